What follows belongs to an exercise in optimizing a design on an open flow for small area; a production flow would make more cautious choices.
RTL that was checked went through simulation tests only; none was proved equivalent to the original.
Runs are listed by start time; runs that overlapped did not see each other's results, and the first one shown may already differ from the original design.
The series may have gaps, and a smaller design here may also do less where the tests do not look.
The RTL of runs 9, 11 and 14 was laid out without a check of its function.
The clock port is modelled as an ideal driver, which makes a skipped or thinned clock tree look cheaper than it is; a real chip needs a root buffer or a tree.
No activity file was given, so power comes from the tool's default toggle rates.

File: run.sh
#!/bin/bash
# synth_recipe.tcl (not shown) runs the flow's synth.tcl, then flattens the netlist and writes it again
# the make line also repeats each setting of config.mk as NAME=value (left out here)
make -C /OpenROAD-flow-scripts/flow DESIGN_CONFIG=/design/flow/config.mk WORK_HOME=/design/flow/orfs CLKGATE_MAP_FILE= SYNTH_SCRIPT=/design/flow/synth_recipe.tcl finish
File: design.v
module divisorDeReloj(
    input relojNexys2,  
    input rst,          
    output salidaReloj,  
    output pulsoReloj    
    );
	reg [23:0]divisorDeReloj;
	always@(posedge(relojNexys2), posedge(rst))
	begin
		if(rst)
			divisorDeReloj <= 24'b000000000000000000000000;
		else  
			divisorDeReloj <= divisorDeReloj + 1;
	end
	assign salidaReloj = divisorDeReloj[16];
	assign pulsoReloj = (divisorDeReloj[16:0] == 17'h0FFFF);
endmodule
module contadorSelector(
    input clk,              
    input rst,              
    input frecuenciaReloj,  
    output [1:0] contador
    );
	reg [1:0] conteoAscendente;  
	always@(posedge(clk), posedge(rst))
	begin
		if(rst)
			conteoAscendente <= 2'b00;
		else if(frecuenciaReloj)
			conteoAscendente <= conteoAscendente + 2'b01;
	end
	assign contador = conteoAscendente;
endmodule
module funcionMatematica(
    input [3:0] binario, 
    input [1:0] selectorOperacion, 
    output reg [7:0] Result 
    );
	always@(binario or selectorOperacion)
	begin
		case(selectorOperacion)
			2'b01 : Result = 2*binario+2;
			2'b10 : Result = binario*binario;
			default : Result = 8'b00000000; 
		endcase
	end
endmodule
module decodificadorBinBCD(
    input [7:0] numBinario, 
    output [3:0] centenasBCD,
    output [3:0] decenasBCD,
    output [3:0] unidadesBCD
    );
	reg [11:0] codigoBCDcompleto;
	reg [19:0] posiciones;
	integer ciclos;
	integer i;
	always@(numBinario)
	begin
		for(ciclos=0; ciclos<=19; ciclos=ciclos+1) begin
			posiciones[ciclos] = 1'b0; 
		end
		posiciones[7:0] = numBinario[7:0];
		for(i=0; i<=7; i=i+1) begin
			if(posiciones[11:8]>4'b0100) begin
				posiciones[11:8] = posiciones[11:8] + 4'b0011;  
			end
			if(posiciones[15:12]>4'b0100) begin
				posiciones[15:12] = posiciones[15:12] + 4'b0011;  
			end
			if(posiciones[19:16]>4'b0100) begin
				posiciones[19:16] = posiciones[19:16] + 4'b0011;  
			end
			posiciones[19:1] = posiciones[18:0];
		end
		codigoBCDcompleto = posiciones[19:8];
	end
	assign centenasBCD = codigoBCDcompleto[11:8]; 
	assign decenasBCD  = codigoBCDcompleto[7:4]; 
	assign unidadesBCD = codigoBCDcompleto[3:0]; 
endmodule
module display7Seg(
    input [3:0] unidades,  
    input [3:0] decenas,  
    input [3:0] centenas,  
    input [1:0] selectorMUX,  
    output reg [3:0] prenderDisplay,  
    output reg [7:0] ledsAhastaDP  
    );
	reg [3:0] digito;
	always@(selectorMUX or unidades or decenas or centenas or digito)
	begin : digitoDisplay  
		case(selectorMUX)
			2'b00 : begin  
				prenderDisplay = 4'b1101; 
				digito = unidades;
			end
			2'b01 : begin  
				prenderDisplay = 4'b1011; 
				digito = decenas;
			end
			2'b10 : begin  
				prenderDisplay = 4'b0111; 
				digito = centenas;
			end
			default : begin  
				prenderDisplay = 4'b1111; 
				digito = 4'b1111;
		   end
		endcase
	end
	always@(digito)
	begin : HEXtoDISP7SEG  
		case(digito)
			4'b0000 : ledsAhastaDP = 8'b00000011;
			4'b0001 : ledsAhastaDP = 8'b10011111;
			4'b0010 : ledsAhastaDP = 8'b00100101;
			4'b0011 : ledsAhastaDP = 8'b00001101;
			4'b0100 : ledsAhastaDP = 8'b10011001;
			4'b0101 : ledsAhastaDP = 8'b01001001;
			4'b0110 : ledsAhastaDP = 8'b01000001;
			4'b0111 : ledsAhastaDP = 8'b00011011;
			4'b1000 : ledsAhastaDP = 8'b00000001;
			4'b1001 : ledsAhastaDP = 8'b00001001;
			default : ledsAhastaDP = 8'b11111111;
		endcase
	end
endmodule
module relojContadorAritmeticaMuxDisp7SegTLD(
    input [3:0] numBinario,
    input [1:0] seleccionarOperacion,
    input clkNexys2,
    input Reset,
    output [3:0] leds,
    output [7:0] ledsDisplay,
    output [3:0] anodoComun
    );
	 assign leds = numBinario;
	wire reloj; 
	wire pulso; 
	wire [1:0] selector; 
	wire [7:0] resultado; 
	wire [3:0] CENTENAS; 
	wire [3:0] DECENAS; 
	wire [3:0] UNIDADES; 
	divisorDeReloj frecuenciaReloj(
			.relojNexys2(clkNexys2),  
			.rst(Reset),
			.salidaReloj(reloj),
			.pulsoReloj(pulso)
		);
	contadorSelector selectorDisplay(
			.clk(clkNexys2),
			.rst(Reset),
			.frecuenciaReloj(pulso),
			.contador(selector)
		);
	funcionMatematica seleccionarFuncion(
			.binario(numBinario),
			.selectorOperacion(seleccionarOperacion),
			.Result(resultado)
		);
	decodificadorBinBCD ShiftAdd_3(
			.numBinario(resultado),
			.centenasBCD(CENTENAS),
			.decenasBCD(DECENAS),
			.unidadesBCD(UNIDADES)
		);
	display7Seg mostrarDigito(
			.unidades(UNIDADES),
			.decenas(DECENAS),
			.centenas(CENTENAS),
			.selectorMUX(selector),  
			.prenderDisplay(anodoComun),  
			.ledsAhastaDP(ledsDisplay)
		);
endmodule
File: constraint.sdc
create_clock -name core_clock -period 20.0 [get_ports {clkNexys2}]
set_input_delay 4.0000 -clock core_clock [delete_from_list [all_inputs] [get_ports {clkNexys2}]]
set_output_delay 4.0000 -clock core_clock [all_outputs]
set_load 0.01 [all_outputs]
File: config.mk
export PLATFORM = sky130hd
export DESIGN_NAME = relojContadorAritmeticaMuxDisp7SegTLD
export DESIGN_NICKNAME = relojContadorAritmeticaMuxDisp7SegTLD
export VERILOG_FILES = /design/flow/design.v
export SDC_FILE = /design/flow/constraint.sdc
export NUM_CORES = 4
export LEC_CHECK = 0
export CAP_MARGIN = 20
export CORE_MARGIN = 2
export CORE_UTILIZATION = 40
export SLEW_MARGIN = 20
==> summary.md, run 1 <==
| Metric | Value |
|---|---|
| Startpoint Class | input port |
| Share of the synthesized area in the top cell type | 17.9% |
| Crit-path max FO | 11 |
| DRT Wirelength | 5.44 mm |
| GRT Residual Overflow | 0 |
| Placed Cells | 400 |
| Fin. max-slew vios | 0 |
| CTS Buffer Depth | 2 |
| Die extent in x | 85.4 um |
| Final worst clock skew | 0.00180 ns |
| Initial Util | 41.5% |
| # diodes | 0 |
| Synth cell count leaders | ha_1, inv_1, nor2_1, dfrtp_1, nand2_1 |
| Synth cell types | 65 |
| Input/output buffers | 21 |
| PwrDens | 53.2 nW/um^2 |
| FP Rows | 29 |
| Clock sink total | 19 |
| CP Data Arrival Time | 12.89 ns |
| R2r startpoint | frecuenciaReloj.divisorDeReloj[2] |
| Synthesized area | 2650 um^2 |
| Detailed-placement wirelength estimate | 4.36 mm |
| CTS Root Cell | clkbuf_8 |
| CP Capture Type | output port |
| Initial antenna violation count | 0 |
| RSZ-0062 raised after global routing | no |
| Die outline area | 7290 um^2 |
| CP most frequent cell | ha_1 |
| Register area share after synthesis | 17.9% |
| Buffers plus inverters on the worst setup path | 7 |
| Nets | 371 |
| Avg Inst Size Synth | 8.49 um^2 |
| I/O pin count | 24 |
| Synthesized flop and latch total | 19 |
| Hold EP | frecuenciaReloj.divisorDeReloj[5] |
| Hold path start | frecuenciaReloj.divisorDeReloj[5] |
| Leakage power | 0.00132 uW |
| Setup bufs post-CTS | 0 |
| Vias in the first global route | 2201 |
| P&R area growth vs syn | 10.3% |
| Num CTS Buffers | 3 |
| Post-CTS Resized | 0 |
| Detailed Route Iter0 Violations | 113 |
| Synth Instances | 312 |
| Async SR Flop Fraction | 100% |
| Worst vdd ir | 56.3 uV |
| Hold depth | 1 |
| # DRC | 0 |
| TritonRoute pass-1 iters | 4 |
| Final period utilization | 84.4% |
| Tot GR Track Use | 15.6% |
| Max_cap viols | 0 |
| Placeable Area | 6390 um^2 |
| Most frequent cell after synthesis | ha_1 |
| Worst path slowest cell | clkdlybuf4s50_1 |
| TNS Setup | 0 ns |
| Fillers | 623 |
| Vias | 2289 |
| Clock latency on the worst-skew pair | 0.25 ns |
| Ys flop type | dfrtp_1 |
| Most area-consuming cells after synthesis | dfrtp_1, ha_1, xnor2_1 |
| Warnings from Yosys | 5 |
| Slew of the pin with the lowest slew margin | 0.874 ns |
| Fraction of layout cells with a size suffix above 1 | 6.73% |
| WL per Instance | 13.5 um |
| Vias per std cell | 5.67 |
| CTS tree | done |
| Post-synth EDFFs | 0 |
| Crit path max-delay family | simple AND/OR/NAND/NOR gates |
| Hold-fix buffers at CTS | 0 |
| Max_slew headroom | 41.4% |
| Fmax | 59.2 MHz |
| Critical Path RT | 16.00 ns |
| Routed Antenna Nets | 0 |
| Pin count of the biggest net entering global routing | 20 |
| Max stage delay on crit path | 0.60 ns |
| Endpoints failing setup | 0 |
| Final-report hold violation count | 0 |
| Chip height | 85.4 um |
| Crit path from | numBinario[0] |
| Fin crit period | 16.89 ns |
| Cell taking the most area after synthesis | dfrtp_1 |
| Non-Filler Instances | 404 |
| CP Class | input port to output port |
| First-pass GRT wire length | 9.74 mm |
| R2R Setup Slk | 18.08 ns |
| Status | timing/DRC/antenna clean |
| Worst reg2reg path depth | 8 |
| Clock transition at the registers of the reported paths | 0.07 ns |
| Hold Path Class | flop to flop |
| Worst hold slack | 0.464 ns |
| H-tree depth | 1 |
| Crit. path cell count | 37 |
| RR Endpoint | selectorDisplay.conteoAscendente[1] |
| Gpl congestion | 0.907 |
[report_power, final]
part	switching, uW	total, uW	internal [uW]
sequential	0	38.4	38.4
combinational	46.5	91.0	44.5
clock	11.9	26.0	14.1
[worst max path at each step]
stage | end | slack, ns
floorplan | ledsDisplay[3] | 5.01
global placement | ledsDisplay[3] | 3.30
detailed placement | ledsDisplay[3] | 3.15
CTS | ledsDisplay[3] | 3.14
global route | ledsDisplay[3] | 2.35
finish | ledsDisplay[3] | 3.11
[cells in the final DEF, fill, tap and decap left out, types with 3 or more instances in the layout]
master,count
ha_1,35
a211oi_1,6
nand2b_1,7
mux2_2,4
nand3_1,11
clkbuf_8,3
a31oi_1,4
nand2_1,19
dfrtp_1,19
and4_1,4
clkdlybuf4s50_1,21
o211ai_1,3
o21ai_0,6
xor2_1,7
and3_1,7
nor2_1,20
or3_1,4
and2_1,5
nor3_1,14
nor2b_1,4
inv_1,30
a21oi_1,13
nand4_1,5
mux2i_1,11
xnor2_1,15
[area by class of cell]
| type | instances | area (um^2) | area share [%] |
|---|---|---|---|
| Clock buffer | 4 | 45.0 | 1.54 |
| Inverter | 31 | 116 | 3.98 |
| Multi-Input combinational cell | 252 | 1980 | 67.7 |
| Sequential cell | 19 | 475 | 16.3 |
| Tap cell | 77 | 96.3 | 3.29 |
| Timing Repair Buffer | 21 | 210 | 7.19 |
[logic make-up after synthesis]
logic type / after synthesis / share of synthesized area (%)
AO/OA/AOI/OAI: 64 / 20.5
AND/OR/NAND/NOR: 113 / 23.7
adder cells (fa/ha/maj): 35 / 16.5
flip-flops: 19 / 17.9
other: 1 / 0.142
buffers and inverters: 42 / 7.46
multiplexers: 16 / 6.42
XOR/XNOR: 22 / 7.27
[through the flow]
step                utilization (%)  power, uW  setup WS (ns)  cell area (um^2)
detailed placement             45.1        130           3.15              2880
global route                   45.8        167           2.35              2920
floorplan                         -        102           5.01              2650
finish                         45.8        155           3.11              2920
global placement               45.1        130           3.30              2880
CTS                            45.8        156           3.14              2920
[per-layer routing]
metal	vias to the layer above	global-route usage [%]	part of all wire (%)	routed length [um]
met1	1070	22.1	49	2640
met5	-	0	0	0
met2	49	25.0	46	2490
li1	1162	-	-	-
met3	8	2.33	4.3	235
met4	0	3.75	1.2	67
[registers in the layout (all words and copies together) (netlist names)]
signal / count
frecuenciaReloj.divisorDeReloj: 17
selectorDisplay.conteoAscendente: 2
==> inputs of run 2 (changes only) <==
==> design.v (replaced) <==
module divisorDeReloj(
    input relojNexys2,
    input rst,
    output pulsoReloj
    );
	reg [16:0] q;
	wire ceros = ~|q[15:0];
	always @(posedge relojNexys2, posedge rst)
	begin
		if (rst)
			q <= 17'h00204;
		else
			q <= {q[15:0], q[16] ^ q[13] ^ ceros};
	end
	assign pulsoReloj = ceros & ~q[16];
endmodule
module contadorSelector(
    input clk,
    input rst,
    input frecuenciaReloj,
    output [1:0] contador
    );
	reg [1:0] j;
	always @(posedge clk, posedge rst)
	begin
		if (rst)
			j <= 2'b00;
		else if (frecuenciaReloj)
			j <= {j[0], ~j[1]};
	end
	assign contador = j;
endmodule
module display7Seg(x, op, sel, an, seg);
  input [3:0] x;
  wire [3:0] x;
  input [1:0] op;
  wire [1:0] op;
  input [1:0] sel;
  wire [1:0] sel;
  output [3:0] an;
  wire [3:0] an;
  output [7:0] seg;
  wire [7:0] seg;
  wire _126_;
  wire _127_;
  wire _128_;
  wire _129_;
  wire _130_;
  wire _131_;
  wire _132_;
  wire _133_;
  wire _134_;
  wire _135_;
  wire _136_;
  wire _137_;
  wire _138_;
  wire _139_;
  wire _140_;
  wire _141_;
  wire _142_;
  wire _143_;
  wire _144_;
  wire _145_;
  wire _146_;
  wire _147_;
  wire _148_;
  wire _149_;
  wire _150_;
  wire _151_;
  wire _152_;
  wire _153_;
  wire _154_;
  wire _155_;
  wire _156_;
  wire _157_;
  wire _158_;
  wire _159_;
  wire _160_;
  wire _161_;
  wire _162_;
  wire _163_;
  wire _164_;
  wire _165_;
  wire _166_;
  wire _167_;
  wire _168_;
  wire _169_;
  wire _170_;
  wire _171_;
  wire _172_;
  wire _173_;
  wire _174_;
  wire _175_;
  wire _176_;
  wire _177_;
  wire _178_;
  wire _179_;
  wire _180_;
  wire _181_;
  wire _182_;
  wire _183_;
  wire _184_;
  wire _185_;
  wire _186_;
  wire _187_;
  wire _188_;
  wire _189_;
  wire _190_;
  wire _191_;
  wire _192_;
  wire _193_;
  wire _194_;
  wire _195_;
  wire _196_;
  wire _197_;
  wire _198_;
  wire _199_;
  wire _200_;
  wire _201_;
  wire _202_;
  wire _203_;
  wire _204_;
  wire _205_;
  wire _206_;
  wire _207_;
  wire _208_;
  wire _209_;
  wire _210_;
  wire _211_;
  wire _212_;
  wire _213_;
  wire _214_;
  wire _215_;
  wire _216_;
  wire _217_;
  wire _218_;
  wire _219_;
  wire _220_;
  wire _221_;
  wire _222_;
  wire _223_;
  wire _224_;
  wire _225_;
  wire _226_;
  wire _227_;
  wire _228_;
  wire _229_;
  wire _230_;
  wire _231_;
  wire _232_;
  wire _233_;
  wire _234_;
  wire _235_;
  wire _236_;
  wire _237_;
  wire _238_;
  wire _239_;
  wire _240_;
  wire _241_;
  wire _242_;
  wire _243_;
  wire _244_;
  wire _245_;
  wire _246_;
  wire _247_;
  wire _248_;
  wire _249_;
  wire _250_;
  wire _251_;
  wire _252_;
  wire _253_;
  wire _254_;
  wire _255_;
  wire _256_;
  wire _257_;
  wire _258_;
  wire _259_;
  wire _260_;
  wire _261_;
  wire _262_;
  wire _263_;
  wire _264_;
  wire _265_;
  wire _266_;
  wire _267_;
  wire _268_;
  wire _269_;
  wire _270_;
  wire _271_;
  wire _272_;
  wire _273_;
  wire _274_;
  wire _275_;
  wire _276_;
  wire _277_;
  wire _278_;
  wire _279_;
  wire _280_;
  wire _281_;
  wire _282_;
  wire _283_;
  wire _284_;
  wire _285_;
  wire _286_;
  wire _287_;
  wire _288_;
  wire _289_;
  wire _290_;
  wire _291_;
  wire _292_;
  wire _293_;
  wire _294_;
  wire _295_;
  wire _296_;
  wire _297_;
  wire _298_;
  wire _299_;
  wire _300_;
  wire _301_;
  wire _302_;
  wire _303_;
  wire _304_;
  wire _305_;
  wire _306_;
  wire _307_;
  wire _308_;
  wire _309_;
  wire _310_;
  wire _311_;
  wire _312_;
  wire _313_;
  wire _314_;
  wire _315_;
  wire _316_;
  wire _317_;
  wire _318_;
  wire _319_;
  wire _320_;
  wire _321_;
  wire _322_;
  wire _323_;
  wire _324_;
  wire _325_;
  wire _326_;
  wire _327_;
  wire _328_;
  wire _329_;
  wire _330_;
  wire _331_;
  wire _332_;
  wire _333_;
  wire _334_;
  wire _335_;
  wire _336_;
  wire _337_;
  wire _338_;
  wire _339_;
  wire _340_;
  wire _341_;
  wire _342_;
  wire _343_;
  wire _344_;
  wire _345_;
  wire _346_;
  wire _347_;
  wire _348_;
  wire _349_;
  wire _350_;
  wire _351_;
  wire _352_;
  wire _353_;
  wire _354_;
  wire _355_;
  wire _356_;
  wire _357_;
  wire _358_;
  wire _359_;
  wire _360_;
  wire _361_;
  wire _362_;
  wire _363_;
  wire _364_;
  wire _365_;
  wire _366_;
  wire _367_;
  wire _368_;
  wire _369_;
  wire _370_;
  wire _371_;
  wire _372_;
  wire _373_;
  wire _374_;
  wire _375_;
  wire _376_;
  wire _377_;
  wire _378_;
  wire _379_;
  wire _380_;
  wire _381_;
  wire _382_;
  wire _383_;
  wire _384_;
  wire _385_;
  wire _386_;
  wire _387_;
  wire _388_;
  wire _389_;
  wire _390_;
  wire _391_;
  wire _392_;
  wire _393_;
  wire _394_;
  wire _395_;
  wire _396_;
  wire _397_;
  wire _398_;
  wire _399_;
  wire _400_;
  wire _401_;
  wire _402_;
  wire _403_;
  wire _404_;
  wire _405_;
  wire _406_;
  wire _407_;
  wire _408_;
  wire _409_;
  wire _410_;
  wire _411_;
  wire _412_;
  wire _413_;
  wire _414_;
  wire _415_;
  wire _416_;
  wire _417_;
  wire _418_;
  wire _419_;
  wire _420_;
  wire _421_;
  wire _422_;
  wire _423_;
  wire _424_;
  wire _425_;
  wire _426_;
  wire _427_;
  wire _428_;
  wire _429_;
  wire _430_;
  wire _431_;
  wire _432_;
  wire _433_;
  wire _434_;
  wire _435_;
  wire _436_;
  wire _437_;
  wire _438_;
  wire _439_;
  wire _440_;
  wire _441_;
  wire _442_;
  wire _443_;
  wire _444_;
  wire _445_;
  wire _446_;
  wire _447_;
  wire _448_;
  wire _449_;
  wire _450_;
  wire _451_;
  wire _452_;
  wire _453_;
  wire _454_;
  wire _455_;
  wire _456_;
  wire _457_;
  wire _458_;
  wire _459_;
  wire _460_;
  wire _461_;
  wire _462_;
  wire _463_;
  wire _464_;
  wire _465_;
  wire _466_;
  wire _467_;
  wire _468_;
  wire _469_;
  wire _470_;
  wire _471_;
  wire _472_;
  wire _473_;
  wire _474_;
  wire _475_;
  wire _476_;
  wire _477_;
  wire _478_;
  wire _479_;
  wire _480_;
  wire _481_;
  wire _482_;
  wire _483_;
  wire _484_;
  wire _485_;
  wire _486_;
  wire _487_;
  wire _488_;
  wire _489_;
  wire _490_;
  wire _491_;
  wire _492_;
  wire _493_;
  wire _494_;
  wire _495_;
  wire _496_;
  wire _497_;
  wire _498_;
  wire _499_;
  wire _500_;
  wire _501_;
  wire _502_;
  wire _503_;
  wire _504_;
  wire _505_;
  wire _506_;
  wire _507_;
  wire _508_;
  wire _509_;
  wire _510_;
  wire _511_;
  wire _512_;
  wire _513_;
  wire _514_;
  wire _515_;
  wire _516_;
  wire _517_;
  wire _518_;
  wire _519_;
  wire _520_;
  wire _521_;
  wire _522_;
  wire _523_;
  wire _524_;
  wire _525_;
  wire _526_;
  wire _527_;
  wire _528_;
  wire _529_;
  wire _530_;
  wire _531_;
  wire _532_;
  wire _533_;
  wire _534_;
  wire _535_;
  assign _307_ = ~sel[0];
  assign _308_ = ~sel[1];
  assign _309_ = _350_ | _351_;
  assign _350_ = ~_307_;
  assign _351_ = ~_308_;
  assign _207_ = _352_ | _353_;
  assign _352_ = ~sel[0];
  assign _353_ = ~sel[1];
  assign _298_ = _354_ & _355_;
  assign _354_ = ~sel[1];
  assign _355_ = ~_307_;
  assign _172_ = ~_298_;
  assign _258_ = _356_ | _357_;
  assign _356_ = ~_307_;
  assign _357_ = ~sel[1];
  assign _270_ = ~x[2];
  assign _277_ = ~x[3];
  assign _283_ = ~op[0];
  assign _280_ = _358_ & _359_;
  assign _358_ = ~op[1];
  assign _359_ = ~_283_;
  assign _278_ = ~_280_;
  assign _364_ = _360_ & _361_;
  assign _365_ = _362_ & _363_;
  assign _243_ = _364_ | _365_;
  assign _360_ = ~_298_;
  assign _361_ = ~_278_;
  assign _362_ = ~_277_;
  assign _363_ = ~_278_;
  assign _271_ = _366_ & _367_;
  assign _366_ = ~x[1];
  assign _367_ = ~_277_;
  assign _247_ = _368_ & _369_;
  assign _368_ = ~_270_;
  assign _369_ = ~_271_;
  assign _265_ = ~op[1];
  assign _261_ = _370_ & _371_;
  assign _370_ = ~op[0];
  assign _371_ = ~_265_;
  assign _375_ = _372_ & _373_;
  assign _248_ = _375_ | _374_;
  assign _372_ = ~_308_;
  assign _373_ = ~x[3];
  assign _374_ = ~_261_;
  assign _253_ = ~_271_;
  assign _379_ = _376_ & _377_;
  assign _249_ = _379_ & _378_;
  assign _376_ = ~_307_;
  assign _377_ = ~x[2];
  assign _378_ = ~_253_;
  assign _389_ = _380_ & _381_;
  assign _390_ = _389_ & _382_;
  assign _391_ = _383_ & _384_;
  assign _392_ = _391_ & _385_;
  assign _393_ = _386_ & _387_;
  assign _394_ = _393_ & _388_;
  assign _395_ = _390_ | _392_;
  assign _240_ = _395_ | _394_;
  assign _380_ = ~sel[0];
  assign _381_ = ~_248_;
  assign _382_ = ~_249_;
  assign _383_ = ~x[0];
  assign _384_ = ~_248_;
  assign _385_ = ~_249_;
  assign _386_ = ~_247_;
  assign _387_ = ~_248_;
  assign _388_ = ~_249_;
  assign _402_ = _396_ & _397_;
  assign _403_ = _398_ & _399_;
  assign _404_ = _400_ & _401_;
  assign _405_ = _402_ | _403_;
  assign _179_ = _405_ | _404_;
  assign _396_ = ~_240_;
  assign _397_ = ~_243_;
  assign _398_ = ~x[0];
  assign _399_ = ~_243_;
  assign _400_ = ~x[3];
  assign _401_ = ~_243_;
  assign _231_ = ~x[0];
  assign _409_ = _406_ & _407_;
  assign _230_ = _409_ & _408_;
  assign _406_ = ~sel[0];
  assign _407_ = ~_270_;
  assign _408_ = ~_271_;
  assign _208_ = _410_ | _411_;
  assign _410_ = ~_230_;
  assign _411_ = ~_231_;
  assign _215_ = _412_ & _413_;
  assign _412_ = ~x[0];
  assign _413_ = ~_270_;
  assign _219_ = _414_ & _415_;
  assign _414_ = ~x[2];
  assign _415_ = ~_231_;
  assign _216_ = _416_ & _417_;
  assign _416_ = ~_271_;
  assign _417_ = ~_219_;
  assign _213_ = _418_ & _419_;
  assign _418_ = ~_215_;
  assign _419_ = ~_216_;
  assign _423_ = _420_ & _421_;
  assign _206_ = _423_ | _422_;
  assign _420_ = ~_307_;
  assign _421_ = ~_231_;
  assign _422_ = ~_213_;
  assign _427_ = _424_ | _425_;
  assign _178_ = _427_ | _426_;
  assign _424_ = ~_206_;
  assign _425_ = ~_207_;
  assign _426_ = ~_208_;
  assign _200_ = ~x[1];
  assign _196_ = _428_ & _429_;
  assign _428_ = ~x[3];
  assign _429_ = ~_200_;
  assign _191_ = _430_ & _431_;
  assign _430_ = ~_271_;
  assign _431_ = ~_196_;
  assign _435_ = _432_ & _433_;
  assign _187_ = _435_ | _434_;
  assign _432_ = ~_231_;
  assign _433_ = ~_191_;
  assign _434_ = ~x[2];
  assign _184_ = _436_ & _437_;
  assign _436_ = ~_248_;
  assign _437_ = ~_187_;
  assign _441_ = _438_ & _439_;
  assign _180_ = _441_ | _440_;
  assign _438_ = ~x[0];
  assign _439_ = ~_196_;
  assign _440_ = ~_184_;
  assign _445_ = _442_ & _443_;
  assign _176_ = _445_ | _444_;
  assign _442_ = ~_178_;
  assign _443_ = ~_179_;
  assign _444_ = ~_180_;
  assign _142_ = ~_176_;
  assign _448_ = _446_ & _447_;
  assign _170_ = _448_ | _240_;
  assign _446_ = ~_172_;
  assign _447_ = ~_278_;
  assign _452_ = _449_ & _450_;
  assign _166_ = _452_ | _451_;
  assign _449_ = ~_247_;
  assign _450_ = ~_178_;
  assign _451_ = ~_170_;
  assign _144_ = ~_166_;
  assign _158_ = _453_ & _454_;
  assign _453_ = ~_219_;
  assign _454_ = ~_253_;
  assign _458_ = _455_ & _456_;
  assign _149_ = _458_ | _457_;
  assign _455_ = ~_196_;
  assign _456_ = ~_158_;
  assign _457_ = ~_307_;
  assign _462_ = _459_ & _460_;
  assign _148_ = _462_ | _461_;
  assign _459_ = ~_215_;
  assign _460_ = ~_219_;
  assign _461_ = ~_298_;
  assign _463_ = _277_ & _149_;
  assign _464_ = _148_ & _149_;
  assign _145_ = _463_ | _464_;
  assign _141_ = _465_ | _466_;
  assign _465_ = ~_144_;
  assign _466_ = ~_145_;
  assign _139_ = _467_ | _468_;
  assign _467_ = ~_141_;
  assign _468_ = ~_142_;
  assign _473_ = _469_ & _470_;
  assign _474_ = _471_ & _472_;
  assign _263_ = _473_ | _474_;
  assign _469_ = ~sel[0];
  assign _470_ = ~_139_;
  assign _471_ = ~_270_;
  assign _472_ = ~_139_;
  assign _478_ = _475_ & _476_;
  assign _333_ = _478_ | _477_;
  assign _475_ = ~_230_;
  assign _476_ = ~_158_;
  assign _477_ = ~op[1];
  assign _482_ = _479_ | _480_;
  assign _328_ = _482_ | _481_;
  assign _479_ = ~_213_;
  assign _480_ = ~_191_;
  assign _481_ = ~_265_;
  assign _487_ = _483_ & _484_;
  assign _488_ = _487_ | _485_;
  assign _229_ = _488_ | _486_;
  assign _483_ = ~_213_;
  assign _484_ = ~_191_;
  assign _485_ = ~_328_;
  assign _486_ = ~_333_;
  assign _202_ = _489_ | _490_;
  assign _489_ = ~_261_;
  assign _490_ = ~_308_;
  assign _205_ = _491_ & _492_;
  assign _491_ = ~x[0];
  assign _492_ = ~_200_;
  assign _194_ = _493_ & _494_;
  assign _493_ = ~_280_;
  assign _494_ = ~_261_;
  assign _499_ = _495_ & _496_;
  assign _500_ = _497_ & _498_;
  assign _225_ = _499_ | _500_;
  assign _495_ = ~sel[0];
  assign _496_ = ~_194_;
  assign _497_ = ~_205_;
  assign _498_ = ~_202_;
  assign _267_ = _501_ | _502_;
  assign _501_ = ~_229_;
  assign _502_ = ~_225_;
  assign _506_ = _503_ & _504_;
  assign _255_ = _506_ | _505_;
  assign _503_ = ~_267_;
  assign _504_ = ~_263_;
  assign _505_ = ~_258_;
  assign _510_ = _507_ | _508_;
  assign _313_ = _510_ | _509_;
  assign _507_ = ~_176_;
  assign _508_ = ~_166_;
  assign _509_ = ~_267_;
  assign _306_ = _511_ | _512_;
  assign _511_ = ~_313_;
  assign _512_ = ~_258_;
  assign _322_ = _513_ | _514_;
  assign _513_ = ~_139_;
  assign _514_ = ~_267_;
  assign _341_ = _515_ | _516_;
  assign _515_ = ~_322_;
  assign _516_ = ~_258_;
  assign _521_ = _517_ & _518_;
  assign _522_ = _519_ & _520_;
  assign _337_ = _521_ | _522_;
  assign _517_ = ~_144_;
  assign _518_ = ~_267_;
  assign _519_ = ~x[0];
  assign _520_ = ~_267_;
  assign _526_ = _523_ & _524_;
  assign _336_ = _526_ | _525_;
  assign _523_ = ~_145_;
  assign _524_ = ~_194_;
  assign _525_ = ~_142_;
  assign _530_ = _527_ & _528_;
  assign _340_ = _530_ | _529_;
  assign _527_ = ~_337_;
  assign _528_ = ~_336_;
  assign _529_ = ~_258_;
  assign _531_ = _341_ & _340_;
  assign _532_ = _263_ & _337_;
  assign _345_ = _531_ | _532_;
  assign _535_ = _533_ & _534_;
  assign _344_ = _535_ | _345_;
  assign _533_ = ~_166_;
  assign _534_ = ~_337_;
  assign _126_ = _205_;
  assign _127_ = _213_;
  assign _128_ = _191_;
  assign _129_ = _265_;
  assign _130_ = _328_;
  assign _131_ = _200_;
  assign _132_ = _230_;
  assign _133_ = _158_;
  assign _134_ = op[1];
  assign _135_ = _333_;
  assign _136_ = x[0];
  assign _137_ = sel[0];
  assign _138_ = _270_;
  assign _140_ = _263_;
  assign _143_ = _139_;
  assign _146_ = _141_;
  assign _147_ = _277_;
  assign _150_ = _145_;
  assign _151_ = _194_;
  assign _152_ = _215_;
  assign _153_ = _219_;
  assign _154_ = _298_;
  assign _155_ = _148_;
  assign _156_ = _261_;
  assign _157_ = _196_;
  assign _159_ = _307_;
  assign _160_ = _149_;
  assign _161_ = _280_;
  assign _162_ = _219_;
  assign _163_ = _253_;
  assign _164_ = _158_;
  assign _165_ = _261_;
  assign _167_ = _144_;
  assign _168_ = _247_;
  assign _169_ = _178_;
  assign _171_ = _166_;
  assign _173_ = _278_;
  assign _174_ = _240_;
  assign _175_ = _170_;
  assign _177_ = _142_;
  assign _181_ = _176_;
  assign _182_ = x[0];
  assign _183_ = _196_;
  assign _185_ = _180_;
  assign _186_ = _248_;
  assign _188_ = _184_;
  assign _189_ = _225_;
  assign _190_ = _231_;
  assign _192_ = x[2];
  assign _193_ = _187_;
  assign _195_ = _271_;
  assign _197_ = _191_;
  assign _198_ = sel[0];
  assign _199_ = x[3];
  assign _201_ = _196_;
  assign _203_ = x[1];
  assign _204_ = _200_;
  assign _209_ = _178_;
  assign _210_ = _308_;
  assign _211_ = _307_;
  assign _212_ = _231_;
  assign _214_ = _206_;
  assign _217_ = _213_;
  assign _218_ = _271_;
  assign _220_ = _216_;
  assign _221_ = _267_;
  assign _222_ = x[2];
  assign _223_ = _231_;
  assign _224_ = _219_;
  assign _226_ = x[0];
  assign _227_ = _270_;
  assign _228_ = _215_;
  assign _232_ = _208_;
  assign _233_ = _202_;
  assign _234_ = sel[0];
  assign _235_ = _270_;
  assign _236_ = _271_;
  assign _237_ = _230_;
  assign _238_ = x[0];
  assign _239_ = _231_;
  assign _241_ = x[0];
  assign _242_ = x[3];
  assign _244_ = _179_;
  assign _245_ = sel[0];
  assign _246_ = x[0];
  assign _250_ = _240_;
  assign _251_ = _307_;
  assign _252_ = x[2];
  assign _254_ = _249_;
  assign _256_ = _271_;
  assign _257_ = _253_;
  assign _259_ = _308_;
  assign _260_ = x[3];
  assign _262_ = _248_;
  assign _264_ = op[0];
  assign _266_ = _261_;
  assign _268_ = op[1];
  assign _269_ = _265_;
  assign _272_ = _247_;
  assign _273_ = x[1];
  assign _274_ = _277_;
  assign _275_ = _271_;
  assign _276_ = _298_;
  assign _279_ = _243_;
  assign _281_ = _278_;
  assign _282_ = op[1];
  assign _284_ = _280_;
  assign _285_ = _313_;
  assign _286_ = op[0];
  assign _287_ = _283_;
  assign _288_ = _267_;
  assign _289_ = x[3];
  assign _290_ = _277_;
  assign _291_ = _166_;
  assign _292_ = x[2];
  assign _293_ = _270_;
  assign _294_ = _176_;
  assign _295_ = _307_;
  assign _296_ = sel[1];
  assign _297_ = _258_;
  assign _299_ = _172_;
  assign _300_ = sel[1];
  assign _301_ = _307_;
  assign _302_ = _298_;
  assign _303_ = sel[0];
  assign _304_ = sel[1];
  assign _305_ = _207_;
  assign _310_ = _258_;
  assign _311_ = sel[1];
  assign _312_ = _308_;
  assign _314_ = sel[0];
  assign _315_ = _307_;
  assign _316_ = _322_;
  assign _317_ = _267_;
  assign _318_ = _139_;
  assign _319_ = _213_;
  assign _320_ = _341_;
  assign _321_ = _258_;
  assign _323_ = _191_;
  assign _324_ = _337_;
  assign _325_ = _267_;
  assign _326_ = x[0];
  assign _327_ = _144_;
  assign _329_ = _336_;
  assign _330_ = _142_;
  assign _331_ = _194_;
  assign _332_ = _145_;
  assign _334_ = _340_;
  assign _335_ = _258_;
  assign _338_ = _229_;
  assign _339_ = _345_;
  assign _342_ = _337_;
  assign _343_ = _263_;
  assign _346_ = _337_;
  assign _347_ = _166_;
  assign _348_ = _345_;
  assign _349_ = _345_;
  assign seg = { _345_, _255_, _306_, _345_, _344_, _341_, _340_, 1'h1 };
  assign an = { _207_, _172_, _309_, 1'h1 };
endmodule
module relojContadorAritmeticaMuxDisp7SegTLD(
    input [3:0] numBinario,
    input [1:0] seleccionarOperacion,
    input clkNexys2,
    input Reset,
    output [3:0] leds,
    output [7:0] ledsDisplay,
    output [3:0] anodoComun
    );
	assign leds = numBinario;
	wire pulso;
	wire [1:0] selector;
	divisorDeReloj frecuenciaReloj(.relojNexys2(clkNexys2), .rst(Reset), .pulsoReloj(pulso));
	contadorSelector selectorDisplay(.clk(clkNexys2), .rst(Reset), .frecuenciaReloj(pulso), .contador(selector));
	display7Seg mostrarDigito(.x(numBinario), .op(seleccionarOperacion), .sel(selector), .an(anodoComun), .seg(ledsDisplay));
endmodule
==> summary.md, run 2 <==
| Metric | Value |
|---|---|
| Top Registers | frecuenciaReloj.q (17), selectorDisplay.j (2) |
| Hold depth | 0 |
| Area of the multi-input gates | 549 um^2 |
| Fin. max-slew vios | 0 |
| Input/output buffers | 21 |
| Share of the synthesized area in the top cell type | 34.9% |
| RSZ-0062 raised after global routing | no |
| Vias | 842 |
| GRT Residual Overflow | 0 |
| Initial Util | 40.9% |
| Crit-path max FO | 11 |
| Clock transition at the registers of the reported paths | 0.10 ns |
| Die extent in x | 59.2 um |
| Warnings from Yosys | 2 |
| Placeable Area | 2980 um^2 |
| Leakage power | 0.000598 uW |
| Hold Path Class | flop to flop |
| CP Class | input port to output port |
| Clk pwr share | 25.3% |
| I/O pin count | 24 |
| Switch Pwr | 19.6 uW |
| Sw Share | 26.5% |
| Synthesized flop and latch total | 19 |
| TNS Setup | 0 ns |
| Placed Cells | 155 |
| Async SR Flop Fraction | 100% |
| TritonRoute pass-1 iters | 4 |
| Commonest cells after routing, fill and taps aside | clkdlybuf4s50_1, dfrtp_1, inv_1 |
| Final worst clock skew | 0.00322 ns |
| Most area-consuming cells after synthesis | dfrtp_1, buf_4, ha_1 |
| Fin crit period | 10.83 ns |
| Worst reg2reg path depth | 4 |
| Crit path from | numBinario[0] |
| Vias in the first global route | 773 |
| Post-synth EDFFs | 0 |
| Max reg flops | 17 |
| Max_slew headroom | 54.8% |
| Synth Instances | 120 |
| Chip height | 59.2 um |
| Startpoint Class | input port |
| Final-report hold violation count | 0 |
| Avg Inst Size Synth | 10.1 um^2 |
| Endpoints failing setup | 0 |
| Vias per std cell | 5.30 |
| Detailed Route Iter0 Violations | 21 |
| # DRC | 0 |
| Fraction of layout cells with a size suffix above 1 | 13.5% |
| Most flop-heavy register | frecuenciaReloj.q |
| Setup bufs post-CTS | 0 |
| Tot GR Track Use | 13.9% |
| Critical path endpoint | ledsDisplay[2] |
| Fin area | 1350 um^2 |
| Sequential power share | 52.0% |
| Initial antenna violation count | 0 |
| CTS tree | done |
| Gpl congestion | 0.837 |
| Routed Antenna Nets | 0 |
| Final period utilization | 54.1% |
| Power Internal | 54.3 uW |
| Synthesized area | 1220 um^2 |
| Die outline area | 3500 um^2 |
| # diodes | 0 |
| Most common cell after layout, fill and taps aside | clkdlybuf4s50_1 |
| Pin count of the biggest net entering global routing | 20 |
| Cell taking the most area after synthesis | dfrtp_1 |
| RR Endpoint | selectorDisplay.j[1] |
| Most frequent cell after synthesis | dfrtp_1 |
| Hold path start | frecuenciaReloj.q[8] |
| FP Rows | 20 |
| R2R Setup Slk | 18.44 ns |
| H-tree depth | 1 |
| CP Capture Type | output port |
| Status | timing/DRC/antenna clean |
| Post-CTS Resized | 0 |
| First-pass GRT wire length | 3.71 mm |
| Non-Filler Instances | 159 |
| Clock sink total | 19 |
| Ys flop type | dfrtp_1 |
| Core Util, Final | 45.2% |
| PwrDens | 54.9 nW/um^2 |
| CP Data Arrival Time | 6.83 ns |
| Slew of the pin with the lowest slew margin | 0.678 ns |
| R2r startpoint | frecuenciaReloj.q[8] |
| Num CTS Buffers | 3 |
| Detailed-placement wirelength estimate | 1.70 mm |
| Max_cap viols | 0 |
| Clock latency on the worst-skew pair | 0.29 ns |
| Critical Path RT | 16.00 ns |
| WL per Instance | 14.2 um |
| FF+latch area | 478 um^2 |
| Comb pwr share | 22.7% |
| P&R area growth vs syn | 10.6% |
| Register area share after synthesis | 39.3% |
| Area after DPL | 1320 um^2 |
| Worst vdd ir | 24.7 uV |
| Fmax | 92.4 MHz |
| Worst hold slack | 0.387 ns |
| Nets | 141 |
| CTS Root Cell | clkbuf_4 |
| CTS Buffer Depth | 2 |
| Synth cell types | 45 |
| DRT Wirelength | 2.26 mm |
| Fillers | 306 |
| Hold-fix buffers at CTS | 0 |
| Synth cell count leaders | dfrtp_1, buf_4, inv_1, ha_1 |
## run 2: changes by cell type after synthesis, moves of 10 or more
| cell | delta |
|---|---|
| a21oi_1 | -11 |
| buf_4 | +10 |
| ha_1 | -29 |
| inv_1 | -21 |
| mux2i_1 | -10 |
| nand2_1 | -16 |
| nand3_1 | -10 |
| nor2_1 | -16 |
| nor3_1 | -13 |
| xnor2_1 | -14 |
## run 2: kinds of logic after synthesis
logic type      share of synthesized area, %
compound gates                          22.2
simple gates                            11.3
other cells                            0.308
xor+xnor                                2.16
mux                                     2.67
fa+ha+maj                               6.17
flops                                   39.3
buf+inv                                 15.9
## run 2: worst min-delay path by stage
stage	endpoint	slack, ns
floorplan	frecuenciaReloj.q[16]	0.35
global placement	frecuenciaReloj.q[11]	0.36
detailed placement	frecuenciaReloj.q[8]	0.37
CTS	frecuenciaReloj.q[8]	0.39
global route	frecuenciaReloj.q[11]	0.41
finish	frecuenciaReloj.q[9]	0.39
## run 2: metrics by stage
stage / total power, uW / setup slack, ns
after detailed placement: 55.8 / 9.19
after global placement: 55.7 / 9.25
after CTS: 74.2 / 9.17
final: 73.9 / 9.17
after floorplan: 51.7 / 10.41
after global routing: 77.4 / 9.05
## run 2: final cells by class
class / instances / share of cell area (%)
clock buffers: 4 / 1.95
inverters: 11 / 3.07
multi-input cells: 71 / 40.8
flip-flops and latches: 19 / 35.5
well taps: 33 / 3.07
repair buffers: 21 / 15.6
## run 2: worst max-delay path: stages
cell	delay, ns
clkdlybuf4s50_1	0.72
inv_1	0.12
ha_1	0.25
a21o_1	0.21
o21ai_2	0.20
a21oi_2	0.09
a311oi_4	0.39
a21o_1	0.20
a21bo_1	0.11
clkdlybuf4s50_1	0.53
## run 2: metal layers
| layer | up-vias | track usage [%] | part of all wire [%] |
|---|---|---|---|
| met1 | 397 | 21.4 | 54 |
| met5 | - | 0 | 0 |
| met4 | 0 | 1.95 | 0 |
| met3 | 0 | 2.18 | 3.7 |
| met2 | 25 | 21.0 | 43 |
| li1 | 420 | - | - |
## run 2: power groups by stage
stage | combinational, uW | clock (uW) | sequential (uW)
2_1_floorplan | 12.6 | 0 | 39.1
3_3_place_gp | 16.6 | 0 | 39.1
3_5_place_dp | 16.7 | 0 | 39.1
4_1_cts | 16.8 | 19.0 | 38.4
5_1_grt | 18.2 | 20.7 | 38.4
6_report | 16.8 | 18.7 | 38.4
==> inputs of run 3 (changes only) <==
==> flow/run.sh (new file) <==
#!/bin/bash
# Own layout flow: the standard flow (standard.sh) with two changes:
#  - synthesis runs the standard flow's synthesis script unchanged, except that Yosys's abc call
#    uses the area-oriented ABC script in flow/area.abc instead of ORFS's speed script;
#  - port buffers are the smallest buffer cell (buf_1) instead of ORFS's default choice.
# Each tool's full output stays in this folder: standard.log here, per-step logs in orfs/logs.
set -euo pipefail
here=$(pwd)
{
  echo "set ::my_abc_script $here/flow/area.abc"
  cat "$here/flow/abc_override.tcl"
  cat "$here/synth_recipe.tcl"
} > "$here/own_synth.tcl"
export BUFFER_PORTS_ARGS="-buffer_cell sky130_fd_sc_hd__buf_1"
bash standard.sh SYNTH_SCRIPT="$here/own_synth.tcl" ADDER_MAP_FILE= finish > "$here/standard.log" 2>&1
==> flow/abc_override.tcl (new file) <==
# Run Yosys's abc with our own ABC script in place of the one ORFS passes.
proc abc {args} {
  set i [lsearch -exact $args -script]
  if { $i >= 0 } {
    lset args [expr { $i + 1 }] $::my_abc_script
  }
  yosys abc {*}$args
}
==> flow/area.abc (new file) <==
strash
dch -f
amap
topo
==> standard.sh (new file) <==
#!/bin/bash
# synth_recipe.tcl (not shown) runs the flow's synth.tcl, then flattens the netlist and writes it again
# the make line also repeats each setting of config.mk as NAME=value (left out here)
make -C /OpenROAD-flow-scripts/flow DESIGN_CONFIG=/design/flow/config.mk WORK_HOME=/design/flow/orfs CLKGATE_MAP_FILE= SYNTH_SCRIPT=/design/flow/synth_recipe.tcl "${@:-finish}"
removed: run.sh
==> summary.md, run 3 <==
| Metric | Value |
|---|---|
| Synth cell types | 23 |
| Vias per std cell | 5.09 |
| Clock sink total | 19 |
| Share of the synthesized area in the top cell type | 44.0% |
| Core Util, Final | 43.9% |
| Register area share after synthesis | 49.5% |
| CP Class | input port to output port |
| Crit path from | numBinario[0] |
| Final-report hold violation count | 0 |
| I/O pin count | 24 |
| Most area-consuming cells after synthesis | dfrtp_1, buf_4, o21ai_0 |
| Clk pwr share | 26.7% |
| CTS Root Cell | clkbuf_4 |
| Commonest cells after routing, fill and taps aside | buf_1, dfrtp_1, nor2_1 |
| Max_cap viols | 0 |
| Fraction of layout cells with a size suffix above 1 | 4.13% |
| Async SR Flop Fraction | 100% |
| Post-synthesis mux area share | 0% |
| Input/output buffers | 21 |
| RR Endpoint | selectorDisplay.j[1] |
| Critical Path RT | 16.00 ns |
| Area of the multi-input gates | 323 um^2 |
| Synth cell count leaders | dfrtp_1, buf_4, nor2_1, clkinv_1, o21ai_0 |
| Pin count of the biggest net entering global routing | 20 |
| TNS Setup | 0 ns |
| Status | timing/DRC/antenna clean |
| Post-synth EDFFs | 0 |
| FF+latch area | 478 um^2 |
| First-pass GRT wire length | 3.02 mm |
| Comb pwr share | 15.3% |
| Die extent in x | 53.1 um |
| Cell taking the most area after synthesis | dfrtp_1 |
| R2R Setup Slk | 18.52 ns |
| Worst reg2reg path depth | 5 |
| GRT Residual Overflow | 0 |
| Initial Util | 42.8% |
| P&R area growth vs syn | 2.46% |
| Fin crit period | 10.47 ns |
| Final worst clock skew | 0.00172 ns |
| Worst vdd ir | 39.9 uV |
| Synthesized flop and latch total | 19 |
| Hold Path Class | flop to flop |
| Final period utilization | 52.4% |
| TritonRoute pass-1 iters | 4 |
| Synth Instances | 111 |
| Synth Area in XOR/XNOR | 0% |
| Initial antenna violation count | 0 |
| Detailed Route Iter0 Violations | 14 |
| Fin area | 990 um^2 |
| CTS tree | done |
| Endpoints failing setup | 0 |
| Vias | 759 |
| Sequential power share | 58.0% |
| DRT Wirelength | 1.77 mm |
| Clock latency on the worst-skew pair | 0.28 ns |
| CTS Buffer Depth | 2 |
| Nets | 130 |
| Startpoint Class | input port |
| Slew of the pin with the lowest slew margin | 0.603 ns |
| Routed Antenna Nets | 0 |
| Switch Pwr | 16.9 uW |
| Power Internal | 49.3 uW |
| PwrDens | 66.9 nW/um^2 |
| Fmax | 95.5 MHz |
| Post-synthesis adder-cell area fraction | 0% |
| Avg Inst Size Synth | 8.70 um^2 |
| Gpl congestion | 0.839 |
| FP Rows | 17 |
| Sw Share | 25.6% |
| Hold-fix buffers at CTS | 0 |
| Area after DPL | 963 um^2 |
| Ys flop type | dfrtp_1 |
| # diodes | 0 |
| Num CTS Buffers | 3 |
| Compound-cell area share of the yosys netlist | 17.6% |
| Largest family of logic cells by synthesized area | compound AO/OA/AOI/OAI gates |
| Chip height | 53.1 um |
| Setup bufs post-CTS | 0 |
| Post-synthesis simple-gate area fraction | 15.0% |
| Max reg flops | 17 |
| H-tree depth | 1 |
| Post-CTS Resized | 0 |
| Crit-path max FO | 6 |
| Tot GR Track Use | 14.7% |
| Most common cell after layout, fill and taps aside | buf_1 |
| RSZ-0062 raised after global routing | no |
| Most flop-heavy register | frecuenciaReloj.q |
| Die outline area | 2820 um^2 |
| Warnings from Yosys | 2 |
| Synthesized area | 966 um^2 |
| R2r startpoint | frecuenciaReloj.q[13] |
| Detailed-placement wirelength estimate | 1.38 mm |
| Clock transition at the registers of the reported paths | 0.09 ns |
| Vias in the first global route | 687 |
| Critical path endpoint | ledsDisplay[3] |
| Max_slew headroom | 59.6% |
| Leakage power | 0.000407 uW |
| # DRC | 0 |
| Most frequent cell after synthesis | dfrtp_1 |
| Tot Pwr | 66.2 uW |
| WL per Instance | 11.8 um |
| CP Capture Type | output port |
| Top Registers | frecuenciaReloj.q (17), selectorDisplay.j (2) |
| Fillers | 243 |
| Fin. max-slew vios | 0 |
| CP Data Arrival Time | 6.47 ns |
| Placeable Area | 2250 um^2 |
[run 3: cell count changes in the layout (fill, tap and decap cells not counted), moves of 4 or more]
cell,before,now
buf_1,0,21
clkdlybuf4s50_1,21,0
clkinv_1,0,13
ha_1,6,0
inv_1,9,0
nand2_1,3,11
nor2_1,4,15
o21ai_0,5,12
o31ai_1,5,1
[run 3: logic make-up after synthesis]
family,Yosys count
buffers and inverters,29
DFF,19
and+or+nand+nor,34
AOI/OAI and AO/OA,28
other,1
[run 3: critical path, cell delays in order]
cell and delay (ns):
buf_1 0.21, clkinv_1 0.22, nor2_1 0.17, o21ai_0 0.15, o21ai_0 0.29, o22ai_1 0.19, o21ai_0 0.28, clkinv_1 0.14
o31ai_1 0.30, nand2_1 0.09, o21ai_0 0.13, o21bai_1 0.15, buf_1 0.16
[run 3: worst min-delay path by stage]
stage / cells after the start / end / startpoint
after global routing: 0 / frecuenciaReloj.q[6] / frecuenciaReloj.q[5]
after floorplan: 0 / frecuenciaReloj.q[12] / frecuenciaReloj.q[11]
final: 0 / frecuenciaReloj.q[8] / frecuenciaReloj.q[7]
after detailed placement: 0 / frecuenciaReloj.q[2] / frecuenciaReloj.q[1]
after global placement: 0 / frecuenciaReloj.q[15] / frecuenciaReloj.q[14]
after CTS: 0 / frecuenciaReloj.q[8] / frecuenciaReloj.q[7]
[run 3: power groups by stage]
stage	combinational [uW]	sequential [uW]	clock, uW
after floorplan	9.73	39.1	0
after CTS	10.1	38.4	18.6
after detailed placement	10.1	39.1	0
after global placement	9.92	39.1	0
final	10.1	38.4	17.7
after global routing	11.6	38.4	20.7
[run 3: per-layer routing]
layer,routed length [um],up-vias,part of all wire (%),track usage (%)
li1,-,385,-,-
met1,913,349,52,22.2
met2,761,25,43,20.8
met3,90,0,5.1,3.39
met4,0,0,0,4.27
met5,0,-,0,0
[run 3: cell type report]
cell class,count,area share [%]
multi-input cells,64,32.6
repair buffers,21,7.96
flip-flops and latches,19,48.3
well taps,28,3.54
inverters,13,4.93
clock buffers,4,2.65
[run 3: metrics by stage]
step / setup WS, ns / hold WS, ns / cells
final: 9.53 / 0.381 / 149
after global routing: 9.24 / 0.400 / 149
after CTS: 9.60 / 0.385 / 149
after detailed placement: 9.63 / 0.365 / 145
after global placement: 9.72 / 0.358 / 145
after floorplan: 10.24 / 0.354 / 112
==> inputs of run 4 (changes only) <==
--- a/config.mk
+++ b/config.mk
@@ -9,3 +9,5 @@
 export CORE_MARGIN = 2
 export CORE_UTILIZATION = 40
+export CTS_CLUSTER_DIAMETER = 300
+export CTS_CLUSTER_SIZE = 30
 export SLEW_MARGIN = 20
==> summary.md, run 4 <==
| Metric | Value |
|---|---|
| Fraction of layout cells with a size suffix above 1 | 4.13% |
| CP Capture Type | output port |
| Setup WS pre-CTS | 9.63 ns |
| Avg Inst Size Synth | 8.70 um^2 |
| DRT Wirelength | 1.77 mm |
| Ys flop type | dfrtp_1 |
| # DRC | 0 |
| Slew of the pin with the lowest slew margin | 0.603 ns |
| Crit path from | numBinario[0] |
| CTS Root Cell | clkbuf_4 |
| CTS tree | done |
| Tot GR Track Use | 14.7% |
| FP Rows | 17 |
| # diodes | 0 |
| Top Registers | frecuenciaReloj.q (17), selectorDisplay.j (2) |
| Startpoint Class | input port |
| Final worst clock skew | 0.00172 ns |
| Vias per std cell | 5.09 |
| Synth Instances | 111 |
| Final period utilization | 52.4% |
| Most common cell after layout, fill and taps aside | buf_1 |
| GRT Residual Overflow | 0 |
| Gpl congestion | 0.839 |
| Leakage power | 0.000407 uW |
| TritonRoute pass-1 iters | 4 |
| Synthesized flop and latch total | 19 |
| Post-synth EDFFs | 0 |
| Register area share after synthesis | 49.5% |
| PwrDens | 66.9 nW/um^2 |
| Hold-fix buffers at CTS | 0 |
| Die extent in x | 53.1 um |
| Worst vdd ir | 39.9 uV |
| Synth cell count leaders | dfrtp_1, buf_4, nor2_1, clkinv_1, o21ai_0 |
| CP Class | input port to output port |
| Nets | 130 |
| Max_cap viols | 0 |
| Detailed-placement wirelength estimate | 1.38 mm |
| Routed Antenna Nets | 0 |
| Cell taking the most area after synthesis | dfrtp_1 |
| CP Data Arrival Time | 6.47 ns |
| Max reg flops | 17 |
| Clock transition at the registers of the reported paths | 0.09 ns |
| Worst reg2reg path depth | 5 |
| RR Endpoint | selectorDisplay.j[1] |
| Hold depth | 0 |
| Initial Util | 42.8% |
| Die outline area | 2820 um^2 |
| R2R Setup Slk | 18.52 ns |
| Critical Path RT | 16.00 ns |
| Area after DPL | 963 um^2 |
| Hold path start | frecuenciaReloj.q[7] |
| Clock sink total | 19 |
| Hold Path Class | flop to flop |
| Num CTS Buffers | 3 |
| Most area-consuming cells after synthesis | dfrtp_1, buf_4, o21ai_0 |
| Synth cell types | 23 |
| Final-report hold violation count | 0 |
| Fmax | 95.5 MHz |
| WL per Instance | 11.8 um |
| Share of the synthesized area in the top cell type | 44.0% |
| Synthesized area | 966 um^2 |
| Vias in the first global route | 687 |
| Post-CTS Resized | 0 |
| Setup bufs post-CTS | 0 |
| Commonest cells after routing, fill and taps aside | buf_1, dfrtp_1, nor2_1 |
| Endpoints failing setup | 0 |
| First-pass GRT wire length | 3.02 mm |
| R2r startpoint | frecuenciaReloj.q[13] |
| Detailed Route Iter0 Violations | 14 |
| Warnings from Yosys | 2 |
| Status | timing/DRC/antenna clean |
| Fin crit period | 10.47 ns |
| Input/output buffers | 21 |
| Async SR Flop Fraction | 100% |
| Hold EP | frecuenciaReloj.q[8] |
| H-tree depth | 1 |
| Vias | 759 |
| Initial antenna violation count | 0 |
| Crit-path max FO | 6 |
| CTS Buffer Depth | 2 |
| Chip height | 53.1 um |
| P&R area growth vs syn | 2.46% |
| Placeable Area | 2250 um^2 |
| Final WS setup | 9.53 ns |
| Pin count of the biggest net entering global routing | 20 |
| Most frequent cell after synthesis | dfrtp_1 |
| Fin. max-slew vios | 0 |
| TNS Setup | 0 ns |
| RSZ-0062 raised after global routing | no |
| Clock latency on the worst-skew pair | 0.28 ns |
| Most flop-heavy register | frecuenciaReloj.q |
| Max_slew headroom | 59.6% |
| Fin area | 990 um^2 |
| I/O pin count | 24 |
## run 4: cell counts in the layout (fill, tap and decap cells not counted)
Identical to the previous run, type by type.
## run 4: cell families after synthesis
kind of cell    synth area share, %
flops                          49.5
buf+inv                        17.5
simple gates                   15.0
other cells                   0.388
compound gates                 17.6
## run 4: worst max path at each step
stage                     slack [ns]             end  cells past startpoint
after floorplan                10.24  ledsDisplay[3]                     12
after global placement          9.72  ledsDisplay[3]                     13
after detailed placement        9.63  ledsDisplay[3]                     13
after CTS                       9.60  ledsDisplay[3]                     13
after global routing            9.24  ledsDisplay[3]                     13
final                           9.53  ledsDisplay[3]                     13
## run 4: routing by layer
layer / global-route usage, % / part of all wire [%]
met1: 22.2 / 52
met2: 20.8 / 43
met3: 3.39 / 5.1
met4: 4.27 / 0
met5: 0 / 0
## run 4: through the flow
step                      hold WS, ns  cells  util, %  total power (uW)
final                           0.381    149     43.9              66.2
after detailed placement        0.365    145     42.7              49.2
after floorplan                 0.354    112        -              48.9
after global placement          0.358    145     42.7              49.1
after CTS                       0.385    149     43.9              67.2
after global routing            0.400    149     43.9              70.7
## run 4: worst max-delay path, stage by stage
cell and delay, ns:
buf_1 0.21, clkinv_1 0.22, nor2_1 0.17, o21ai_0 0.15, o21ai_0 0.29, o22ai_1 0.19
o21ai_0 0.28, clkinv_1 0.14, o31ai_1 0.30, nand2_1 0.09, o21ai_0 0.13, o21bai_1 0.15
buf_1 0.16
## run 4: layout make-up
| type | count | area [um^2] |
|---|---|---|
| inverters | 13 | 48.8 |
| repair buffers | 21 | 78.8 |
| well taps | 28 | 35.0 |
| multi-input cells | 64 | 323 |
| flip-flops and latches | 19 | 478 |
| fillers | 243 | 1260 |
| clock buffers | 4 | 26.3 |
## run 4: power by group
part / switching [uW] / internal (uW)
sequential: 0 / 38.4
combinational: 7.00 / 3.12
clock: 9.94 / 7.74
==> inputs of run 5 (changes only) <==
--- a/flow/run.sh
+++ b/flow/run.sh
@@ -13,3 +13,4 @@
 } > "$here/own_synth.tcl"
 export BUFFER_PORTS_ARGS="-buffer_cell sky130_fd_sc_hd__buf_1"
+export CTS_ARGS="-sink_clustering_enable -repair_clock_nets -dont_use_dummy_load -sink_clustering_size 30 -sink_clustering_max_diameter 300 -root_buf sky130_fd_sc_hd__clkbuf_4 -buf_list sky130_fd_sc_hd__clkbuf_4"
 bash standard.sh SYNTH_SCRIPT="$here/own_synth.tcl" ADDER_MAP_FILE= finish > "$here/standard.log" 2>&1
--- a/config.mk
+++ b/config.mk
@@ -7,7 +7,5 @@
 export LEC_CHECK = 0
 export CAP_MARGIN = 20
-export CORE_MARGIN = 2
-export CORE_UTILIZATION = 40
-export CTS_CLUSTER_DIAMETER = 300
-export CTS_CLUSTER_SIZE = 30
+export CORE_AREA = 2.3 2.72 57.5 57.12
+export DIE_AREA = 0 0 60 60
 export SLEW_MARGIN = 20
==> summary.md, run 5 <==
| Metric | Value |
|---|---|
| Avg Inst Size Synth | 8.70 um^2 |
| DRT Wirelength | 1.75 mm |
| Chip height | 60 um |
| Gpl congestion | 0.865 |
| Final-report hold violation count | 0 |
| Comb pwr share | 15.6% |
| Fin crit period | 10.42 ns |
| Worst vdd ir | 44.2 uV |
| Most flop-heavy register | frecuenciaReloj.q |
| TritonRoute pass-1 iters | 4 |
| Tot GR Track Use | 11.2% |
| Max_slew headroom | 57.8% |
| # DRC | 0 |
| Most frequent cell after synthesis | dfrtp_1 |
| Compound-cell area share of the yosys netlist | 17.6% |
| FP Rows | 20 |
| RSZ-0062 raised after global routing | no |
| P&R area growth vs syn | 2.72% |
| Fraction of layout cells with a size suffix above 1 | 4.17% |
| Sw Share | 25.5% |
| Post-CTS Resized | 0 |
| Ys flop type | dfrtp_1 |
| Max_cap viols | 0 |
| WL per Instance | 11.4 um |
| Synthesized flop and latch total | 19 |
| Clock sink total | 19 |
| Synthesized area | 966 um^2 |
| Post-synthesis simple-gate area fraction | 15.0% |
| Async SR Flop Fraction | 100% |
| Vias | 769 |
| # diodes | 0 |
| CTS tree | done |
| Synth Area in XOR/XNOR | 0% |
| Vias per std cell | 5.03 |
| Synth Instances | 111 |
| Synth cell count leaders | dfrtp_1, buf_4, nor2_1, clkinv_1, o21ai_0 |
| Share of the synthesized area in the top cell type | 44.0% |
| Slew of the pin with the lowest slew margin | 0.628 ns |
| Most area-consuming cells after synthesis | dfrtp_1, buf_4, o21ai_0 |
| Input/output buffers | 21 |
| Cell taking the most area after synthesis | dfrtp_1 |
| Fmax | 96.0 MHz |
| Top Registers | frecuenciaReloj.q (17), selectorDisplay.j (2) |
| PwrDens | 65.6 nW/um^2 |
| Final period utilization | 52.1% |
| Fin. max-slew vios | 0 |
| Largest family of logic cells by synthesized area | compound AO/OA/AOI/OAI gates |
| CP most frequent cell | o21ai_0 |
| Commonest cells after routing, fill and taps aside | buf_1, dfrtp_1, nor2_1 |
| Clock latency on the worst-skew pair | 0.28 ns |
| Endpoints failing setup | 0 |
| Max reg flops | 17 |
| Worst hold slack | 0.382 ns |
| GRT Residual Overflow | 0 |
| Max stage delay on crit path | 0.28 ns |
| Post-synthesis mux area share | 0% |
| Num CTS Buffers | 3 |
| Clock transition at the registers of the reported paths | 0.09 ns |
| H-tree depth | 1 |
| Critical path cell sequence | buf_1, clkinv_1, nor2_1, o21ai_0, o21ai_0, o22ai_1, o21ai_0, clkinv_1, o31ai_1, nand2_1, o21ai_0, o21bai_1, buf_1 |
| Most common cell after layout, fill and taps aside | buf_1 |
| CTS Buffer Depth | 2 |
| Post-synthesis adder-cell area fraction | 0% |
| Final worst clock skew | 0.00582 ns |
| Placeable Area | 3000 um^2 |
| Fillers | 329 |
| Startpoint Class | input port |
| Detailed-placement wirelength estimate | 1.46 mm |
| Register area share after synthesis | 49.5% |
| Leakage power | 0.000406 uW |
| Initial Util | 32.2% |
| CTS Root Cell | clkbuf_4 |
| Routed Antenna Nets | 0 |
| I/O pin count | 24 |
| Nets | 130 |
| Warnings from Yosys | 2 |
| Hold Path Class | flop to flop |
| Pin count of the biggest net entering global routing | 20 |
| Hold-fix buffers at CTS | 0 |
| Synth cell types | 23 |
| CP Capture Type | output port |
| Detailed Route Iter0 Violations | 35 |
| Post-synth EDFFs | 0 |
| Crit-path max FO | 6 |
| Status | timing/DRC/antenna clean |
| Setup bufs post-CTS | 0 |
| Switch Pwr | 16.6 uW |
| CP Data Arrival Time | 6.42 ns |
| TNS Setup | 0 ns |
| Vias in the first global route | 731 |
| Sequential power share | 59.0% |
| Power Internal | 48.5 uW |
| CP Class | input port to output port |
| Die extent in x | 60 um |
| Worst path slowest cell | o21ai_0 |
| Critical Path RT | 16.00 ns |
| Clk pwr share | 25.4% |
| Initial antenna violation count | 0 |
| Die outline area | 3600 um^2 |
| First-pass GRT wire length | 3.05 mm |
| Tot Pwr | 65.1 uW |
run 5: cell counts after synthesis:
Identical to the previous run, type by type.
run 5: cells by family after synthesis:
family / count (synthesis)
AOI/OAI and AO/OA: 28
buffers and inverters: 29
DFF: 19
other: 1
and+or+nand+nor: 34
run 5: worst paths after layout:
| kind | start | end | slack [ns] | cells past startpoint |
|---|---|---|---|---|
| max | numBinario[0] | ledsDisplay[3] | 9.58 | 13 |
| min | frecuenciaReloj.q[8] | frecuenciaReloj.q[9] | 0.38 | 0 |
| max reg2reg | frecuenciaReloj.q[11] | selectorDisplay.j[0] | 18.54 | 5 |
| min reg2reg | frecuenciaReloj.q[8] | frecuenciaReloj.q[9] | 0.38 | 0 |
| max in group asynchronous | Reset | frecuenciaReloj.q[2] | 15.97 | 2 |
| min in group asynchronous | Reset | frecuenciaReloj.q[11] | 3.69 | 2 |
run 5: final cells by class:
cell class                      instances  area [um^2]  share of cell area [%]
Sequential cell                        19          478                    48.2
Multi-Input combinational cell         64          323                    32.5
Timing Repair Buffer                   21         78.8                    7.94
Inverter                               13         48.8                    4.92
Tap cell                               33         41.3                    4.16
Clock buffer                            3         22.5                    2.27
run 5: power groups by stage:
stage	clock network, uW	logic (uW)	registers [uW]
finish	16.6	10.1	38.4
global route	19.8	11.6	38.4
CTS	17.5	10.2	38.4
detailed placement	0	10.2	39.1
global placement	0	10.1	39.1
floorplan	0	9.73	39.1
run 5: worst max-delay path: cells and delay by family:
kind | cells | cell delay, ns
buffers and inverters | 4 | 0.70
AO/OA/AOI/OAI | 7 | 1.46
AND/OR/NAND/NOR | 2 | 0.24
run 5: metrics by stage:
step | utilization [%] | area (um^2) | setup slack [ns] | cells
detailed placement | 32.3 | 970 | 9.59 | 150
floorplan | - | 970 | 10.24 | 112
global placement | 32.3 | 970 | 9.66 | 150
finish | 33.0 | 992 | 9.58 | 153
CTS | 33.0 | 992 | 9.58 | 153
global route | 33.0 | 992 | 9.15 | 153
run 5: layer usage:
metal	global-route usage (%)	vias to the layer above	wire, um
met5	0	-	0
met4	3.81	0	27
met3	2.81	4	96
met2	19.6	29	885
met1	13.4	359	741
li1	-	377	-
==> inputs of run 6 (changes only) <==
==> design.v (replaced) <==
module divisorDeReloj(
    input relojNexys2,
    input rst,
    output pulsoReloj
    );
	reg [16:0] q;
	wire ceros = ~|q[15:0];
	always @(posedge relojNexys2, posedge rst)
	begin
		if (rst)
			q <= 17'h00204;
		else
			q <= {q[15:0], q[16] ^ q[13] ^ ceros};
	end
	assign pulsoReloj = ceros & ~q[16];
endmodule
module contadorSelector(
    input clk,
    input rst,
    input frecuenciaReloj,
    output [1:0] contador
    );
	reg [1:0] j;
	always @(posedge clk, posedge rst)
	begin
		if (rst)
			j <= 2'b00;
		else if (frecuenciaReloj)
			j <= {j[0], ~j[1]};
	end
	assign contador = j;
endmodule
module display7Seg(x, op, sel, an, seg);
  input [3:0] x;
  wire [3:0] x;
  input [1:0] op;
  wire [1:0] op;
  input [1:0] sel;
  wire [1:0] sel;
  output [3:0] an;
  wire [3:0] an;
  output [7:0] seg;
  wire [7:0] seg;
  wire _087_;
  wire _088_;
  wire _089_;
  wire _090_;
  wire _091_;
  wire _092_;
  wire _093_;
  wire _094_;
  wire _095_;
  wire _096_;
  wire _097_;
  wire _098_;
  wire _099_;
  wire _100_;
  wire _101_;
  wire _102_;
  wire _103_;
  wire _104_;
  wire _105_;
  wire _106_;
  wire _107_;
  wire _108_;
  wire _109_;
  wire _110_;
  wire _111_;
  wire _112_;
  wire _113_;
  wire _114_;
  wire _115_;
  wire _116_;
  wire _117_;
  wire _118_;
  wire _119_;
  wire _120_;
  wire _121_;
  wire _122_;
  wire _123_;
  wire _124_;
  wire _125_;
  wire _126_;
  wire _127_;
  wire _128_;
  wire _129_;
  wire _130_;
  wire _131_;
  wire _132_;
  wire _133_;
  wire _134_;
  wire _135_;
  wire _136_;
  wire _137_;
  wire _138_;
  wire _139_;
  wire _140_;
  wire _141_;
  wire _142_;
  wire _143_;
  wire _144_;
  wire _145_;
  wire _146_;
  wire _147_;
  wire _148_;
  wire _149_;
  wire _150_;
  wire _151_;
  wire _152_;
  wire _153_;
  wire _154_;
  wire _155_;
  wire _156_;
  wire _157_;
  wire _158_;
  wire _159_;
  wire _160_;
  wire _161_;
  wire _162_;
  wire _163_;
  wire _164_;
  wire _165_;
  wire _166_;
  wire _167_;
  wire _168_;
  wire _169_;
  wire _170_;
  wire _171_;
  wire _172_;
  wire _173_;
  wire _174_;
  wire _175_;
  wire _176_;
  wire _177_;
  wire _178_;
  wire _179_;
  wire _180_;
  wire _181_;
  wire _182_;
  wire _183_;
  wire _184_;
  wire _185_;
  wire _186_;
  wire _187_;
  wire _188_;
  wire _189_;
  wire _190_;
  wire _191_;
  wire _192_;
  wire _193_;
  wire _194_;
  wire _195_;
  wire _196_;
  wire _197_;
  wire _198_;
  wire _199_;
  wire _200_;
  wire _201_;
  wire _202_;
  wire _203_;
  wire _204_;
  wire _205_;
  wire _206_;
  wire _207_;
  wire _208_;
  wire _209_;
  wire _210_;
  wire _211_;
  wire _212_;
  wire _213_;
  wire _214_;
  wire _215_;
  wire _216_;
  wire _217_;
  wire _218_;
  wire _219_;
  wire _220_;
  wire _221_;
  wire _222_;
  wire _223_;
  wire _224_;
  wire _225_;
  wire _226_;
  wire _227_;
  wire _228_;
  wire _229_;
  wire _230_;
  wire _231_;
  wire _232_;
  wire _233_;
  wire _234_;
  wire _235_;
  wire _236_;
  wire _237_;
  wire _238_;
  wire _239_;
  wire _240_;
  wire _241_;
  wire _242_;
  wire _243_;
  wire _244_;
  wire _245_;
  wire _246_;
  wire _247_;
  wire _248_;
  wire _249_;
  wire _250_;
  wire _251_;
  wire _252_;
  wire _253_;
  wire _254_;
  wire _255_;
  wire _256_;
  wire _257_;
  wire _258_;
  wire _259_;
  wire _260_;
  wire _261_;
  wire _262_;
  wire _263_;
  wire _264_;
  wire _265_;
  wire _266_;
  wire _267_;
  wire _268_;
  wire _269_;
  wire _270_;
  wire _271_;
  wire _272_;
  wire _273_;
  wire _274_;
  wire _275_;
  wire _276_;
  wire _277_;
  wire _278_;
  wire _279_;
  wire _280_;
  wire _281_;
  wire _282_;
  wire _283_;
  wire _284_;
  wire _285_;
  wire _286_;
  wire _287_;
  wire _288_;
  wire _289_;
  wire _290_;
  wire _291_;
  wire _292_;
  wire _293_;
  wire _294_;
  wire _295_;
  wire _296_;
  wire _297_;
  wire _298_;
  wire _299_;
  wire _300_;
  wire _301_;
  wire _302_;
  wire _303_;
  wire _304_;
  wire _305_;
  wire _306_;
  wire _307_;
  wire _308_;
  wire _309_;
  wire _310_;
  wire _311_;
  wire _312_;
  wire _313_;
  wire _314_;
  wire _315_;
  wire _316_;
  wire _317_;
  wire _318_;
  wire _319_;
  wire _320_;
  wire _321_;
  wire _322_;
  wire _323_;
  wire _324_;
  wire _325_;
  wire _326_;
  wire _327_;
  wire _328_;
  wire _329_;
  wire _330_;
  wire _331_;
  wire _332_;
  wire _333_;
  wire _334_;
  wire _335_;
  wire _336_;
  wire _337_;
  wire _338_;
  wire _339_;
  wire _340_;
  wire _341_;
  wire _342_;
  wire _343_;
  wire _344_;
  wire _345_;
  wire _346_;
  wire _347_;
  wire _348_;
  wire _349_;
  wire _350_;
  wire _351_;
  wire _352_;
  wire _353_;
  wire _354_;
  wire _355_;
  wire _356_;
  wire _357_;
  wire _358_;
  wire _359_;
  wire _360_;
  wire _361_;
  wire _362_;
  wire _363_;
  wire _364_;
  wire _365_;
  wire _366_;
  wire _367_;
  wire _368_;
  wire _369_;
  wire _370_;
  wire _371_;
  wire _372_;
  wire _373_;
  wire _374_;
  wire _375_;
  wire _376_;
  wire _377_;
  wire _378_;
  wire _379_;
  wire _380_;
  wire _381_;
  wire _382_;
  wire _383_;
  wire _384_;
  wire _385_;
  wire _386_;
  wire _387_;
  assign _228_ = ~sel[0];
  assign _229_ = ~sel[1];
  assign _159_ = _260_ | _261_;
  assign _260_ = ~_228_;
  assign _261_ = ~_229_;
  assign _190_ = _262_ | _263_;
  assign _262_ = ~sel[0];
  assign _263_ = ~_229_;
  assign _199_ = ~op[0];
  assign _218_ = ~x[3];
  assign _214_ = x[1] | _218_;
  assign _191_ = _264_ | _265_;
  assign _264_ = ~x[2];
  assign _265_ = ~_214_;
  assign _143_ = _266_ | _267_;
  assign _266_ = ~x[1];
  assign _267_ = ~_218_;
  assign _203_ = ~x[0];
  assign _144_ = _268_ & _269_;
  assign _268_ = ~x[2];
  assign _269_ = ~_203_;
  assign _273_ = _270_ & _271_;
  assign _195_ = _273_ & _272_;
  assign _270_ = ~_203_;
  assign _271_ = ~_214_;
  assign _272_ = ~_199_;
  assign _277_ = _274_ & _275_;
  assign _149_ = _277_ & _276_;
  assign _274_ = ~x[2];
  assign _275_ = ~_214_;
  assign _276_ = ~_195_;
  assign _175_ = _278_ & _279_;
  assign _278_ = ~_190_;
  assign _279_ = ~_191_;
  assign _176_ = _280_ & _281_;
  assign _280_ = ~_199_;
  assign _281_ = ~op[1];
  assign _180_ = _282_ | _283_;
  assign _282_ = ~_199_;
  assign _283_ = ~op[1];
  assign _177_ = ~_180_;
  assign _289_ = _284_ & _285_;
  assign _290_ = _289_ & _286_;
  assign _291_ = _287_ & _288_;
  assign _150_ = _290_ | _291_;
  assign _284_ = ~_228_;
  assign _285_ = ~x[3];
  assign _286_ = ~_175_;
  assign _287_ = ~_176_;
  assign _288_ = ~_177_;
  assign _165_ = _292_ & _293_;
  assign _292_ = ~x[0];
  assign _293_ = ~_180_;
  assign _297_ = _294_ & _295_;
  assign _155_ = _297_ | _296_;
  assign _294_ = ~_176_;
  assign _295_ = ~_165_;
  assign _296_ = ~_175_;
  assign _298_ = _159_ | _191_;
  assign _156_ = _298_ | _180_;
  assign _302_ = _299_ & _300_;
  assign _151_ = _302_ | _301_;
  assign _299_ = ~_218_;
  assign _300_ = ~_155_;
  assign _301_ = ~_156_;
  assign _303_ = sel[0] & _149_;
  assign _304_ = _303_ | _150_;
  assign _145_ = _304_ | _151_;
  assign _311_ = _305_ & _306_;
  assign _312_ = _307_ & _308_;
  assign _313_ = _309_ & _310_;
  assign _314_ = _311_ | _312_;
  assign _140_ = _314_ | _313_;
  assign _305_ = ~_190_;
  assign _306_ = ~_145_;
  assign _307_ = ~_143_;
  assign _308_ = ~_145_;
  assign _309_ = ~_144_;
  assign _310_ = ~_145_;
  assign _319_ = _315_ & _316_;
  assign _320_ = _319_ | _317_;
  assign _135_ = _320_ | _318_;
  assign _315_ = ~x[0];
  assign _316_ = ~_191_;
  assign _317_ = ~_229_;
  assign _318_ = ~_140_;
  assign _172_ = _321_ | _322_;
  assign _321_ = ~_199_;
  assign _322_ = ~_135_;
  assign _326_ = _323_ & _324_;
  assign _089_ = _326_ & _325_;
  assign _323_ = ~_165_;
  assign _324_ = ~_135_;
  assign _325_ = ~_175_;
  assign _125_ = _327_ | _328_;
  assign _327_ = ~x[0];
  assign _328_ = ~_177_;
  assign _094_ = _329_ & _330_;
  assign _329_ = ~sel[0];
  assign _330_ = ~_125_;
  assign _334_ = _331_ & _332_;
  assign _095_ = _334_ & _333_;
  assign _331_ = ~_199_;
  assign _332_ = ~x[2];
  assign _333_ = ~_214_;
  assign _338_ = _335_ | _336_;
  assign _098_ = _338_ | _337_;
  assign _335_ = ~sel[0];
  assign _336_ = ~_229_;
  assign _337_ = ~_176_;
  assign _108_ = _339_ | _340_;
  assign _339_ = ~sel[0];
  assign _340_ = ~sel[1];
  assign _103_ = _341_ | _342_;
  assign _341_ = ~sel[1];
  assign _342_ = ~_108_;
  assign _347_ = _343_ | _344_;
  assign _348_ = _347_ | _345_;
  assign _099_ = _348_ | _346_;
  assign _343_ = ~_214_;
  assign _344_ = ~_143_;
  assign _345_ = ~_103_;
  assign _346_ = ~_140_;
  assign _096_ = _349_ | _350_;
  assign _349_ = ~_098_;
  assign _350_ = ~_099_;
  assign _351_ = sel[1] | _094_;
  assign _352_ = _351_ | _095_;
  assign _090_ = _352_ | _096_;
  assign _356_ = _353_ & _354_;
  assign _163_ = _356_ & _355_;
  assign _353_ = ~_150_;
  assign _354_ = ~_089_;
  assign _355_ = ~_090_;
  assign _361_ = _357_ & _358_;
  assign _362_ = _359_ & _360_;
  assign _212_ = _361_ | _362_;
  assign _357_ = ~_145_;
  assign _358_ = ~_172_;
  assign _359_ = ~_098_;
  assign _360_ = ~_150_;
  assign _153_ = _363_ & _364_;
  assign _363_ = ~_125_;
  assign _364_ = ~_099_;
  assign _369_ = _365_ & _366_;
  assign _370_ = _369_ & _367_;
  assign _208_ = _370_ & _368_;
  assign _365_ = ~_089_;
  assign _366_ = ~_163_;
  assign _367_ = ~_151_;
  assign _368_ = ~_153_;
  assign _205_ = ~_103_;
  assign _371_ = _212_ & _208_;
  assign _372_ = _172_ & _163_;
  assign _373_ = _371_ | _372_;
  assign _238_ = _373_ | _205_;
  assign _375_ = _238_ | _094_;
  assign _257_ = _375_ | _374_;
  assign _374_ = ~_155_;
  assign _376_ = _096_ & _089_;
  assign _377_ = _376_ | _205_;
  assign _245_ = _377_ | _153_;
  assign _244_ = _212_ | _245_;
  assign _258_ = ~_143_;
  assign _378_ = _195_ | _144_;
  assign _379_ = _378_ | _090_;
  assign _256_ = _379_ | _208_;
  assign _385_ = _380_ & _381_;
  assign _386_ = _382_ & _383_;
  assign _387_ = _385_ | _386_;
  assign _254_ = _387_ | _384_;
  assign _380_ = ~_257_;
  assign _381_ = ~_256_;
  assign _382_ = ~_156_;
  assign _383_ = ~_258_;
  assign _384_ = ~_103_;
  assign _087_ = _098_;
  assign _088_ = _150_;
  assign _091_ = _163_;
  assign _092_ = _150_;
  assign _093_ = sel[1];
  assign _097_ = _090_;
  assign _100_ = _096_;
  assign _101_ = _214_;
  assign _102_ = _143_;
  assign _104_ = _140_;
  assign _105_ = _099_;
  assign _106_ = _153_;
  assign _107_ = sel[1];
  assign _109_ = _103_;
  assign _110_ = _099_;
  assign _111_ = sel[0];
  assign _112_ = sel[1];
  assign _113_ = _108_;
  assign _114_ = _125_;
  assign _115_ = sel[0];
  assign _116_ = _229_;
  assign _117_ = _176_;
  assign _118_ = _098_;
  assign _119_ = _145_;
  assign _120_ = _199_;
  assign _121_ = x[2];
  assign _122_ = _214_;
  assign _123_ = _095_;
  assign _124_ = sel[0];
  assign _126_ = _094_;
  assign _127_ = x[0];
  assign _128_ = _177_;
  assign _129_ = _125_;
  assign _130_ = _165_;
  assign _131_ = _135_;
  assign _132_ = _175_;
  assign _133_ = _089_;
  assign _134_ = _199_;
  assign _136_ = _172_;
  assign _137_ = x[0];
  assign _138_ = _191_;
  assign _139_ = _229_;
  assign _141_ = _135_;
  assign _142_ = _190_;
  assign _146_ = _140_;
  assign _147_ = _208_;
  assign _148_ = sel[0];
  assign _152_ = _145_;
  assign _154_ = _218_;
  assign _157_ = _151_;
  assign _158_ = _151_;
  assign _160_ = _191_;
  assign _161_ = _180_;
  assign _162_ = _156_;
  assign _164_ = _176_;
  assign _166_ = _175_;
  assign _167_ = _155_;
  assign _168_ = _089_;
  assign _169_ = x[0];
  assign _170_ = _180_;
  assign _171_ = _165_;
  assign _173_ = _228_;
  assign _174_ = x[3];
  assign _178_ = _150_;
  assign _179_ = _205_;
  assign _181_ = _177_;
  assign _182_ = _103_;
  assign _183_ = _199_;
  assign _184_ = op[1];
  assign _185_ = _180_;
  assign _186_ = _212_;
  assign _187_ = _199_;
  assign _188_ = op[1];
  assign _189_ = _176_;
  assign _192_ = _175_;
  assign _193_ = x[2];
  assign _194_ = _214_;
  assign _196_ = _149_;
  assign _197_ = _203_;
  assign _198_ = _214_;
  assign _200_ = _195_;
  assign _201_ = _238_;
  assign _202_ = x[2];
  assign _204_ = _144_;
  assign _206_ = x[0];
  assign _207_ = _203_;
  assign _209_ = x[1];
  assign _210_ = _218_;
  assign _211_ = _143_;
  assign _213_ = x[2];
  assign _215_ = _191_;
  assign _216_ = _163_;
  assign _217_ = x[1];
  assign _219_ = _214_;
  assign _220_ = _172_;
  assign _221_ = x[3];
  assign _222_ = _218_;
  assign _223_ = op[0];
  assign _224_ = _199_;
  assign _225_ = sel[0];
  assign _226_ = _229_;
  assign _227_ = _190_;
  assign _230_ = _159_;
  assign _231_ = _257_;
  assign _232_ = sel[1];
  assign _233_ = _229_;
  assign _234_ = _155_;
  assign _235_ = sel[0];
  assign _236_ = _228_;
  assign _237_ = _094_;
  assign _239_ = _245_;
  assign _240_ = _153_;
  assign _241_ = _205_;
  assign _242_ = _089_;
  assign _243_ = _096_;
  assign _246_ = _212_;
  assign _247_ = _258_;
  assign _248_ = _143_;
  assign _249_ = _256_;
  assign _250_ = _208_;
  assign _251_ = _090_;
  assign _252_ = _144_;
  assign _253_ = _195_;
  assign _255_ = _103_;
  assign _259_ = _156_;
  assign seg = { _238_, _254_, _245_, _238_, _257_, _244_, _208_, 1'h1 };
  assign an = { _108_, _190_, _159_, 1'h1 };
endmodule
module relojContadorAritmeticaMuxDisp7SegTLD(
    input [3:0] numBinario,
    input [1:0] seleccionarOperacion,
    input clkNexys2,
    input Reset,
    output [3:0] leds,
    output [7:0] ledsDisplay,
    output [3:0] anodoComun
    );
	assign leds = numBinario;
	wire pulso;
	wire [1:0] selector;
	divisorDeReloj frecuenciaReloj(.relojNexys2(clkNexys2), .rst(Reset), .pulsoReloj(pulso));
	contadorSelector selectorDisplay(.clk(clkNexys2), .rst(Reset), .frecuenciaReloj(pulso), .contador(selector));
	display7Seg mostrarDigito(.x(numBinario), .op(seleccionarOperacion), .sel(selector), .an(anodoComun), .seg(ledsDisplay));
endmodule
==> summary.md, run 6 <==
| Metric | Value |
|---|---|
| Area after DPL | 925 um^2 |
| Crit path max-delay family | simple AND/OR/NAND/NOR gates |
| Hold depth | 0 |
| Die outline area | 3600 um^2 |
| Most flop-heavy register | frecuenciaReloj.q |
| Hold-fix buffers at CTS | 0 |
| Clock sink total | 19 |
| CP most frequent cell | nor2_1 |
| Fin area | 947 um^2 |
| Fillers | 323 |
| Max_slew headroom | 59.1% |
| Startpoint Class | input port |
| Initial Util | 30.7% |
| Most common cell after layout, fill and taps aside | buf_1 |
| Final period utilization | 56.7% |
| WL per Instance | 12.7 um |
| # diodes | 0 |
| Tot Pwr | 64.7 uW |
| Ys flop type | dfrtp_1 |
| Chip height | 60 um |
| Final worst clock skew | 0.00901 ns |
| CTS Buffer Depth | 2 |
| TritonRoute pass-1 iters | 4 |
| Tot GR Track Use | 11.2% |
| Endpoints failing setup | 0 |
| Critical path cell sequence | buf_1, clkinv_1, nor2_1, clkinv_1, nand2_1, nor2_1, o21ai_0, o21ai_0, a311o_1, a31oi_1, o211ai_1, nor3_1, nor3_1, nor4_1, a221o_1, nor2_1, nand2_1, o41ai_1, buf_1 |
| Critical Path RT | 16.00 ns |
| Cell taking the most area after synthesis | dfrtp_1 |
| Switch Pwr | 16.4 uW |
| PwrDens | 68.4 nW/um^2 |
| Async SR Flop Fraction | 100% |
| Worst path slowest cell | nor4_1 |
| Synth cell count leaders | dfrtp_1, buf_4, nor2_1, clkinv_1, nand2_1 |
| Nets | 118 |
| Gpl congestion | 1.03 |
| Post-CTS Resized | 0 |
| Final WS setup | 8.66 ns |
| Fin crit period | 11.34 ns |
| Vias | 729 |
| Synthesized flop and latch total | 19 |
| Max_cap viols | 0 |
| Max stage delay on crit path | 0.45 ns |
| Commonest cells after routing, fill and taps aside | buf_1, dfrtp_1, nor2_1 |
| Synth cell types | 24 |
| Fmax | 88.2 MHz |
| Status | timing/DRC/antenna clean |
| Most area-consuming cells after synthesis | dfrtp_1, buf_4, dfstp_2 |
| CTS tree | done |
| Worst vdd ir | 31.5 uV |
| Leakage power | 0.000404 uW |
| Num CTS Buffers | 3 |
| Power Internal | 48.3 uW |
| I/O pin count | 24 |
| H-tree depth | 1 |
| Clock latency on the worst-skew pair | 0.28 ns |
| Initial antenna violation count | 0 |
| Sequential power share | 59.3% |
| Warnings from Yosys | 2 |
| CTS Root Cell | clkbuf_4 |
| Setup WS pre-CTS | 8.82 ns |
| Sw Share | 25.3% |
| Clock transition at the registers of the reported paths | 0.10 ns |
| Pin count of the biggest net entering global routing | 20 |
| Detailed Route Iter0 Violations | 92 |
| CP Class | input port to output port |
| Crit. path cell count | 19 |
| Crit-path max FO | 3 |
| TNS Setup | 0 ns |
| Vias in the first global route | 700 |
| Worst reg2reg path depth | 5 |
| CP Data Arrival Time | 7.34 ns |
| Setup bufs post-CTS | 0 |
| Die extent in x | 60 um |
| P&R area growth vs syn | 2.85% |
| Worst hold slack | 0.377 ns |
| Most frequent cell after synthesis | dfrtp_1 |
| Buffers plus inverters on the worst setup path | 4 |
| Vias per std cell | 5.17 |
| CP Capture Type | output port |
| First-pass GRT wire length | 3.02 mm |
| Input/output buffers | 21 |
| FP Rows | 20 |
| Slew of the pin with the lowest slew margin | 0.610 ns |
| Final-report hold violation count | 0 |
| Placeable Area | 3000 um^2 |
| # DRC | 0 |
| Register area share after synthesis | 51.9% |
| GRT Residual Overflow | 0 |
| Fraction of layout cells with a size suffix above 1 | 4.63% |
| Routed Antenna Nets | 0 |
| Synth Instances | 99 |
| Clk pwr share | 25.8% |
| Fin. max-slew vios | 0 |
| Share of the synthesized area in the top cell type | 46.2% |
| RSZ-0062 raised after global routing | no |
| Top Registers | frecuenciaReloj.q (17), selectorDisplay.j (2) |
| Avg Inst Size Synth | 9.30 um^2 |
| Post-synth EDFFs | 0 |
| DRT Wirelength | 1.79 mm |
| Comb pwr share | 14.8% |
| Max reg flops | 17 |
| Detailed-placement wirelength estimate | 1.39 mm |
| Hold Path Class | flop to flop |
| Synthesized area | 921 um^2 |
[run 6: cell count changes after synthesis, moves of 2 or more]
| cell | previous run | this run |
|---|---|---|
| clkinv_1 | 13 | 10 |
| nand2_1 | 11 | 9 |
| nand3_1 | 1 | 3 |
| nor2_1 | 15 | 12 |
| nor3_1 | 1 | 4 |
| o21ai_0 | 12 | 3 |
[run 6: kinds of logic (layout without fill, tap and decap cells)]
family	after synthesis	in the layout	share of synthesized area, %
buffers and inverters	26	34	17.1
other	1	2	0.407
and+or+nand+nor	37	37	18.5
DFF	19	19	51.9
AOI/OAI and AO/OA	16	16	12.1
[run 6: cell type report]
| cell class | count | area, um^2 | area share (%) |
|---|---|---|---|
| Timing Repair Buffer | 21 | 78.8 | 8.32 |
| Inverter | 10 | 37.5 | 3.96 |
| Clock buffer | 3 | 22.5 | 2.38 |
| Tap cell | 33 | 41.3 | 4.36 |
| Multi-Input combinational cell | 55 | 289 | 30.5 |
| Sequential cell | 19 | 478 | 50.5 |
[run 6: worst register-to-register path: stages, from the launching register on]
cell      delay [ns]
dfrtp_1         0.40
nor4_1          0.30
nand4_1         0.17
nor2_1          0.24
clkinv_1        0.12
o22ai_1         0.14
[run 6: per-layer routing]
layer	vias to the layer above	wire length, um	part of all wire (%)	track usage (%)
met5	-	0	0	0
li1	350	-	-	-
met4	0	21	1.2	4.76
met1	346	777	43	13.4
met3	4	107	6.0	2.60
met2	29	881	49	19.1
[run 6: worst paths after layout]
kind	start	end	slack, ns
min reg2reg	frecuenciaReloj.q[8]	frecuenciaReloj.q[9]	0.38
max in group asynchronous	Reset	frecuenciaReloj.q[2]	15.99
max	numBinario[3]	ledsDisplay[6]	8.66
min	frecuenciaReloj.q[8]	frecuenciaReloj.q[9]	0.38
max reg2reg	frecuenciaReloj.q[11]	selectorDisplay.j[1]	18.56
min in group asynchronous	Reset	frecuenciaReloj.q[14]	3.67
[run 6: power by group through the flow]
stage                     combinational [uW]  sequential, uW  clock [uW]
after floorplan                         9.24            39.1           0
after global placement                  9.24            39.1           0
after detailed placement                9.45            39.1           0
after CTS                               9.49            38.4        17.8
after global routing                    10.9            38.4        20.3
final                                   9.61            38.4        16.7
[run 6: metrics by stage]
stage	util, %	std cells
floorplan	-	100
global placement	30.8	138
detailed placement	30.8	138
CTS	31.5	141
global route	31.5	141
finish	31.5	141
==> inputs of run 7 (changes only) <==
==> flow/run.sh (replaced) <==
#!/bin/bash
# Own layout flow: the standard flow (standard.sh) with these changes:
#  - synthesis runs the standard flow's synthesis script unchanged, except that Yosys's abc call
#    uses the area-oriented ABC script in flow/area.abc instead of ORFS's speed script,
#    and Yosys does not map half/full adders to adder cells before ABC;
#  - port buffers are the smallest buffer cell (buf_1) instead of ORFS's default choice;
#  - after CTS, the clock tree's leaf buffers are removed and its root buffer, sized up,
#    drives all the flip-flops directly (flow/one_clock_buffer.tcl).
# Each tool's full output stays in this folder: *.log here, per-step logs in orfs/logs.
set -euo pipefail
here=$(pwd)
{
  echo "set ::my_abc_script $here/flow/area.abc"
  cat "$here/flow/abc_override.tcl"
  cat "$here/synth_recipe.tcl"
} > "$here/own_synth.tcl"
export BUFFER_PORTS_ARGS="-buffer_cell sky130_fd_sc_hd__buf_1"
export CTS_ARGS="-sink_clustering_enable -repair_clock_nets -dont_use_dummy_load -sink_clustering_size 30 -sink_clustering_max_diameter 300 -root_buf sky130_fd_sc_hd__clkbuf_4 -buf_list sky130_fd_sc_hd__clkbuf_4"
args=(SYNTH_SCRIPT="$here/own_synth.tcl" ADDER_MAP_FILE=)
bash standard.sh "${args[@]}" cts > "$here/standard_to_cts.log" 2>&1
export RESULTS_DIR="$here/orfs/results/$FLOW_PLATFORM/relojContadorAritmeticaMuxDisp7SegTLD/base"
export CLOCK_PORT=clkNexys2
export ROOT_CLOCK_BUFFER=${ROOT_CLOCK_BUFFER:-sky130_fd_sc_hd__clkbuf_8}
openroad -no_init -exit "$here/flow/one_clock_buffer.tcl" > "$here/one_clock_buffer.log" 2>&1
bash standard.sh "${args[@]}" finish > "$here/standard_finish.log" 2>&1
==> flow/one_clock_buffer.tcl (new file) <==
# After CTS: replace the two-level clock tree (root buffer feeding leaf buffers) by the
# root buffer alone, sized up, driving every clock sink. The clock port still feeds
# only the root buffer's input.
set results $::env(RESULTS_DIR)
read_db $results/4_cts.odb
set db [ord::get_db]
set block [ord::get_db_block]
set port_net [$block findNet $::env(CLOCK_PORT)]
set root ""
foreach it [$port_net getITerms] {
  set inst [$it getInst]
  if { [string match "*clkbuf*" [[$inst getMaster] getName]] } { set root $inst }
}
if { $root == "" } { error "no root clock buffer" }
set root_net [[$root findITerm X] getNet]
foreach it [$root_net getITerms] {
  set inst [$it getInst]
  if { $inst == $root } { continue }
  if { ![string match "*clkbuf*" [[$inst getMaster] getName]] } { continue }
  set leaf_net [[$inst findITerm X] getNet]
  foreach sink [$leaf_net getITerms] {
    if { [$sink getInst] == $inst } { continue }
    $sink disconnect
    $sink connect $root_net
  }
  puts "removing leaf clock buffer [$inst getName]"
  odb::dbInst_destroy $inst
  odb::dbNet_destroy $leaf_net
}
$root swapMaster [$db findMaster $::env(ROOT_CLOCK_BUFFER)]
detailed_placement
check_placement -verbose
write_db $results/4_cts.odb
==> summary.md, run 7 <==
| Metric | Value |
|---|---|
| Status | timing/DRC/antenna clean |
| Hold-fix buffers at CTS | 0 |
| Crit-path max FO | 3 |
| Ys flop type | dfrtp_1 |
| Vias per std cell | 5.27 |
| Max_cap viols | 0 |
| Most flop-heavy register | frecuenciaReloj.q |
| Initial Util | 30.7% |
| TritonRoute pass-1 iters | 5 |
| Synthesized flop and latch total | 19 |
| Vias in the first global route | 684 |
| Fraction of layout cells with a size suffix above 1 | 2.83% |
| Setup bufs post-CTS | 0 |
| Die outline area | 3600 um^2 |
| P&R area growth vs syn | 1.90% |
| DRT Wirelength | 1.77 mm |
| Commonest cells after routing, fill and taps aside | buf_1, dfrtp_1, nor2_1 |
| Startpoint Class | input port |
| Routed Antenna Nets | 0 |
| Fin crit period | 11.32 ns |
| Fillers | 319 |
| Async SR Flop Fraction | 100% |
| Initial antenna violation count | 0 |
| Tot Pwr | 60.8 uW |
| CP Capture Type | output port |
| Die extent in x | 60 um |
| Hold Path Class | flop to flop |
| Final worst clock skew | 0.00208 ns |
| Fin. max-slew vios | 0 |
| Leakage power | 0.000398 uW |
| First-pass GRT wire length | 2.93 mm |
| I/O pin count | 24 |
| # diodes | 0 |
| FP Rows | 20 |
| Clock latency on the worst-skew pair | 0.15 ns |
| DR WL met2 | 886 um |
| Synth cell count leaders | dfrtp_1, buf_4, nor2_1, clkinv_1, nand2_1 |
| Final period utilization | 56.6% |
| Post-synth EDFFs | 0 |
| Post-CTS Resized | 0 |
| Synthesized area | 921 um^2 |
| GRT Residual Overflow | 0 |
| Synth cell types | 24 |
| # DRC | 0 |
| Max reg flops | 17 |
| Tot GR Track Use | 11.9% |
| Share of the synthesized area in the top cell type | 46.2% |
| Worst vdd ir | 39.8 uV |
| Top Metal Used | met4 |
| Met3 WL post-DR | 141 um |
| Most frequent cell after synthesis | dfrtp_1 |
| Max_slew headroom | 59.1% |
| RSZ-0062 raised after global routing | no |
| Detailed-placement wirelength estimate | 1.39 mm |
| Nets | 116 |
| Clock sink total | 19 |
| Avg Inst Size Synth | 9.30 um^2 |
| Warnings from Yosys | 2 |
| Wl on met1 | 718 um |
| Area of the multi-input gates | 289 um^2 |
| Input/output buffers | 21 |
| TNS Setup | 0 ns |
| Critical Path RT | 16.00 ns |
| Non-Filler Instances | 139 |
| Final-report hold violation count | 0 |
| Vias | 733 |
| PwrDens | 64.7 nW/um^2 |
| FF+latch area | 478 um^2 |
| Slew of the pin with the lowest slew margin | 0.610 ns |
| Detailed Route Iter0 Violations | 101 |
| WL per Instance | 12.7 um |
| Chip height | 60 um |
| Top Registers | frecuenciaReloj.q (17), selectorDisplay.j (2) |
| CP Data Arrival Time | 7.32 ns |
| Fmax | 88.3 MHz |
| CP Class | input port to output port |
| Clock transition at the registers of the reported paths | 0.10 ns |
| Placed Cells | 138 |
| Most area-consuming cells after synthesis | dfrtp_1, buf_4, dfstp_2 |
| Placeable Area | 3000 um^2 |
| Register area share after synthesis | 51.9% |
| Endpoints failing setup | 0 |
| Cell taking the most area after synthesis | dfrtp_1 |
| Gpl congestion | 1.03 |
| Pin count of the biggest net entering global routing | 20 |
| Synth Instances | 99 |
| Most common cell after layout, fill and taps aside | buf_1 |
-- run 7: cell counts after synthesis --
Identical to the previous run, type by type.
-- run 7: power by group --
group	internal (uW)	leakage [uW]	switching, uW	total, uW
Sequential	38.4	0.000237	0	38.4
Clock	4.64	0.00000719	8.12	12.8
Combinational	2.96	0.000154	6.62	9.58
Total	46.0	0.000398	14.7	60.8
-- run 7: path summary, 6_finish.rpt --
path                                  startpoint                    end  slack, ns  depth (start not counted)
max                                numBinario[3]         ledsDisplay[6]       8.68                         19
max reg2reg                 frecuenciaReloj.q[7]   selectorDisplay.j[1]      18.55                          5
max in group asynchronous                  Reset   frecuenciaReloj.q[2]      15.86                          2
min                        frecuenciaReloj.q[10]  frecuenciaReloj.q[11]       0.39                          0
min reg2reg                frecuenciaReloj.q[10]  frecuenciaReloj.q[11]       0.39                          0
min in group asynchronous                  Reset  frecuenciaReloj.q[15]       3.80                          2
-- run 7: through the flow --
stage	instance area, um^2	hold WS [ns]	util (%)	worst slack, ns
floorplan	925	0.354	-	9.43
finish	938	0.388	31.3	8.68
global placement	925	0.363	30.8	8.91
global route	938	0.402	31.3	8.18
CTS	947	0.384	31.5	8.80
detailed placement	925	0.361	30.8	8.82
-- run 7: logic make-up after synthesis --
kind of cell           Yosys count  share of synthesized area (%)
other                            1                          0.407
and+or+nand+nor                 37                           18.5
AOI/OAI and AO/OA               16                           12.1
buffers and inverters           26                           17.1
DFF                             19                           51.9
-- run 7: critical path, cell delays in order --
cell and delay (ns):
buf_1 0.13, clkinv_1 0.11, nor2_1 0.16, clkinv_1 0.12
nand2_1 0.12, nor2_1 0.07, o21ai_0 0.12, o21ai_0 0.16
a311o_1 0.33, a31oi_1 0.22, o211ai_1 0.16, nor3_1 0.40
nor3_1 0.12, nor4_1 0.45, a221o_1 0.29, nor2_1 0.05
nand2_1 0.09, o41ai_1 0.07, buf_1 0.15
-- run 7: layout make-up --
cell class,count,share of cell area (%)
inverters,10,4.00
clock buffers,1,1.47
multi-input cells,55,30.8
flip-flops and latches,19,50.9
repair buffers,21,8.40
well taps,33,4.40
-- run 7: metal layers --
layer  GRT usage, %  vias to the layer above
li1               -                      347
met1           15.0                      342
met2           20.7                       40
met3           1.30                        4
met4           4.44                        0
met5              0                        -
==> inputs of run 8 (changes only) <==
--- a/flow/run.sh
+++ b/flow/run.sh
@@ -17,5 +17,5 @@
 export BUFFER_PORTS_ARGS="-buffer_cell sky130_fd_sc_hd__buf_1"
 export CTS_ARGS="-sink_clustering_enable -repair_clock_nets -dont_use_dummy_load -sink_clustering_size 30 -sink_clustering_max_diameter 300 -root_buf sky130_fd_sc_hd__clkbuf_4 -buf_list sky130_fd_sc_hd__clkbuf_4"
-args=(SYNTH_SCRIPT="$here/own_synth.tcl" ADDER_MAP_FILE=)
+args=(SYNTH_SCRIPT="$here/own_synth.tcl" ADDER_MAP_FILE= SKIP_REPAIR_TIE_FANOUT=1)
 bash standard.sh "${args[@]}" cts > "$here/standard_to_cts.log" 2>&1
 export RESULTS_DIR="$here/orfs/results/$FLOW_PLATFORM/relojContadorAritmeticaMuxDisp7SegTLD/base"
==> summary.md, run 8 <==
| Metric | Value |
|---|---|
| Status | timing/DRC/antenna clean |
| Worst vdd ir | 50.4 uV |
| DRT Wirelength | 1.70 mm |
| Critical path cell sequence | buf_1, clkinv_1, nor2_1, clkinv_1, nand2_1, nor2_1, o21ai_0, o21ai_0, a311o_1, a31oi_1, o211ai_1, nor3_1, nor3_1, nor4_1, a221o_1, nor2_1, nand2_1, o41ai_1, buf_1 |
| RR Endpoint | selectorDisplay.j[1] |
| TritonRoute pass-1 iters | 5 |
| FP Rows | 20 |
| Synthesized flop and latch total | 19 |
| Placeable Area | 3000 um^2 |
| TNS Setup | 0 ns |
| Met1 usage | 12.3% |
| Input/output buffers | 21 |
| Warnings from Yosys | 2 |
| Die outline area | 3600 um^2 |
| CP Data Arrival Time | 7.33 ns |
| Synthesized area | 921 um^2 |
| Synth cell count leaders | dfrtp_1, buf_4, nor2_1, clkinv_1, nand2_1 |
| Vias per std cell | 5.36 |
| Avg Inst Size Synth | 9.30 um^2 |
| Final worst clock skew | 0.00367 ns |
| Chip height | 60 um |
| Slew of the pin with the lowest slew margin | 0.612 ns |
| Most area-consuming cells after synthesis | dfrtp_1, buf_4, dfstp_2 |
| Hold Path Class | flop to flop |
| Max_cap viols | 0 |
| Synth cell types | 24 |
| Fin. max-slew vios | 0 |
| Register area share after synthesis | 51.9% |
| Vias | 740 |
| Most common cell after layout, fill and taps aside | buf_1 |
| Async SR Flop Fraction | 100% |
| Fmax | 88.3 MHz |
| PwrDens | 65.1 nW/um^2 |
| CP most frequent cell | nor2_1 |
| Worst reg2reg path depth | 5 |
| Initial antenna violation count | 0 |
| Met2 Use GR | 19.6% |
| Final WS setup | 8.67 ns |
| Setup WS pre-CTS | 8.75 ns |
| FF+latch area | 478 um^2 |
| Endpoints failing setup | 0 |
| Post-synth EDFFs | 0 |
| R2R Setup Slk | 18.54 ns |
| # diodes | 0 |
| Fraction of layout cells with a size suffix above 1 | 2.86% |
| Crit path from | numBinario[3] |
| P&R area growth vs syn | 1.49% |
| Max stage delay on crit path | 0.48 ns |
| Max_slew headroom | 59.0% |
| Most flop-heavy register | frecuenciaReloj.q |
| Tot Pwr | 60.8 uW |
| Final-report hold violation count | 0 |
| Clock sink total | 19 |
| Hold-fix buffers at CTS | 0 |
| Routed Antenna Nets | 0 |
| Synth Instances | 99 |
| Tot GR Track Use | 10.5% |
| Commonest cells after routing, fill and taps aside | buf_1, dfrtp_1, nor2_1 |
| CP Capture Type | output port |
| Vias in the first global route | 616 |
| Most frequent cell after synthesis | dfrtp_1 |
| WL per Instance | 12.3 um |
| Final period utilization | 56.6% |
| # DRC | 0 |
| Startpoint Class | input port |
| Top Registers | frecuenciaReloj.q (17), selectorDisplay.j (2) |
| Buffers plus inverters on the worst setup path | 4 |
| Clock latency on the worst-skew pair | 0.16 ns |
| CP Class | input port to output port |
| Met3 Use GR | 1.73% |
| R2r startpoint | frecuenciaReloj.q[7] |
| Worst hold slack | 0.386 ns |
| Cell taking the most area after synthesis | dfrtp_1 |
| Pin count of the biggest net entering global routing | 20 |
| Ys flop type | dfrtp_1 |
| I/O pin count | 24 |
| Crit path max-delay family | simple AND/OR/NAND/NOR gates |
| Detailed-placement wirelength estimate | 1.33 mm |
| Fin crit period | 11.33 ns |
| GRT Residual Overflow | 0 |
| Crit-path max FO | 3 |
| Die extent in x | 60 um |
| Setup bufs post-CTS | 0 |
| Leakage power | 0.000394 uW |
| Crit. path cell count | 19 |
| Fillers | 323 |
| Gpl congestion | 0.903 |
| Nets | 115 |
| Clock transition at the registers of the reported paths | 0.10 ns |
| Non-Filler Instances | 138 |
| First-pass GRT wire length | 2.60 mm |
| Post-CTS Resized | 0 |
| Initial Util | 30.7% |
| RSZ-0062 raised after global routing | no |
| Critical path endpoint | ledsDisplay[6] |
| Area of the multi-input gates | 285 um^2 |
| Max reg flops | 17 |
| Critical Path RT | 16.00 ns |
| Worst path slowest cell | nor4_1 |
| Detailed Route Iter0 Violations | 34 |
| Placed Cells | 137 |
| GR peak layer | met2 |
| Share of the synthesized area in the top cell type | 46.2% |
-- run 8: cell counts after synthesis --
Identical to the previous run, type by type.
-- run 8: area by class of cell --
type / count / area share [%]
sequential: 19 / 51.1
timing repair buffer: 21 / 8.43
inverter: 10 / 4.02
multi-input combinational: 54 / 30.5
tap: 33 / 4.42
clock buffer: 1 / 1.47
-- run 8: worst register-to-register path, delay by kind of cell, from the launching register on --
kind | cells | cell delay [ns]
compound gates | 1 | 0.14
buf+inv | 1 | 0.13
simple gates | 3 | 0.73
flops | 1 | 0.39
-- run 8: metrics by stage --
stage | cell area, um^2 | util, %
final | 935 | 31.1
after global routing | 935 | 31.1
after CTS | 943 | 31.4
after detailed placement | 921 | 30.7
after global placement | 921 | 30.7
after floorplan | 921 | -
-- run 8: worst min-delay path by stage --
| stage | endpoint | slack, ns | cells after the start | from |
|---|---|---|---|---|
| finish | frecuenciaReloj.q[7] | 0.39 | 0 | frecuenciaReloj.q[6] |
| global route | frecuenciaReloj.q[7] | 0.40 | 0 | frecuenciaReloj.q[6] |
| CTS | frecuenciaReloj.q[7] | 0.38 | 0 | frecuenciaReloj.q[6] |
| detailed placement | frecuenciaReloj.q[7] | 0.36 | 0 | frecuenciaReloj.q[6] |
| global placement | frecuenciaReloj.q[8] | 0.36 | 0 | frecuenciaReloj.q[7] |
| floorplan | frecuenciaReloj.q[12] | 0.35 | 0 | frecuenciaReloj.q[11] |
-- run 8: cells by family after synthesis --
kind of cell | count (synthesis) | synth area share (%)
and+or+nand+nor | 37 | 18.5
buffers and inverters | 26 | 17.1
DFF | 19 | 51.9
other | 1 | 0.407
AOI/OAI and AO/OA | 16 | 12.1
-- run 8: power breakdown --
part / internal (uW) / switching [uW] / leakage (uW)
sequential: 38.4 / 0 / 0.000237
clock: 4.65 / 8.29 / 0.00000719
combinational: 2.96 / 6.50 / 0.000150
total: 46.0 / 14.8 / 0.000394
-- run 8: layer usage --
layer / share of wire, % / vias up / wire [um]
li1: - / 341 / -
met1: 42 / 343 / 710
met2: 47 / 50 / 796
met3: 9.6 / 6 / 163
met4: 1.7 / 0 / 29
met5: 0 / - / 0
==> inputs of run 9 (changes only) <==
--- a/design.v
+++ b/design.v
@@ -11,5 +11,5 @@
 			q <= 17'h00204;
 		else
-			q <= {q[15:0], q[16] ^ q[13] ^ ceros};
+			q <= {q[15:0], q[16] ^ (q[13] | ceros)};
 	end
 	assign pulsoReloj = ceros & ~q[16];
==> summary.md, run 9 <==
| Metric | Value |
|---|---|
| Placeable Area | 3000 um^2 |
| Input/output buffers | 21 |
| Max reg flops | 17 |
| CP Capture Type | output port |
| Die outline area | 3600 um^2 |
| Clock sink total | 19 |
| Pin count of the biggest net entering global routing | 20 |
| Crit-path max FO | 3 |
| Avg Inst Size Synth | 9.23 um^2 |
| Sw Share | 24.5% |
| Max stage delay on crit path | 0.48 ns |
| Vias per std cell | 5.12 |
| Routed Antenna Nets | 0 |
| Worst path slowest cell | nor4_1 |
| Vias in the first global route | 645 |
| Synth Instances | 100 |
| Ys flop type | dfrtp_1 |
| Synth cell types | 24 |
| Max_cap viols | 0 |
| Final period utilization | 56.2% |
| Switch Pwr | 15.0 uW |
| Tot GR Track Use | 11.4% |
| Sequential power share | 63.0% |
| Clock transition at the registers of the reported paths | 0.10 ns |
| Detailed Route Iter0 Violations | 64 |
| Final worst clock skew | 0.00133 ns |
| Comb pwr share | 15.4% |
| Startpoint Class | input port |
| P&R area growth vs syn | 1.49% |
| # diodes | 0 |
| DRT Wirelength | 1.69 mm |
| Top Registers | frecuenciaReloj.q (17), selectorDisplay.j (2) |
| Critical Path RT | 16.00 ns |
| Setup bufs post-CTS | 0 |
| Final-report hold violation count | 0 |
| Hold-fix buffers at CTS | 0 |
| Most frequent cell after synthesis | dfrtp_1 |
| Synth cell count leaders | dfrtp_1, buf_4, nor2_1, clkinv_1, nand2_1 |
| Synthesized area | 923 um^2 |
| Endpoints failing setup | 0 |
| Max_slew headroom | 58.1% |
| Fmax | 89.0 MHz |
| Status | timing/DRC/antenna clean |
| Hold Path Class | flop to flop |
| CP most frequent cell | nor2_1 |
| Nets | 116 |
| Post-CTS Resized | 0 |
| Warnings from Yosys | 2 |
| RSZ-0062 raised after global routing | no |
| Cell taking the most area after synthesis | dfrtp_1 |
| TritonRoute pass-1 iters | 4 |
| Most area-consuming cells after synthesis | dfrtp_1, buf_4, dfstp_2 |
| Initial antenna violation count | 0 |
| I/O pin count | 24 |
| Critical path cell sequence | buf_1, clkinv_1, nor2_1, clkinv_1, nand2_1, nor2_1, o21ai_0, o21ai_0, a311o_1, a31oi_1, o211ai_1, nor3_1, nor3_1, nor4_1, a221o_1, nor2_1, nand2_1, o41ai_1, buf_1 |
| Post-synth EDFFs | 0 |
| Detailed-placement wirelength estimate | 1.37 mm |
| Most common cell after layout, fill and taps aside | buf_1 |
| Power Internal | 46.0 uW |
| CP Class | input port to output port |
| PwrDens | 65.1 nW/um^2 |
| Fin. max-slew vios | 0 |
| Chip height | 60 um |
| Synthesized flop and latch total | 19 |
| Worst vdd ir | 40.2 uV |
| # DRC | 0 |
| Register area share after synthesis | 51.8% |
| Async SR Flop Fraction | 100% |
| Fraction of layout cells with a size suffix above 1 | 2.83% |
| FP Rows | 20 |
| Die extent in x | 60 um |
| Most flop-heavy register | frecuenciaReloj.q |
| Fin crit period | 11.23 ns |
| GRT Residual Overflow | 0 |
| Initial Util | 30.8% |
| First-pass GRT wire length | 2.77 mm |
| Commonest cells after routing, fill and taps aside | buf_1, dfrtp_1, nor2_1 |
| WL per Instance | 12.2 um |
| Gpl congestion | 0.900 |
| Slew of the pin with the lowest slew margin | 0.625 ns |
| TNS Setup | 0 ns |
| Clk pwr share | 21.6% |
| Share of the synthesized area in the top cell type | 46.1% |
| CP Data Arrival Time | 7.23 ns |
| Non-Filler Instances | 139 |
| Leakage power | 0.000394 uW |
| Placed Cells | 138 |
| Clock latency on the worst-skew pair | 0.16 ns |
| Vias | 712 |
-- run 9: final cells by class --
cell class | count | area [um^2]
inverter | 10 | 37.5
tap | 33 | 41.3
fill | 313 | 2070
sequential | 19 | 478
clock buffer | 1 | 13.8
multi-input combinational | 55 | 288
timing repair buffer | 21 | 78.8
-- run 9: power groups by stage --
stage | logic, uW | clock network [uW] | registers, uW
final | 9.39 | 13.2 | 38.4
after global routing | 10.6 | 15.2 | 38.4
after CTS | 9.41 | 18.0 | 38.4
after detailed placement | 9.36 | 0 | 39.1
after global placement | 9.46 | 0 | 39.1
after floorplan | 9.24 | 0 | 39.1
-- run 9: worst max-delay path: cells and delay by family --
family / cells / cell delay, ns
AO/OA/AOI/OAI: 7 / 1.31
buffers and inverters: 4 / 0.50
AND/OR/NAND/NOR: 8 / 1.43
-- run 9: path summary, 6_finish.rpt --
path                                  startpoint               endpoint  slack [ns]  cells past startpoint
setup / recovery                   numBinario[3]         ledsDisplay[6]        8.77                     19
hold / removal             frecuenciaReloj.q[11]  frecuenciaReloj.q[12]        0.39                      0
setup reg to reg            frecuenciaReloj.q[7]   selectorDisplay.j[1]       18.62                      5
hold reg to reg            frecuenciaReloj.q[11]  frecuenciaReloj.q[12]        0.39                      0
max in group asynchronous                  Reset   frecuenciaReloj.q[2]       15.86                      2
min in group asynchronous                  Reset   frecuenciaReloj.q[4]        3.80                      2
-- run 9: metal layers --
metal,track usage (%),routed length (um),share of wire [%]
met5,0,0,0
met4,3.81,53,3.1
met3,2.38,102,6.0
met2,16.5,799,47
met1,16.8,734,43
-- run 9: cells by family after synthesis --
group / Yosys count / synth area share (%)
buffers and inverters: 26 / 17.1
flip-flops: 19 / 51.8
AO/OA/AOI/OAI: 15 / 11.2
other: 1 / 0.406
AND/OR/NAND/NOR: 39 / 19.5
-- run 9: through the flow --
| step | instance area [um^2] | setup WS, ns | utilization [%] | hold slack (ns) | power, uW |
|---|---|---|---|---|---|
| 2_1_floorplan | 923 | 9.43 | - | 0.354 | 48.4 |
| 3_3_place_gp | 923 | 8.75 | 30.8 | 0.364 | 48.6 |
| 3_5_place_dp | 923 | 8.80 | 30.8 | 0.364 | 48.5 |
| 4_1_cts | 946 | 8.78 | 31.5 | 0.382 | 65.8 |
| 5_1_grt | 937 | 8.33 | 31.2 | 0.404 | 64.3 |
| 6_report | 937 | 8.77 | 31.2 | 0.390 | 61.0 |
==> inputs of run 10 (changes only) <==
--- a/design.v
+++ b/design.v
@@ -11,5 +11,5 @@
 			q <= 17'h00204;
 		else
-			q <= {q[15:0], q[16] ^ (q[13] | ceros)};
+			q <= {q[15:0], q[16] ^ q[13] ^ ceros};
 	end
 	assign pulsoReloj = ceros & ~q[16];
--- a/flow/run.sh
+++ b/flow/run.sh
@@ -21,5 +21,5 @@
 export RESULTS_DIR="$here/orfs/results/$FLOW_PLATFORM/relojContadorAritmeticaMuxDisp7SegTLD/base"
 export CLOCK_PORT=clkNexys2
-export ROOT_CLOCK_BUFFER=${ROOT_CLOCK_BUFFER:-sky130_fd_sc_hd__clkbuf_8}
+export ROOT_CLOCK_BUFFER=${ROOT_CLOCK_BUFFER:-sky130_fd_sc_hd__buf_6}
 openroad -no_init -exit "$here/flow/one_clock_buffer.tcl" > "$here/one_clock_buffer.log" 2>&1
 bash standard.sh "${args[@]}" finish > "$here/standard_finish.log" 2>&1
==> summary.md, run 10 <==
| Metric | Value |
|---|---|
| FP Rows | 20 |
| Worst vdd ir | 48.3 uV |
| Vias per std cell | 5.33 |
| Synthesized flop and latch total | 19 |
| Avg Inst Size Synth | 9.30 um^2 |
| P&R area growth vs syn | 1.22% |
| Placeable Area | 3000 um^2 |
| CP most frequent cell | nor2_1 |
| PwrDens | 64.4 nW/um^2 |
| Chip height | 60 um |
| WL per Instance | 12.3 um |
| Most area-consuming cells after synthesis | dfrtp_1, buf_4, dfstp_2 |
| Fin. max-slew vios | 0 |
| Clock sink total | 19 |
| Detailed-placement wirelength estimate | 1.33 mm |
| CP Capture Type | output port |
| TritonRoute pass-1 iters | 4 |
| Clock latency on the worst-skew pair | 0.13 ns |
| Input/output buffers | 21 |
| I/O pin count | 24 |
| Most frequent cell after synthesis | dfrtp_1 |
| Core Util, Final | 31.0% |
| DRT Wirelength | 1.69 mm |
| CP Data Arrival Time | 7.33 ns |
| Detailed Route Iter0 Violations | 35 |
| Hold Path Class | flop to flop |
| Max_cap viols | 0 |
| Area after DPL | 921 um^2 |
| Synthesized area | 921 um^2 |
| # DRC | 0 |
| Fraction of layout cells with a size suffix above 1 | 2.86% |
| Fillers | 323 |
| Gpl congestion | 0.903 |
| Most flop-heavy register | frecuenciaReloj.q |
| Max stage delay on crit path | 0.48 ns |
| TNS Setup | 0 ns |
| Synth cell types | 24 |
| Commonest cells after routing, fill and taps aside | buf_1, dfrtp_1, nor2_1 |
| Max_slew headroom | 59.0% |
| Buffers plus inverters on the worst setup path | 4 |
| Async SR Flop Fraction | 100% |
| Share of the synthesized area in the top cell type | 46.2% |
| Slew of the pin with the lowest slew margin | 0.611 ns |
| Hold-fix buffers at CTS | 0 |
| Fin crit period | 11.33 ns |
| Initial antenna violation count | 0 |
| Synth Instances | 99 |
| CP Class | input port to output port |
| Worst path slowest cell | nor4_1 |
| Final period utilization | 56.6% |
| Die outline area | 3600 um^2 |
| Clock transition at the registers of the reported paths | 0.11 ns |
| Routed Antenna Nets | 0 |
| RSZ-0062 raised after global routing | no |
| # diodes | 0 |
| Fmax | 88.3 MHz |
| Crit path max-delay family | simple AND/OR/NAND/NOR gates |
| Crit-path max FO | 3 |
| Worst hold slack | 0.384 ns |
| Critical Path RT | 16.00 ns |
| Post-synth EDFFs | 0 |
| Register area share after synthesis | 51.9% |
| Setup bufs post-CTS | 0 |
| Most common cell after layout, fill and taps aside | buf_1 |
| Final worst clock skew | 0.00105 ns |
| Die extent in x | 60 um |
| Critical path cell sequence | buf_1, clkinv_1, nor2_1, clkinv_1, nand2_1, nor2_1, o21ai_0, o21ai_0, a311o_1, a31oi_1, o211ai_1, nor3_1, nor3_1, nor4_1, a221o_1, nor2_1, nand2_1, o41ai_1, buf_1 |
| Nets | 115 |
| Fin area | 932 um^2 |
| Top Registers | frecuenciaReloj.q (17), selectorDisplay.j (2) |
| Setup WS pre-CTS | 8.75 ns |
| Vias | 736 |
| Final-report hold violation count | 0 |
| Synth cell count leaders | dfrtp_1, buf_4, nor2_1, clkinv_1, nand2_1 |
| Final WS setup | 8.67 ns |
| Post-CTS Resized | 0 |
| Status | timing/DRC/antenna clean |
| Tot GR Track Use | 10.5% |
| Cell taking the most area after synthesis | dfrtp_1 |
| Initial Util | 30.7% |
| Ys flop type | dfrtp_1 |
| Vias in the first global route | 616 |
| Startpoint Class | input port |
| Warnings from Yosys | 2 |
| First-pass GRT wire length | 2.60 mm |
| GRT Residual Overflow | 0 |
| Endpoints failing setup | 0 |
| Leakage power | 0.000393 uW |
| Max reg flops | 17 |
| Pin count of the biggest net entering global routing | 20 |
## run 10: cell types whose count changed in the layout (fill, tap and decap cells not counted), sizes merged
cell    previous run  this run
a21oi              1         2
nand2             10         9
buf               21        22
nor2b              1         0
clkbuf             1         0
a211oi             0         1
o21ai              4         3
## run 10: kinds of logic after synthesis
family / Yosys count / share of synthesized area (%)
flops: 19 / 51.9
compound gates: 16 / 12.1
simple gates: 37 / 18.5
other cells: 1 / 0.407
buf+inv: 26 / 17.1
## run 10: through the flow
step                      total power, uW  instances
after floorplan                      48.4         99
after global placement               48.7        137
after detailed placement             48.6        137
after CTS                            65.7        140
after global routing                 62.8        138
final                                60.0        138
## run 10: path summary, 6_finish.rpt
path | startpoint | end | slack, ns | cells past startpoint
worst min register to register | frecuenciaReloj.q[6] | frecuenciaReloj.q[7] | 0.38 | 0
worst max-delay path | numBinario[3] | ledsDisplay[6] | 8.67 | 19
min in group asynchronous | Reset | frecuenciaReloj.q[14] | 3.82 | 2
worst min-delay path | frecuenciaReloj.q[6] | frecuenciaReloj.q[7] | 0.38 | 0
max in group asynchronous | Reset | frecuenciaReloj.q[9] | 15.84 | 2
worst max register to register | frecuenciaReloj.q[7] | selectorDisplay.j[1] | 18.54 | 5
## run 10: layout make-up
class	instances	area [um^2]	area share, %
inverter	10	37.5	4.03
timing repair buffer	21	78.8	8.46
clock buffer	1	11.3	1.21
tap	33	41.3	4.43
sequential	19	478	51.3
multi-input combinational	54	285	30.6
## run 10: layer usage
| layer | share of wire (%) | global-route usage (%) |
|---|---|---|
| met5 | 0 | 0 |
| met4 | 1.4 | 2.54 |
| met3 | 8.8 | 1.73 |
| met2 | 48 | 19.6 |
| met1 | 42 | 12.3 |
## run 10: report_power, final
part	switching [uW]	total (uW)	internal, uW
clock network	8.10	12.1	4.05
logic	6.51	9.47	2.96
registers	0	38.4	38.4
total	14.6	60.0	45.4
==> inputs of run 11 (changes only) <==
==> design.v (replaced) <==
module divisorDeReloj(
    input relojNexys2,
    input rst,
    output pulsoReloj
    );
	reg [16:0] q;
	wire ceros = ~|q[15:0];
	always @(posedge relojNexys2, posedge rst)
	begin
		if (rst)
			q <= 17'h00204;
		else
			q <= {q[15:0], q[16] ^ q[13] ^ ceros};
	end
	assign pulsoReloj = ceros & ~q[16];
endmodule
module contadorSelector(
    input clk,
    input rst,
    input frecuenciaReloj,
    output [1:0] contador
    );
	reg [1:0] j;
	always @(posedge clk, posedge rst)
	begin
		if (rst)
			j <= 2'b00;
		else if (frecuenciaReloj)
			j <= {j[0], ~j[1]};
	end
	assign contador = j;
endmodule
module display7Seg(ys__n0, ys__n1, ys__n3, ys__n5, ys__n6, ys__n9, ys__n10, ys__n12, ys__n7, ys__n18, ys__n64, ys__n65, ys__n68, ys__n73, ys__n77, ys__n79, ys__n86);
  input ys__n0;
  wire ys__n0;
  input ys__n1;
  wire ys__n1;
  input ys__n3;
  wire ys__n3;
  input ys__n5;
  wire ys__n5;
  input ys__n6;
  wire ys__n6;
  input ys__n9;
  wire ys__n9;
  input ys__n10;
  wire ys__n10;
  input ys__n12;
  wire ys__n12;
  output ys__n7;
  wire ys__n7;
  output ys__n18;
  wire ys__n18;
  output ys__n64;
  wire ys__n64;
  output ys__n65;
  wire ys__n65;
  output ys__n68;
  wire ys__n68;
  output ys__n73;
  wire ys__n73;
  output ys__n77;
  wire ys__n77;
  output ys__n79;
  wire ys__n79;
  output ys__n86;
  wire ys__n86;
  wire _000_;
  wire _001_;
  wire _002_;
  wire _003_;
  wire _004_;
  wire _005_;
  wire _006_;
  wire _007_;
  wire _008_;
  wire _009_;
  wire _010_;
  wire _011_;
  wire _012_;
  wire _013_;
  wire _014_;
  wire _015_;
  wire _016_;
  wire _017_;
  wire _018_;
  wire _019_;
  wire _020_;
  wire _021_;
  wire _022_;
  wire _023_;
  wire _024_;
  wire _025_;
  wire _026_;
  wire _027_;
  wire _028_;
  wire _029_;
  wire _030_;
  wire _031_;
  wire _032_;
  wire _033_;
  wire _034_;
  wire _035_;
  wire _036_;
  wire _037_;
  wire _038_;
  wire _039_;
  wire _040_;
  wire _041_;
  wire _042_;
  wire _043_;
  wire _044_;
  wire _045_;
  wire _046_;
  wire _047_;
  wire _048_;
  wire _049_;
  wire _050_;
  wire _051_;
  wire _052_;
  wire _053_;
  wire _054_;
  wire _055_;
  wire _056_;
  wire _057_;
  wire _058_;
  wire _059_;
  wire _060_;
  wire _061_;
  wire _062_;
  wire _063_;
  wire _064_;
  wire _065_;
  wire _066_;
  wire _067_;
  wire _068_;
  assign _047_ = 4'h2 >> { ys__n6, ys__n5 };
  assign _041_ = 4'h4 >> { ys__n1, ys__n0 };
  assign _040_ = 4'h2 >> { _041_, ys__n3 };
  assign _039_ = 4'h4 >> { _040_, ys__n7 };
  assign _038_ = 4'h2 >> { _039_, _042_ };
  assign _037_ = 4'h2 >> { ys__n10, ys__n9 };
  assign _036_ = 4'h1 >> { _037_, _045_ };
  assign _035_ = 4'h1 >> { _036_, _038_ };
  assign _034_ = 4'h4 >> { _035_, _043_ };
  assign _033_ = 4'h2 >> { ys__n10, ys__n1 };
  assign _032_ = 4'h1 >> { ys__n3, ys__n0 };
  assign ys__n65 = 4'hd >> { _047_, ys__n5 };
  assign _031_ = 4'h8 >> { _032_, _033_ };
  assign _030_ = 4'h2 >> { ys__n1, ys__n0 };
  assign _029_ = 4'h4 >> { ys__n12, ys__n5 };
  assign _028_ = 4'h1 >> { ys__n18, ys__n3 };
  assign _027_ = 4'h8 >> { _028_, _029_ };
  assign _026_ = 4'h4 >> { _027_, _030_ };
  assign _025_ = 4'h2 >> { _033_, ys__n3 };
  assign _024_ = 4'h2 >> { _025_, _029_ };
  assign _023_ = 4'h8 >> { _032_, ys__n6 };
  assign _022_ = 4'h4 >> { _023_, _024_ };
  assign ys__n7 = 4'h7 >> { ys__n65, ys__n6 };
  assign _021_ = 4'h8 >> { _040_, _045_ };
  assign _020_ = 4'h4 >> { _021_, ys__n18 };
  assign _019_ = 4'h4 >> { _045_, ys__n12 };
  assign _018_ = 4'h1 >> { _019_, _037_ };
  assign _017_ = 4'h2 >> { _018_, _039_ };
  assign _016_ = 4'h8 >> { _017_, ys__n1 };
  assign _015_ = 4'h1 >> { _016_, _020_ };
  assign _014_ = 4'h4 >> { _015_, _022_ };
  assign _013_ = 4'h8 >> { _014_, _035_ };
  assign _012_ = 4'h4 >> { _013_, _026_ };
  assign _046_ = 4'h4 >> { ys__n65, _047_ };
  assign _011_ = 4'h1 >> { _030_, _041_ };
  assign _010_ = 4'h8 >> { _011_, _012_ };
  assign _009_ = 4'h4 >> { _035_, ys__n10 };
  assign _008_ = 4'h4 >> { _009_, ys__n7 };
  assign _007_ = 4'h1 >> { _008_, _010_ };
  assign _006_ = 4'h4 >> { _007_, _031_ };
  assign _005_ = 4'h8 >> { _006_, _046_ };
  assign _004_ = 4'h8 >> { _005_, _034_ };
  assign _003_ = 4'h8 >> { _018_, ys__n6 };
  assign _002_ = 4'h8 >> { _003_, _040_ };
  assign ys__n18 = 4'hb >> { _046_, ys__n6 };
  assign _001_ = 4'h8 >> { _002_, _010_ };
  assign _000_ = 4'h2 >> { ys__n12, ys__n3 };
  assign _068_ = 4'h4 >> { _000_, _041_ };
  assign _067_ = 4'h2 >> { _068_, _046_ };
  assign _066_ = 4'h8 >> { _067_, _012_ };
  assign _065_ = 4'h1 >> { _019_, _039_ };
  assign _064_ = 4'h8 >> { _065_, _066_ };
  assign _063_ = 4'h1 >> { _064_, _001_ };
  assign _062_ = 4'h8 >> { _063_, _015_ };
  assign ys__n64 = 4'h4 >> { _062_, _004_ };
  assign _045_ = 4'h4 >> { ys__n10, ys__n9 };
  assign _061_ = 4'h1 >> { _001_, _047_ };
  assign _060_ = 4'h4 >> { _064_, _007_ };
  assign ys__n68 = 4'hd >> { _060_, _061_ };
  assign _059_ = 4'h1 >> { ys__n68, _008_ };
  assign _058_ = 4'h2 >> { _066_, _045_ };
  assign _057_ = 4'h8 >> { _058_, _013_ };
  assign ys__n73 = 4'hd >> { _057_, _059_ };
  assign _056_ = 4'h2 >> { _064_, _004_ };
  assign _055_ = 4'h4 >> { _056_, _058_ };
  assign _054_ = 4'h8 >> { ys__n73, ys__n64 };
  assign _044_ = 4'h4 >> { ys__n12, ys__n6 };
  assign ys__n77 = 4'he >> { _054_, _055_ };
  assign _053_ = 4'h1 >> { _017_, _043_ };
  assign ys__n79 = 4'hb >> { _053_, ys__n77 };
  assign _052_ = 4'h4 >> { _020_, _030_ };
  assign _051_ = 4'h4 >> { _005_, _024_ };
  assign _050_ = 4'h4 >> { _051_, ys__n79 };
  assign _049_ = 4'h4 >> { _050_, ys__n64 };
  assign _048_ = 4'h1 >> { _049_, _052_ };
  assign ys__n86 = 4'hb >> { _048_, _047_ };
  assign _043_ = 4'h8 >> { _044_, _045_ };
  assign _042_ = 4'h4 >> { ys__n6, ys__n1 };
endmodule
module relojContadorAritmeticaMuxDisp7SegTLD(
    input [3:0] numBinario,
    input [1:0] seleccionarOperacion,
    input clkNexys2,
    input Reset,
    output [3:0] leds,
    output [7:0] ledsDisplay,
    output [3:0] anodoComun
    );
	assign leds = numBinario;
	wire pulso;
	wire [1:0] selector;
	divisorDeReloj frecuenciaReloj(.relojNexys2(clkNexys2), .rst(Reset), .pulsoReloj(pulso));
	contadorSelector selectorDisplay(.clk(clkNexys2), .rst(Reset), .frecuenciaReloj(pulso), .contador(selector));
	display7Seg mostrarDigito(.x(numBinario), .op(seleccionarOperacion), .sel(selector), .an(anodoComun), .seg(ledsDisplay));
endmodule
==> summary.md, run 11 <==
| Metric | Value |
|---|---|
| Warnings from Yosys | 0 |
| Tool Error | ERROR: Module `display7Seg' referenced in module `relojContadorAritmeticaMuxDisp7SegTLD' in cell `mostrarDigito' does not have a port named 'seg'. |
| Status | did not finish |
| Exit stage | Yosys front end (1_1_yosys_canonicalize) |
==> inputs of run 12 (changes only) <==
==> design.v (replaced) <==
module divisorDeReloj(
    input relojNexys2,
    input rst,
    output pulsoReloj
    );
	reg [16:0] q;
	wire ceros = ~|q[15:0];
	always @(posedge relojNexys2, posedge rst)
	begin
		if (rst)
			q <= 17'h00204;
		else
			q <= {q[15:0], q[16] ^ q[13] ^ ceros};
	end
	assign pulsoReloj = ceros & ~q[16];
endmodule
module contadorSelector(
    input clk,
    input rst,
    input frecuenciaReloj,
    output [1:0] contador
    );
	reg [1:0] j;
	always @(posedge clk, posedge rst)
	begin
		if (rst)
			j <= 2'b00;
		else if (frecuenciaReloj)
			j <= {j[0], ~j[1]};
	end
	assign contador = j;
endmodule
module display7Seg(x, op, sel, an, seg);
  input [3:0] x;
  wire [3:0] x;
  input [1:0] op;
  wire [1:0] op;
  input [1:0] sel;
  wire [1:0] sel;
  output [3:0] an;
  wire [3:0] an;
  output [7:0] seg;
  wire [7:0] seg;
  wire _081_;
  wire _082_;
  wire _083_;
  wire _084_;
  wire _085_;
  wire _086_;
  wire _087_;
  wire _088_;
  wire _089_;
  wire _090_;
  wire _091_;
  wire _092_;
  wire _093_;
  wire _094_;
  wire _095_;
  wire _096_;
  wire _097_;
  wire _098_;
  wire _099_;
  wire _100_;
  wire _101_;
  wire _102_;
  wire _103_;
  wire _104_;
  wire _105_;
  wire _106_;
  wire _107_;
  wire _108_;
  wire _109_;
  wire _110_;
  wire _111_;
  wire _112_;
  wire _113_;
  wire _114_;
  wire _115_;
  wire _116_;
  wire _117_;
  wire _118_;
  wire _119_;
  wire _120_;
  wire _121_;
  wire _122_;
  wire _123_;
  wire _124_;
  wire _125_;
  wire _126_;
  wire _127_;
  wire _128_;
  wire _129_;
  wire _130_;
  wire _131_;
  wire _132_;
  wire _133_;
  wire _134_;
  wire _135_;
  wire _136_;
  wire _137_;
  wire _138_;
  wire _139_;
  wire _140_;
  wire _141_;
  wire _142_;
  wire _143_;
  wire _144_;
  wire _145_;
  wire _146_;
  wire _147_;
  wire _148_;
  wire _149_;
  wire _150_;
  wire _151_;
  wire _152_;
  wire _153_;
  wire _154_;
  wire _155_;
  wire _156_;
  wire _157_;
  wire _158_;
  wire _159_;
  wire _160_;
  wire _161_;
  wire _162_;
  wire _163_;
  wire _164_;
  wire _165_;
  wire _166_;
  wire _167_;
  wire _168_;
  wire _169_;
  wire _170_;
  wire _171_;
  wire _172_;
  wire _173_;
  wire _174_;
  wire _175_;
  wire _176_;
  wire _177_;
  wire _178_;
  wire _179_;
  wire _180_;
  wire _181_;
  wire _182_;
  wire _183_;
  wire _184_;
  wire _185_;
  wire _186_;
  wire _187_;
  wire _188_;
  wire _189_;
  wire _190_;
  wire _191_;
  wire _192_;
  wire _193_;
  wire _194_;
  wire _195_;
  wire _196_;
  wire _197_;
  wire _198_;
  wire _199_;
  wire _200_;
  wire _201_;
  wire _202_;
  wire _203_;
  wire _204_;
  wire _205_;
  wire _206_;
  wire _207_;
  wire _208_;
  wire _209_;
  wire _210_;
  wire _211_;
  wire _212_;
  wire _213_;
  wire _214_;
  wire _215_;
  wire _216_;
  wire _217_;
  wire _218_;
  wire _219_;
  wire _220_;
  wire _221_;
  wire _222_;
  wire _223_;
  wire _224_;
  wire _225_;
  wire _226_;
  wire _227_;
  wire _228_;
  wire _229_;
  wire _230_;
  wire _231_;
  wire _232_;
  wire _233_;
  wire _234_;
  wire _235_;
  wire _236_;
  wire _237_;
  wire _238_;
  wire _239_;
  wire _240_;
  wire _241_;
  wire _242_;
  wire _243_;
  wire _244_;
  wire _245_;
  wire _246_;
  wire _247_;
  wire _248_;
  wire _249_;
  wire _250_;
  wire _251_;
  wire _252_;
  wire _253_;
  wire _254_;
  wire _255_;
  wire _256_;
  wire _257_;
  wire _258_;
  wire _259_;
  wire _260_;
  wire _261_;
  wire _262_;
  wire _263_;
  wire _264_;
  wire _265_;
  wire _266_;
  wire _267_;
  wire _268_;
  wire _269_;
  wire _270_;
  wire _271_;
  wire _272_;
  wire _273_;
  wire _274_;
  wire _275_;
  wire _276_;
  wire _277_;
  wire _278_;
  wire _279_;
  wire _280_;
  wire _281_;
  wire _282_;
  wire _283_;
  wire _284_;
  wire _285_;
  wire _286_;
  wire _287_;
  wire _288_;
  wire _289_;
  wire _290_;
  wire _291_;
  wire _292_;
  wire _293_;
  wire _294_;
  wire _295_;
  wire _296_;
  wire _297_;
  wire _298_;
  wire _299_;
  wire _300_;
  wire _301_;
  wire _302_;
  wire _303_;
  wire _304_;
  wire _305_;
  wire _306_;
  wire _307_;
  wire _308_;
  wire _309_;
  wire _310_;
  wire _311_;
  wire _312_;
  wire _313_;
  wire _314_;
  wire _315_;
  wire _316_;
  wire _317_;
  wire _318_;
  wire _319_;
  wire _320_;
  wire _321_;
  wire _322_;
  wire _323_;
  wire _324_;
  wire _325_;
  wire _326_;
  wire _327_;
  wire _328_;
  wire _329_;
  wire _330_;
  wire _331_;
  wire _332_;
  wire _333_;
  wire _334_;
  wire _335_;
  wire _336_;
  wire _337_;
  wire _338_;
  wire _339_;
  wire _340_;
  wire _341_;
  wire _342_;
  wire _343_;
  wire _344_;
  wire _345_;
  wire _346_;
  wire _347_;
  wire _348_;
  wire _349_;
  wire _350_;
  wire _351_;
  wire _352_;
  wire _353_;
  wire _354_;
  wire _355_;
  wire _356_;
  wire _357_;
  wire _358_;
  wire _359_;
  wire _360_;
  wire _361_;
  wire _362_;
  wire _363_;
  wire _364_;
  wire _365_;
  wire _366_;
  wire _367_;
  wire _368_;
  wire _369_;
  wire _370_;
  wire _371_;
  wire _372_;
  wire _373_;
  wire _374_;
  wire _375_;
  wire _376_;
  wire _377_;
  wire _378_;
  wire _379_;
  wire _380_;
  wire _381_;
  wire _382_;
  wire _383_;
  wire _384_;
  wire _385_;
  wire _386_;
  wire _387_;
  wire _388_;
  wire _389_;
  wire _390_;
  wire _391_;
  wire _392_;
  wire _393_;
  wire _394_;
  wire _395_;
  wire _396_;
  wire _397_;
  wire _398_;
  wire _399_;
  wire _400_;
  wire _401_;
  wire _402_;
  wire _403_;
  wire _404_;
  wire _405_;
  wire _406_;
  wire _407_;
  wire _408_;
  wire _409_;
  wire _410_;
  wire _411_;
  wire _412_;
  wire _413_;
  wire _414_;
  wire _415_;
  wire _416_;
  assign _228_ = ~sel[1];
  assign _257_ = _254_ & _255_;
  assign _225_ = _257_ | _256_;
  assign _254_ = ~_228_;
  assign _255_ = ~sel[0];
  assign _256_ = ~sel[1];
  assign _209_ = _258_ | _259_;
  assign _258_ = ~sel[0];
  assign _259_ = ~_225_;
  assign _219_ = ~sel[0];
  assign _193_ = _260_ | _261_;
  assign _260_ = ~_228_;
  assign _261_ = ~_219_;
  assign _213_ = ~x[3];
  assign _265_ = _262_ & _263_;
  assign _210_ = _265_ | _264_;
  assign _262_ = ~x[1];
  assign _263_ = ~_213_;
  assign _264_ = ~x[2];
  assign _186_ = _266_ & _267_;
  assign _266_ = ~_209_;
  assign _267_ = ~_210_;
  assign _202_ = ~op[0];
  assign _199_ = _268_ | _269_;
  assign _268_ = ~_202_;
  assign _269_ = ~op[1];
  assign _274_ = _270_ & _271_;
  assign _275_ = _272_ & _273_;
  assign _187_ = _274_ | _275_;
  assign _270_ = ~x[0];
  assign _271_ = ~_199_;
  assign _272_ = ~_202_;
  assign _273_ = ~op[1];
  assign _279_ = _276_ & _277_;
  assign _189_ = _279_ & _278_;
  assign _276_ = ~_210_;
  assign _277_ = ~_199_;
  assign _278_ = ~_193_;
  assign _280_ = _186_ & _187_;
  assign _281_ = _280_ & x[3];
  assign _145_ = _281_ | _189_;
  assign _168_ = ~x[0];
  assign _153_ = ~_199_;
  assign _140_ = _282_ | _283_;
  assign _282_ = ~x[1];
  assign _283_ = ~_213_;
  assign _141_ = _284_ & _285_;
  assign _284_ = ~x[2];
  assign _285_ = ~_193_;
  assign _166_ = _213_ | op[1];
  assign _292_ = _286_ & _287_;
  assign _293_ = _292_ & _288_;
  assign _294_ = _289_ & _290_;
  assign _295_ = _294_ & _291_;
  assign _162_ = _293_ | _295_;
  assign _286_ = ~x[2];
  assign _287_ = ~sel[1];
  assign _288_ = ~_168_;
  assign _289_ = ~_166_;
  assign _290_ = ~sel[1];
  assign _291_ = ~_168_;
  assign _300_ = _296_ & _297_;
  assign _301_ = _300_ & _298_;
  assign _146_ = _301_ & _299_;
  assign _296_ = ~x[1];
  assign _297_ = ~x[2];
  assign _298_ = ~_219_;
  assign _299_ = ~_162_;
  assign _154_ = _302_ & _303_;
  assign _302_ = ~_202_;
  assign _303_ = ~op[1];
  assign _309_ = _304_ & _305_;
  assign _310_ = _309_ & _306_;
  assign _311_ = _307_ & _308_;
  assign _147_ = _310_ | _311_;
  assign _304_ = ~x[3];
  assign _305_ = ~_219_;
  assign _306_ = ~_186_;
  assign _307_ = ~_153_;
  assign _308_ = ~_154_;
  assign _312_ = _145_ | _146_;
  assign _142_ = _312_ | _147_;
  assign _321_ = _313_ & _314_;
  assign _322_ = _315_ & _316_;
  assign _323_ = _317_ & _318_;
  assign _324_ = _319_ & _320_;
  assign _325_ = _321_ | _322_;
  assign _326_ = _325_ | _323_;
  assign _135_ = _326_ | _324_;
  assign _313_ = ~_228_;
  assign _314_ = ~_142_;
  assign _315_ = ~x[0];
  assign _316_ = ~_142_;
  assign _317_ = ~_140_;
  assign _318_ = ~_142_;
  assign _319_ = ~_141_;
  assign _320_ = ~_142_;
  assign _331_ = _327_ & _328_;
  assign _332_ = _331_ | _329_;
  assign _129_ = _332_ | _330_;
  assign _327_ = ~x[0];
  assign _328_ = ~_210_;
  assign _329_ = ~_228_;
  assign _330_ = ~_135_;
  assign _339_ = _333_ & _334_;
  assign _340_ = _339_ & _335_;
  assign _341_ = _336_ & _337_;
  assign _342_ = _341_ & _338_;
  assign _086_ = _340_ | _342_;
  assign _333_ = ~_168_;
  assign _334_ = ~_186_;
  assign _335_ = ~_129_;
  assign _336_ = ~_153_;
  assign _337_ = ~_186_;
  assign _338_ = ~_129_;
  assign _347_ = _343_ & _344_;
  assign _348_ = _347_ | _345_;
  assign _119_ = _348_ | _346_;
  assign _343_ = ~x[1];
  assign _344_ = ~_213_;
  assign _345_ = ~_140_;
  assign _346_ = ~_135_;
  assign _353_ = _349_ & _350_;
  assign _354_ = _353_ & _351_;
  assign _087_ = _354_ & _352_;
  assign _349_ = ~_219_;
  assign _350_ = ~_210_;
  assign _351_ = ~_187_;
  assign _352_ = ~_119_;
  assign _358_ = _355_ & _356_;
  assign _091_ = _358_ & _357_;
  assign _355_ = ~_168_;
  assign _356_ = ~_199_;
  assign _357_ = ~sel[0];
  assign _362_ = _359_ & _360_;
  assign _102_ = _362_ & _361_;
  assign _359_ = ~op[1];
  assign _360_ = ~_147_;
  assign _361_ = ~_209_;
  assign _098_ = _363_ & _119_;
  assign _363_ = ~_102_;
  assign _369_ = _364_ & _365_;
  assign _370_ = _369_ & _366_;
  assign _371_ = _370_ | _367_;
  assign _092_ = _371_ | _368_;
  assign _364_ = ~x[1];
  assign _365_ = ~x[2];
  assign _366_ = ~_166_;
  assign _367_ = ~_098_;
  assign _368_ = ~_228_;
  assign _375_ = _372_ & _373_;
  assign _088_ = _375_ & _374_;
  assign _372_ = ~_147_;
  assign _373_ = ~_091_;
  assign _374_ = ~_092_;
  assign _380_ = _376_ & _377_;
  assign _381_ = _380_ & _378_;
  assign _232_ = _381_ & _379_;
  assign _376_ = ~_145_;
  assign _377_ = ~_086_;
  assign _378_ = ~_087_;
  assign _379_ = ~_088_;
  assign _105_ = ~_086_;
  assign _115_ = _382_ & _383_;
  assign _382_ = ~_228_;
  assign _383_ = ~sel[0];
  assign _101_ = _384_ & _385_;
  assign _384_ = ~_115_;
  assign _385_ = ~_087_;
  assign _389_ = _386_ & _387_;
  assign _170_ = _389_ | _388_;
  assign _386_ = ~_098_;
  assign _387_ = ~_105_;
  assign _388_ = ~_101_;
  assign _205_ = _390_ | _391_;
  assign _390_ = ~_153_;
  assign _391_ = ~_129_;
  assign _201_ = _392_ & _393_;
  assign _392_ = ~_102_;
  assign _393_ = ~_170_;
  assign _397_ = _394_ & _395_;
  assign _227_ = _397_ | _396_;
  assign _394_ = ~_142_;
  assign _395_ = ~_205_;
  assign _396_ = ~_201_;
  assign _398_ = _105_ & _205_;
  assign _399_ = _398_ & _088_;
  assign _400_ = _232_ & _227_;
  assign _239_ = _399_ | _400_;
  assign _401_ = _186_ & _187_;
  assign _402_ = _401_ | _091_;
  assign _251_ = _402_ | _239_;
  assign _407_ = _403_ & _404_;
  assign _408_ = _405_ & _406_;
  assign _249_ = _407_ | _408_;
  assign _403_ = ~_189_;
  assign _404_ = ~_115_;
  assign _405_ = ~_140_;
  assign _406_ = ~_115_;
  assign _414_ = _409_ & _410_;
  assign _415_ = _414_ & _411_;
  assign _416_ = _415_ & _412_;
  assign _248_ = _416_ | _413_;
  assign _409_ = ~_162_;
  assign _410_ = ~_092_;
  assign _411_ = ~_251_;
  assign _412_ = ~_232_;
  assign _413_ = ~_249_;
  assign _081_ = sel[0];
  assign _082_ = _115_;
  assign _083_ = _086_;
  assign _084_ = _105_;
  assign _085_ = _145_;
  assign _089_ = _232_;
  assign _090_ = _147_;
  assign _093_ = _088_;
  assign _094_ = _170_;
  assign _095_ = x[1];
  assign _096_ = x[2];
  assign _097_ = _166_;
  assign _099_ = _228_;
  assign _100_ = _092_;
  assign _103_ = _119_;
  assign _104_ = _098_;
  assign _106_ = op[1];
  assign _107_ = _147_;
  assign _108_ = _209_;
  assign _109_ = _102_;
  assign _110_ = _098_;
  assign _111_ = _168_;
  assign _112_ = _199_;
  assign _113_ = sel[0];
  assign _114_ = _091_;
  assign _116_ = _219_;
  assign _117_ = _210_;
  assign _118_ = _187_;
  assign _120_ = _087_;
  assign _121_ = x[1];
  assign _122_ = _213_;
  assign _123_ = _140_;
  assign _124_ = _135_;
  assign _125_ = _119_;
  assign _126_ = _168_;
  assign _127_ = _153_;
  assign _128_ = _186_;
  assign _130_ = _086_;
  assign _131_ = _205_;
  assign _132_ = x[0];
  assign _133_ = _210_;
  assign _134_ = _228_;
  assign _136_ = _129_;
  assign _137_ = _129_;
  assign _138_ = _228_;
  assign _139_ = x[0];
  assign _143_ = _135_;
  assign _144_ = _153_;
  assign _148_ = _142_;
  assign _149_ = _087_;
  assign _150_ = x[3];
  assign _151_ = _219_;
  assign _152_ = _186_;
  assign _155_ = _147_;
  assign _156_ = _202_;
  assign _157_ = op[1];
  assign _158_ = _154_;
  assign _159_ = x[1];
  assign _160_ = x[2];
  assign _161_ = _219_;
  assign _163_ = _146_;
  assign _164_ = _201_;
  assign _165_ = x[2];
  assign _167_ = sel[1];
  assign _169_ = _162_;
  assign _171_ = _213_;
  assign _172_ = op[1];
  assign _173_ = _166_;
  assign _174_ = _102_;
  assign _175_ = x[2];
  assign _176_ = _193_;
  assign _177_ = _141_;
  assign _178_ = _101_;
  assign _179_ = x[1];
  assign _180_ = _213_;
  assign _181_ = _140_;
  assign _182_ = _199_;
  assign _183_ = _153_;
  assign _184_ = x[0];
  assign _185_ = _168_;
  assign _188_ = x[3];
  assign _190_ = _145_;
  assign _191_ = _210_;
  assign _192_ = _199_;
  assign _194_ = _189_;
  assign _195_ = _227_;
  assign _196_ = _202_;
  assign _197_ = op[1];
  assign _198_ = x[0];
  assign _200_ = _187_;
  assign _203_ = op[1];
  assign _204_ = _199_;
  assign _206_ = op[0];
  assign _207_ = _202_;
  assign _208_ = _142_;
  assign _211_ = _186_;
  assign _212_ = x[1];
  assign _214_ = x[2];
  assign _215_ = _210_;
  assign _216_ = x[3];
  assign _217_ = _213_;
  assign _218_ = _228_;
  assign _220_ = _193_;
  assign _221_ = sel[0];
  assign _222_ = _219_;
  assign _223_ = _239_;
  assign _224_ = sel[0];
  assign _226_ = _209_;
  assign _229_ = sel[0];
  assign _230_ = sel[1];
  assign _231_ = _225_;
  assign _233_ = sel[1];
  assign _234_ = _228_;
  assign _235_ = _088_;
  assign _236_ = _205_;
  assign _237_ = _105_;
  assign _238_ = _251_;
  assign _240_ = _091_;
  assign _241_ = _187_;
  assign _242_ = _186_;
  assign _243_ = _249_;
  assign _244_ = _115_;
  assign _245_ = _140_;
  assign _246_ = _189_;
  assign _247_ = _228_;
  assign _250_ = _232_;
  assign _252_ = _092_;
  assign _253_ = _162_;
  assign seg = { _239_, _248_, _170_, _239_, _251_, _227_, _232_, 1'h1 };
  assign an = { _225_, _209_, _193_, 1'h1 };
endmodule
module relojContadorAritmeticaMuxDisp7SegTLD(
    input [3:0] numBinario,
    input [1:0] seleccionarOperacion,
    input clkNexys2,
    input Reset,
    output [3:0] leds,
    output [7:0] ledsDisplay,
    output [3:0] anodoComun
    );
	assign leds = numBinario;
	wire pulso;
	wire [1:0] selector;
	divisorDeReloj frecuenciaReloj(.relojNexys2(clkNexys2), .rst(Reset), .pulsoReloj(pulso));
	contadorSelector selectorDisplay(.clk(clkNexys2), .rst(Reset), .frecuenciaReloj(pulso), .contador(selector));
	display7Seg mostrarDigito(.x(numBinario), .op(seleccionarOperacion), .sel(selector), .an(anodoComun), .seg(ledsDisplay));
endmodule
==> summary.md, run 12 <==
| Metric | Value |
|---|---|
| Most flop-heavy register | frecuenciaReloj.q |
| Routed Antenna Nets | 0 |
| Detailed-placement wirelength estimate | 1.38 mm |
| Die outline area | 3600 um^2 |
| Placed Cells | 130 |
| PwrDens | 65.8 nW/um^2 |
| CP Data Arrival Time | 7.72 ns |
| WL per Instance | 13.3 um |
| Initial Util | 30.5% |
| Detailed Route Iter0 Violations | 118 |
| Fmax | 85.3 MHz |
| Crit-path max FO | 4 |
| Synthesized flop and latch total | 19 |
| Non-Filler Instances | 131 |
| Endpoints failing setup | 0 |
| CP Capture Type | output port |
| Fillers | 311 |
| Warnings from Yosys | 2 |
| Commonest cells after routing, fill and taps aside | buf_1, dfrtp_1, clkinv_1 |
| P&R area growth vs syn | 1.23% |
| Post-CTS Resized | 0 |
| Setup bufs post-CTS | 0 |
| Max_slew headroom | 58.8% |
| Pin count of the biggest net entering global routing | 20 |
| Hold Path Class | flop to flop |
| Hold-fix buffers at CTS | 0 |
| Chip height | 60 um |
| RSZ-0062 raised after global routing | no |
| # DRC | 0 |
| Fraction of layout cells with a size suffix above 1 | 3.06% |
| Final WS setup | 8.28 ns |
| Fin crit period | 11.72 ns |
| Synth cell types | 25 |
| First-pass GRT wire length | 3.17 mm |
| Most frequent cell after synthesis | dfrtp_1 |
| Synth Instances | 92 |
| Final-report hold violation count | 0 |
| Vias per std cell | 5.45 |
| I/O pin count | 24 |
| Vias in the first global route | 639 |
| Vias | 714 |
| Die extent in x | 60 um |
| Clock latency on the worst-skew pair | 0.13 ns |
| Most common cell after layout, fill and taps aside | buf_1 |
| Async SR Flop Fraction | 100% |
| Share of the synthesized area in the top cell type | 46.4% |
| Register area share after synthesis | 52.1% |
| Nets | 108 |
| Post-synth EDFFs | 0 |
| GRT Residual Overflow | 0 |
| Tot GR Track Use | 12.6% |
| Most area-consuming cells after synthesis | dfrtp_1, buf_4, dfstp_2 |
| FP Rows | 20 |
| TNS Setup | 0 ns |
| Area after DPL | 917 um^2 |
| Critical Path RT | 16.00 ns |
| Placeable Area | 3000 um^2 |
| Final worst clock skew | 0.00290 ns |
| Synth cell count leaders | dfrtp_1, buf_4, clkinv_1, nor4_1, nand2_1 |
| Initial antenna violation count | 0 |
| CP Class | input port to output port |
| Final period utilization | 58.6% |
| TritonRoute pass-1 iters | 4 |
| Fin area | 928 um^2 |
| Slew of the pin with the lowest slew margin | 0.615 ns |
| Leakage power | 0.000365 uW |
| Setup WS pre-CTS | 8.43 ns |
| Startpoint Class | input port |
| Max_cap viols | 0 |
| Status | timing/DRC/antenna clean |
| Top Registers | frecuenciaReloj.q (17), selectorDisplay.j (2) |
| Fin. max-slew vios | 0 |
| Max reg flops | 17 |
| Cell taking the most area after synthesis | dfrtp_1 |
| Worst hold slack | 0.390 ns |
| Ys flop type | dfrtp_1 |
| Clock transition at the registers of the reported paths | 0.11 ns |
| Gpl congestion | 0.998 |
| Worst vdd ir | 54.2 uV |
| Clock sink total | 19 |
| Avg Inst Size Synth | 9.97 um^2 |
| Input/output buffers | 21 |
| # diodes | 0 |
| Synthesized area | 917 um^2 |
| DRT Wirelength | 1.75 mm |
run 12: critical path, stage by stage:
cell	delay [ns]
buf_1	0.19
clkinv_1	0.15
o21ai_0	0.42
nor2_1	0.19
a31o_1	0.24
or3_1	0.41
a41oi_1	0.23
o211ai_1	0.15
nor2b_1	0.18
o311ai_0	0.17
nor3_1	0.12
nor4_1	0.44
a32o_1	0.24
a211o_1	0.14
nor4_1	0.06
a221o_1	0.27
buf_1	0.13
run 12: logic make-up (layout without fill, tap and decap cells):
logic type	count (synthesis)	count (layout)	share of synthesized area, %
AOI/OAI and AO/OA	20	20	15.8
and+or+nand+nor	27	27	14.9
buffers and inverters	25	31	16.8
other	1	1	0.409
DFF	19	19	52.1
run 12: through the flow:
step | power [uW] | utilization [%]
final | 61.1 | 30.9
after global placement | 49.3 | 30.5
after detailed placement | 49.4 | 30.5
after global routing | 64.7 | 30.9
after CTS | 66.6 | 31.3
after floorplan | 49.2 | -
run 12: layer usage:
metal / GRT usage (%) / part of all wire, % / vias up
met5: 0 / 0 / -
met4: 0.952 / 0.97 / 0
met3: 1.52 / 7.8 / 5
met2: 21.4 / 49 / 34
met1: 17.9 / 42 / 340
li1: - / - / 335
run 12: worst paths after layout:
path,startpoint,endpoint,slack [ns],cells after the start
setup / recovery,numBinario[3],ledsDisplay[6],8.28,17
hold / removal,frecuenciaReloj.q[11],frecuenciaReloj.q[12],0.39,0
setup reg to reg,frecuenciaReloj.q[1],selectorDisplay.j[1],18.54,5
hold reg to reg,frecuenciaReloj.q[11],frecuenciaReloj.q[12],0.39,0
max in group asynchronous,Reset,frecuenciaReloj.q[2],15.84,2
min in group asynchronous,Reset,frecuenciaReloj.q[10],3.82,2
run 12: area by class of cell:
class,count,area (um^2),area share (%)
clock buffers,1,11.3,1.21
well taps,33,41.3,4.45
inverters,9,33.8,3.64
repair buffers,21,78.8,8.49
flip-flops and latches,19,478,51.5
multi-input cells,48,285,30.7
run 12: power breakdown:
part	internal [uW]	switching, uW
logic	3.31	7.12
clock network	4.05	8.25
registers	38.4	0
==> inputs of run 13 (changes only) <==
--- a/flow/run.sh
+++ b/flow/run.sh
@@ -5,6 +5,8 @@
 #    and Yosys does not map half/full adders to adder cells before ABC;
 #  - port buffers are the smallest buffer cell (buf_1) instead of ORFS's default choice;
-#  - after CTS, the clock tree's leaf buffers are removed and its root buffer, sized up,
-#    drives all the flip-flops directly (flow/one_clock_buffer.tcl).
+#  - the two constant outputs share one tie cell (SKIP_REPAIR_TIE_FANOUT=1);
+#  - after CTS, the clock tree's leaf buffers are removed and its root buffer, resized to
+#    buf_6, drives all 19 flip-flops directly (flow/one_clock_buffer.tcl). Every flip-flop
+#    then gets the clock through the same single buffer.
 # Each tool's full output stays in this folder: *.log here, per-step logs in orfs/logs.
 set -euo pipefail
--- a/flow/one_clock_buffer.tcl
+++ b/flow/one_clock_buffer.tcl
@@ -1,4 +1,4 @@
 # After CTS: replace the two-level clock tree (root buffer feeding leaf buffers) by the
-# root buffer alone, sized up, driving every clock sink. The clock port still feeds
+# root buffer alone, resized to ROOT_CLOCK_BUFFER, driving every clock sink. The clock port still feeds
 # only the root buffer's input.
 set results $::env(RESULTS_DIR)
==> summary.md, run 13 <==
| Metric | Value |
|---|---|
| Status | timing/DRC/antenna clean |
| Area after DPL | 917 um^2 |
| Final worst clock skew | 0.00290 ns |
| Async SR Flop Fraction | 100% |
| Final period utilization | 58.6% |
| # DRC | 0 |
| P&R area growth vs syn | 1.23% |
| Critical Path RT | 16.00 ns |
| R2R Setup Slk | 18.54 ns |
| RR Endpoint | selectorDisplay.j[1] |
| Hold-fix buffers at CTS | 0 |
| Input/output buffers | 21 |
| Max stage delay on crit path | 0.44 ns |
| Final-report hold violation count | 0 |
| Fraction of layout cells with a size suffix above 1 | 3.06% |
| Die outline area | 3600 um^2 |
| Detailed Route Iter0 Violations | 118 |
| Clock latency on the worst-skew pair | 0.13 ns |
| Most common cell after layout, fill and taps aside | buf_1 |
| Compound-cell area share of the yosys netlist | 15.8% |
| FF+latch area | 478 um^2 |
| Gpl congestion | 0.998 |
| Comb pwr share | 17.1% |
| Clock transition at the registers of the reported paths | 0.11 ns |
| Hold path start | frecuenciaReloj.q[11] |
| Sw Share | 25.1% |
| Share of the synthesized area in the top cell type | 46.4% |
| Fillers | 311 |
| Vias | 714 |
| Initial Util | 30.5% |
| Vias in the first global route | 639 |
| Fmax | 85.3 MHz |
| Hold Path Class | flop to flop |
| Largest family of logic cells by synthesized area | buffers and inverters |
| Fin. max-slew vios | 0 |
| First-pass GRT wire length | 3.17 mm |
| Pin count of the biggest net entering global routing | 20 |
| Clock sink total | 19 |
| Most area-consuming cells after synthesis | dfrtp_1, buf_4, dfstp_2 |
| Worst path slowest cell | nor4_1 |
| Area of the multi-input gates | 285 um^2 |
| Synthesized area | 917 um^2 |
| PwrDens | 65.8 nW/um^2 |
| Hold EP | frecuenciaReloj.q[12] |
| Power Internal | 45.8 uW |
| RSZ-0062 raised after global routing | no |
| Synth Area in XOR/XNOR | 0% |
| Non-Filler Instances | 131 |
| Placeable Area | 3000 um^2 |
| CP Capture Type | output port |
| Fin area | 928 um^2 |
| Endpoints failing setup | 0 |
| CP Data Arrival Time | 7.72 ns |
| Chip height | 60 um |
| Tot GR Track Use | 12.6% |
| Synth Instances | 92 |
| Critical path cell sequence | buf_1, clkinv_1, o21ai_0, nor2_1, a31o_1, or3_1, a41oi_1, o211ai_1, nor2b_1, o311ai_0, nor3_1, nor4_1, a32o_1, a211o_1, nor4_1, a221o_1, buf_1 |
| Die extent in x | 60 um |
| Worst vdd ir | 54.2 uV |
| Worst reg2reg path depth | 5 |
| DRT Wirelength | 1.75 mm |
| Ys flop type | dfrtp_1 |
| TritonRoute pass-1 iters | 4 |
| Warnings from Yosys | 2 |
| Routed Antenna Nets | 0 |
| Startpoint Class | input port |
| Most frequent cell after synthesis | dfrtp_1 |
| Crit-path max FO | 4 |
| Worst hold slack | 0.390 ns |
| Initial antenna violation count | 0 |
| CP Class | input port to output port |
| Most flop-heavy register | frecuenciaReloj.q |
| Max_cap viols | 0 |
| Post-synthesis mux area share | 0% |
| Commonest cells after routing, fill and taps aside | buf_1, dfrtp_1, clkinv_1 |
| FP Rows | 20 |
| Post-CTS Resized | 0 |
| Post-synthesis simple-gate area fraction | 14.9% |
| I/O pin count | 24 |
| R2r startpoint | frecuenciaReloj.q[1] |
| WL per Instance | 13.3 um |
| Switch Pwr | 15.4 uW |
| Slew of the pin with the lowest slew margin | 0.615 ns |
| Nets | 108 |
| Vias per std cell | 5.45 |
| Register area share after synthesis | 52.1% |
| Setup bufs post-CTS | 0 |
| Synth cell count leaders | dfrtp_1, buf_4, clkinv_1, nor4_1, nand2_1 |
| Leakage power | 0.000365 uW |
| TNS Setup | 0 ns |
| Post-synthesis adder-cell area fraction | 0% |
| Clk pwr share | 20.1% |
| Sequential power share | 62.8% |
| Avg Inst Size Synth | 9.97 um^2 |
| Max_slew headroom | 58.8% |
| Fin crit period | 11.72 ns |
| Synth cell types | 25 |
| Max reg flops | 17 |
| Tot Pwr | 61.1 uW |
| Post-synth EDFFs | 0 |
| # diodes | 0 |
| Detailed-placement wirelength estimate | 1.38 mm |
| Synthesized flop and latch total | 19 |
| Top Registers | frecuenciaReloj.q (17), selectorDisplay.j (2) |
| Cell taking the most area after synthesis | dfrtp_1 |
| GRT Residual Overflow | 0 |
| Placed Cells | 130 |
| Hold depth | 0 |
## run 13: kinds of logic (layout without fill, tap and decap cells)
| group | Yosys count | after routing |
|---|---|---|
| AND/OR/NAND/NOR | 27 | 27 |
| AO/OA/AOI/OAI | 20 | 20 |
| flip-flops | 19 | 19 |
| buffers and inverters | 25 | 31 |
| other | 1 | 1 |
## run 13: worst max path at each step
stage             startpoint              to  slack, ns  cells after the start
5_1_grt        numBinario[3]  ledsDisplay[6]       7.90                     17
2_1_floorplan  numBinario[3]  ledsDisplay[6]       9.14                     17
3_3_place_gp   numBinario[3]  ledsDisplay[6]       8.46                     17
4_1_cts        numBinario[3]  ledsDisplay[6]       8.41                     17
3_5_place_dp   numBinario[3]  ledsDisplay[6]       8.43                     17
6_report       numBinario[3]  ledsDisplay[6]       8.28                     17
## run 13: area by class of cell
type,instances,area share (%)
clock buffer,1,1.21
inverter,9,3.64
multi-input combinational,48,30.7
sequential,19,51.5
tap,33,4.45
timing repair buffer,21,8.49
## run 13: routing by layer
| layer | track usage (%) | up-vias | share of wire, % |
|---|---|---|---|
| met4 | 0.952 | 0 | 0.97 |
| met2 | 21.4 | 34 | 49 |
| met1 | 17.9 | 340 | 42 |
| met5 | 0 | - | 0 |
| li1 | - | 335 | - |
| met3 | 1.52 | 5 | 7.8 |
## run 13: power by group through the flow
stage               Combinational, uW  Clock (uW)  Sequential, uW
floorplan                        10.0           0            39.1
global placement                 10.2           0            39.1
finish                           10.4        12.3            38.4
CTS                              10.3        17.8            38.4
detailed placement               10.3           0            39.1
global route                     11.6        14.7            38.4
## run 13: critical path: cells and delay by family
kind / cells / cell delay [ns]
buffers and inverters: 3 / 0.47
AND/OR/NAND/NOR: 6 / 1.40
AO/OA/AOI/OAI: 8 / 1.86
## run 13: through the flow
stage / util (%) / setup slack, ns
6_report: 30.9 / 8.28
5_1_grt: 30.9 / 7.90
4_1_cts: 31.3 / 8.41
3_5_place_dp: 30.5 / 8.43
3_3_place_gp: 30.5 / 8.46
2_1_floorplan: - / 9.14
==> inputs of run 14 (changes only) <==
--- a/design.v
+++ b/design.v
@@ -11,5 +11,5 @@
 			q <= 17'h00204;
 		else
-			q <= {q[15:0], q[16] ^ q[13] ^ ceros};
+			q <= {q[15:0], q[16] ^ (q[13] | ceros)};
 	end
 	assign pulsoReloj = ceros & ~q[16];
==> summary.md, run 14 <==
| Metric | Value |
|---|---|
| TNS Setup | 0 ns |
| RSZ-0062 raised after global routing | no |
| Area after DPL | 920 um^2 |
| First-pass GRT wire length | 2.92 mm |
| DRT Wirelength | 1.82 mm |
| Clock latency on the worst-skew pair | 0.14 ns |
| Vias per std cell | 5.73 |
| Pin count of the biggest net entering global routing | 20 |
| Hold Path Class | flop to flop |
| CP Class | input port to output port |
| Ys flop type | dfrtp_1 |
| Status | timing/DRC/antenna clean |
| Avg Inst Size Synth | 9.89 um^2 |
| I/O pin count | 24 |
| Vias in the first global route | 672 |
| CP Capture Type | output port |
| Crit-path max FO | 4 |
| Clock sink total | 19 |
| FP Rows | 20 |
| Most area-consuming cells after synthesis | dfrtp_1, buf_4, dfstp_2 |
| Chip height | 60 um |
| Commonest cells after routing, fill and taps aside | buf_1, dfrtp_1, clkinv_1 |
| # DRC | 0 |
| Top Registers | frecuenciaReloj.q (17), selectorDisplay.j (2) |
| Fmax | 85.1 MHz |
| Max_cap viols | 0 |
| TritonRoute pass-1 iters | 4 |
| PwrDens | 65.9 nW/um^2 |
| Fin. max-slew vios | 0 |
| Tot GR Track Use | 12.0% |
| Top Metal Used | met4 |
| Routed Antenna Nets | 0 |
| Vias | 756 |
| Critical path cell sequence | buf_1, clkinv_1, o21ai_0, nor2_1, a31o_1, or3_1, a41oi_1, o211ai_1, nor2b_1, o311ai_0, nor3_1, nor4_1, a32o_1, a211o_1, nor4_1, a221o_1, buf_1 |
| Initial antenna violation count | 0 |
| Final worst clock skew | 0.00236 ns |
| Switch Pwr | 15.6 uW |
| Comb pwr share | 17.1% |
| Leakage power | 0.000365 uW |
| Share of the synthesized area in the top cell type | 46.3% |
| Startpoint Class | input port |
| Post-CTS Resized | 0 |
| Wl on met1 | 765 um |
| Gpl congestion | 1.11 |
| Most flop-heavy register | frecuenciaReloj.q |
| Fin area | 931 um^2 |
| Die outline area | 3600 um^2 |
| Fraction of layout cells with a size suffix above 1 | 3.03% |
| Placeable Area | 3000 um^2 |
| Detailed-placement wirelength estimate | 1.42 mm |
| Synthesized area | 920 um^2 |
| Synth Instances | 93 |
| Final-report hold violation count | 0 |
| Max stage delay on crit path | 0.44 ns |
| Synthesized flop and latch total | 19 |
| P&R area growth vs syn | 1.22% |
| Most frequent cell after synthesis | dfrtp_1 |
| Power Internal | 45.8 uW |
| Worst path slowest cell | nor4_1 |
| Critical Path RT | 16.00 ns |
| Synth cell types | 25 |
| Sequential power share | 62.6% |
| Most common cell after layout, fill and taps aside | buf_1 |
| Endpoints failing setup | 0 |
| Max reg flops | 17 |
| WL per Instance | 13.8 um |
| Warnings from Yosys | 2 |
| Slew of the pin with the lowest slew margin | 0.614 ns |
| Synth cell count leaders | dfrtp_1, buf_4, clkinv_1, nor4_1, nand2_1 |
| Detailed Route Iter0 Violations | 59 |
| Register area share after synthesis | 52.0% |
| Worst vdd ir | 48.7 uV |
| Async SR Flop Fraction | 100% |
| Post-synth EDFFs | 0 |
| Fin crit period | 11.75 ns |
| Clk pwr share | 20.4% |
| Initial Util | 30.6% |
| Cell taking the most area after synthesis | dfrtp_1 |
| GRT Residual Overflow | 0 |
| Fillers | 323 |
| Met3 WL post-DR | 151 um |
| CP Data Arrival Time | 7.75 ns |
| Final period utilization | 58.8% |
| DR WL met2 | 868 um |
| # diodes | 0 |
| Input/output buffers | 21 |
| Die extent in x | 60 um |
| Hold-fix buffers at CTS | 0 |
| Sw Share | 25.4% |
| Core Util, Final | 31.0% |
| Nets | 109 |
| Setup bufs post-CTS | 0 |
| Max_slew headroom | 58.8% |
| Clock transition at the registers of the reported paths | 0.11 ns |
==> run 14: cell types whose count changed after synthesis <==
cell and change:
a21oi_1 -1, a211oi_1 -1, nor2b_1 +1, o21ai_0 +1, nand2_1 +1
==> run 14: logic make-up after synthesis <==
family | count (synthesis) | share of synthesized area [%]
AND/OR/NAND/NOR | 29 | 15.9
flip-flops | 19 | 52.0
other | 1 | 0.408
AO/OA/AOI/OAI | 19 | 15.0
buffers and inverters | 25 | 16.7
==> run 14: through the flow <==
stage | instances | setup WS (ns) | hold slack (ns) | power [uW]
2_1_floorplan | 93 | 9.14 | 0.354 | 49.2
3_3_place_gp | 131 | 8.49 | 0.362 | 49.2
3_5_place_dp | 131 | 8.37 | 0.365 | 49.5
4_1_cts | 134 | 8.36 | 0.387 | 66.4
5_1_grt | 132 | 7.96 | 0.405 | 65.3
6_report | 132 | 8.25 | 0.390 | 61.4
==> run 14: critical path, delay by kind of cell <==
family                 cells  cell delay (ns)
buffers and inverters      3             0.44
and+or+nand+nor            6             1.43
AOI/OAI and AO/OA          8             1.89
==> run 14: final timing paths <==
path	start	endpoint	slack (ns)	depth (start not counted)
setup / recovery	numBinario[3]	ledsDisplay[6]	8.25	17
hold / removal	frecuenciaReloj.q[12]	frecuenciaReloj.q[13]	0.39	0
setup reg to reg	frecuenciaReloj.q[7]	selectorDisplay.j[1]	18.57	5
hold reg to reg	frecuenciaReloj.q[12]	frecuenciaReloj.q[13]	0.39	0
max in group asynchronous	Reset	frecuenciaReloj.q[9]	15.84	2
min in group asynchronous	Reset	frecuenciaReloj.q[14]	3.82	2
==> run 14: power groups by stage <==
| stage | Sequential, uW | Clock, uW | Combinational [uW] |
|---|---|---|---|
| final | 38.4 | 12.5 | 10.5 |
| after CTS | 38.4 | 17.6 | 10.4 |
| after detailed placement | 39.2 | 0 | 10.3 |
| after global placement | 39.1 | 0 | 10.1 |
| after floorplan | 39.1 | 0 | 10.0 |
| after global routing | 38.4 | 15.2 | 11.7 |
==> run 14: final cells by class <==
cell class	instances	area [um^2]	share of cell area, %
clock buffers	1	11.3	1.21
inverters	9	33.8	3.63
multi-input cells	49	288	30.9
flip-flops and latches	19	478	51.3
well taps	33	41.3	4.44
repair buffers	21	78.8	8.47
==> run 14: metal layers <==
| layer | track usage (%) | up-vias |
|---|---|---|
| li1 | - | 335 |
| met1 | 16.7 | 366 |
| met2 | 19.7 | 49 |
| met3 | 1.52 | 6 |
| met4 | 2.86 | 0 |
| met5 | 0 | - |
==> inputs of run 15 (changes only) <==
==> design.v (replaced) <==
module divisorDeReloj(
    input relojNexys2,
    input rst,
    output pulsoReloj
    );
	reg [16:0] q;
	wire ceros = ~|q[15:0];
	always @(posedge relojNexys2, posedge rst)
	begin
		if (rst)
			q <= 17'h00204;
		else
			q <= {q[15:0], q[16] ^ q[13] ^ ceros};
	end
	assign pulsoReloj = ceros & ~q[16];
endmodule
module contadorSelector(
    input clk,
    input rst,
    input frecuenciaReloj,
    output [1:0] contador
    );
	reg [1:0] j;
	always @(posedge clk, posedge rst)
	begin
		if (rst)
			j <= 2'b00;
		else if (frecuenciaReloj)
			j <= {j[0], ~j[1]};
	end
	assign contador = j;
endmodule
module display7Seg(x, op, sel, an, seg);
  input [3:0] x;
  wire [3:0] x;
  input [1:0] op;
  wire [1:0] op;
  input [1:0] sel;
  wire [1:0] sel;
  output [3:0] an;
  wire [3:0] an;
  output [7:0] seg;
  wire [7:0] seg;
  wire _087_;
  wire _088_;
  wire _089_;
  wire _090_;
  wire _091_;
  wire _092_;
  wire _093_;
  wire _094_;
  wire _095_;
  wire _096_;
  wire _097_;
  wire _098_;
  wire _099_;
  wire _100_;
  wire _101_;
  wire _102_;
  wire _103_;
  wire _104_;
  wire _105_;
  wire _106_;
  wire _107_;
  wire _108_;
  wire _109_;
  wire _110_;
  wire _111_;
  wire _112_;
  wire _113_;
  wire _114_;
  wire _115_;
  wire _116_;
  wire _117_;
  wire _118_;
  wire _119_;
  wire _120_;
  wire _121_;
  wire _122_;
  wire _123_;
  wire _124_;
  wire _125_;
  wire _126_;
  wire _127_;
  wire _128_;
  wire _129_;
  wire _130_;
  wire _131_;
  wire _132_;
  wire _133_;
  wire _134_;
  wire _135_;
  wire _136_;
  wire _137_;
  wire _138_;
  wire _139_;
  wire _140_;
  wire _141_;
  wire _142_;
  wire _143_;
  wire _144_;
  wire _145_;
  wire _146_;
  wire _147_;
  wire _148_;
  wire _149_;
  wire _150_;
  wire _151_;
  wire _152_;
  wire _153_;
  wire _154_;
  wire _155_;
  wire _156_;
  wire _157_;
  wire _158_;
  wire _159_;
  wire _160_;
  wire _161_;
  wire _162_;
  wire _163_;
  wire _164_;
  wire _165_;
  wire _166_;
  wire _167_;
  wire _168_;
  wire _169_;
  wire _170_;
  wire _171_;
  wire _172_;
  wire _173_;
  wire _174_;
  wire _175_;
  wire _176_;
  wire _177_;
  wire _178_;
  wire _179_;
  wire _180_;
  wire _181_;
  wire _182_;
  wire _183_;
  wire _184_;
  wire _185_;
  wire _186_;
  wire _187_;
  wire _188_;
  wire _189_;
  wire _190_;
  wire _191_;
  wire _192_;
  wire _193_;
  wire _194_;
  wire _195_;
  wire _196_;
  wire _197_;
  wire _198_;
  wire _199_;
  wire _200_;
  wire _201_;
  wire _202_;
  wire _203_;
  wire _204_;
  wire _205_;
  wire _206_;
  wire _207_;
  wire _208_;
  wire _209_;
  wire _210_;
  wire _211_;
  wire _212_;
  wire _213_;
  wire _214_;
  wire _215_;
  wire _216_;
  wire _217_;
  wire _218_;
  wire _219_;
  wire _220_;
  wire _221_;
  wire _222_;
  wire _223_;
  wire _224_;
  wire _225_;
  wire _226_;
  wire _227_;
  wire _228_;
  wire _229_;
  wire _230_;
  wire _231_;
  wire _232_;
  wire _233_;
  wire _234_;
  wire _235_;
  wire _236_;
  wire _237_;
  wire _238_;
  wire _239_;
  wire _240_;
  wire _241_;
  wire _242_;
  wire _243_;
  wire _244_;
  wire _245_;
  wire _246_;
  wire _247_;
  wire _248_;
  wire _249_;
  wire _250_;
  wire _251_;
  wire _252_;
  wire _253_;
  wire _254_;
  wire _255_;
  wire _256_;
  wire _257_;
  wire _258_;
  wire _259_;
  wire _260_;
  wire _261_;
  wire _262_;
  wire _263_;
  wire _264_;
  wire _265_;
  wire _266_;
  wire _267_;
  wire _268_;
  wire _269_;
  wire _270_;
  wire _271_;
  wire _272_;
  wire _273_;
  wire _274_;
  wire _275_;
  wire _276_;
  wire _277_;
  wire _278_;
  wire _279_;
  wire _280_;
  wire _281_;
  wire _282_;
  wire _283_;
  wire _284_;
  wire _285_;
  wire _286_;
  wire _287_;
  wire _288_;
  wire _289_;
  wire _290_;
  wire _291_;
  wire _292_;
  wire _293_;
  wire _294_;
  wire _295_;
  wire _296_;
  wire _297_;
  wire _298_;
  wire _299_;
  wire _300_;
  wire _301_;
  wire _302_;
  wire _303_;
  wire _304_;
  wire _305_;
  wire _306_;
  wire _307_;
  wire _308_;
  wire _309_;
  wire _310_;
  wire _311_;
  wire _312_;
  wire _313_;
  wire _314_;
  wire _315_;
  wire _316_;
  wire _317_;
  wire _318_;
  wire _319_;
  wire _320_;
  wire _321_;
  wire _322_;
  wire _323_;
  wire _324_;
  wire _325_;
  wire _326_;
  wire _327_;
  wire _328_;
  wire _329_;
  wire _330_;
  wire _331_;
  wire _332_;
  wire _333_;
  wire _334_;
  wire _335_;
  wire _336_;
  wire _337_;
  wire _338_;
  wire _339_;
  wire _340_;
  wire _341_;
  wire _342_;
  wire _343_;
  wire _344_;
  wire _345_;
  wire _346_;
  wire _347_;
  wire _348_;
  wire _349_;
  wire _350_;
  wire _351_;
  wire _352_;
  wire _353_;
  wire _354_;
  wire _355_;
  wire _356_;
  wire _357_;
  wire _358_;
  wire _359_;
  wire _360_;
  wire _361_;
  wire _362_;
  wire _363_;
  wire _364_;
  wire _365_;
  wire _366_;
  wire _367_;
  wire _368_;
  wire _369_;
  wire _370_;
  wire _371_;
  wire _372_;
  wire _373_;
  wire _374_;
  wire _375_;
  wire _376_;
  wire _377_;
  wire _378_;
  wire _379_;
  wire _380_;
  wire _381_;
  wire _382_;
  wire _383_;
  wire _384_;
  wire _385_;
  wire _386_;
  wire _387_;
  wire _388_;
  wire _389_;
  wire _390_;
  wire _391_;
  wire _392_;
  wire _393_;
  wire _394_;
  wire _395_;
  wire _396_;
  wire _397_;
  wire _398_;
  assign _230_ = ~sel[0];
  assign _231_ = ~sel[1];
  assign _137_ = _260_ | _261_;
  assign _260_ = ~_230_;
  assign _261_ = ~_231_;
  assign _226_ = ~x[1];
  assign _223_ = _262_ | _263_;
  assign _262_ = ~x[3];
  assign _263_ = ~_226_;
  assign _207_ = _264_ | _265_;
  assign _264_ = ~x[2];
  assign _265_ = ~_223_;
  assign _215_ = ~op[0];
  assign _198_ = _266_ | _267_;
  assign _266_ = ~_215_;
  assign _267_ = ~op[1];
  assign _208_ = _268_ | _269_;
  assign _268_ = ~sel[0];
  assign _269_ = ~_231_;
  assign _204_ = _270_ & _271_;
  assign _270_ = ~_207_;
  assign _271_ = ~_208_;
  assign _275_ = _272_ & _273_;
  assign _199_ = _275_ & _274_;
  assign _272_ = ~_230_;
  assign _273_ = ~x[3];
  assign _274_ = ~_204_;
  assign _276_ = _207_ | _198_;
  assign _192_ = _276_ | _199_;
  assign _193_ = ~x[0];
  assign _280_ = _277_ & _278_;
  assign _173_ = _280_ & _279_;
  assign _277_ = ~_230_;
  assign _278_ = ~_192_;
  assign _279_ = ~_193_;
  assign _186_ = _281_ & _282_;
  assign _281_ = ~x[3];
  assign _282_ = ~_226_;
  assign _180_ = ~_186_;
  assign _181_ = _283_ & _284_;
  assign _283_ = ~x[2];
  assign _284_ = ~_193_;
  assign _288_ = _285_ | _286_;
  assign _163_ = _288_ | _287_;
  assign _285_ = ~_230_;
  assign _286_ = ~_180_;
  assign _287_ = ~_181_;
  assign _172_ = _215_ | op[1];
  assign _289_ = _198_ & _172_;
  assign _290_ = _289_ | _173_;
  assign _168_ = _290_ | _199_;
  assign _164_ = _291_ & _292_;
  assign _291_ = ~sel[1];
  assign _292_ = ~_168_;
  assign _297_ = _293_ & _294_;
  assign _298_ = _297_ | _295_;
  assign _139_ = _298_ | _296_;
  assign _293_ = ~_230_;
  assign _294_ = ~x[3];
  assign _295_ = ~_163_;
  assign _296_ = ~_164_;
  assign _302_ = _299_ & _300_;
  assign _148_ = _302_ & _301_;
  assign _299_ = ~x[2];
  assign _300_ = ~_223_;
  assign _301_ = ~_230_;
  assign _149_ = _303_ | _304_;
  assign _303_ = ~_207_;
  assign _304_ = ~_198_;
  assign _144_ = _305_ & _306_;
  assign _305_ = ~_148_;
  assign _306_ = ~_149_;
  assign _310_ = _307_ & _308_;
  assign _140_ = _310_ & _309_;
  assign _307_ = ~x[0];
  assign _308_ = ~_144_;
  assign _309_ = ~_204_;
  assign _315_ = _311_ & _312_;
  assign _316_ = _313_ & _314_;
  assign _103_ = _315_ | _316_;
  assign _311_ = ~_139_;
  assign _312_ = ~_140_;
  assign _313_ = ~_137_;
  assign _314_ = ~_192_;
  assign _133_ = ~_139_;
  assign _130_ = _317_ | _318_;
  assign _317_ = ~_204_;
  assign _318_ = ~_133_;
  assign _323_ = _319_ & _320_;
  assign _324_ = _323_ & _321_;
  assign _120_ = _324_ | _322_;
  assign _319_ = ~sel[0];
  assign _320_ = ~_193_;
  assign _321_ = ~_198_;
  assign _322_ = ~_130_;
  assign _328_ = _325_ & _326_;
  assign _121_ = _328_ & _327_;
  assign _325_ = ~x[2];
  assign _326_ = ~_223_;
  assign _327_ = ~_172_;
  assign _108_ = _329_ & _330_;
  assign _329_ = ~_120_;
  assign _330_ = ~_121_;
  assign _334_ = _331_ & _332_;
  assign _114_ = _334_ & _333_;
  assign _331_ = ~_208_;
  assign _332_ = ~_199_;
  assign _333_ = ~_172_;
  assign _341_ = _335_ & _336_;
  assign _342_ = _337_ & _338_;
  assign _343_ = _339_ & _340_;
  assign _344_ = _341_ | _342_;
  assign _109_ = _344_ | _343_;
  assign _335_ = ~_223_;
  assign _336_ = ~_114_;
  assign _337_ = ~_180_;
  assign _338_ = ~_114_;
  assign _339_ = ~_163_;
  assign _340_ = ~_114_;
  assign _348_ = _345_ | _346_;
  assign _104_ = _348_ | _347_;
  assign _345_ = ~_164_;
  assign _346_ = ~_108_;
  assign _347_ = ~_109_;
  assign _351_ = _349_ & _350_;
  assign _088_ = _351_ & _104_;
  assign _349_ = ~_173_;
  assign _350_ = ~_103_;
  assign _151_ = _352_ | _353_;
  assign _352_ = ~_230_;
  assign _353_ = ~sel[1];
  assign _087_ = _354_ & _355_;
  assign _354_ = ~_181_;
  assign _355_ = ~_104_;
  assign _357_ = _088_ | _148_;
  assign _358_ = _357_ | _103_;
  assign _106_ = _358_ | _356_;
  assign _356_ = ~_109_;
  assign _364_ = _359_ & _360_;
  assign _365_ = _364_ & _361_;
  assign _366_ = _365_ | _362_;
  assign _147_ = _366_ | _363_;
  assign _359_ = ~sel[0];
  assign _360_ = ~_193_;
  assign _361_ = ~_186_;
  assign _362_ = ~_087_;
  assign _363_ = ~_106_;
  assign _372_ = _367_ & _368_;
  assign _373_ = _372_ & _369_;
  assign _374_ = _373_ | _370_;
  assign _210_ = _374_ | _371_;
  assign _367_ = ~_137_;
  assign _368_ = ~_192_;
  assign _369_ = ~_186_;
  assign _370_ = ~_151_;
  assign _371_ = ~_147_;
  assign _380_ = _375_ & _376_;
  assign _381_ = _380_ & _377_;
  assign _382_ = _381_ & _378_;
  assign _244_ = _382_ | _379_;
  assign _375_ = ~_109_;
  assign _376_ = ~_088_;
  assign _377_ = ~_120_;
  assign _378_ = ~_210_;
  assign _379_ = ~_151_;
  assign _387_ = _383_ & _384_;
  assign _388_ = _387_ & _385_;
  assign _243_ = _388_ & _386_;
  assign _383_ = ~_198_;
  assign _384_ = ~_168_;
  assign _385_ = ~_133_;
  assign _386_ = ~_148_;
  assign _389_ = _114_ | _244_;
  assign _247_ = _389_ | _243_;
  assign _250_ = _390_ | _391_;
  assign _390_ = ~_088_;
  assign _391_ = ~_247_;
  assign _395_ = _392_ & _393_;
  assign _254_ = _395_ | _394_;
  assign _392_ = ~_106_;
  assign _393_ = ~_243_;
  assign _394_ = ~_250_;
  assign _396_ = _120_ | _243_;
  assign _253_ = _396_ | _254_;
  assign _257_ = _397_ | _398_;
  assign _397_ = ~sel[0];
  assign _398_ = ~sel[1];
  assign _089_ = _148_;
  assign _090_ = _103_;
  assign _091_ = _109_;
  assign _092_ = _106_;
  assign _093_ = _186_;
  assign _094_ = _181_;
  assign _095_ = _104_;
  assign _096_ = _087_;
  assign _097_ = _193_;
  assign _098_ = _230_;
  assign _099_ = sel[1];
  assign _100_ = _151_;
  assign _101_ = sel[0];
  assign _102_ = _173_;
  assign _105_ = _088_;
  assign _107_ = _164_;
  assign _110_ = _104_;
  assign _111_ = _223_;
  assign _112_ = _180_;
  assign _113_ = _163_;
  assign _115_ = _109_;
  assign _116_ = _208_;
  assign _117_ = _199_;
  assign _118_ = _172_;
  assign _119_ = _114_;
  assign _122_ = _108_;
  assign _123_ = x[2];
  assign _124_ = _223_;
  assign _125_ = _172_;
  assign _126_ = _121_;
  assign _127_ = sel[0];
  assign _128_ = _193_;
  assign _129_ = _198_;
  assign _131_ = _120_;
  assign _132_ = _204_;
  assign _134_ = _130_;
  assign _135_ = _139_;
  assign _136_ = _133_;
  assign _138_ = _192_;
  assign _141_ = _103_;
  assign _142_ = _210_;
  assign _143_ = x[0];
  assign _145_ = _204_;
  assign _146_ = _140_;
  assign _150_ = _144_;
  assign _152_ = _207_;
  assign _153_ = _198_;
  assign _154_ = _149_;
  assign _155_ = _186_;
  assign _156_ = x[2];
  assign _157_ = _223_;
  assign _158_ = _230_;
  assign _159_ = _148_;
  assign _160_ = _192_;
  assign _161_ = _230_;
  assign _162_ = x[3];
  assign _165_ = _139_;
  assign _166_ = _137_;
  assign _167_ = sel[1];
  assign _169_ = _164_;
  assign _170_ = _147_;
  assign _171_ = _198_;
  assign _174_ = _199_;
  assign _175_ = _168_;
  assign _176_ = _215_;
  assign _177_ = op[1];
  assign _178_ = _172_;
  assign _179_ = _230_;
  assign _182_ = _163_;
  assign _183_ = x[2];
  assign _184_ = _193_;
  assign _185_ = _181_;
  assign _187_ = _180_;
  assign _188_ = x[3];
  assign _189_ = _226_;
  assign _190_ = _186_;
  assign _191_ = _230_;
  assign _194_ = _173_;
  assign _195_ = x[0];
  assign _196_ = _193_;
  assign _197_ = _207_;
  assign _200_ = _192_;
  assign _201_ = _244_;
  assign _202_ = _230_;
  assign _203_ = x[3];
  assign _205_ = _199_;
  assign _206_ = _151_;
  assign _209_ = _204_;
  assign _211_ = sel[0];
  assign _212_ = _231_;
  assign _213_ = _208_;
  assign _214_ = _120_;
  assign _216_ = op[1];
  assign _217_ = _198_;
  assign _218_ = _088_;
  assign _219_ = op[0];
  assign _220_ = _215_;
  assign _221_ = _109_;
  assign _222_ = x[2];
  assign _224_ = _207_;
  assign _225_ = x[3];
  assign _227_ = _223_;
  assign _228_ = x[1];
  assign _229_ = _226_;
  assign _232_ = _137_;
  assign _233_ = sel[1];
  assign _234_ = _231_;
  assign _235_ = sel[0];
  assign _236_ = _230_;
  assign _237_ = _243_;
  assign _238_ = _148_;
  assign _239_ = _133_;
  assign _240_ = _168_;
  assign _241_ = _198_;
  assign _242_ = _247_;
  assign _245_ = _114_;
  assign _246_ = _250_;
  assign _248_ = _088_;
  assign _249_ = _254_;
  assign _251_ = _243_;
  assign _252_ = _106_;
  assign _255_ = _243_;
  assign _256_ = _120_;
  assign _258_ = sel[1];
  assign _259_ = sel[0];
  assign seg = { _254_, _210_, _244_, _254_, _253_, _247_, _088_, 1'h1 };
  assign an = { _257_, _208_, _137_, 1'h1 };
endmodule
module relojContadorAritmeticaMuxDisp7SegTLD(
    input [3:0] numBinario,
    input [1:0] seleccionarOperacion,
    input clkNexys2,
    input Reset,
    output [3:0] leds,
    output [7:0] ledsDisplay,
    output [3:0] anodoComun
    );
	assign leds = numBinario;
	wire pulso;
	wire [1:0] selector;
	divisorDeReloj frecuenciaReloj(.relojNexys2(clkNexys2), .rst(Reset), .pulsoReloj(pulso));
	contadorSelector selectorDisplay(.clk(clkNexys2), .rst(Reset), .frecuenciaReloj(pulso), .contador(selector));
	display7Seg mostrarDigito(.x(numBinario), .op(seleccionarOperacion), .sel(selector), .an(anodoComun), .seg(ledsDisplay));
endmodule
==> summary.md, run 15 <==
| Metric | Value |
|---|---|
| Tot GR Track Use | 11.2% |
| Top Metal Used | met4 |
| Comb pwr share | 15.1% |
| Clk pwr share | 20.8% |
| Most common cell after layout, fill and taps aside | buf_1 |
| Cell taking the most area after synthesis | dfrtp_1 |
| Final period utilization | 60.9% |
| Clock transition at the registers of the reported paths | 0.11 ns |
| CP Capture Type | output port |
| Hold EP | frecuenciaReloj.q[9] |
| Crit-path max FO | 5 |
| Max reg flops | 17 |
| Synthesized flop and latch total | 19 |
| R2r startpoint | frecuenciaReloj.q[11] |
| Register area share after synthesis | 52.5% |
| Synth cell types | 25 |
| Startpoint Class | input port |
| Met3 WL post-DR | 91 um |
| Critical path cell sequence | buf_1, nand2_1, nand2_1, nor2_1, nor3_1, or3_1, nor3_1, a211o_1, nor2_1, o211ai_1, o32ai_1, nor3_1, nor3_1, nor3_1, nand2_1, nand3b_1, o311ai_0, o41ai_1, or3_1, nand2_1, o21ai_0, or3_1, buf_1 |
| Chip height | 60 um |
| CP Data Arrival Time | 8.17 ns |
| Crit path max-delay family | simple AND/OR/NAND/NOR gates |
| Final-report hold violation count | 0 |
| Fraction of layout cells with a size suffix above 1 | 3.00% |
| Slew of the pin with the lowest slew margin | 0.628 ns |
| Hold depth | 0 |
| Clock latency on the worst-skew pair | 0.13 ns |
| Nets | 110 |
| Most area-consuming cells after synthesis | dfrtp_1, buf_4, dfstp_2 |
| Sw Share | 24.3% |
| Max stage delay on crit path | 0.44 ns |
| CP Class | input port to output port |
| Async SR Flop Fraction | 100% |
| Hold-fix buffers at CTS | 0 |
| Die extent in x | 60 um |
| Buffers plus inverters on the worst setup path | 2 |
| Max_cap viols | 0 |
| Fin area | 922 um^2 |
| FP Rows | 20 |
| CP most frequent cell | nor3_1 |
| R2R Setup Slk | 18.55 ns |
| Initial antenna violation count | 0 |
| Switch Pwr | 14.6 uW |
| Commonest cells after routing, fill and taps aside | buf_1, dfrtp_1, nand2_1 |
| Most flop-heavy register | frecuenciaReloj.q |
| Fin. max-slew vios | 0 |
| Worst hold slack | 0.385 ns |
| Gpl congestion | 0.923 |
| Vias | 683 |
| First-pass GRT wire length | 2.71 mm |
| Worst reg2reg path depth | 5 |
| Synthesized area | 911 um^2 |
| Detailed-placement wirelength estimate | 1.22 mm |
| Top Registers | frecuenciaReloj.q (17), selectorDisplay.j (2) |
| Post-CTS Resized | 0 |
| Synth cell count leaders | dfrtp_1, buf_4, nand2_1, clkinv_1, nor3_1 |
| Sequential power share | 64.1% |
| Fin crit period | 12.17 ns |
| WL per Instance | 11.9 um |
| Hold Path Class | flop to flop |
| Vias in the first global route | 648 |
| Hold path start | frecuenciaReloj.q[8] |
| Pin count of the biggest net entering global routing | 20 |
| Status | timing/DRC/antenna clean |
| Critical Path RT | 16.00 ns |
| DRT Wirelength | 1.58 mm |
| Synth Instances | 94 |
| RR Endpoint | selectorDisplay.j[0] |
| Most frequent cell after synthesis | dfrtp_1 |
| P&R area growth vs syn | 1.24% |
| Warnings from Yosys | 2 |
| Endpoints failing setup | 0 |
| Share of the synthesized area in the top cell type | 46.7% |
| Post-synth EDFFs | 0 |
| Routed Antenna Nets | 0 |
| Detailed Route Iter0 Violations | 86 |
| Initial Util | 30.3% |
| Fmax | 82.2 MHz |
| TritonRoute pass-1 iters | 6 |
| DR WL met2 | 758 um |
| I/O pin count | 24 |
| # DRC | 0 |
| Worst vdd ir | 49.3 uV |
| Die outline area | 3600 um^2 |
| PwrDens | 65.0 nW/um^2 |
| Wl on met1 | 729 um |
| Clock sink total | 19 |
| Placeable Area | 3000 um^2 |
| Worst path slowest cell | o32ai_1 |
| Avg Inst Size Synth | 9.69 um^2 |
| Leakage power | 0.000366 uW |
| Setup bufs post-CTS | 0 |
| GRT Residual Overflow | 0 |
| # diodes | 0 |
| TNS Setup | 0 ns |
| Area after DPL | 911 um^2 |
| Input/output buffers | 21 |
| Power Internal | 45.4 uW |
| Vias per std cell | 5.14 |
| Ys flop type | dfrtp_1 |
| RSZ-0062 raised after global routing | no |
| Max_slew headroom | 57.9% |
| Final worst clock skew | 0.000587 ns |
[run 15: final cells by class]
class	count	area, um^2
Inverter	9	33.8
Fill cell	320	2080
Sequential cell	19	478
Multi-Input combinational cell	50	279
Clock buffer	1	11.3
Tap cell	33	41.3
Timing Repair Buffer	21	78.8
[run 15: power by group through the flow]
stage	registers, uW	logic [uW]	clock network, uW
after floorplan	39.1	9.28	0
after global placement	39.1	8.93	0
after detailed placement	39.2	9.08	0
after CTS	38.4	9.12	18.1
after global routing	38.4	10.4	15.1
final	38.4	9.04	12.5
[run 15: cells by family (layout without fill, tap and decap cells)]
group	count (synthesis)	in the layout	share of synthesized area (%)
DFF	19	19	52.5
AOI/OAI and AO/OA	14	14	11.0
and+or+nand+nor	35	35	19.2
buffers and inverters	25	31	16.9
other	1	1	0.412
[run 15: per-stage QoR]
step                setup slack, ns  util (%)  cells  total power [uW]
detailed placement             7.93      30.3    132              48.2
finish                         7.83      30.7    133              59.9
global route                   7.41      30.7    133              64.0
floorplan                      8.64         -     94              48.4
global placement               8.06      30.3    132              48.1
CTS                            7.92      31.1    135              65.7
[run 15: metal layers]
layer | vias up | track usage [%]
li1 | 329 | -
met1 | 325 | 15.6
met2 | 27 | 19.4
met3 | 2 | 1.52
met4 | 0 | 0.635
met5 | - | 0
[run 15: worst max path at each step]
stage | start | to | slack (ns) | depth (start not counted)
after detailed placement | numBinario[3] | ledsDisplay[3] | 7.93 | 23
final | numBinario[3] | ledsDisplay[3] | 7.83 | 23
after global placement | numBinario[3] | ledsDisplay[3] | 8.06 | 23
after floorplan | numBinario[1] | ledsDisplay[3] | 8.64 | 23
after CTS | numBinario[3] | ledsDisplay[3] | 7.92 | 23
after global routing | numBinario[3] | ledsDisplay[3] | 7.41 | 23
==> inputs of run 16 (changes only) <==
==> design.v (replaced) <==
module divisorDeReloj(
    input relojNexys2,
    input rst,
    output pulsoReloj
    );
	reg [16:0] q;
	wire ceros = ~|q[15:0];
	always @(posedge relojNexys2, posedge rst)
	begin
		if (rst)
			q <= 17'h00204;
		else
			q <= {q[15:0], q[16] ^ q[13] ^ ceros};
	end
	assign pulsoReloj = ceros & ~q[16];
endmodule
module contadorSelector(
    input clk,
    input rst,
    input frecuenciaReloj,
    output [1:0] contador
    );
	reg [1:0] j;
	always @(posedge clk, posedge rst)
	begin
		if (rst)
			j <= 2'b00;
		else if (frecuenciaReloj)
			j <= {j[0], ~j[1]};
	end
	assign contador = j;
endmodule
module display7Seg(x, op, sel, an, seg);
  input [3:0] x;
  wire [3:0] x;
  input [1:0] op;
  wire [1:0] op;
  input [1:0] sel;
  wire [1:0] sel;
  output [3:0] an;
  wire [3:0] an;
  output [7:0] seg;
  wire [7:0] seg;
  wire _089_;
  wire _090_;
  wire _091_;
  wire _092_;
  wire _093_;
  wire _094_;
  wire _095_;
  wire _096_;
  wire _097_;
  wire _098_;
  wire _099_;
  wire _100_;
  wire _101_;
  wire _102_;
  wire _103_;
  wire _104_;
  wire _105_;
  wire _106_;
  wire _107_;
  wire _108_;
  wire _109_;
  wire _110_;
  wire _111_;
  wire _112_;
  wire _113_;
  wire _114_;
  wire _115_;
  wire _116_;
  wire _117_;
  wire _118_;
  wire _119_;
  wire _120_;
  wire _121_;
  wire _122_;
  wire _123_;
  wire _124_;
  wire _125_;
  wire _126_;
  wire _127_;
  wire _128_;
  wire _129_;
  wire _130_;
  wire _131_;
  wire _132_;
  wire _133_;
  wire _134_;
  wire _135_;
  wire _136_;
  wire _137_;
  wire _138_;
  wire _139_;
  wire _140_;
  wire _141_;
  wire _142_;
  wire _143_;
  wire _144_;
  wire _145_;
  wire _146_;
  wire _147_;
  wire _148_;
  wire _149_;
  wire _150_;
  wire _151_;
  wire _152_;
  wire _153_;
  wire _154_;
  wire _155_;
  wire _156_;
  wire _157_;
  wire _158_;
  wire _159_;
  wire _160_;
  wire _161_;
  wire _162_;
  wire _163_;
  wire _164_;
  wire _165_;
  wire _166_;
  wire _167_;
  wire _168_;
  wire _169_;
  wire _170_;
  wire _171_;
  wire _172_;
  wire _173_;
  wire _174_;
  wire _175_;
  wire _176_;
  wire _177_;
  wire _178_;
  wire _179_;
  wire _180_;
  wire _181_;
  wire _182_;
  wire _183_;
  wire _184_;
  wire _185_;
  wire _186_;
  wire _187_;
  wire _188_;
  wire _189_;
  wire _190_;
  wire _191_;
  wire _192_;
  wire _193_;
  wire _194_;
  wire _195_;
  wire _196_;
  wire _197_;
  wire _198_;
  wire _199_;
  wire _200_;
  wire _201_;
  wire _202_;
  wire _203_;
  wire _204_;
  wire _205_;
  wire _206_;
  wire _207_;
  wire _208_;
  wire _209_;
  wire _210_;
  wire _211_;
  wire _212_;
  wire _213_;
  wire _214_;
  wire _215_;
  wire _216_;
  wire _217_;
  wire _218_;
  wire _219_;
  wire _220_;
  wire _221_;
  wire _222_;
  wire _223_;
  wire _224_;
  wire _225_;
  wire _226_;
  wire _227_;
  wire _228_;
  wire _229_;
  wire _230_;
  wire _231_;
  wire _232_;
  wire _233_;
  wire _234_;
  wire _235_;
  wire _236_;
  wire _237_;
  wire _238_;
  wire _239_;
  wire _240_;
  wire _241_;
  wire _242_;
  wire _243_;
  wire _244_;
  wire _245_;
  wire _246_;
  wire _247_;
  wire _248_;
  wire _249_;
  wire _250_;
  wire _251_;
  wire _252_;
  wire _253_;
  wire _254_;
  wire _255_;
  wire _256_;
  wire _257_;
  wire _258_;
  wire _259_;
  wire _260_;
  wire _261_;
  wire _262_;
  wire _263_;
  wire _264_;
  wire _265_;
  wire _266_;
  wire _267_;
  wire _268_;
  wire _269_;
  wire _270_;
  wire _271_;
  wire _272_;
  wire _273_;
  wire _274_;
  wire _275_;
  wire _276_;
  wire _277_;
  wire _278_;
  wire _279_;
  wire _280_;
  wire _281_;
  wire _282_;
  wire _283_;
  wire _284_;
  wire _285_;
  wire _286_;
  wire _287_;
  wire _288_;
  wire _289_;
  wire _290_;
  wire _291_;
  wire _292_;
  wire _293_;
  wire _294_;
  wire _295_;
  wire _296_;
  wire _297_;
  wire _298_;
  wire _299_;
  wire _300_;
  wire _301_;
  wire _302_;
  wire _303_;
  wire _304_;
  wire _305_;
  wire _306_;
  wire _307_;
  wire _308_;
  wire _309_;
  wire _310_;
  wire _311_;
  wire _312_;
  wire _313_;
  wire _314_;
  wire _315_;
  wire _316_;
  wire _317_;
  wire _318_;
  wire _319_;
  wire _320_;
  wire _321_;
  wire _322_;
  wire _323_;
  wire _324_;
  wire _325_;
  wire _326_;
  wire _327_;
  wire _328_;
  wire _329_;
  wire _330_;
  wire _331_;
  wire _332_;
  wire _333_;
  wire _334_;
  wire _335_;
  wire _336_;
  wire _337_;
  wire _338_;
  wire _339_;
  wire _340_;
  wire _341_;
  wire _342_;
  wire _343_;
  wire _344_;
  wire _345_;
  wire _346_;
  wire _347_;
  wire _348_;
  wire _349_;
  wire _350_;
  wire _351_;
  wire _352_;
  wire _353_;
  wire _354_;
  wire _355_;
  wire _356_;
  wire _357_;
  wire _358_;
  wire _359_;
  wire _360_;
  wire _361_;
  wire _362_;
  wire _363_;
  wire _364_;
  wire _365_;
  wire _366_;
  wire _367_;
  wire _368_;
  wire _369_;
  wire _370_;
  wire _371_;
  wire _372_;
  wire _373_;
  wire _374_;
  wire _375_;
  wire _376_;
  wire _377_;
  wire _378_;
  wire _379_;
  wire _380_;
  wire _381_;
  wire _382_;
  wire _383_;
  wire _384_;
  wire _385_;
  wire _386_;
  wire _387_;
  wire _388_;
  wire _389_;
  wire _390_;
  wire _391_;
  wire _392_;
  wire _393_;
  wire _394_;
  wire _395_;
  wire _396_;
  wire _397_;
  wire _398_;
  wire _399_;
  wire _400_;
  wire _401_;
  wire _402_;
  wire _403_;
  wire _404_;
  wire _405_;
  wire _406_;
  wire _407_;
  wire _408_;
  wire _409_;
  wire _410_;
  wire _411_;
  wire _412_;
  wire _413_;
  assign _231_ = ~sel[1];
  assign _229_ = _259_ | _260_;
  assign _259_ = ~_231_;
  assign _260_ = ~sel[0];
  assign _151_ = _261_ | _262_;
  assign _261_ = ~sel[0];
  assign _262_ = ~_229_;
  assign _223_ = ~sel[0];
  assign _190_ = _263_ | _264_;
  assign _263_ = ~_231_;
  assign _264_ = ~_223_;
  assign _216_ = ~x[1];
  assign _176_ = _265_ & _266_;
  assign _265_ = ~x[3];
  assign _266_ = ~_216_;
  assign _208_ = _267_ | _268_;
  assign _267_ = ~x[3];
  assign _268_ = ~_216_;
  assign _195_ = _269_ | _270_;
  assign _269_ = ~x[2];
  assign _270_ = ~_208_;
  assign _201_ = ~op[0];
  assign _275_ = _271_ & _272_;
  assign _276_ = _275_ | _273_;
  assign _196_ = _276_ | _274_;
  assign _271_ = ~_231_;
  assign _272_ = ~x[3];
  assign _273_ = ~op[1];
  assign _274_ = ~_201_;
  assign _280_ = _277_ & _278_;
  assign _134_ = _280_ & _279_;
  assign _277_ = ~_223_;
  assign _278_ = ~_195_;
  assign _279_ = ~_196_;
  assign _189_ = ~x[0];
  assign _187_ = _281_ & _282_;
  assign _281_ = ~_189_;
  assign _282_ = ~_190_;
  assign _181_ = ~_187_;
  assign _286_ = _283_ & _284_;
  assign _164_ = _286_ & _285_;
  assign _283_ = ~op[1];
  assign _284_ = ~_201_;
  assign _285_ = ~sel[1];
  assign _178_ = _287_ & _288_;
  assign _287_ = ~x[2];
  assign _288_ = ~_181_;
  assign _175_ = ~_178_;
  assign _293_ = _289_ & _290_;
  assign _294_ = _291_ & _292_;
  assign _170_ = _293_ | _294_;
  assign _289_ = ~_175_;
  assign _290_ = ~_176_;
  assign _291_ = ~_223_;
  assign _292_ = ~x[3];
  assign _298_ = _295_ & _296_;
  assign _165_ = _298_ & _297_;
  assign _295_ = ~sel[1];
  assign _296_ = ~_196_;
  assign _297_ = ~_170_;
  assign _303_ = _299_ & _300_;
  assign _304_ = _301_ & _302_;
  assign _107_ = _303_ | _304_;
  assign _299_ = ~_223_;
  assign _300_ = ~_165_;
  assign _301_ = ~_164_;
  assign _302_ = ~_165_;
  assign _123_ = _305_ | _306_;
  assign _305_ = ~_208_;
  assign _306_ = ~_175_;
  assign _152_ = _307_ & _308_;
  assign _307_ = ~x[2];
  assign _308_ = ~_208_;
  assign _148_ = _309_ & _310_;
  assign _309_ = ~_151_;
  assign _310_ = ~_152_;
  assign _315_ = _311_ & _312_;
  assign _316_ = _313_ & _314_;
  assign _128_ = _315_ | _316_;
  assign _311_ = ~_195_;
  assign _312_ = ~_187_;
  assign _313_ = ~_148_;
  assign _314_ = ~_187_;
  assign _321_ = _317_ & _318_;
  assign _322_ = _321_ & _319_;
  assign _136_ = _322_ & _320_;
  assign _317_ = ~x[2];
  assign _318_ = ~_208_;
  assign _319_ = ~_229_;
  assign _320_ = ~x[0];
  assign _137_ = ~_195_;
  assign _326_ = _323_ & _324_;
  assign _130_ = _326_ | _325_;
  assign _323_ = ~_136_;
  assign _324_ = ~_137_;
  assign _325_ = ~_164_;
  assign _131_ = _327_ | _328_;
  assign _327_ = ~_189_;
  assign _328_ = ~_134_;
  assign _334_ = _329_ & _330_;
  assign _335_ = _331_ & _332_;
  assign _336_ = _334_ | _335_;
  assign _124_ = _336_ | _333_;
  assign _329_ = ~_223_;
  assign _330_ = ~_130_;
  assign _331_ = ~_196_;
  assign _332_ = ~_128_;
  assign _333_ = ~_131_;
  assign _340_ = _337_ & _338_;
  assign _108_ = _340_ & _339_;
  assign _337_ = ~_123_;
  assign _338_ = ~_124_;
  assign _339_ = ~_176_;
  assign _347_ = _341_ & _342_;
  assign _348_ = _343_ & _344_;
  assign _349_ = _345_ & _346_;
  assign _350_ = _347_ | _348_;
  assign _114_ = _350_ | _349_;
  assign _341_ = ~_229_;
  assign _342_ = ~_136_;
  assign _343_ = ~_137_;
  assign _344_ = ~_136_;
  assign _345_ = ~_189_;
  assign _346_ = ~_136_;
  assign _354_ = _351_ & _352_;
  assign _109_ = _354_ & _353_;
  assign _351_ = ~sel[1];
  assign _352_ = ~_196_;
  assign _353_ = ~_114_;
  assign _357_ = _355_ & _356_;
  assign _104_ = _357_ | _109_;
  assign _355_ = ~_107_;
  assign _356_ = ~_108_;
  assign _361_ = _358_ & _359_;
  assign _172_ = _361_ | _360_;
  assign _358_ = ~_208_;
  assign _359_ = ~_181_;
  assign _360_ = ~_104_;
  assign _092_ = _362_ & _363_;
  assign _362_ = ~_165_;
  assign _363_ = ~_134_;
  assign _094_ = _364_ | _365_;
  assign _364_ = ~_114_;
  assign _365_ = ~_164_;
  assign _371_ = _366_ & _367_;
  assign _372_ = _371_ & _368_;
  assign _373_ = _369_ & _370_;
  assign _254_ = _372_ | _373_;
  assign _366_ = ~_189_;
  assign _367_ = ~_176_;
  assign _368_ = ~_092_;
  assign _369_ = ~_170_;
  assign _370_ = ~_094_;
  assign _225_ = ~_254_;
  assign _111_ = _374_ | _375_;
  assign _374_ = ~_172_;
  assign _375_ = ~_225_;
  assign _380_ = _376_ & _377_;
  assign _381_ = _378_ & _379_;
  assign _243_ = _380_ | _381_;
  assign _376_ = ~_176_;
  assign _377_ = ~_111_;
  assign _378_ = ~_134_;
  assign _379_ = ~_111_;
  assign _386_ = _382_ & _383_;
  assign _387_ = _384_ & _385_;
  assign _206_ = _386_ | _387_;
  assign _382_ = ~sel[1];
  assign _383_ = ~_109_;
  assign _384_ = ~_223_;
  assign _385_ = ~_109_;
  assign _393_ = _388_ & _389_;
  assign _394_ = _393_ & _390_;
  assign _395_ = _394_ & _391_;
  assign _237_ = _395_ | _392_;
  assign _388_ = ~_152_;
  assign _389_ = ~_178_;
  assign _390_ = ~_172_;
  assign _391_ = ~_225_;
  assign _392_ = ~_206_;
  assign _399_ = _396_ & _397_;
  assign _242_ = _399_ & _398_;
  assign _396_ = ~_124_;
  assign _397_ = ~_254_;
  assign _398_ = ~_237_;
  assign _245_ = _400_ & _401_;
  assign _400_ = ~_243_;
  assign _401_ = ~_242_;
  assign _406_ = _402_ & _403_;
  assign _407_ = _404_ & _405_;
  assign _252_ = _406_ | _407_;
  assign _402_ = ~_243_;
  assign _403_ = ~_245_;
  assign _404_ = ~_242_;
  assign _405_ = ~_245_;
  assign _248_ = _408_ & _409_;
  assign _408_ = ~_104_;
  assign _409_ = ~_242_;
  assign _251_ = _124_ | _252_;
  assign _413_ = _410_ & _411_;
  assign _255_ = _413_ & _412_;
  assign _410_ = ~_104_;
  assign _411_ = ~_242_;
  assign _412_ = ~_124_;
  assign _089_ = _225_;
  assign _090_ = _189_;
  assign _091_ = _176_;
  assign _093_ = _170_;
  assign _095_ = _254_;
  assign _096_ = _114_;
  assign _097_ = _164_;
  assign _098_ = _094_;
  assign _099_ = _165_;
  assign _100_ = _134_;
  assign _101_ = _092_;
  assign _102_ = _208_;
  assign _103_ = _181_;
  assign _105_ = _172_;
  assign _106_ = _243_;
  assign _110_ = _104_;
  assign _112_ = sel[1];
  assign _113_ = _196_;
  assign _115_ = _109_;
  assign _116_ = _134_;
  assign _117_ = _229_;
  assign _118_ = _137_;
  assign _119_ = _189_;
  assign _120_ = _136_;
  assign _121_ = _114_;
  assign _122_ = _176_;
  assign _125_ = _176_;
  assign _126_ = _108_;
  assign _127_ = _196_;
  assign _129_ = _223_;
  assign _132_ = _124_;
  assign _133_ = _189_;
  assign _135_ = _131_;
  assign _138_ = _164_;
  assign _139_ = _130_;
  assign _140_ = _195_;
  assign _141_ = _137_;
  assign _142_ = x[2];
  assign _143_ = _208_;
  assign _144_ = _229_;
  assign _145_ = x[0];
  assign _146_ = _136_;
  assign _147_ = _195_;
  assign _149_ = _187_;
  assign _150_ = _128_;
  assign _153_ = _148_;
  assign _154_ = _206_;
  assign _155_ = x[2];
  assign _156_ = _208_;
  assign _157_ = _152_;
  assign _158_ = _109_;
  assign _159_ = _208_;
  assign _160_ = _175_;
  assign _161_ = _123_;
  assign _162_ = _223_;
  assign _163_ = _223_;
  assign _166_ = _107_;
  assign _167_ = sel[1];
  assign _168_ = sel[1];
  assign _169_ = _196_;
  assign _171_ = _165_;
  assign _173_ = _223_;
  assign _174_ = x[3];
  assign _177_ = _170_;
  assign _179_ = _175_;
  assign _180_ = x[2];
  assign _182_ = _178_;
  assign _183_ = op[1];
  assign _184_ = _201_;
  assign _185_ = sel[1];
  assign _186_ = _164_;
  assign _188_ = _181_;
  assign _191_ = _187_;
  assign _192_ = x[0];
  assign _193_ = _189_;
  assign _194_ = _223_;
  assign _197_ = _134_;
  assign _198_ = _231_;
  assign _199_ = x[3];
  assign _200_ = op[1];
  assign _202_ = _196_;
  assign _203_ = _237_;
  assign _204_ = op[0];
  assign _205_ = _201_;
  assign _207_ = x[2];
  assign _209_ = _195_;
  assign _210_ = _225_;
  assign _211_ = x[3];
  assign _212_ = _216_;
  assign _213_ = _208_;
  assign _214_ = _172_;
  assign _215_ = x[3];
  assign _217_ = _176_;
  assign _218_ = _178_;
  assign _219_ = x[1];
  assign _220_ = _216_;
  assign _221_ = _152_;
  assign _222_ = _231_;
  assign _224_ = _190_;
  assign _226_ = sel[0];
  assign _227_ = _223_;
  assign _228_ = sel[0];
  assign _230_ = _151_;
  assign _232_ = sel[0];
  assign _233_ = _229_;
  assign _234_ = sel[1];
  assign _235_ = _231_;
  assign _236_ = _242_;
  assign _238_ = _254_;
  assign _239_ = _124_;
  assign _240_ = _111_;
  assign _241_ = _245_;
  assign _244_ = _252_;
  assign _246_ = _242_;
  assign _247_ = _243_;
  assign _249_ = _242_;
  assign _250_ = _104_;
  assign _253_ = _124_;
  assign _256_ = _124_;
  assign _257_ = _242_;
  assign _258_ = _104_;
  assign seg = { _252_, _237_, _255_, _252_, _251_, _248_, _243_, 1'h1 };
  assign an = { _151_, _229_, _190_, 1'h1 };
endmodule
module relojContadorAritmeticaMuxDisp7SegTLD(
    input [3:0] numBinario,
    input [1:0] seleccionarOperacion,
    input clkNexys2,
    input Reset,
    output [3:0] leds,
    output [7:0] ledsDisplay,
    output [3:0] anodoComun
    );
	assign leds = numBinario;
	wire pulso;
	wire [1:0] selector;
	divisorDeReloj frecuenciaReloj(.relojNexys2(clkNexys2), .rst(Reset), .pulsoReloj(pulso));
	contadorSelector selectorDisplay(.clk(clkNexys2), .rst(Reset), .frecuenciaReloj(pulso), .contador(selector));
	display7Seg mostrarDigito(.x(numBinario), .op(seleccionarOperacion), .sel(selector), .an(anodoComun), .seg(ledsDisplay));
endmodule
==> summary.md, run 16 <==
| Metric | Value |
|---|---|
| Final period utilization | 53.7% |
| Final-report hold violation count | 0 |
| CP Capture Type | output port |
| Fin. max-slew vios | 0 |
| Critical path cell sequence | buf_1, nand2_1, nor4_1, o21ai_0, o221ai_1, nor3_1, o21ai_0, o21a_1, nand3_1, o211ai_1, nor3_1, nor2_1, a21oi_1, or2_0, buf_1 |
| Max stage delay on crit path | 0.40 ns |
| Share of the synthesized area in the top cell type | 47.0% |
| Warnings from Yosys | 2 |
| Startpoint Class | input port |
| Fin crit period | 10.74 ns |
| Status | timing/DRC/antenna clean |
| Most frequent cell after synthesis | dfrtp_1 |
| Ys flop type | dfrtp_1 |
| Placeable Area | 3000 um^2 |
| Post-synthesis simple-gate area fraction | 17.4% |
| Avg Inst Size Synth | 9.52 um^2 |
| CP Data Arrival Time | 6.74 ns |
| PwrDens | 64.6 nW/um^2 |
| Buffers plus inverters on the worst setup path | 2 |
| Most area-consuming cells after synthesis | dfrtp_1, buf_4, dfstp_2 |
| Detailed Route Iter0 Violations | 85 |
| Synth cell count leaders | dfrtp_1, buf_4, clkinv_1, nor2_1, nand2_1 |
| Max reg flops | 17 |
| Initial Util | 30.1% |
| # DRC | 0 |
| Synthesized flop and latch total | 19 |
| Cell taking the most area after synthesis | dfrtp_1 |
| Max_slew headroom | 59.1% |
| Endpoints failing setup | 0 |
| RSZ-0062 raised after global routing | no |
| Non-Filler Instances | 134 |
| Initial antenna violation count | 0 |
| Most common cell after layout, fill and taps aside | buf_1 |
| Hold Path Class | flop to flop |
| Compound-cell area share of the yosys netlist | 12.3% |
| Commonest cells after routing, fill and taps aside | buf_1, dfrtp_1, nor2_1, clkinv_1, nand2_1 |
| TNS Setup | 0 ns |
| Tot GR Track Use | 10.4% |
| CP Class | input port to output port |
| Area after DPL | 905 um^2 |
| Fin area | 916 um^2 |
| Register area share after synthesis | 52.8% |
| Hold path start | frecuenciaReloj.q[1] |
| Die extent in x | 60 um |
| Fmax | 93.1 MHz |
| Chip height | 60 um |
| Hold-fix buffers at CTS | 0 |
| Crit path from | numBinario[3] |
| WL per Instance | 11.9 um |
| Synth cell types | 24 |
| DRT Wirelength | 1.59 mm |
| First-pass GRT wire length | 2.53 mm |
| Core Util, Final | 30.5% |
| Worst vdd ir | 48.2 uV |
| Post-synthesis adder-cell area fraction | 0% |
| Setup bufs post-CTS | 0 |
| Routed Antenna Nets | 0 |
| Fraction of layout cells with a size suffix above 1 | 2.97% |
| Synth Area in XOR/XNOR | 0% |
| I/O pin count | 24 |
| Final worst clock skew | 0.00272 ns |
| Gpl congestion | 1.02 |
| Top Registers | frecuenciaReloj.q (17), selectorDisplay.j (2) |
| FP Rows | 20 |
| Clock latency on the worst-skew pair | 0.13 ns |
| Vias in the first global route | 571 |
| Async SR Flop Fraction | 100% |
| Pin count of the biggest net entering global routing | 20 |
| Synth Instances | 95 |
| Post-CTS Resized | 0 |
| Crit-path max FO | 5 |
| GRT Residual Overflow | 0 |
| Leakage power | 0.000365 uW |
| Detailed-placement wirelength estimate | 1.24 mm |
| Post-synthesis mux area share | 0% |
| Clock transition at the registers of the reported paths | 0.11 ns |
| Nets | 111 |
| Die outline area | 3600 um^2 |
| Vias per std cell | 5.19 |
| P&R area growth vs syn | 1.24% |
| Most flop-heavy register | frecuenciaReloj.q |
| Worst path slowest cell | nor4_1 |
| Synthesized area | 905 um^2 |
| Max_cap viols | 0 |
| Placed Cells | 133 |
| Post-synth EDFFs | 0 |
| TritonRoute pass-1 iters | 4 |
| Input/output buffers | 21 |
| Largest family of logic cells by synthesized area | simple AND/OR/NAND/NOR gates |
| Vias | 696 |
| R2r startpoint | frecuenciaReloj.q[7] |
| Clock sink total | 19 |
| Critical Path RT | 16.00 ns |
| Crit path max-delay family | simple AND/OR/NAND/NOR gates |
| # diodes | 0 |
| Slew of the pin with the lowest slew margin | 0.610 ns |
-- run 16: cell types whose count changed in the layout (fill, tap and decap cells not counted), moves of 2 or more --
| cell | previous run | this run |
|---|---|---|
| nor2_1 | 4 | 9 |
| nor3_1 | 8 | 5 |
| nand3_1 | 0 | 3 |
| a21oi_1 | 1 | 4 |
| o22ai_1 | 4 | 2 |
| or3_1 | 4 | 1 |
| nand2_1 | 11 | 7 |
-- run 16: cell families (layout without fill, tap and decap cells) --
kind of cell,after synthesis,count (layout)
DFF,19,19
buffers and inverters,25,31
AOI/OAI and AO/OA,17,17
other,1,1
and+or+nand+nor,33,33
-- run 16: area by class of cell --
type | instances | area (um^2)
clock buffer | 1 | 11.3
inverter | 9 | 33.8
timing repair buffer | 21 | 78.8
tap | 33 | 41.3
multi-input combinational | 51 | 273
sequential | 19 | 478
fill | 334 | 2090
-- run 16: power breakdown --
group / switching, uW / total, uW / internal [uW]
clock network: 8.31 / 12.4 / 4.05
registers: 0 / 38.4 / 38.4
logic: 5.88 / 8.43 / 2.55
-- run 16: metrics by stage --
stage,total power (uW),hold slack (ns),setup WS (ns)
finish,59.2,0.389,9.26
global placement,47.3,0.360,9.51
floorplan,47.9,0.354,9.90
CTS,64.4,0.386,9.31
detailed placement,47.6,0.360,9.31
global route,62.3,0.401,8.99
-- run 16: final timing paths --
| path | slack, ns | cells past startpoint | end |
|---|---|---|---|
| min | 0.39 | 0 | frecuenciaReloj.q[2] |
| max | 9.26 | 15 | ledsDisplay[3] |
| max in group asynchronous | 15.85 | 2 | frecuenciaReloj.q[9] |
| min in group asynchronous | 3.82 | 2 | frecuenciaReloj.q[14] |
| max reg2reg | 18.56 | 5 | selectorDisplay.j[1] |
| min reg2reg | 0.39 | 0 | frecuenciaReloj.q[2] |
-- run 16: worst reg2reg max path, stage by stage, from the launching register on --
cell,delay [ns]
dfrtp_1,0.39
nor4_1,0.35
nand4_1,0.16
nor2_1,0.23
clkinv_1,0.12
o22ai_1,0.12
-- run 16: routing by layer --
layer / share of wire [%] / vias up / track usage, %
li1: - / 328 / -
met1: 43 / 323 / 13.2
met2: 49 / 39 / 18.6
met3: 6.2 / 6 / 1.30
met4: 1.4 / 0 / 2.54
met5: 0 / - / 0

## what the ideal ports hide
Ports are ideal in the flow. The routed layouts listed here were re-timed in OpenROAD.
Step 1 assumes that a clkbuf_16 drives the clock port and a buf_2 every other input.
Step 2 also shifts input and output timing later by t, the mid clock arrival at the registers, as if the neighbouring blocks saw the same clock.
a / b / c = ideal ports / drivers / drivers and shift; a / b = the first two.
| run | shift t [ns] | slack for setup (ns) | worst setup path at the end | latest minus earliest clock arrival (ns) | worst data-port slew with drivers (ns) |
|---|---|---|---|---|---|
| run 1 | 0.271 | 3.110 / 3.089 / 3.089 | input to output | 0.001 / 0.002 | 0.03 |
| run 2 | 0.302 | 9.172 / 9.149 / 9.149 | input to output | 0.003 / 0.003 | 0.03 |
| run 3 | 0.297 | 9.529 / 9.507 / 9.507 | input to output | 0.002 / 0.002 | 0.03 |
| run 4 | 0.297 | 9.529 / 9.507 / 9.507 | input to output | 0.002 / 0.002 | 0.03 |
| run 5 | 0.293 | 9.582 / 9.561 / 9.561 | input to output | 0.006 / 0.005 | 0.03 |
| run 6 | 0.293 | 8.661 / 8.636 / 8.636 | input to output | 0.009 / 0.009 | 0.03 |
| run 7 | 0.175 | 8.678 / 8.653 / 8.653 | input to output | 0.002 / 0.002 | 0.03 |
| run 8 | 0.175 | 8.670 / 8.638 / 8.638 | input to output | 0.004 / 0.004 | 0.03 |
| run 9 | 0.178 | 8.766 / 8.743 / 8.743 | input to output | 0.001 / 0.001 | 0.03 |
| run 10 | 0.153 | 8.673 / 8.641 / 8.641 | input to output | 0.001 / 0.001 | 0.03 |
| run 12 | 0.154 | 8.278 / 8.253 / 8.253 | input to output | 0.003 / 0.003 | 0.03 |
| run 13 | 0.154 | 8.278 / 8.253 / 8.253 | input to output | 0.003 / 0.003 | 0.03 |
| run 14 | 0.155 | 8.246 / 8.224 / 8.224 | input to output | 0.003 / 0.002 | 0.03 |
| run 15 | 0.153 | 7.830 / 7.808 / 7.808 | input to output | 0.001 / 0.001 | 0.03 |
| run 16 | 0.155 | 9.258 / 9.233 / 9.233 | input to output | 0.003 / 0.003 | 0.03 |
After both steps setup and hold are still met in every run listed.
